This design comes from an exercise in tuning for a short achievable clock period and few clock cycles on the open sky130 flow, not from production work.
The RTL was checked by simulation tests, not by an equivalence proof against the original design.
Runs are listed by start time; runs that overlapped did not see each other's results, and the first one shown may already differ from the original design.
The series may have gaps, and a smaller design here may also do less where the tests do not look.
Power figures rest on the tool's default switching activity, not on a simulated workload.

<file path="design.v">
package pcmux;
typedef enum bit {
     pc_plus4 = 1'b0
    ,alu_out  = 1'b1
} pcmux_sel_t;
endpackage
package cmpmux;
typedef enum bit {
     rs2_out = 1'b0
    ,i_imm   = 1'b1
} cmpmux_sel_t;
endpackage
package alumux;
typedef enum bit {
     rs1_out = 1'b0
    ,pc_out  = 1'b1
} alumux1_sel_t;
typedef enum bit [2:0] {
     i_imm   = 3'b000
    ,u_imm   = 3'b001
    ,b_imm   = 3'b010
    ,s_imm   = 3'b011
    ,j_imm   = 3'b100
    ,rs2_out = 3'b101
} alumux2_sel_t;
endpackage
package regfilemux;      
typedef enum bit [3:0] {
     alu_out  = 4'b0000
    ,br_en    = 4'b0001
    ,u_imm    = 4'b0010
    ,pc_plus4 = 4'b0011
    ,lw       = 4'b0100
    ,lb       = 4'b0101
    ,lbu      = 4'b0110   
    ,lh       = 4'b0111
    ,lhu      = 4'b1000   
} regfilemux_sel_t;
endpackage
package exmem_rd_mux;
typedef enum bit [1:0] {
     alu_out  = 2'b00
    ,br_en    = 2'b01
    ,u_imm    = 2'b10
    ,pc_plus4 = 2'b11
} exmem_rd_mux_sel_t;
endpackage
package ex_rsmux;
typedef enum bit [1:0] {
     id_ex  = 2'b00
    ,ex_mem = 2'b01
    ,mem_wb = 2'b10
} ex_rsmux_sel_t;
endpackage
package mem_rsmux;
typedef enum bit {
     ex_mem = 1'b0
    ,mem_wb = 1'b1
} mem_rsmux_sel_t;
endpackage
package rv32i_types;
typedef logic [31:0] rv32i_word;
typedef logic [4:0]  rv32i_reg;
typedef logic [3:0]  rv32i_mem_wmask;
typedef enum bit [6:0] {
    op_lui   = 7'b0110111,  
    op_auipc = 7'b0010111,  
    op_jal   = 7'b1101111,  
    op_jalr  = 7'b1100111,  
    op_br    = 7'b1100011,  
    op_load  = 7'b0000011,  
    op_store = 7'b0100011,  
    op_imm   = 7'b0010011,  
    op_reg   = 7'b0110011,  
    op_csr   = 7'b1110011,  
    no_op    = 7'b0000000
} rv32i_opcode;
typedef enum bit [2:0] {
    beq  = 3'b000,
    bne  = 3'b001,
    blt  = 3'b100,
    bge  = 3'b101,
    bltu = 3'b110,
    bgeu = 3'b111
} branch_funct3_t;
typedef enum bit [2:0] {
    lb  = 3'b000,
    lh  = 3'b001,
    lw  = 3'b010,
    lbu = 3'b100,
    lhu = 3'b101
} load_funct3_t;
typedef enum bit [2:0] {
    sb = 3'b000,
    sh = 3'b001,
    sw = 3'b010
} store_funct3_t;
typedef enum bit [2:0] {
    add  = 3'b000,  
    sll  = 3'b001,
    slt  = 3'b010,
    sltu = 3'b011,
    axor = 3'b100,
    sr   = 3'b101,  
    aor  = 3'b110,
    aand = 3'b111
} arith_funct3_t;
typedef enum bit [2:0] {
    alu_add = 3'b000,
    alu_sll = 3'b001,
    alu_sra = 3'b010,
    alu_sub = 3'b011,
    alu_xor = 3'b100,
    alu_srl = 3'b101,
    alu_or  = 3'b110,
    alu_and = 3'b111
} alu_ops;
typedef struct packed {
    logic [6:0]      opcode;          
    logic [2:0]      funct3;
    logic            alumux1_sel;     
    logic [2:0]      alumux2_sel;     
    logic            cmpmux_sel;      
    logic [3:0]      regfilemux_sel;  
    logic [2:0]      aluop;           
    logic [2:0]      cmpop;           
    logic            load_regfile;
    logic            data_read;
    logic            data_write;
    logic            do_jump;        
    logic            is_ujump;       
} control_word_t;
typedef struct packed {
    logic [31:0] inst;
    logic [4:0]  rs1_addr;
    logic [4:0]  rs2_addr;
    logic [31:0] rs1_rdata;
    logic [31:0] rs2_rdata;
    logic        load_regfile;
    logic [4:0]  rd_addr;
    logic [31:0] rd_wdata;
    logic [31:0] pc_rdata;
    logic [31:0] pc_wdata;
    logic [31:0] mem_addr;
    logic [3:0]  mem_rmask;
    logic [3:0]  mem_wmask;
    logic [31:0] mem_rdata;
    logic [31:0] mem_wdata;
} monitor_signals;
endpackage : rv32i_types
import rv32i_types::*;
module alu
(
    input logic [2:0] aluop,
    input [31:0] a, b,
    output logic [31:0] f
);
always_comb
begin
    unique case (aluop)
        alu_add:  f = a + b;
        alu_sll:  f = a << b[4:0];
        alu_sra:  f = $signed(a) >>> b[4:0];
        alu_sub:  f = a - b;
        alu_xor:  f = a ^ b;
        alu_srl:  f = a >> b[4:0];
        alu_or:   f = a | b;
        alu_and:  f = a & b;
    endcase
end
endmodule
import rv32i_types::*;
module cmp
(
    input logic [2:0] cmpop,
    input rv32i_types::rv32i_word rs1,
    input rv32i_types::rv32i_word cmpmux_out,
    output logic br_en
);
always_comb
begin
    unique case (cmpop)
    beq:     br_en = (rs1 == cmpmux_out);
    bne:     br_en = (rs1 != cmpmux_out);
    blt:     br_en = ($signed(rs1) < $signed(cmpmux_out));
    bge:     br_en = ($signed(rs1) >= $signed(cmpmux_out));
    bltu:    br_en = (rs1 < cmpmux_out);
    bgeu:    br_en = (rs1 >= cmpmux_out);
    default: br_en = 1'b0;
    endcase
end
endmodule
import rv32i_types::*;
module control_rom(
    input logic [6:0] opcode,
    input logic [2:0] funct3,
    input logic [6:0] funct7,
    output rv32i_types::control_word_t ctrl
);
always_comb
begin : control_word_logic
    ctrl.opcode         = opcode;
    ctrl.funct3         = funct3;
    ctrl.alumux1_sel    = alumux::rs1_out;
    ctrl.alumux2_sel    = alumux::i_imm;
    ctrl.cmpmux_sel     = cmpmux::rs2_out;
    ctrl.regfilemux_sel = regfilemux::alu_out;
    ctrl.aluop          = funct3;
    ctrl.cmpop          = funct3;
    ctrl.load_regfile   = 1'b0;
    ctrl.data_read      = 1'b0;
    ctrl.data_write     = 1'b0;
    ctrl.do_jump        = 1'b0;
    ctrl.is_ujump       = 1'b0;
    unique case (opcode)
        op_lui: begin
            ctrl.regfilemux_sel = regfilemux::u_imm;
            ctrl.load_regfile = 1'b1;
        end
        op_auipc: begin
            ctrl.aluop = alu_add;
            ctrl.alumux1_sel = alumux::pc_out;
            ctrl.alumux2_sel = alumux::u_imm;
            ctrl.regfilemux_sel = regfilemux::alu_out;
            ctrl.load_regfile = 1'b1;
        end
        op_jal: begin
            ctrl.aluop = alu_add;
            ctrl.alumux1_sel = alumux::pc_out;
            ctrl.alumux2_sel = alumux::j_imm;
            ctrl.regfilemux_sel = regfilemux::pc_plus4;
            ctrl.load_regfile = 1'b1;
            ctrl.do_jump  = 1'b1;
            ctrl.is_ujump = 1'b1;
        end
        op_jalr: begin
            ctrl.aluop = alu_add;
            ctrl.alumux1_sel = alumux::rs1_out;
            ctrl.alumux2_sel = alumux::i_imm;
            ctrl.regfilemux_sel = regfilemux::pc_plus4;
            ctrl.load_regfile = 1'b1;
            ctrl.do_jump  = 1'b1;
            ctrl.is_ujump = 1'b1;
        end
        op_br: begin
            ctrl.aluop = alu_add;
            ctrl.alumux1_sel = alumux::pc_out;
            ctrl.alumux2_sel = alumux::b_imm;
            ctrl.cmpmux_sel = cmpmux::rs2_out;
            ctrl.cmpop = funct3;
            ctrl.do_jump  = 1'b1;
            ctrl.is_ujump = 1'b0;
        end
        op_load: begin
            ctrl.aluop = alu_add;
            ctrl.alumux1_sel = alumux::rs1_out;
            ctrl.alumux2_sel = alumux::i_imm;
            ctrl.data_read = 1'b1;
            ctrl.load_regfile = 1'b1;
            case (funct3)
                lb:  ctrl.regfilemux_sel = regfilemux::lb;
                lh:  ctrl.regfilemux_sel = regfilemux::lh;
                lw:  ctrl.regfilemux_sel = regfilemux::lw;
                lbu: ctrl.regfilemux_sel = regfilemux::lbu;
                lhu: ctrl.regfilemux_sel = regfilemux::lhu;
                default: ctrl.regfilemux_sel = regfilemux::alu_out;
            endcase
        end
        op_store: begin
            ctrl.aluop = alu_add;
            ctrl.alumux1_sel = alumux::rs1_out;
            ctrl.alumux2_sel = alumux::s_imm;
            ctrl.data_write = 1'b1;
        end
        op_imm: begin
            ctrl.alumux1_sel = alumux::rs1_out;
            ctrl.alumux2_sel = alumux::i_imm;
            ctrl.load_regfile = 1'b1;
            case (funct3)
                slt: begin
                    ctrl.regfilemux_sel = regfilemux::br_en;
                    ctrl.cmpmux_sel = cmpmux::i_imm;
                    ctrl.cmpop = rv32i_types::blt;
                end
                sltu: begin
                    ctrl.regfilemux_sel = regfilemux::br_en;
                    ctrl.cmpmux_sel = cmpmux::i_imm;
                    ctrl.cmpop = rv32i_types::bltu;
                end
                sr: begin
                    if (funct7[5]) ctrl.aluop = alu_sra;  
                    else           ctrl.aluop = alu_srl;  
                end
					 default: ;
            endcase
        end
        op_reg: begin
            ctrl.alumux1_sel = alumux::rs1_out;
            ctrl.alumux2_sel = alumux::rs2_out;
            ctrl.load_regfile = 1'b1;
            case (funct3)
                add: begin
                    if (funct7[5]) ctrl.aluop = alu_sub;  
                    else           ctrl.aluop = alu_add;  
                end
                slt: begin
                    ctrl.regfilemux_sel = regfilemux::br_en;
                    ctrl.cmpop = rv32i_types::blt;
                end
                sltu: begin
                    ctrl.regfilemux_sel = regfilemux::br_en;
                    ctrl.cmpop = rv32i_types::bltu;
                end
                sr: begin
                    if (funct7[5]) ctrl.aluop = alu_sra;  
                    else           ctrl.aluop = alu_srl;  
                end
					 default: ;
            endcase
        end
        default: ctrl = 0;  
    endcase
end
endmodule
import rv32i_types::*;
module fw_control
(
    input logic exmem_load_regfile,
    input logic memwb_load_regfile,
    input logic [6:0] idex_opcode,
    input logic [6:0] exmem_opcode,
    input logic [4:0] idex_rs1,
    input logic [4:0] idex_rs2,
    input logic [4:0] exmem_rs2,
    input logic [4:0] exmem_rd,
    input logic [4:0] memwb_rd,
    output logic [1:0] ex_rs1mux_sel,
    output logic [1:0] ex_rs2mux_sel
);
always_comb
begin
    ex_rs1mux_sel  = ex_rsmux::id_ex;
    ex_rs2mux_sel  = ex_rsmux::id_ex;
    if (idex_rs1 == exmem_rd) begin
        if (exmem_load_regfile && (exmem_rd != 0)) ex_rs1mux_sel = ex_rsmux::ex_mem;
        else                                       ex_rs1mux_sel = ex_rsmux::id_ex;
    end else if (idex_rs1 == memwb_rd) begin
        if (memwb_load_regfile && (memwb_rd != 0)) ex_rs1mux_sel = ex_rsmux::mem_wb;
        else                                       ex_rs1mux_sel = ex_rsmux::id_ex;
    end else ;
    if (idex_rs2 == exmem_rd) begin
        if (exmem_load_regfile && (exmem_rd != 0)) ex_rs2mux_sel = ex_rsmux::ex_mem;
        else                                       ex_rs2mux_sel = ex_rsmux::id_ex;
    end else if (idex_rs2 == memwb_rd) begin
        if (memwb_load_regfile && (memwb_rd != 0)) ex_rs2mux_sel = ex_rsmux::mem_wb;
        else                                       ex_rs2mux_sel = ex_rsmux::id_ex;
    end else ;
end
endmodule
import rv32i_types::*;
module hd_control
(
    input logic [6:0] ifid_opcode,
    input logic [6:0] idex_opcode,
    input logic [4:0]  idex_rd,
    input logic [4:0]  ifid_rs1,
    input logic [4:0]  ifid_rs2,
    input logic do_jump,
    input logic is_ujump,
    input logic br_en,
    output logic lu_hazard
);
always_comb
begin
    if (idex_opcode == op_load) begin
        if (ifid_rs1 == idex_rd) begin
            if (ifid_opcode == op_jalr ||
                ifid_opcode == op_br ||
                ifid_opcode == op_load ||
                ifid_opcode == op_store ||
                ifid_opcode == op_imm ||
                ifid_opcode == op_reg) lu_hazard = 1'b1;
            else                       lu_hazard = 1'b0;
        end else if (ifid_rs2 == idex_rd) begin
            if (ifid_opcode == op_br ||
                ifid_opcode == op_store ||
                ifid_opcode == op_imm ||
                ifid_opcode == op_reg) lu_hazard = 1'b1;
            else                       lu_hazard = 1'b0;
        end else lu_hazard = 1'b0;
    end else lu_hazard = 1'b0;
end
endmodule
module regfile
(
    input clk,
    input rst,
    input load,
    input [31:0] in,
    input [4:0] src_a, src_b, dest,
    output logic [31:0] reg_a, reg_b
);
logic [31:0] data [32];
always_ff @(posedge clk)
begin
    if (rst)
    begin
        for (int i=0; i<32; i=i+1) begin
            data[i] <= '0;
        end
    end
    else if (load && dest)
    begin
        data[dest] <= in;
    end
end
always_comb
begin
    if (load & (dest == src_a)) reg_a = src_a ? in : 0; 
    else               reg_a = src_a ? data[src_a] : 0;
    if (load & (dest == src_b)) reg_b = src_b ? in : 0;
    else               reg_b = src_b ? data[src_b] : 0;
end
endmodule
module pc_register #(parameter width = 32)
(
    input clk,
    input rst,
    input load,
    input [width-1:0] in,
    output logic [width-1:0] out
);
logic [width-1:0] data;
always_ff @(posedge clk)
begin
    if (rst)
    begin
        data <= 32'h00000060;
    end
    else if (load)
    begin
        data <= in;
    end
    else
    begin
        data <= data;
    end
end
always_comb
begin
    out = data;
end
endmodule
module shift_reg  #(parameter MSB=8)
(
    input clk,                   
    input rst,                   
    input d,                     
    input en,                    
    output reg [MSB-1:0] out     
);
always @ (posedge clk)
begin
    if (rst)
        out <= 0;
    else begin
        if (en)
            out <= {out[MSB-2:0], d};
        else
            out <= out;
    end
end
endmodule
module array_16set #(parameter width = 1)
(
  input  clk,
  input  rst,
  input  logic load,
  input  logic [3:0] rindex,
  input  logic [3:0] windex,
  input  logic [width-1:0] datain,
  output logic [width-1:0] dataout
);
logic [width-1:0] data [16];
always_comb
begin
    dataout = (load & (rindex == windex)) ? datain : data[rindex];
end
always_ff @(posedge clk)
begin
    if (rst) begin
        for (int i = 0; i < 16; i++)
            data[i] <= '0;
    end
    else begin
        if (load)
            data[windex] <= datain;
    end
end
endmodule
import rv32i_types::*;
module bc_stage_reg
#(parameter idx_width = 4)
(
    input clk,
    input rst,
    input load,
    input [idx_width-1:0] btb_idx_in,
    input [idx_width-1:0] bht_idx_in,
    input        cond_in,
    input [31:0] addr_in,
    output logic [idx_width-1:0] btb_idx_out,
    output logic [idx_width-1:0] bht_idx_out,
    output logic        cond_out,
    output logic [31:0] addr_out
);
logic [idx_width-1:0] btb_idx, bht_idx;
logic        cond;
logic [31:0] addr;
always_ff @(posedge clk)
begin
    if (rst) begin
        btb_idx <= '0;
        bht_idx <= '0;
        cond <= '0;
        addr <= '0;
    end
    else begin
        if (load) begin
            btb_idx <= btb_idx_in;
            bht_idx <= bht_idx_in;
            cond <= cond_in;
            addr <= addr_in;
        end
        else begin
            btb_idx <= btb_idx;
            bht_idx <= bht_idx;
            cond <= cond;
            addr <= addr;
        end
    end
end
always_comb
begin
    btb_idx_out = btb_idx;
    bht_idx_out = bht_idx;
    cond_out = cond;
    addr_out = addr;
end
endmodule
import rv32i_types::*;
module branch_control_global
(
    input clk,
    input rst,
    input [31:0] pc,
    input do_jump,
    input is_ujump,
    input br_en,
    input [31:0] true_addr,
    input [31:0] pc_idex,
    input load_ifid,
    input load_idex,
    input ifid_rst,
    input idex_rst,
    output logic [31:0] pred_addr,
    output logic [31:0] recv_addr,
    output logic br_hazard
);
logic load_gbh, load_tag, load_btb, load_bht;
logic [3:0] gbh;
logic [3:0] btb_rindex, btb_windex, bht_rindex, bht_windex;
logic [3:0] btb_idx_id, btb_idx_ex, bht_idx_id, bht_idx_ex;
logic [25:0] tag_in, tag_out;
logic [31:0] btb_in, btb_out, addr_ifid, addr_idex;
logic        bht_in, bht_out, cond_ifid, cond_idex, pred_cond;
assign btb_rindex = pc[5:2];
assign bht_rindex = pc[5:2] ^ gbh;
assign btb_windex = btb_idx_ex;
assign bht_windex = bht_idx_ex;
assign tag_in = pc_idex[31:6];
assign btb_in = true_addr;
assign pred_cond = bht_out & (pc[31:6] == tag_out);
assign pred_addr = pred_cond ? btb_out : (pc + 4);
always_comb
begin : btb_bht_update_logic
    br_hazard = 1'b0;
    recv_addr = true_addr;
    bht_in    = 1'b0;
    load_gbh  = 1'b0;
    load_tag  = 1'b0;
    load_btb  = 1'b0;
    load_bht  = 1'b0;
    if (do_jump) begin
        load_gbh = (is_ujump) ? 1'b0 : 1'b1;
        if (is_ujump | br_en) begin
            if (cond_idex) begin
                if (addr_idex == true_addr) ;
                else begin
                    br_hazard = 1'b1;
                    load_btb  = 1'b1;
                end
            end
            else begin
                br_hazard = 1'b1;
                bht_in    = 1'b1;
                load_tag  = 1'b1;
                load_btb  = 1'b1;
                load_bht  = 1'b1;
            end
        end
        else begin
            if (cond_idex) begin
                br_hazard = 1'b1;
                recv_addr = pc_idex + 4;
                load_bht  = 1'b1;
            end
            else ;
        end
    end
    else begin
        if (cond_idex) begin
            br_hazard = 1'b1;
            recv_addr = pc_idex + 4;
            load_bht  = 1'b1;
        end
        else ;
    end
end
shift_reg #(4) bhr (.clk(clk), .rst(rst), .d(br_en), .en(load_gbh), .out(gbh));
array_16set #(26) tag (clk, rst, load_tag, btb_rindex, btb_windex, tag_in, tag_out);
array_16set #(32) btb (clk, rst, load_btb, btb_rindex, btb_windex, btb_in, btb_out);
array_16set #(1)  bht (clk, rst, load_bht, bht_rindex, bht_windex, bht_in, bht_out);
bc_stage_reg ifid (clk, ifid_rst, load_ifid, btb_rindex, bht_rindex, pred_cond, btb_out,   btb_idx_id, bht_idx_id, cond_ifid, addr_ifid);
bc_stage_reg idex (clk, idex_rst, load_idex, btb_idx_id, bht_idx_id, cond_ifid, addr_ifid, btb_idx_ex, bht_idx_ex, cond_idex, addr_idex);
endmodule
import rv32i_types::*;
module if_id_reg(
    input clk,
    input rst,
    input load,
    input [31:0] pc_i,
    input [31:0] ir_i,
    output [31:0] pc_o,
    output [31:0] ir_o,
    output logic [6:0] opcode,
    output [2:0] funct3,
    output [6:0] funct7,
    output [4:0] rs1,
    output [4:0] rs2,
    output [4:0] rd
);
logic[31:0] pc_;
logic[31:0] ir_;
assign pc_o = pc_;
assign ir_o = ir_;
assign opcode = ir_[6:0];
assign funct3 = ir_[14:12];
assign funct7 = ir_[31:25];
assign rs1    = ir_[19:15];
assign rs2    = ir_[24:20];
assign rd     = ir_[11:7];
always_ff @(posedge clk)
begin
    if (rst)
    begin
        pc_ <= '0;
        ir_ <= '0;
    end
    else if (load == 1'b1)
    begin
        pc_ <= pc_i;
        ir_ <= ir_i;
    end
    else
    begin
        pc_ <= pc_;
        ir_ <= ir_;
    end
end
endmodule
import rv32i_types::*;
module id_ex_reg(
    input clk,
    input rst,
    input load,
    input [31:0] pc_i,
    input [31:0] ir_i,
    input [31:0] rs1_val_i,
    input [31:0] rs2_val_i,
    input rv32i_types::control_word_t ctrl_wd_i,
    output [31:0] i_imm,
    output [31:0] s_imm,
    output [31:0] b_imm,
    output [31:0] u_imm,
    output [31:0] j_imm,
    output [31:0] pc_o,
    output [31:0] ir_o,
    output [31:0] rs1_val_o,
    output [31:0] rs2_val_o,
    output [4:0]  rs1,
    output [4:0]  rs2,
    output [4:0]  rd,
    output rv32i_types::control_word_t ctrl_wd_o
);
logic[31:0] pc_;
logic[31:0] ir_;
logic[31:0] rs1_val_;
logic[31:0] rs2_val_;
rv32i_types::control_word_t ctrl_wd_;
assign i_imm = {{21{ir_[31]}}, ir_[30:20]};
assign s_imm = {{21{ir_[31]}}, ir_[30:25], ir_[11:7]};
assign b_imm = {{20{ir_[31]}}, ir_[7], ir_[30:25], ir_[11:8], 1'b0};
assign u_imm = {ir_[31:12], 12'h000};
assign j_imm = {{12{ir_[31]}}, ir_[19:12], ir_[20], ir_[30:21], 1'b0};
assign rs1   = ir_[19:15];
assign rs2   = ir_[24:20];
assign rd    = ir_[11:7];
assign pc_o = pc_;
assign ir_o = ir_;
assign rs1_val_o = rs1_val_;
assign rs2_val_o = rs2_val_;
assign ctrl_wd_o = ctrl_wd_;
always_ff @(posedge clk)
begin
    if (rst)
    begin
        pc_      <= '0;
        ir_      <= '0;
        ctrl_wd_ <= '0;
        rs1_val_ <= '0;
        rs2_val_ <= '0;
    end
    else if (load == 1'b1)
    begin
        pc_      <= pc_i;
        ir_      <= ir_i;
        ctrl_wd_ <= ctrl_wd_i;
        rs1_val_ <= rs1_val_i;
        rs2_val_ <= rs2_val_i;
    end
    else
    begin
        pc_      <= pc_;
        ir_      <= ir_;
        ctrl_wd_ <= ctrl_wd_;  
        rs1_val_ <= rs1_val_;
        rs2_val_ <= rs2_val_;
    end
end
endmodule
import rv32i_types::*;
module ex_mem_reg(
    input clk,
    input rst,
    input load,
    input [31:0] pc_i,
    input [31:0] pc_next_i,
    input [31:0] ir_i,
    input [31:0] alu_i,
    input        br_en_i,
    input [31:0] rs2_val_i,
    input rv32i_types::control_word_t ctrl_wd_i,
    output [31:0] pc_o,
    output [31:0] pc_next_o,
    output [31:0] ir_o,
    output [31:0] alu_o,
    output        br_en_o,
    output [31:0] u_imm,
    output [4:0]  rs2,
    output [4:0]  rd,
    output [31:0] rs2_val_o,
    output rv32i_types::control_word_t ctrl_wd_o
);
logic [31:0] pc_;
logic [31:0] pc_next_;
logic [31:0] ir_;
logic [31:0] alu_;
logic        br_en_;
logic [31:0] rs2_val_;
rv32i_types::control_word_t ctrl_wd_;
assign pc_o    = pc_;
assign ir_o    = ir_;
assign alu_o   = alu_;
assign br_en_o = br_en_;
assign u_imm   = {ir_[31:12], 12'h000};
assign rs2       = ir_[24:20];
assign rd        = ir_[11:7];
assign rs2_val_o = rs2_val_;
assign ctrl_wd_o = ctrl_wd_;
assign pc_next_o = pc_next_;
always_ff @(posedge clk)
begin
    if (rst)
    begin
        pc_      <= '0;
        ir_      <= '0;
        ctrl_wd_ <= '0;
        alu_     <= '0;
        br_en_   <= '0;
        rs2_val_ <= '0;
        pc_next_ <= '0;    
    end
    else if (load == 1'b1)
    begin
        pc_      <= pc_i;
        ir_      <= ir_i;
        ctrl_wd_ <= ctrl_wd_i;
        alu_     <= alu_i;
        br_en_   <= br_en_i;
        rs2_val_ <= rs2_val_i;
        pc_next_ <= pc_next_i;
    end
    else
    begin
        pc_      <= pc_;
        ir_      <= ir_;
        ctrl_wd_ <= ctrl_wd_;
        alu_     <= alu_;
        br_en_   <= br_en_;
        rs2_val_ <= rs2_val_;
        pc_next_ <= pc_next_;
    end
end
endmodule
import rv32i_types::*;
module mem_wb_reg(
    input clk,
    input rst,
    input load,
    input [31:0] pc_i,
    input [31:0] pc_next_i,
    input [31:0] ir_i,
    input [31:0] alu_i,
    input        br_en_i,
    input [31:0] data_rdata_i,
    input rv32i_types::control_word_t ctrl_wd_i,
    output [31:0] pc_o,
    output [31:0] pc_next_o,
    output [31:0] ir_o,
    output [31:0] alu_o,
    output        br_en_o,
    output [31:0] data_rdata_o,
    output [31:0] u_imm,
    output [4:0]  rd,
    output rv32i_types::control_word_t ctrl_wd_o
);
logic [31:0] pc_;
logic [31:0] pc_next_;
logic [31:0] ir_;
logic [31:0] alu_;
logic        br_en_;
logic [31:0] data_rdata_;
rv32i_types::control_word_t ctrl_wd_;
assign pc_o         = pc_;
assign ir_o         = ir_;
assign alu_o        = alu_;
assign br_en_o      = br_en_;
assign data_rdata_o = data_rdata_;
assign u_imm        = {ir_[31:12], 12'h000};
assign rd           = ir_[11:7];
assign ctrl_wd_o    = ctrl_wd_;
assign pc_next_o    = pc_next_;
always_ff @(posedge clk)
begin
    if (rst)
    begin
        pc_         <= '0;
        ir_         <= '0;
        ctrl_wd_    <= '0;
        alu_        <= '0;
        br_en_      <= '0; 
        data_rdata_ <= '0;
        pc_next_    <= '0;      
    end
    else if (load == 1'b1)
    begin
        pc_         <= pc_i;
        ir_         <= ir_i;
        ctrl_wd_    <= ctrl_wd_i;
        alu_        <= alu_i;
        br_en_      <= br_en_i;
        data_rdata_ <= data_rdata_i;
        pc_next_    <= pc_next_i;
    end
    else
    begin
        pc_         <= pc_;
        ir_         <= ir_;
        ctrl_wd_    <= ctrl_wd_;
        alu_        <= alu_;
        br_en_      <= br_en_;
        data_rdata_ <= data_rdata_;
        pc_next_    <= pc_next_;
    end
end
endmodule
import rv32i_types::*;
module datapath(
    input clk,
    input rst,
    output logic inst_read,
    output logic [31:0] inst_addr,
    input  logic inst_resp,
    input  logic [31:0] inst_rdata,
    output logic data_read,
    output logic data_write,
    output logic [3:0]  data_mbe,
    output logic [31:0] data_addr,
    output logic [31:0] data_wdata,
    input  logic data_resp,
    input  logic [31:0] data_rdata
);
logic load_pc;
logic [1:0]  pcmux_sel;
logic [31:0] pcmux_out;
logic [31:0] pc_out;
logic load_ifid;
logic [31:0] ifid_pc;
logic [31:0] ifid_ir;
logic [6:0] ifid_opcode;
logic [2:0]  ifid_funct3;
logic [6:0]  ifid_funct7;
logic [4:0]  ifid_rs1;
logic [4:0]  ifid_rs2;
logic [4:0]  ifid_rd;
logic [31:0] rs1_out;
logic [31:0] rs2_out;
logic [31:0] regfilemux_out;
rv32i_types::control_word_t ctrl_wd;
logic load_idex;
logic [31:0] idex_i_imm;
logic [31:0] idex_s_imm;
logic [31:0] idex_b_imm;
logic [31:0] idex_u_imm;
logic [31:0] idex_j_imm;
logic [4:0]  idex_rs1;
logic [4:0]  idex_rs2;
logic [4:0]  idex_rd;
logic [31:0] idex_pc;
logic [31:0] idex_ir;
logic [31:0] idex_rs1_val;
logic [31:0] idex_rs2_val;
rv32i_types::control_word_t idex_ctrl_wd;
logic [31:0] alumux1_out;
logic [31:0] alumux2_out;
logic [31:0] cmpmux_out;
logic [31:0] alu_out;
logic br_en;
logic load_exmem;
logic [31:0] exmem_pc;
logic [31:0] exmem_ir;
logic [31:0] exmem_alu;
logic        exmem_br_en;
logic [31:0] exmem_u_imm;
logic [4:0]  exmem_rs2;
logic [4:0]  exmem_rd;
logic [31:0] exmem_rs2_val;
logic [31:0] exmem_rd_val;
rv32i_types::control_word_t exmem_ctrl_wd;
logic load_memwb;
logic [31:0] memwb_pc;
logic [31:0] memwb_ir;
logic [31:0] memwb_alu;
logic        memwb_br_en;
logic [31:0] memwb_rdata;
logic [31:0] memwb_u_imm;
logic [4:0]  memwb_rd;
rv32i_types::control_word_t memwb_ctrl_wd;
logic [1:0]  ex_rs1mux_sel;
logic [1:0]  ex_rs2mux_sel;
logic [31:0] ex_rs1mux_out;
logic [31:0] ex_rs2mux_out;
logic [31:0] mem_rs2mux_out;
logic lu_hazard;
logic br_hazard;
logic inst_ready;
logic data_ready;
logic ifid_rst;
logic idex_rst;
logic exmem_rst;
logic memwb_rst;
logic [31:0] exmem_pcn, memwb_pcn;
logic [31:0] pred_addr, recv_addr;
assign inst_addr  = pc_out;
assign inst_read  = 1'b1;
assign inst_ready = inst_resp;
assign data_ready = data_resp | (~exmem_ctrl_wd.data_read & ~exmem_ctrl_wd.data_write);
assign load_pc    = inst_ready & data_ready & (~lu_hazard);
assign load_ifid  = inst_ready & data_ready & (~lu_hazard);
assign load_idex  = inst_ready & data_ready;
assign load_exmem = inst_ready & data_ready;
assign load_memwb = inst_ready & data_ready;
assign ifid_rst  = rst |  (br_hazard & inst_ready & data_ready);
assign idex_rst  = rst | ((br_hazard | lu_hazard) & inst_ready & data_ready);
assign exmem_rst = rst;
assign memwb_rst = rst;
always_comb
begin
    if (br_hazard) pcmux_sel = pcmux::alu_out;
    else           pcmux_sel = pcmux::pc_plus4;
end
always_comb
begin
    unique case (pcmux_sel)
        pcmux::pc_plus4:    pcmux_out = pred_addr;
        pcmux::alu_out:     pcmux_out = recv_addr;
        default: pcmux_out = '0;
    endcase
end
pc_register PC(
    .clk    (clk),
    .rst    (rst),
    .load   (load_pc),
    .in     (pcmux_out),
    .out    (pc_out)
);
if_id_reg IF_ID(
    .clk    (clk),
    .rst    (ifid_rst),
    .load   (load_ifid),
    .pc_i   (pc_out),
    .ir_i   (inst_rdata),
    .pc_o   (ifid_pc),
    .ir_o   (ifid_ir),
    .opcode (ifid_opcode),
    .funct3 (ifid_funct3),
    .funct7 (ifid_funct7),
    .rs1    (ifid_rs1),
    .rs2    (ifid_rs2),
    .rd     (ifid_rd)
);
regfile regfile(
    .clk    (clk),
    .rst    (rst),
    .load   (memwb_ctrl_wd.load_regfile),
    .in     (regfilemux_out),
    .src_a  (ifid_rs1),
    .src_b  (ifid_rs2),
    .dest   (memwb_rd),
    .reg_a  (rs1_out),
    .reg_b  (rs2_out)
);
control_rom control_rom(
    .opcode (ifid_opcode),
    .funct3 (ifid_funct3),
    .funct7 (ifid_funct7),
    .ctrl   (ctrl_wd)
);
id_ex_reg ID_EX(
    .clk       (clk),
    .rst       (idex_rst),
    .load      (load_idex),
    .pc_i      (ifid_pc),
    .ir_i      (ifid_ir),
    .rs1_val_i (rs1_out),
    .rs2_val_i (rs2_out),
    .ctrl_wd_i (ctrl_wd),
    .i_imm     (idex_i_imm),
    .s_imm     (idex_s_imm),
    .b_imm     (idex_b_imm),
    .u_imm     (idex_u_imm),
    .j_imm     (idex_j_imm),
    .rs1       (idex_rs1),
    .rs2       (idex_rs2),
    .rd        (idex_rd),
    .pc_o      (idex_pc),
    .ir_o      (idex_ir),
    .rs1_val_o (idex_rs1_val),
    .rs2_val_o (idex_rs2_val),
    .ctrl_wd_o (idex_ctrl_wd)
);
always_comb
begin
    unique case (idex_ctrl_wd.alumux1_sel)
        alumux::rs1_out:    alumux1_out = ex_rs1mux_out;
        alumux::pc_out:     alumux1_out = idex_pc;
        default: alumux1_out = '0;
    endcase
    unique case (idex_ctrl_wd.alumux2_sel)
        alumux::i_imm:      alumux2_out = idex_i_imm;
        alumux::u_imm:      alumux2_out = idex_u_imm;
        alumux::b_imm:      alumux2_out = idex_b_imm;
        alumux::s_imm:      alumux2_out = idex_s_imm;
        alumux::j_imm:      alumux2_out = idex_j_imm;
        alumux::rs2_out:    alumux2_out = ex_rs2mux_out;
        default: alumux2_out = '0;
    endcase
    unique case (idex_ctrl_wd.cmpmux_sel)
        cmpmux::rs2_out:    cmpmux_out = ex_rs2mux_out;
        cmpmux::i_imm:      cmpmux_out = idex_i_imm;
        default: cmpmux_out = '0;
    endcase
end
alu ALU(
    .aluop (idex_ctrl_wd.aluop),
    .a     (alumux1_out),
    .b     (alumux2_out),
    .f     (alu_out)
);
cmp CMP(
    .rs1        (ex_rs1mux_out),
    .cmpop      (idex_ctrl_wd.cmpop),
    .cmpmux_out (cmpmux_out),
    .br_en      (br_en)
);
ex_mem_reg EX_MEM(
    .clk        (clk),
    .rst        (exmem_rst),
    .load       (load_exmem),
    .pc_i       (idex_pc),
    .ir_i       (idex_ir),
    .alu_i      (alu_out),
    .br_en_i    (br_en),
    .rs2_val_i  (ex_rs2mux_out),
    .ctrl_wd_i  (idex_ctrl_wd),
    .pc_o       (exmem_pc),
    .ir_o       (exmem_ir),
    .alu_o      (exmem_alu),
    .br_en_o    (exmem_br_en),
    .u_imm      (exmem_u_imm),
    .rs2        (exmem_rs2),
    .rd         (exmem_rd),
    .rs2_val_o  (exmem_rs2_val),
    .ctrl_wd_o  (exmem_ctrl_wd),
    .pc_next_i  (pcmux_out),
    .pc_next_o  (exmem_pcn)
);
assign data_read  = exmem_ctrl_wd.data_read;
assign data_write = exmem_ctrl_wd.data_write;
assign data_addr  = {exmem_alu[31:2], 2'd0};
assign data_wdata = exmem_rs2_val << (exmem_alu[1:0] * 8);
always_comb
begin : data_mbe_logic
    data_mbe   = '0;
    case (exmem_ctrl_wd.opcode)
        op_load: begin
            unique case (exmem_ctrl_wd.funct3)
                lb:  data_mbe = 4'b0001 << (exmem_alu[1:0]);
                lh:  data_mbe = 4'b0011 << {exmem_alu[1], 1'b0};
                lw:  data_mbe = 4'b1111;
                lbu: data_mbe = 4'b0001 << (exmem_alu[1:0]);
                lhu: data_mbe = 4'b0011 << {exmem_alu[1], 1'b0};
                default: data_mbe = 4'b0000;
            endcase
        end
        op_store: begin
            unique case (exmem_ctrl_wd.funct3)
                sb: data_mbe = 4'b0001 << (exmem_alu[1:0]);
                sh: data_mbe = 4'b0011 << {exmem_alu[1], 1'b0};
                sw: data_mbe = 4'b1111;
                default: data_mbe = 4'b0000;
            endcase
        end
		  default: data_mbe = 4'b0000;
    endcase
end
mem_wb_reg MEM_WB(
    .clk          (clk),
    .rst          (memwb_rst),
    .load         (load_memwb),
    .pc_i         (exmem_pc),
    .ir_i         (exmem_ir),
    .alu_i        (exmem_alu),
    .br_en_i      (exmem_br_en),
    .data_rdata_i (data_rdata),
    .ctrl_wd_i    (exmem_ctrl_wd),
    .pc_o         (memwb_pc),
    .ir_o         (memwb_ir),
    .alu_o        (memwb_alu),
    .br_en_o      (memwb_br_en),
    .data_rdata_o (memwb_rdata),
    .u_imm        (memwb_u_imm),
    .rd           (memwb_rd),
    .ctrl_wd_o    (memwb_ctrl_wd),
    .pc_next_i    (exmem_pcn),
    .pc_next_o    (memwb_pcn)
);
always_comb begin : MUXES
    unique case (memwb_ctrl_wd.regfilemux_sel)
        regfilemux::alu_out:    regfilemux_out = memwb_alu;
        regfilemux::br_en:      regfilemux_out = {31'd0, memwb_br_en};
        regfilemux::u_imm:      regfilemux_out = memwb_u_imm;
        regfilemux::pc_plus4:   regfilemux_out = memwb_pc + 4;
        regfilemux::lw:         regfilemux_out = memwb_rdata;
        regfilemux::lb: begin
            case (memwb_alu[1:0])
                2'b00: regfilemux_out = {{24{memwb_rdata[7]}},  memwb_rdata[7:0]};
                2'b01: regfilemux_out = {{24{memwb_rdata[15]}}, memwb_rdata[15:8]};
                2'b10: regfilemux_out = {{24{memwb_rdata[23]}}, memwb_rdata[23:16]};
                2'b11: regfilemux_out = {{24{memwb_rdata[31]}}, memwb_rdata[31:24]};
            endcase
        end
        regfilemux::lbu: begin
            case (memwb_alu[1:0])
                2'b00: regfilemux_out = {24'd0, memwb_rdata[7:0]};
                2'b01: regfilemux_out = {24'd0, memwb_rdata[15:8]};
                2'b10: regfilemux_out = {24'd0, memwb_rdata[23:16]};
                2'b11: regfilemux_out = {24'd0, memwb_rdata[31:24]};
            endcase
        end
        regfilemux::lh: begin
            case (memwb_alu[1])
                1'b0: regfilemux_out = {{16{memwb_rdata[15]}}, memwb_rdata[15:0]};
                1'b1: regfilemux_out = {{16{memwb_rdata[31]}}, memwb_rdata[31:16]};
            endcase
        end
        regfilemux::lhu: begin
            case (memwb_alu[1])
                1'b0: regfilemux_out = {16'd0, memwb_rdata[15:0]};
                1'b1: regfilemux_out = {16'd0, memwb_rdata[31:16]};
            endcase
        end
        default: regfilemux_out = '0;
    endcase 
end
hd_control hd_control(
    .ifid_opcode (ifid_opcode),
    .idex_opcode (idex_ctrl_wd.opcode),
    .idex_rd     (idex_rd),
    .ifid_rs1    (ifid_rs1),
    .ifid_rs2    (ifid_rs2),
    .do_jump     (idex_ctrl_wd.do_jump),
    .is_ujump    (idex_ctrl_wd.is_ujump),
    .br_en       (br_en),
    .lu_hazard   (lu_hazard)
);
branch_control_global bc (
    .pc        (pc_out),
    .do_jump   (idex_ctrl_wd.do_jump),
    .is_ujump  (idex_ctrl_wd.is_ujump),
    .br_en     (br_en),
    .true_addr (alu_out),
    .pc_idex   (idex_pc),
    .*
);
fw_control fw_control(
    .exmem_load_regfile (exmem_ctrl_wd.load_regfile),
    .memwb_load_regfile (memwb_ctrl_wd.load_regfile),
    .idex_opcode        (idex_ctrl_wd.opcode),
    .exmem_opcode       (exmem_ctrl_wd.opcode),
    .idex_rs1           (idex_rs1),
    .idex_rs2           (idex_rs2),
    .exmem_rs2          (exmem_rs2),
    .exmem_rd           (exmem_rd),
    .memwb_rd           (memwb_rd),
    .ex_rs1mux_sel      (ex_rs1mux_sel),
    .ex_rs2mux_sel      (ex_rs2mux_sel)
);
always_comb
begin
    unique case (exmem_ctrl_wd.regfilemux_sel[1:0])
        exmem_rd_mux::alu_out:  exmem_rd_val = exmem_alu;
        exmem_rd_mux::br_en:    exmem_rd_val = {31'd0, exmem_br_en};
        exmem_rd_mux::u_imm:    exmem_rd_val = exmem_u_imm;
        exmem_rd_mux::pc_plus4: exmem_rd_val = exmem_pc + 4;
    endcase
    unique case (ex_rs1mux_sel)
        ex_rsmux::id_ex:  ex_rs1mux_out = idex_rs1_val;
        ex_rsmux::ex_mem: ex_rs1mux_out = exmem_rd_val;
        ex_rsmux::mem_wb: ex_rs1mux_out = regfilemux_out;
        default: ex_rs1mux_out = '0;      
    endcase
    unique case (ex_rs2mux_sel)
        ex_rsmux::id_ex:  ex_rs2mux_out = idex_rs2_val;
        ex_rsmux::ex_mem: ex_rs2mux_out = exmem_rd_val;
        ex_rsmux::mem_wb: ex_rs2mux_out = regfilemux_out;
        default: ex_rs2mux_out = '0;      
    endcase
end
endmodule
</file>
<file path="run.sh">
#!/bin/bash
# synth_recipe.tcl (not shown) runs the flow's synth.tcl, then flattens the netlist and writes it again
# the make line also repeats each setting of config.mk as NAME=value (left out here)
make -C /OpenROAD-flow-scripts/flow DESIGN_CONFIG=/design/flow/config.mk WORK_HOME=/design/flow/orfs CLKGATE_MAP_FILE= SYNTH_SCRIPT=/design/flow/synth_recipe.tcl finish
</file>
<file path="config.mk">
export PLATFORM = sky130hd
export DESIGN_NAME = datapath
export DESIGN_NICKNAME = datapath
export VERILOG_FILES = /design/flow/design.v
export SDC_FILE = /design/flow/constraint.sdc
export NUM_CORES = 4
export LEC_CHECK = 0
export CAP_MARGIN = 25
export CORE_MARGIN = 2
export CORE_UTILIZATION = 35
export PLACE_DENSITY = 0.55
export SLEW_MARGIN = 35
</file>
<file path="constraint.sdc">
create_clock -name core_clock -period 11.0 [get_ports {clk}]
set_input_delay 2.2000 -clock core_clock [delete_from_list [all_inputs] [get_ports {clk}]]
set_output_delay 2.2000 -clock core_clock [all_outputs]
set_load 0.01 [all_outputs]
</file>
==> run_results.csv, run 1 <==
group,metric,value,unit
global_route,met3_usage,5.53,%
status,status,"complete, no violations",
sta,finalWorstSetupSlack,0.450,ns
cells_and_area,finalNonFillerCells,17200,
yosys,yosys-top-cells-area,"edfxtp_1 (43%), mux4_2 (16%), dfxtp_1 (8.9%)",
yosys,synth_edf_count,1968,
floorplan,die_area,396000,um^2
placed_design,gp_congestion,1.06,
drt,postRouteAntennaNets,0,
worst_setup_path,cpPeakStageDelay,0.79,ns
cts,htree_levels,5,
cts,tritoncts,"yes",
cts,ctsHoldBuffers,0,
cts,path_clk_slew,0.06,ns
global_route,antenna_found_initial,36,
placed_design,portBuffers,167,
sta,slew_headroom,26.2,%
worst_setup_path,end_kind,"register",
global_route,grt.busiest_layer,"met2",
global_route,grt_pass1_wl,804000,um
drt,wl_per_cell,33.8,um
worst_setup_path,worstPathRequired,11.64,ns
cts,clock_sinks,2573,
worst_setup_path,crit_top_cell,"buf_4",
yosys,yosysTopAreaCell,"edfxtp_1",
cells_and_area,mostFrequentLayoutCell,"nor2_1",
sta,setup-tns-final,0,ns
yosys,synth-seq-area-share,52.1,%
global_route,overflow,0,
drt,drc,0,
drt,via_count,105000,
cts,cts_made_buffers,298,
drt,drt_iter0_drc,14000,
yosys,yosys.cell_types.count,107,
sta,period_minus_slack,10.55,ns
worst_setup_path,critPathBufInv,8,
worst_setup_path,critPathKind,"register to register",
yosys,synthArstFlopShare,0,%
job,cap_violations,0,
sta,max_freq,94.8,MHz
cells_and_area,final_util,39.9,%
global_route,grt_max_degree,160,
power_and_ir_drop,p_seq_share,43.8,%
worst_setup_path,cp_max_fo,29,
floorplan,die_y,629,um
cts,cts-root-buf,"clkbuf_16",
worst_setup_path,cp_top_family,"compound AO/OA/AOI/OAI gates",
yosys,synthCells,11900,
floorplan,row_count,229,
yosys,dominantRegCellSynth,"edfxtp_1",
sta,skew,0.0746,ns
placed_design,place_ws,0.797,ns
power_and_ir_drop,switching_share,29.7,%
sta,rsz0062_at_grt,"false",
cells_and_area,final_cell_mix,"nor2_1 (2,069), edfxtp_1 (1,968), nand2_1 (1,205), mux4_2 (943), dfxtp_1 (585)",
cts,clkLatencyLatePin,0.99,ns
placed_design,dpl.hpwl,390000,um
floorplan,ios,171,
worst_setup_path,critPathLaunchType,"register",
hold_path,worstHoldPathType,"register to register",
global_route,grt_use_met2,45.0,%
power_and_ir_drop,leakage,53.3,nW
worst_setup_path,slowest_stage,"o31ai_4",
yosys,synth_top_area_share,43.2,%
floorplan,die_x,629,um
power_and_ir_drop,powerDensity,164,nW/um^2
sta,hold_viol_final,0,
drt,drt_wl_total,580000,um
placed_design,place_inst,16600,
floorplan,initial_core_util,35.1,%
cts,ctsResizeCount,0,
power_and_ir_drop,p_sw,0.00755,W
worst_setup_path,arrival,11.19,ns
sta,drv_slew,0,
floorplan,core,389000,um^2
cts,post-cts-setup-buffer-count,0,
power_and_ir_drop,internal-power,0.0179,W
yosys,yosys_warnings,18,
yosys,postSynthRegisterBits,2573,
sta,final-setup-viol-count,0,
drt,vias_per_cell,6.14,
sta,worst_pin_slew,1.11,ns
cts,cts_buffer_depth,4,
global_route,grt_pass1_vias,101000,
sta,fin_crit_sh,95.9,%
global_route,grt_usage,28.5,%
worst_setup_path,regToRegSetupSlack,0.45,ns
global_route,globalRouteMet1Util,36.7,%
cells_and_area,nets,11900,
power_and_ir_drop,pwr-share-clk,38.6,%
drt,dr.pass1.iters,6,
power_and_ir_drop,peakVddDrop,0.000136,V
sta,hold_ws,0.422,ns
cells_and_area,drive_gt1_share,18.8,%
yosys,synth_area,137000,um^2
yosys,synth_area_per_cell,11.5,um^2
cells_and_area,syn2layout_area_growth,13.6,%
power_and_ir_drop,combPwrFrac,17.6,%
-- flip-flops by register name, indices dropped and copies added (netlist names), 5 cells and up, named ones only --
register	cells
ID_EX.rs1_val_	32
bc.ifid.addr	32
MEM_WB.ctrl_wd_	5
EX_MEM.alu_	32
ID_EX.rs2_val_	32
EX_MEM.pc_	32
bc.tag.data	416
EX_MEM.ctrl_wd_	17
regfile.data	1024
PC.data	32
bc.bht.data	16
bc.btb.data	512
MEM_WB.ir_	25
ID_EX.pc_	29
ID_EX.ctrl_wd_	30
EX_MEM.rs2_val_	32
MEM_WB.pc_	32
MEM_WB.data_rdata_	32
IF_ID.pc_	32
ID_EX.ir_	25
EX_MEM.ir_	25
bc.idex.addr	32
MEM_WB.alu_	32
IF_ID.ir_	32
-- path summary, 6_finish.rpt --
kind / end / depth (start not counted) / start
min: EX_MEM.ctrl_wd_[22]$_SDFFE_PP0P_ / 2 / ID_EX.ctrl_wd_[22]$_SDFFE_PP0P_
min reg2reg: EX_MEM.ctrl_wd_[22]$_SDFFE_PP0P_ / 2 / ID_EX.ctrl_wd_[22]$_SDFFE_PP0P_
max: bc.btb.data[13][21]$_SDFFCE_PN0P_ / 33 / MEM_WB.ctrl_wd_[13]$_SDFFE_PP0P_
max reg2reg: bc.btb.data[13][21]$_SDFFCE_PN0P_ / 33 / MEM_WB.ctrl_wd_[13]$_SDFFE_PP0P_
-- stage by stage --
step | area [um^2] | power [W]
2_1_floorplan | 137000 | 0.0136
3_3_place_gp | 145000 | 0.0156
3_5_place_dp | 146000 | 0.0157
4_1_cts | 155000 | 0.0254
5_1_grt | 155000 | 0.0260
6_report | 155000 | 0.0254
-- cell usage after synthesis, drive strengths merged (22+ instances only) --
| cell type | count |
|---|---|
| a2111oi | 34 |
| a211oi | 137 |
| a21o | 76 |
| a21oi | 641 |
| a221oi | 33 |
| a22oi | 37 |
| a31oi | 47 |
| a32oi | 76 |
| and2 | 79 |
| and3 | 431 |
| and4 | 24 |
| buf | 315 |
| clkbuf | 898 |
| dfxtp | 605 |
| edfxtp | 1968 |
| ha | 138 |
| inv | 150 |
| mux2 | 23 |
| mux2i | 230 |
| mux4 | 943 |
| nand2 | 1269 |
| nand2b | 36 |
| nand3 | 135 |
| nand4 | 82 |
| nor2 | 2088 |
| nor2b | 28 |
| nor3 | 165 |
| nor4 | 47 |
| o211a | 32 |
| o211ai | 62 |
| o21a | 43 |
| o21ai | 278 |
| o221ai | 41 |
| o22ai | 49 |
| o31ai | 42 |
| or2 | 36 |
| or3 | 44 |
| or4 | 22 |
| xnor2 | 131 |
| xor2 | 73 |
-- layer usage --
layer  share of wire [%]  up-vias
li1                    -    43900
met1                  38    54200
met2                  46     5770
met3                 9.1     1317
met4                 6.6       16
met5               0.017        -
-- power by group through the flow --
stage / combinational [W] / clock, W / sequential, W
finish: 0.00449 / 0.00982 / 0.0111
global route: 0.00461 / 0.0103 / 0.0112
CTS: 0.00434 / 0.00992 / 0.0111
detailed placement: 0.00432 / 0 / 0.0113
global placement: 0.00432 / 0 / 0.0113
floorplan: 0.00248 / 0 / 0.0111
-- cell type report --
cell class	count	area (um^2)
flip-flops and latches	2573	71300
fillers	37400	234000
diodes	13	32.5
clock buffers	391	8140
clock inverters	145	1270
multi-input cells	7994	61100
repair buffers	687	6380
inverters	151	569
well taps	5197	6500
-- tightest hold or removal path, cell delays in order (launching register included) --
cell and delay [ns]:
dfxtp_1 0.31, nand2_1 0.05, a21oi_1 0.05
-- kinds of logic after synthesis --
group,Yosys count,share of synthesized area [%]
other,2,0.00549
adder cells (fa/ha/maj),139,1.28
AO/OA/AOI/OAI,1881,9.28
AND/OR/NAND/NOR,4539,14.6
XOR/XNOR,204,1.32
buffers and inverters,1364,4.04
flip-flops,2573,52.1
multiplexers,1196,17.4
Testbench counts, summed over its fixed seeds: cycles 81,443.
==> run 2: changes to the inputs <==
==> design.v (replaced) <==
package pcmux;
typedef enum bit {
     pc_plus4 = 1'b0
    ,alu_out  = 1'b1
} pcmux_sel_t;
endpackage
package cmpmux;
typedef enum bit {
     rs2_out = 1'b0
    ,i_imm   = 1'b1
} cmpmux_sel_t;
endpackage
package alumux;
typedef enum bit {
     rs1_out = 1'b0
    ,pc_out  = 1'b1
} alumux1_sel_t;
typedef enum bit [2:0] {
     i_imm   = 3'b000
    ,u_imm   = 3'b001
    ,b_imm   = 3'b010
    ,s_imm   = 3'b011
    ,j_imm   = 3'b100
    ,rs2_out = 3'b101
} alumux2_sel_t;
endpackage
package regfilemux;      
typedef enum bit [3:0] {
     alu_out  = 4'b0000
    ,br_en    = 4'b0001
    ,u_imm    = 4'b0010
    ,pc_plus4 = 4'b0011
    ,lw       = 4'b0100
    ,lb       = 4'b0101
    ,lbu      = 4'b0110   
    ,lh       = 4'b0111
    ,lhu      = 4'b1000   
} regfilemux_sel_t;
endpackage
package exmem_rd_mux;
typedef enum bit [1:0] {
     alu_out  = 2'b00
    ,br_en    = 2'b01
    ,u_imm    = 2'b10
    ,pc_plus4 = 2'b11
} exmem_rd_mux_sel_t;
endpackage
package ex_rsmux;
typedef enum bit [1:0] {
     id_ex  = 2'b00
    ,ex_mem = 2'b01
    ,mem_wb = 2'b10
} ex_rsmux_sel_t;
endpackage
package mem_rsmux;
typedef enum bit {
     ex_mem = 1'b0
    ,mem_wb = 1'b1
} mem_rsmux_sel_t;
endpackage
package rv32i_types;
typedef logic [31:0] rv32i_word;
typedef logic [4:0]  rv32i_reg;
typedef logic [3:0]  rv32i_mem_wmask;
typedef enum bit [6:0] {
    op_lui   = 7'b0110111,  
    op_auipc = 7'b0010111,  
    op_jal   = 7'b1101111,  
    op_jalr  = 7'b1100111,  
    op_br    = 7'b1100011,  
    op_load  = 7'b0000011,  
    op_store = 7'b0100011,  
    op_imm   = 7'b0010011,  
    op_reg   = 7'b0110011,  
    op_csr   = 7'b1110011,  
    no_op    = 7'b0000000
} rv32i_opcode;
typedef enum bit [2:0] {
    beq  = 3'b000,
    bne  = 3'b001,
    blt  = 3'b100,
    bge  = 3'b101,
    bltu = 3'b110,
    bgeu = 3'b111
} branch_funct3_t;
typedef enum bit [2:0] {
    lb  = 3'b000,
    lh  = 3'b001,
    lw  = 3'b010,
    lbu = 3'b100,
    lhu = 3'b101
} load_funct3_t;
typedef enum bit [2:0] {
    sb = 3'b000,
    sh = 3'b001,
    sw = 3'b010
} store_funct3_t;
typedef enum bit [2:0] {
    add  = 3'b000,  
    sll  = 3'b001,
    slt  = 3'b010,
    sltu = 3'b011,
    axor = 3'b100,
    sr   = 3'b101,  
    aor  = 3'b110,
    aand = 3'b111
} arith_funct3_t;
typedef enum bit [2:0] {
    alu_add = 3'b000,
    alu_sll = 3'b001,
    alu_sra = 3'b010,
    alu_sub = 3'b011,
    alu_xor = 3'b100,
    alu_srl = 3'b101,
    alu_or  = 3'b110,
    alu_and = 3'b111
} alu_ops;
typedef struct packed {
    logic [6:0]      opcode;          
    logic [2:0]      funct3;
    logic            alumux1_sel;     
    logic [2:0]      alumux2_sel;     
    logic            cmpmux_sel;      
    logic [3:0]      regfilemux_sel;  
    logic [2:0]      aluop;           
    logic [2:0]      cmpop;           
    logic            load_regfile;
    logic            data_read;
    logic            data_write;
    logic            do_jump;        
    logic            is_ujump;       
} control_word_t;
typedef struct packed {
    logic [31:0] inst;
    logic [4:0]  rs1_addr;
    logic [4:0]  rs2_addr;
    logic [31:0] rs1_rdata;
    logic [31:0] rs2_rdata;
    logic        load_regfile;
    logic [4:0]  rd_addr;
    logic [31:0] rd_wdata;
    logic [31:0] pc_rdata;
    logic [31:0] pc_wdata;
    logic [31:0] mem_addr;
    logic [3:0]  mem_rmask;
    logic [3:0]  mem_wmask;
    logic [31:0] mem_rdata;
    logic [31:0] mem_wdata;
} monitor_signals;
endpackage : rv32i_types
module datapath (
    input clk,
    input rst,
    output logic        inst_read,
    output logic [31:0] inst_addr,
    input  logic        inst_resp,
    input  logic [31:0] inst_rdata,
    output logic        data_read,
    output logic        data_write,
    output logic [3:0]  data_mbe,
    output logic [31:0] data_addr,
    output logic [31:0] data_wdata,
    input  logic        data_resp,
    input  logic [31:0] data_rdata
);
localparam int BTB_IB = 5;               
localparam int BTB_N  = 1 << BTB_IB;
localparam int BTB_TB = 6;               
localparam int RAS_B  = 3;               
localparam int RAS_N  = 1 << RAS_B;
logic        gstall;         
logic        lu_stall;       
logic        ex_mis;         
logic [31:0] ex_redirect;
logic [31:0] pc;
logic             btb_v    [BTB_N];
logic [BTB_TB-1:0] btb_tag [BTB_N];
logic [29:0]      btb_tgt  [BTB_N];
logic             btb_jmp  [BTB_N];     
logic             btb_ret  [BTB_N];     
logic [1:0]       btb_ctr  [BTB_N];
logic [29:0]      ras [RAS_N];
logic [RAS_B-1:0] ras_sp;
logic        d_v;
logic [31:0] d_pc, d_ir, d_pnext;
logic        e_v, e_we, e_load, e_store, e_br, e_jal, e_jalr, e_mis_s;
logic [4:0]  e_rd;
logic [31:0] e_a, e_b, e_sd, e_pre, e_pc, e_pc4, e_redir, e_jcmp;
logic        e_okt, e_okn;
logic        e_aR, e_aEM, e_aMW, e_bR, e_bEM, e_bMW, e_sR, e_sEM, e_sMW, e_sWB;
logic        e_sub, e_sra;
logic        e_add, e_sll, e_sr, e_slt, e_sltu, e_xor, e_or, e_and, e_pres;
logic        e_beq, e_blt, e_bltu, e_binv;
logic        e_mb, e_mh, e_mw;
logic [2:0]  e_f3;
logic        e_call, e_ret;
logic        e_nw;           
logic [4:0]  e_rs1, e_rs2;
logic        m_we, m_load, m_store, m_sWB, m_jmp;
logic [4:0]  m_rd;
logic [31:0] m_res, m_wdata;
logic [3:0]  m_mbe;
logic [2:0]  m_f3;
logic        w_we;
logic [4:0]  w_rd;
logic [31:0] w_res;
logic [31:0] rf [32];
logic        u_v, u_br, u_taken, u_jmp, u_ret, u_call, u_clear;
logic [31:0] u_pc, u_tgt, u_pc4;
assign inst_addr = pc;
assign inst_read = 1'b1;
wire [BTB_IB-1:0] f_idx = pc[BTB_IB+1:2];
wire [BTB_TB-1:0] f_tag = pc[BTB_IB+BTB_TB+1:BTB_IB+2];
wire        f_hit   = btb_v[f_idx] && (btb_tag[f_idx] == f_tag);
wire        f_taken = f_hit && (btb_jmp[f_idx] || btb_ctr[f_idx][1]);
wire [29:0] f_tgt   = btb_ret[f_idx] ? ras[ras_sp] : btb_tgt[f_idx];
wire [31:0] f_pc4   = pc + 32'd4;
wire [31:0] f_next  = f_taken ? {f_tgt, 2'b00} : f_pc4;
always_ff @(posedge clk) begin
    if (rst) begin
        pc  <= 32'h0000_0060;
        d_v <= 1'b0;
    end else if (!gstall) begin
        if (ex_mis) begin
            pc  <= ex_redirect;
            d_v <= 1'b0;
        end else if (!lu_stall) begin
            pc  <= f_next;
            d_v <= 1'b1;
        end
    end
end
always_ff @(posedge clk) begin
    if (!gstall && !lu_stall) begin
        d_pc    <= pc;
        d_ir    <= inst_rdata;
        d_pnext <= f_next;
    end
end
wire [6:0] op  = d_ir[6:0];
wire [4:0] rd  = d_ir[11:7];
wire [4:0] rs1 = d_ir[19:15];
wire [4:0] rs2 = d_ir[24:20];
wire [2:0] f3  = d_ir[14:12];
wire       f7b = d_ir[30];
wire i_lui   = (op == 7'b0110111);
wire i_auipc = (op == 7'b0010111);
wire i_jal   = (op == 7'b1101111);
wire i_jalr  = (op == 7'b1100111);
wire i_br    = (op == 7'b1100011);
wire i_load  = (op == 7'b0000011);
wire i_store = (op == 7'b0100011);
wire i_opimm = (op == 7'b0010011);
wire i_op    = (op == 7'b0110011);
wire i_alu   = i_opimm | i_op;
wire use1 = i_jalr | i_br | i_load | i_store | i_alu;
wire use2 = i_br | i_op;                  
wire wr   = (i_lui | i_auipc | i_jal | i_jalr | i_load | i_alu) && (rd != 5'd0);
wire [31:0] imm_i = {{21{d_ir[31]}}, d_ir[30:20]};
wire [31:0] imm_s = {{21{d_ir[31]}}, d_ir[30:25], d_ir[11:7]};
wire [31:0] imm_b = {{20{d_ir[31]}}, d_ir[7], d_ir[30:25], d_ir[11:8], 1'b0};
wire [31:0] imm_u = {d_ir[31:12], 12'h000};
wire [31:0] imm_j = {{12{d_ir[31]}}, d_ir[19:12], d_ir[20], d_ir[30:21], 1'b0};
wire [31:0] pcimm   = i_br ? imm_b : (i_jal ? imm_j : imm_u);
wire [31:0] d_tgt   = d_pc + pcimm;
wire [31:0] d_pc4   = d_pc + 32'd4;
wire [31:0] d_bimm  = i_store ? imm_s : imm_i;
wire [31:0] d_pre   = i_lui ? imm_u : (i_auipc ? d_tgt : d_pc4);
wire        d_okt   = (d_pnext == d_tgt);
wire        d_okn   = (d_pnext == d_pc4);
wire [31:0] d_jcmp  = d_pnext - imm_i;
wire [31:0] rv1 = (rs1 == 5'd0) ? 32'd0 : ((w_we && w_rd == rs1) ? w_res : rf[rs1]);
wire [31:0] rv2 = (rs2 == 5'd0) ? 32'd0 : ((w_we && w_rd == rs2) ? w_res : rf[rs2]);
wire ex_w    = e_we;                      
wire h1_ex   = ex_w && (e_rd == rs1);
wire h2_ex   = ex_w && (e_rd == rs2);
wire h1_mem  = m_we && (m_rd == rs1);
wire h2_mem  = m_we && (m_rd == rs2);
assign lu_stall = d_v && e_load && ((use1 && h1_ex) || (use2 && h2_ex));
wire useimm = !i_op && !i_br;
wire qz_ok = !m_jmp && !(m_load && e_store && (e_rs2 == m_rd));
wire q1 = e_nw && (e_rd == rs1) && qz_ok;
wire q2 = e_nw && (e_rd == rs2) && qz_ok;
wire alu_add  = (i_alu && f3 == 3'd0) || i_load || i_store;
wire alu_sub  = i_op && f3 == 3'd0 && f7b;
wire link1 = (rd == 5'd1) || (rd == 5'd5);
wire link2 = (rs1 == 5'd1) || (rs1 == 5'd5);
wire bubble = lu_stall || ex_mis || !d_v;
always_ff @(posedge clk) begin
    if (rst) begin
        e_v <= 1'b0; e_we <= 1'b0; e_load <= 1'b0; e_store <= 1'b0;
        e_br <= 1'b0; e_jal <= 1'b0; e_jalr <= 1'b0; e_mis_s <= 1'b0; e_nw <= 1'b0;
    end else if (!gstall) begin
        e_v     <= !bubble;
        e_we    <= !bubble && wr;
        e_load  <= !bubble && i_load;
        e_store <= !bubble && i_store;
        e_br    <= !bubble && i_br;
        e_jal   <= !bubble && i_jal;
        e_jalr  <= !bubble && i_jalr;
        e_nw    <= !bubble && (i_store || i_br);
        e_mis_s <= !bubble && (i_jal ? !d_okt : (!i_br && !i_jalr && !d_okn));
    end
end
always_ff @(posedge clk) begin
    if (!gstall) begin
        e_rd    <= rd;
        e_rs1   <= rs1;
        e_rs2   <= rs2;
        e_a     <= rv1;
        e_b     <= useimm ? d_bimm : rv2;
        e_sd    <= rv2;
        e_pre   <= d_pre;
        e_pc    <= d_pc;
        e_pc4   <= d_pc4;
        e_redir <= (i_br || i_jal) ? d_tgt : d_pc4;
        e_jcmp  <= d_jcmp;
        e_okt   <= d_okt;
        e_okn   <= d_okn;
        e_aEM <= h1_ex;
        e_aMW <= !h1_ex && h1_mem && !q1;
        e_aR  <= !h1_ex && !(h1_mem && !q1);
        e_bEM <= !useimm && h2_ex;
        e_bMW <= !useimm && !h2_ex && h2_mem && !q2;
        e_bR  <= useimm || (!h2_ex && !(h2_mem && !q2));
        e_sEM <= h2_ex && !e_load;
        e_sWB <= h2_ex && e_load;
        e_sMW <= !h2_ex && h2_mem && !q2;
        e_sR  <= !h2_ex && !(h2_mem && !q2);
        e_sub  <= alu_sub;
        e_sra  <= f7b;
        e_add  <= alu_add;
        e_sll  <= i_alu && f3 == 3'd1;
        e_slt  <= i_alu && f3 == 3'd2;
        e_sltu <= i_alu && f3 == 3'd3;
        e_xor  <= i_alu && f3 == 3'd4;
        e_sr   <= i_alu && f3 == 3'd5;
        e_or   <= i_alu && f3 == 3'd6;
        e_and  <= i_alu && f3 == 3'd7;
        e_pres <= i_lui || i_auipc || i_jal || i_jalr;
        e_beq  <= f3[2:1] == 2'b00;
        e_blt  <= f3[2:1] == 2'b10;
        e_bltu <= f3[2:1] == 2'b11;
        e_binv <= f3[0] && f3[2:1] != 2'b01;
        e_mb <= f3 == 3'd0 || (i_load && f3 == 3'd4);
        e_mh <= f3 == 3'd1 || (i_load && f3 == 3'd5);
        e_mw <= f3 == 3'd2;
        e_f3 <= f3;
        e_call <= link1;
        e_ret  <= i_jalr && link2 && !link1;
    end
end
wire [31:0] A  = ({32{e_aR}} & e_a)  | ({32{e_aEM}} & m_res) | ({32{e_aMW}} & w_res);
wire [31:0] B  = ({32{e_bR}} & e_b)  | ({32{e_bEM}} & m_res) | ({32{e_bMW}} & w_res);
wire [31:0] SD = ({32{e_sR}} & e_sd) | ({32{e_sEM}} & m_res) | ({32{e_sMW}} & w_res);
wire [31:0] sum  = A + (B ^ {32{e_sub}}) + {31'd0, e_sub};
wire        eq   = (A == B);
wire        lt   = ($signed(A) < $signed(B));
wire        ltu  = (A < B);
wire [31:0] shl  = A << B[4:0];
wire [31:0] shr  = $signed({e_sra & A[31], A}) >>> B[4:0];
wire [31:0] ex_res =
      ({32{e_add}}  & sum)
    | ({32{e_sll}}  & shl)
    | ({32{e_sr}}   & shr)
    | ({32{e_slt}}  & {31'd0, lt})
    | ({32{e_sltu}} & {31'd0, ltu})
    | ({32{e_xor}}  & (A ^ B))
    | ({32{e_or}}   & (A | B))
    | ({32{e_and}}  & (A & B))
    | ({32{e_pres}} & e_pre);
wire taken = e_binv ^ ((e_beq & eq) | (e_blt & lt) | (e_bltu & ltu));
wire jalr_bad = (A != e_jcmp);
assign ex_mis = e_mis_s
              | (e_br & (taken ? !e_okt : !e_okn))
              | (e_jalr & jalr_bad);
assign ex_redirect = e_jalr ? sum : ((e_br & !taken) ? e_pc4 : e_redir);
wire [3:0] ex_mbe = e_mb ? (4'b0001 << sum[1:0]) :
                    e_mh ? (4'b0011 << {sum[1], 1'b0}) :
                    e_mw ? 4'b1111 : 4'b0000;
always_ff @(posedge clk) begin
    if (rst) begin
        m_we <= 1'b0; m_load <= 1'b0; m_store <= 1'b0;
    end else if (!gstall) begin
        m_we    <= e_we;
        m_load  <= e_load;
        m_store <= e_store;
    end
end
always_ff @(posedge clk) begin
    if (!gstall) begin
        m_rd    <= e_rd;
        m_res   <= ex_res;
        m_wdata <= SD << {sum[1:0], 3'b000};
        m_mbe   <= (e_load || e_store) ? ex_mbe : 4'b0000;
        m_sWB   <= e_sWB;
        m_f3    <= e_f3;
        m_jmp   <= e_jal | e_jalr;
    end
end
always_ff @(posedge clk) begin
    if (rst) u_v <= 1'b0;
    else     u_v <= !gstall && e_v;
    u_br    <= e_br;
    u_taken <= taken;
    u_jmp   <= e_jal | e_jalr;
    u_ret   <= e_jalr & e_ret;
    u_call  <= (e_jal | e_jalr) & e_call;
    u_clear <= !e_br && !e_jal && !e_jalr && !e_okn;
    u_pc    <= e_pc;
    u_tgt   <= e_jalr ? sum : e_redir;
    u_pc4   <= e_pc4;
end
wire [BTB_IB-1:0] u_idx = u_pc[BTB_IB+1:2];
wire [BTB_TB-1:0] u_tag = u_pc[BTB_IB+BTB_TB+1:BTB_IB+2];
wire u_hit = btb_v[u_idx] && (btb_tag[u_idx] == u_tag);
wire [1:0] u_ctr = btb_ctr[u_idx];
always_ff @(posedge clk) begin
    if (rst) begin
        for (int i = 0; i < BTB_N; i++) btb_v[i] <= 1'b0;
    end else if (u_v) begin
        if (u_clear) begin
            if (u_hit) btb_v[u_idx] <= 1'b0;
        end else if (u_jmp || (u_br && u_taken && !(u_hit && !btb_jmp[u_idx]))) begin
            btb_v[u_idx]   <= 1'b1;
            btb_tag[u_idx] <= u_tag;
            btb_tgt[u_idx] <= u_tgt[31:2];
            btb_jmp[u_idx] <= u_jmp;
            btb_ret[u_idx] <= u_ret;
            btb_ctr[u_idx] <= 2'b10;
        end else if (u_br && u_hit && !btb_jmp[u_idx]) begin
            if (u_taken) begin
                btb_tgt[u_idx] <= u_tgt[31:2];
                if (u_ctr != 2'b11) btb_ctr[u_idx] <= u_ctr + 2'b01;
            end else begin
                if (u_ctr != 2'b00) btb_ctr[u_idx] <= u_ctr - 2'b01;
            end
        end
    end
end
always_ff @(posedge clk) begin
    if (rst) begin
        ras_sp <= '0;
        for (int i = 0; i < RAS_N; i++) ras[i] <= '0;
    end else if (u_v) begin
        if (u_call) begin
            ras_sp <= ras_sp + 1'b1;
            ras[ras_sp + 1'b1] <= u_pc4[31:2];
        end else if (u_ret) begin
            ras_sp <= ras_sp - 1'b1;
        end
    end
end
assign gstall = ~inst_resp | ((m_load | m_store) & ~data_resp);
assign data_read  = m_load;
assign data_write = m_store;
assign data_addr  = {m_res[31:2], 2'b00};
assign data_mbe   = m_mbe;
assign data_wdata = m_sWB ? (w_res << {m_res[1:0], 3'b000}) : m_wdata;
logic [31:0] ld_val;
logic [7:0]  by;
logic [15:0] hw;
always_comb begin
    case (m_res[1:0])
        2'd0: by = data_rdata[7:0];
        2'd1: by = data_rdata[15:8];
        2'd2: by = data_rdata[23:16];
        default: by = data_rdata[31:24];
    endcase
    hw = m_res[1] ? data_rdata[31:16] : data_rdata[15:0];
    case (m_f3)
        3'd0:    ld_val = {{24{by[7]}}, by};
        3'd1:    ld_val = {{16{hw[15]}}, hw};
        3'd4:    ld_val = {24'd0, by};
        3'd5:    ld_val = {16'd0, hw};
        3'd2:    ld_val = data_rdata;
        default: ld_val = m_res;
    endcase
end
always_ff @(posedge clk) begin
    if (rst) w_we <= 1'b0;
    else if (!gstall) w_we <= m_we;
end
always_ff @(posedge clk) begin
    if (!gstall) begin
        w_rd  <= m_rd;
        w_res <= m_load ? ld_val : m_res;
    end
end
always_ff @(posedge clk) begin
    if (rst) begin
        for (int i = 0; i < 32; i++) rf[i] <= 32'd0;
    end else if (w_we) begin
        rf[w_rd] <= w_res;
    end
end
endmodule
==> run_results.csv, run 2 <==
group,metric,value,unit
cells_and_area,syn2layout_area_growth,14.2,%
worst_setup_path,rr_startpoint,"d_ir[5]$_DFFE_PP_",
cts,ctsResizeCount,0,
floorplan,die_x,676,um
worst_setup_path,critPathKind,"register to register",
cts,post-cts-setup-buffer-count,0,
drt,postRouteAntennaNets,0,
cells_and_area,regMostFlops,"rf",
cts,clock_sinks,3211,
sta,max_freq,133,MHz
drt,wl_met3,45100,um
sta,period_minus_slack,7.53,ns
worst_setup_path,cp_max_fo,46,
drt,dr.max_layer_used,"met5",
cells_and_area,largest_reg_flops,1024,
hold_path,worstHoldPathType,"register to register",
sta,skew,0.106,ns
yosys,synth_area_per_cell,14.8,um^2
worst_setup_path,critPathLaunchType,"register",
sta,worst_pin_slew,1.01,ns
cts,tritoncts,"yes",
cells_and_area,finalNonFillerCells,17000,
floorplan,die_y,676,um
worst_setup_path,regToRegSetupSlack,3.47,ns
yosys,post-synth-top-count-cell,"edfxtp_1",
yosys,synthArstFlopShare,0,%
cts,cts_buffer_depth,4,
cts,cts_made_buffers,354,
status,status,"complete, no violations",
floorplan,ios,171,
worst_setup_path,end_kind,"register",
worst_setup_path,cpPeakStageDelay,0.74,ns
floorplan,row_count,246,
sta,rsz0062_at_grt,"false",
cts,clkLatencyLatePin,0.98,ns
yosys,yosysTopAreaCell,"edfxtp_1",
placed_design,place_inst,16300,
cells_and_area,mostFrequentLayoutCell,"edfxtp_1",
job,cap_violations,0,
placed_design,dpl.hpwl,378000,um
cells_and_area,drive_gt1_share,21.1,%
placed_design,gp_congestion,0.929,
worst_setup_path,crit_chain,"buf_4 -> nor2b_1 -> and3_1 -> and2_1 -> nor2_2 -> buf_4 -> nor2_1 -> a21o_1 -> ha_1 -> a21oi_1 -> o2111ai_1 -> nand3_1 -> nor3b_1 -> xor2_1 -> xor2_1 -> nand3_1 -> or4_1 -> or4_1 -> nor4_2 -> o21ai_1",
drt,met1_length,222000,um
yosys,dominantRegCellSynth,"edfxtp_1",
sta,hold_viol_final,0,
cts,htree_levels,5,
drt,wl_per_cell,33.4,um
yosys,yosys.cell_types.count,98,
cells_and_area,final_cell_mix,"edfxtp_1 (3,066), and2_1 (1,258), mux4_2 (1,127), nor2_1 (559), nand2_1 (465)",
global_route,grt_pass1_vias,99100,
power_and_ir_drop,powerDensity,166,nW/um^2
global_route,grt_pass1_wl,787000,um
yosys,synthTopCellsByCount,"edfxtp_1 (3,066), and2_1 (1,261), mux4_2 (1,127)",
sta,setup-tns-final,0,ns
global_route,grt_max_degree,129,
worst_setup_path,cp-startpoint,"d_ir[5]$_DFFE_PP_",
floorplan,core,450000,um^2
yosys,synthCells,10700,
power_and_ir_drop,peakVddDrop,0.000156,V
yosys,synth_area,158000,um^2
cts,cts-root-buf,"clkbuf_16",
sta,hold_ws,0.354,ns
drt,drt_iter0_drc,12800,
yosys,synth-seq-area-share,60.0,%
worst_setup_path,slowest_stage,"nor2_1",
sta,slew_headroom,31.9,%
floorplan,die_area,458000,um^2
placed_design,portBuffers,167,
yosys,synth_edf_count,3066,
global_route,antenna_found_initial,34,
cells_and_area,nets,11000,
drt,via_count,99500,
worst_setup_path,r2r_cells,20,
cts,ctsHoldBuffers,0,
drt,dr.pass1.iters,9,
worst_setup_path,worstPathRequired,11.79,ns
cts,path_clk_slew,0.07,ns
global_route,grt_usage,24.2,%
drt,vias_per_cell,5.86,
yosys,synth_top_area_share,58.2,%
drt,drc,0,
worst_setup_path,crit_path_end,"e_mis_s$_SDFFE_PP0N_",
worst_setup_path,worstReg2RegEnd,"e_mis_s$_SDFFE_PP0N_",
yosys,yosys_warnings,1,
sta,drv_slew,0,
drt,met2WireLength,273000,um
yosys,postSynthRegisterBits,3211,
sta,fin_crit_sh,68.5,%
drt,drt_wl_total,567000,um
global_route,overflow,0,
worst_setup_path,arrival,8.32,ns
yosys,yosys-top-cells-area,"edfxtp_1 (58%), mux4_2 (16%), and2_1 (5.0%)",
cells_and_area,largestRegisters,"rf x1024, btb_tgt x960, ras x240",
floorplan,initial_core_util,35.2,%
sta,final-setup-viol-count,0,
power_and_ir_drop,leakage,60.9,nW
run 2: cell count changes in the layout (fill, tap and decap cells not counted), moves of 77 or more:
cell	previous run	this run
nor2_1	2069	559
and2_1	77	1258
edfxtp_1	1968	3066
nand2_1	1205	465
dfxtp_1	585	111
and3_1	430	32
a21oi_1	578	353
mux4_2	943	1127
buf_4	450	318
o21ai_0	259	340
a22oi_1	37	114
run 2: routing by layer:
layer | vias up | global-route usage [%]
li1 | 41400 | -
met1 | 52200 | 31.7
met2 | 4848 | 40.0
met3 | 975 | 4.01
met4 | 6 | 9.86
met5 | - | 0
run 2: cell families after synthesis:
logic type	count (synthesis)	share of synthesized area (%)
adder cells (fa/ha/maj)	197	1.57
XOR/XNOR	318	1.80
other	2	0.00475
flip-flops	3211	60.0
AND/OR/NAND/NOR	2885	9.56
AO/OA/AOI/OAI	1500	6.20
buffers and inverters	1100	2.74
multiplexers	1449	18.1
run 2: how the worst min path moves through the flow:
stage                             endpoint  depth (start not counted)  slack (ns)                from
final                      u_pc[6]$_DFF_P_                          0        0.35   e_pc[6]$_DFFE_PN_
after global routing       u_pc[4]$_DFF_P_                          0        0.37   e_pc[4]$_DFFE_PN_
after CTS                  u_pc[6]$_DFF_P_                          0        0.35   e_pc[6]$_DFFE_PN_
after detailed placement   u_pc[6]$_DFF_P_                          0        0.34   e_pc[6]$_DFFE_PN_
after global placement     u_pc[6]$_DFF_P_                          0        0.34   e_pc[6]$_DFFE_PN_
after floorplan           u_pc[10]$_DFF_P_                          0        0.32  e_pc[10]$_DFFE_PN_
run 2: final cells by class:
| type | instances | area [um^2] |
|---|---|---|
| antenna | 35 | 87.6 |
| clock buffer | 483 | 9730 |
| clock inverter | 159 | 1580 |
| fill | 40700 | 269000 |
| inverter | 204 | 778 |
| multi-input combinational | 6352 | 60200 |
| sequential | 3211 | 95100 |
| tap | 5952 | 7450 |
| timing repair buffer | 571 | 5930 |
run 2: worst max-delay path: cells and delay by family (launching register included):
kind	cells	cell delay [ns]
and+or+nand+nor	11	4.39
AOI/OAI and AO/OA	4	0.77
xor gates and xnor gates	2	0.72
DFF	1	0.33
adders and majority gates	1	0.38
buffers and inverters	2	0.80
run 2: per-stage QoR:
step / util [%] / power, W / worst slack [ns] / cell area [um^2]
2_1_floorplan: - / 0.0166 / 1.62 / 158000
3_3_place_gp: 37.2 / 0.0184 / 3.20 / 167000
3_5_place_dp: 37.6 / 0.0185 / 3.59 / 169000
4_1_cts: 40.1 / 0.0301 / 3.59 / 181000
5_1_grt: 40.2 / 0.0309 / 3.11 / 181000
6_report: 40.2 / 0.0300 / 3.47 / 181000
run 2: report_power, final:
part           leakage, nW  switching, W  internal [W]
combinational         24.4       0.00259       0.00148
sequential            30.9      0.000419        0.0138
clock                 5.49       0.00502       0.00671
total                 60.9       0.00802        0.0220
Testbench counts for the RTL of run 2, summed over its fixed seeds: cycles 77,522.
==> run 3: changes to the inputs <==
--- a/design.v
+++ b/design.v
@@ -182,18 +182,19 @@
 logic [29:0]      ras [RAS_N];
 logic [RAS_B-1:0] ras_sp;
 logic        d_v;
-logic [31:0] d_pc, d_ir, d_pnext;
+logic [31:0] d_pc, d_ir, d_pnext, d_pc4;
 logic        e_v, e_we, e_load, e_store, e_br, e_jal, e_jalr, e_mis_s;
 logic [4:0]  e_rd;
 logic [31:0] e_a, e_b, e_sd, e_pre, e_pc, e_pc4, e_redir, e_jcmp;
-logic        e_okt, e_okn;
+logic        e_okn;
+logic [31:0] e_tgt, e_pnext;
 logic        e_aR, e_aEM, e_aMW, e_bR, e_bEM, e_bMW, e_sR, e_sEM, e_sMW, e_sWB;
 logic        e_sub, e_sra;
 logic        e_add, e_sll, e_sr, e_slt, e_sltu, e_xor, e_or, e_and, e_pres;
 logic        e_beq, e_blt, e_bltu, e_binv;
 logic        e_mb, e_mh, e_mw;
 logic [2:0]  e_f3;
-logic        e_call, e_ret;
+logic        e_ret;
 logic        e_nw;           
 logic [4:0]  e_rs1, e_rs2;
 logic        m_we, m_load, m_store, m_sWB, m_jmp;
@@ -205,8 +206,8 @@
 logic [4:0]  w_rd;
 logic [31:0] w_res;
 logic [31:0] rf [32];
-logic        u_v, u_br, u_taken, u_jmp, u_ret, u_call, u_clear;
-logic [31:0] u_pc, u_tgt, u_pc4;
+logic        u_v, u_br, u_taken, u_jmp, u_ret, u_clear;
+logic [31:0] u_pc, u_tgt;
 assign inst_addr = pc;
 assign inst_read = 1'b1;
 wire [BTB_IB-1:0] f_idx = pc[BTB_IB+1:2];
@@ -235,6 +236,7 @@
         d_pc    <= pc;
         d_ir    <= inst_rdata;
         d_pnext <= f_next;
+        d_pc4   <= f_pc4;
     end
 end
 wire [6:0] op  = d_ir[6:0];
@@ -263,10 +265,8 @@
 wire [31:0] imm_j = {{12{d_ir[31]}}, d_ir[19:12], d_ir[20], d_ir[30:21], 1'b0};
 wire [31:0] pcimm   = i_br ? imm_b : (i_jal ? imm_j : imm_u);
 wire [31:0] d_tgt   = d_pc + pcimm;
-wire [31:0] d_pc4   = d_pc + 32'd4;
 wire [31:0] d_bimm  = i_store ? imm_s : imm_i;
 wire [31:0] d_pre   = i_lui ? imm_u : (i_auipc ? d_tgt : d_pc4);
-wire        d_okt   = (d_pnext == d_tgt);
 wire        d_okn   = (d_pnext == d_pc4);
 wire [31:0] d_jcmp  = d_pnext - imm_i;
 wire [31:0] rv1 = (rs1 == 5'd0) ? 32'd0 : ((w_we && w_rd == rs1) ? w_res : rf[rs1]);
@@ -299,7 +299,7 @@
         e_jal   <= !bubble && i_jal;
         e_jalr  <= !bubble && i_jalr;
         e_nw    <= !bubble && (i_store || i_br);
-        e_mis_s <= !bubble && (i_jal ? !d_okt : (!i_br && !i_jalr && !d_okn));
+        e_mis_s <= !bubble && !i_jal && !i_br && !i_jalr && !d_okn;
     end
 end
 always_ff @(posedge clk) begin
@@ -315,7 +315,8 @@
         e_pc4   <= d_pc4;
         e_redir <= (i_br || i_jal) ? d_tgt : d_pc4;
         e_jcmp  <= d_jcmp;
-        e_okt   <= d_okt;
+        e_tgt   <= d_tgt;
+        e_pnext <= d_pnext;
         e_okn   <= d_okn;
         e_aEM <= h1_ex;
         e_aMW <= !h1_ex && h1_mem && !q1;
@@ -346,7 +347,6 @@
         e_mh <= f3 == 3'd1 || (i_load && f3 == 3'd5);
         e_mw <= f3 == 3'd2;
         e_f3 <= f3;
-        e_call <= link1;
         e_ret  <= i_jalr && link2 && !link1;
     end
 end
@@ -370,8 +370,10 @@
     | ({32{e_and}}  & (A & B))
     | ({32{e_pres}} & e_pre);
 wire taken = e_binv ^ ((e_beq & eq) | (e_blt & lt) | (e_bltu & ltu));
+wire e_okt = (e_pnext == e_tgt);
 wire jalr_bad = (A != e_jcmp);
 assign ex_mis = e_mis_s
+              | (e_jal & !e_okt)
               | (e_br & (taken ? !e_okt : !e_okn))
               | (e_jalr & jalr_bad);
 assign ex_redirect = e_jalr ? sum : ((e_br & !taken) ? e_pc4 : e_redir);
@@ -405,11 +407,9 @@
     u_taken <= taken;
     u_jmp   <= e_jal | e_jalr;
     u_ret   <= e_jalr & e_ret;
-    u_call  <= (e_jal | e_jalr) & e_call;
     u_clear <= !e_br && !e_jal && !e_jalr && !e_okn;
     u_pc    <= e_pc;
     u_tgt   <= e_jalr ? sum : e_redir;
-    u_pc4   <= e_pc4;
 end
 wire [BTB_IB-1:0] u_idx = u_pc[BTB_IB+1:2];
 wire [BTB_TB-1:0] u_tag = u_pc[BTB_IB+BTB_TB+1:BTB_IB+2];
@@ -442,11 +442,11 @@
     if (rst) begin
         ras_sp <= '0;
         for (int i = 0; i < RAS_N; i++) ras[i] <= '0;
-    end else if (u_v) begin
-        if (u_call) begin
+    end else if (!gstall && !bubble && (i_jal || i_jalr)) begin
+        if (link1) begin
             ras_sp <= ras_sp + 1'b1;
-            ras[ras_sp + 1'b1] <= u_pc4[31:2];
-        end else if (u_ret) begin
+            ras[ras_sp + 1'b1] <= d_pc4[31:2];
+        end else if (i_jalr && link2) begin
             ras_sp <= ras_sp - 1'b1;
         end
     end
--- a/config.mk
+++ b/config.mk
@@ -9,4 +9,5 @@
 export CORE_MARGIN = 2
 export CORE_UTILIZATION = 35
 export PLACE_DENSITY = 0.55
+export SETUP_SLACK_MARGIN = 5
 export SLEW_MARGIN = 35
==> run_results.csv, run 3 <==
group,metric,value,unit
cts,cts-root-buf,"clkbuf_16",
worst_setup_path,arrival,3.87,ns
cells_and_area,finalNonFillerCells,16800,
floorplan,row_count,247,
global_route,grt_pass1_vias,99300,
yosys,synth_area,159000,um^2
sta,setup-tns-final,0,ns
status,status,"complete, no violations",
drt,wl_per_cell,35.2,um
yosys,yosys-top-cells-area,"edfxtp_1 (60%), mux4_2 (16%), and2_1 (4.9%)",
cells_and_area,regMostFlops,"rf",
power_and_ir_drop,powerDensity,170,nW/um^2
sta,drv_slew,0,
cts,htree_levels,5,
cells_and_area,final_util,40.1,%
worst_setup_path,worstPathRequired,8.80,ns
placed_design,gp_congestion,0.988,
drt,via_count,101000,
drt,vias_per_cell,5.98,
sta,slew_headroom,26.7,%
sta,fin_crit_sh,55.2,%
global_route,antenna_found_initial,72,
drt,drc,0,
yosys,synth_top_area_share,59.7,%
global_route,overflow,0,
floorplan,die_area,459000,um^2
hold_path,worstHoldPathType,"register to register",
sta,skew,0.115,ns
cts,cts_made_buffers,362,
cts,tritoncts,"yes",
yosys,synth-seq-area-share,61.1,%
sta,max_freq,165,MHz
placed_design,place_inst,16100,
cts,path_clk_slew,0.06,ns
yosys,yosys.cell_types.count,87,
cells_and_area,largestRegisters,"rf x1024, btb_tgt x960, ras x240",
yosys,synthArstFlopShare,0,%
cells_and_area,syn2layout_area_growth,14.1,%
worst_setup_path,rr_startpoint,"e_bEM$_DFFE_PN_",
yosys,synth_edf_count,3157,
yosys,yosysTopAreaCell,"edfxtp_1",
worst_setup_path,cpPeakStageDelay,0.76,ns
floorplan,core,452000,um^2
worst_setup_path,critPathKind,"register to primary output",
power_and_ir_drop,power,0.0309,W
cts,clock_sinks,3271,
placed_design,place_ws,3.60,ns
placed_design,portBuffers,167,
power_and_ir_drop,peakVddDrop,0.000135,V
yosys,synthCells,10500,
worst_setup_path,cp_max_fo,46,
yosys,synthTopCellsByCount,"edfxtp_1 (3,157), and2_1 (1,256), mux4_2 (1,147)",
hold_path,holdCritStartpoint,"e_pc[3]$_DFFE_PN_",
sta,worst_pin_slew,1.10,ns
floorplan,initial_core_util,35.1,%
cells_and_area,nFillCells,41200,
cells_and_area,largest_reg_flops,1024,
sta,finalWorstSetupSlack,4.93,ns
global_route,grt_usage,25.2,%
cts,ctsHoldBuffers,0,
cells_and_area,final_cell_mix,"edfxtp_1 (3,157), and2_1 (1,254), mux4_2 (1,147), nor2_1 (504), nand2_1 (504)",
worst_setup_path,critPathBufInv,2,
yosys,post-synth-top-count-cell,"edfxtp_1",
yosys,postSynthRegisterBits,3271,
sta,period_minus_slack,6.07,ns
yosys,dominantRegCellSynth,"edfxtp_1",
cts,clkLatencyLatePin,1.00,ns
drt,dr.pass1.iters,8,
sta,final-setup-viol-count,0,
power_and_ir_drop,leakage,61.6,nW
cells_and_area,mostFrequentLayoutCell,"edfxtp_1",
yosys,synth_area_per_cell,15.2,um^2
global_route,grt_pass1_wl,814000,um
worst_setup_path,cp-startpoint,"m_res[0]$_DFFE_PN_",
sta,hold_viol_final,0,
cts,cts_buffer_depth,4,
drt,drt_iter0_drc,14600,
worst_setup_path,crit_chain,"buf_4 -> nor2b_1 -> a211oi_1 -> a21oi_1 -> mux2_2 -> clkdlybuf4s50_1",
floorplan,ios,171,
yosys,yosys_warnings,1,
drt,drt_wl_total,592000,um
placed_design,dpl.hpwl,385000,um
floorplan,die_y,678,um
worst_setup_path,slowest_stage,"a211oi_1",
global_route,grt_max_degree,152,
job,cap_violations,0,
cells_and_area,drive_gt1_share,22.6,%
worst_setup_path,critPathLaunchType,"register",
worst_setup_path,cp_top_family,"buffers and inverters",
worst_setup_path,end_kind,"primary output",
drt,postRouteAntennaNets,0,
cells_and_area,nets,10800,
floorplan,die_x,678,um
sta,rsz0062_at_grt,"true",
-- run 3: layout make-up --
class | count | area [um^2] | area share [%]
Sequential cell | 3271 | 97200 | 53.6
Antenna cell | 27 | 67.6 | 0.0373
Multi-Input combinational cell | 6131 | 58800 | 32.4
Clock inverter | 195 | 1870 | 1.03
Timing Repair Buffer | 573 | 5410 | 2.98
Inverter | 171 | 673 | 0.371
Tap cell | 5976 | 7480 | 4.12
Clock buffer | 472 | 9820 | 5.41
-- run 3: report_power, final --
group          switching, W  internal [W]
Clock               0.00516       0.00694
Combinational       0.00278       0.00151
Sequential         0.000406        0.0141
-- run 3: through the flow --
step,instance area (um^2),hold WS (ns)
after detailed placement,169000,0.329
final,181000,0.340
after global placement,168000,0.336
after floorplan,159000,0.323
after CTS,181000,0.343
after global routing,181000,0.342
-- run 3: kinds of logic (layout without fill, tap and decap cells) --
logic type / count (synthesis) / count (layout) / synth area share, %
buffers and inverters: 1067 / 1411 / 2.66
DFF: 3271 / 3271 / 61.1
muxes: 1410 / 1410 / 18.0
AOI/OAI and AO/OA: 1374 / 1374 / 5.69
other: 2 / 30 / 0.00473
and+or+nand+nor: 2845 / 2858 / 9.44
xor gates and xnor gates: 290 / 290 / 1.60
adders and majority gates: 196 / 196 / 1.56
-- run 3: timing repair --
action                                 4_1_cts  5_1_grt
gates resized for setup                     28       19
pin swaps                                   16        2
setup buffers                               35        7
endpoints found under the hold margin        0        0
setup endpoints to repair                  529     1220
gates cloned                                 8        5
-- run 3: final timing paths --
kind / endpoint / slack [ns] / cells after the start
hold reg to reg: u_pc[3]$_DFF_P_ / 0.34 / 0
setup / recovery: data_wdata[28] / 4.93 / 6
hold / removal: u_pc[3]$_DFF_P_ / 0.34 / 0
setup reg to reg: ras[2][15]$_SDFFCE_PN0P_ / 5.10 / 19
-- run 3: layer usage --
| layer | GRT usage, % | routed length [um] |
|---|---|---|
| met1 | 34.6 | 237000 |
| met2 | 38.5 | 266000 |
| met3 | 5.19 | 58100 |
| met4 | 11.3 | 31300 |
| met5 | 0 | 85 |
Testbench counts for the RTL of run 3, summed over its fixed seeds: cycles 76,862.
==> run 4: changes to the inputs <==
--- a/design.v
+++ b/design.v
@@ -194,7 +194,7 @@
 logic        e_beq, e_blt, e_bltu, e_binv;
 logic        e_mb, e_mh, e_mw;
 logic [2:0]  e_f3;
-logic        e_ret;
+logic        e_ret, e_call;
 logic        e_nw;           
 logic [4:0]  e_rs1, e_rs2;
 logic        m_we, m_load, m_store, m_sWB, m_jmp;
@@ -290,6 +290,7 @@
     if (rst) begin
         e_v <= 1'b0; e_we <= 1'b0; e_load <= 1'b0; e_store <= 1'b0;
         e_br <= 1'b0; e_jal <= 1'b0; e_jalr <= 1'b0; e_mis_s <= 1'b0; e_nw <= 1'b0;
+        e_call <= 1'b0; e_ret <= 1'b0;
     end else if (!gstall) begin
         e_v     <= !bubble;
         e_we    <= !bubble && wr;
@@ -299,6 +300,8 @@
         e_jal   <= !bubble && i_jal;
         e_jalr  <= !bubble && i_jalr;
         e_nw    <= !bubble && (i_store || i_br);
+        e_call  <= !bubble && (i_jal || i_jalr) && link1;
+        e_ret   <= !bubble && i_jalr && link2 && !link1;
         e_mis_s <= !bubble && !i_jal && !i_br && !i_jalr && !d_okn;
     end
 end
@@ -347,7 +350,6 @@
         e_mh <= f3 == 3'd1 || (i_load && f3 == 3'd5);
         e_mw <= f3 == 3'd2;
         e_f3 <= f3;
-        e_ret  <= i_jalr && link2 && !link1;
     end
 end
 wire [31:0] A  = ({32{e_aR}} & e_a)  | ({32{e_aEM}} & m_res) | ({32{e_aMW}} & w_res);
@@ -406,47 +408,69 @@
     u_br    <= e_br;
     u_taken <= taken;
     u_jmp   <= e_jal | e_jalr;
-    u_ret   <= e_jalr & e_ret;
+    u_ret   <= e_ret;
     u_clear <= !e_br && !e_jal && !e_jalr && !e_okn;
     u_pc    <= e_pc;
     u_tgt   <= e_jalr ? sum : e_redir;
 end
 wire [BTB_IB-1:0] u_idx = u_pc[BTB_IB+1:2];
 wire [BTB_TB-1:0] u_tag = u_pc[BTB_IB+BTB_TB+1:BTB_IB+2];
-wire u_hit = btb_v[u_idx] && (btb_tag[u_idx] == u_tag);
+wire       u_hit = btb_v[u_idx] && (btb_tag[u_idx] == u_tag);
+wire       u_hbr = u_hit && !btb_jmp[u_idx];       
 wire [1:0] u_ctr = btb_ctr[u_idx];
+logic             bw_en;
+logic [BTB_IB-1:0] bw_idx;
+logic             bw_v, bw_jmp, bw_ret;
+logic [BTB_TB-1:0] bw_tag;
+logic [29:0]      bw_tgt;
+logic [1:0]       bw_ctr;
+always_ff @(posedge clk) begin
+    if (rst) bw_en <= 1'b0;
+    else     bw_en <= u_v && ((u_clear && u_hit) || u_jmp || (u_br && (u_taken || u_hbr)));
+    bw_idx <= u_idx;
+    bw_tag <= u_tag;
+    if (u_clear) begin
+        bw_v   <= 1'b0;
+        bw_jmp <= btb_jmp[u_idx];
+        bw_ret <= btb_ret[u_idx];
+        bw_tgt <= btb_tgt[u_idx];
+        bw_ctr <= u_ctr;
+    end else if (u_jmp || !u_hbr) begin
+        bw_v   <= 1'b1;
+        bw_jmp <= u_jmp;
+        bw_ret <= u_ret;
+        bw_tgt <= u_tgt[31:2];
+        bw_ctr <= 2'b10;
+    end else begin
+        bw_v   <= 1'b1;
+        bw_jmp <= 1'b0;
+        bw_ret <= 1'b0;
+        bw_tgt <= u_taken ? u_tgt[31:2] : btb_tgt[u_idx];
+        bw_ctr <= u_taken ? ((u_ctr == 2'b11) ? 2'b11 : u_ctr + 2'b01)
+                          : ((u_ctr == 2'b00) ? 2'b00 : u_ctr - 2'b01);
+    end
+end
 always_ff @(posedge clk) begin
     if (rst) begin
         for (int i = 0; i < BTB_N; i++) btb_v[i] <= 1'b0;
-    end else if (u_v) begin
-        if (u_clear) begin
-            if (u_hit) btb_v[u_idx] <= 1'b0;
-        end else if (u_jmp || (u_br && u_taken && !(u_hit && !btb_jmp[u_idx]))) begin
-            btb_v[u_idx]   <= 1'b1;
-            btb_tag[u_idx] <= u_tag;
-            btb_tgt[u_idx] <= u_tgt[31:2];
-            btb_jmp[u_idx] <= u_jmp;
-            btb_ret[u_idx] <= u_ret;
-            btb_ctr[u_idx] <= 2'b10;
-        end else if (u_br && u_hit && !btb_jmp[u_idx]) begin
-            if (u_taken) begin
-                btb_tgt[u_idx] <= u_tgt[31:2];
-                if (u_ctr != 2'b11) btb_ctr[u_idx] <= u_ctr + 2'b01;
-            end else begin
-                if (u_ctr != 2'b00) btb_ctr[u_idx] <= u_ctr - 2'b01;
-            end
-        end
+    end else if (bw_en) begin
+        btb_v[bw_idx]   <= bw_v;
+        btb_tag[bw_idx] <= bw_tag;
+        btb_tgt[bw_idx] <= bw_tgt;
+        btb_jmp[bw_idx] <= bw_jmp;
+        btb_ret[bw_idx] <= bw_ret;
+        btb_ctr[bw_idx] <= bw_ctr;
     end
 end
 always_ff @(posedge clk) begin
     if (rst) begin
         ras_sp <= '0;
         for (int i = 0; i < RAS_N; i++) ras[i] <= '0;
-    end else if (!gstall && !bubble && (i_jal || i_jalr)) begin
-        if (link1) begin
+    end else if (!gstall) begin
+        if (e_call) begin
             ras_sp <= ras_sp + 1'b1;
-            ras[ras_sp + 1'b1] <= d_pc4[31:2];
-        end else if (i_jalr && link2) begin
+            ras[ras_sp + 1'b1] <= e_pc4[31:2];
+        end else if (e_ret) begin
             ras_sp <= ras_sp - 1'b1;
         end
     end
==> run_results.csv, run 4 <==
group,metric,value,unit
sta,drv_slew,0,
worst_setup_path,arrival,3.64,ns
cts,cts_made_buffers,370,
yosys,synth_edf_count,3156,
worst_setup_path,worstReg2RegEnd,"pc[1]$_SDFFE_PP0P_",
yosys,synthCells,10800,
yosys,synthArstFlopShare,0,%
sta,final-setup-viol-count,0,
yosys,yosys.cell_types.count,84,
drt,drt_wl_total,629000,um
cells_and_area,final_cell_area,190000,um^2
floorplan,die_x,695,um
drt,drc,0,
hold_path,min_path_cells,0,
hold_path,worstHoldPathType,"register to register",
placed_design,postPlaceCellArea,178000,um^2
power_and_ir_drop,power,0.0317,W
placed_design,place_ws,4.38,ns
drt,postRouteAntennaNets,0,
floorplan,initial_core_util,35.2,%
yosys,synth_top_area_share,56.7,%
sta,setup-tns-final,0,ns
power_and_ir_drop,leakage,64.2,nW
cells_and_area,largest_reg_flops,1024,
cts,htree_levels,5,
floorplan,ios,171,
global_route,antenna_found_initial,80,
job,cap_violations,0,
yosys,dominantRegCellSynth,"edfxtp_1",
floorplan,die_y,695,um
cells_and_area,nets,11100,
worst_setup_path,worstPathRequired,8.80,ns
yosys,synth-seq-area-share,58.6,%
cells_and_area,drive_gt1_share,24.6,%
hold_path,holdPathEnd,"u_pc[5]$_DFF_P_",
worst_setup_path,end_kind,"primary output",
global_route,grt_pass1_vias,106000,
floorplan,core,475000,um^2
drt,drt_iter0_drc,15300,
drt,dr.pass1.iters,10,
yosys,synth_area,167000,um^2
sta,worst_pin_slew,1.09,ns
hold_path,holdCritStartpoint,"e_pc[5]$_DFFE_PN_",
cts,clock_sinks,3319,
sta,fin_crit_sh,53.1,%
sta,period_minus_slack,5.84,ns
cts,cts-root-buf,"clkbuf_16",
yosys,synth_area_per_cell,15.5,um^2
placed_design,portBuffers,167,
yosys,yosys_warnings,1,
drt,wl_per_cell,35.9,um
global_route,grt_pass1_wl,861000,um
global_route,grt_max_degree,239,
cts,ctsHoldBuffers,0,
cells_and_area,mostFrequentLayoutCell,"edfxtp_1",
status,status,"complete, no violations",
global_route,overflow,0,
yosys,post-synth-top-count-cell,"edfxtp_1",
sta,hold_viol_final,0,
worst_setup_path,critPathLaunchType,"register",
floorplan,die_area,483000,um^2
placed_design,gp_congestion,0.958,
global_route,grt_usage,25.5,%
cts,cts_buffer_depth,4,
yosys,synthTopCellsByCount,"edfxtp_1 (3,156), mux4_2 (1,472), and2_1 (1,292)",
sta,skew,0.145,ns
sta,max_freq,171,MHz
sta,slew_headroom,26.8,%
cts,clkLatencyLatePin,1.01,ns
cts,tritoncts,"yes",
placed_design,dpl.hpwl,402000,um
worst_setup_path,r2r_cells,19,
floorplan,row_count,253,
cells_and_area,regMostFlops,"rf",
cells_and_area,final_cell_mix,"edfxtp_1 (3,156), mux4_2 (1,472), and2_1 (1,290), nand2_1 (514), nor2_1 (452)",
power_and_ir_drop,powerDensity,167,nW/um^2
worst_setup_path,critPathKind,"register to primary output",
yosys,yosysTopAreaCell,"edfxtp_1",
cells_and_area,largestRegisters,"rf x1024, btb_tgt x960, ras x240",
yosys,postSynthRegisterBits,3319,
drt,via_count,106000,
power_and_ir_drop,peakVddDrop,0.000151,V
worst_setup_path,rr_startpoint,"e_aR$_DFFE_PN_",
worst_setup_path,cp_max_fo,47,
sta,finalWorstSetupSlack,5.16,ns
cts,path_clk_slew,0.06,ns
yosys,yosys-top-cells-area,"edfxtp_1 (57%), mux4_2 (20%), and2_1 (4.8%)",
worst_setup_path,regToRegSetupSlack,5.17,ns
sta,rsz0062_at_grt,"false",
cells_and_area,syn2layout_area_growth,13.6,%
drt,vias_per_cell,6.06,
## run 4: cell count changes in the layout (fill, tap and decap cells not counted), sizes merged, moves of 28 or more
| cell | change |
|---|---|
| a22oi | -45 |
| mux4 | +325 |
| dfxtp | +49 |
| o21ai | +81 |
| xnor2 | +31 |
| nor2 | -75 |
| mux2i | +48 |
| nand2b | -28 |
| or2 | -50 |
| and2 | +36 |
## run 4: stage by stage
step                cells  hold WS, ns  utilization (%)
floorplan           10800        0.323                -
global placement    16800        0.331             37.2
detailed placement  16800        0.328             37.4
CTS                 17500        0.348             39.9
global route        17500        0.349             40.0
finish              17500        0.345             40.0
## run 4: worst max path at each step
stage | from | end | slack [ns] | depth (start not counted)
floorplan | rst | rf[0][0]$_SDFFCE_PN0P_ | 5.04 | 7
global placement | e_bEM$_DFFE_PN_ | register | 4.06 | 16
detailed placement | e_bEM$_DFFE_PN_ | register | 4.38 | 16
CTS | w_res[14]$_DFFE_PN_ | register | 5.06 | 18
global route | d_ir[5]$_DFFE_PP_ | e_pre[29]$_DFFE_PN_ | 5.02 | 19
finish | m_res[0]$_DFFE_PN_ | data_wdata[29] | 5.16 | 6
## run 4: cell families (layout without fill, tap and decap cells)
logic type               count (synthesis)  in the layout  share of synthesized area, %
XOR/XNOR                               295            295                          1.55
multiplexers                          1803           1803                          21.9
adder cells (fa/ha/maj)                195            195                          1.47
flip-flops                            3319           3319                          58.6
other                                    2             22                       0.00449
buffers and inverters                 1101           1392                          2.62
AO/OA/AOI/OAI                         1398           1398                          5.38
AND/OR/NAND/NOR                       2697           2697                          8.46
## run 4: power by group
group          leakage, nW  internal (W)  switching (W)
combinational         26.6       0.00169        0.00292
clock                 5.70       0.00695        0.00528
sequential            31.9        0.0144       0.000490
## run 4: repair_timing
item | in CTS | in global routing
resized for setup | 8 | 3
pin swaps | 5 | 2
buffers inserted | 7 | 6
setup endpoints to repair | 68 | 33
## run 4: final cells by class
class | instances | area, um^2
Clock inverter | 176 | 1630
Antenna cell | 19 | 47.5
Inverter | 161 | 638
Tap cell | 6375 | 7980
Sequential cell | 3319 | 98200
Multi-Input combinational cell | 6391 | 66000
Fill cell | 43100 | 285000
Clock buffer | 496 | 10100
Timing Repair Buffer | 559 | 5300
## run 4: worst max-delay path, cell delays in order, from the launching register on
cell             delay (ns)
edfxtp_1               0.32
buf_4                  0.59
nor2b_1                0.18
a211oi_1               0.68
a21oi_1                0.08
mux2_2                 0.29
clkdlybuf4s50_1        0.48
## run 4: per-layer routing
| layer | routed length [um] | GRT usage, % | vias to the layer above |
|---|---|---|---|
| met2 | 285000 | 39.4 | 6113 |
| met3 | 64800 | 5.92 | 1172 |
| met4 | 31500 | 10.9 | 30 |
| li1 | - | - | 42500 |
| met5 | 237 | 0 | - |
| met1 | 247000 | 34.5 | 56100 |
Testbench counts for the RTL of run 4, summed over its fixed seeds: cycles 76,862.
==> run 5: changes to the inputs <==
==> flow/run.sh (new file) <==
#!/bin/bash
# Standard layout, with timing repair aiming further below the clock period.
set -euo pipefail
bash standard.sh SETUP_SLACK_MARGIN=7 finish > standard_flow.log 2>&1
==> standard.sh (new file) <==
#!/bin/bash
# synth_recipe.tcl (not shown) runs the flow's synth.tcl, then flattens the netlist and writes it again
# the make line also repeats each setting of config.mk as NAME=value (left out here)
make -C /OpenROAD-flow-scripts/flow DESIGN_CONFIG=/design/flow/config.mk WORK_HOME=/design/flow/orfs CLKGATE_MAP_FILE= SYNTH_SCRIPT=/design/flow/synth_recipe.tcl "${@:-finish}"
removed: run.sh
==> run_results.csv, run 5 <==
group,metric,value,unit
global_route,overflow,0,
sta,period_minus_slack,5.01,ns
drt,via_count,110000,
cts,tritoncts,"yes",
placed_design,place_ws,4.43,ns
global_route,antenna_found_initial,70,
global_route,grt_max_degree,141,
worst_setup_path,cp_max_fo,9,
power_and_ir_drop,powerDensity,165,nW/um^2
sta,final-setup-viol-count,0,
global_route,grt_pass1_vias,109000,
sta,worst_pin_slew,1.05,ns
placed_design,postPlaceCellArea,177000,um^2
cells_and_area,mostFrequentLayoutCell,"edfxtp_1",
placed_design,portBuffers,167,
floorplan,row_count,253,
drt,drt_iter0_drc,17000,
drt,vias_per_cell,6.14,
status,status,"complete, no violations",
yosys,synthArstFlopShare,0,%
cells_and_area,nFillCells,42100,
yosys,yosysTopAreaCell,"edfxtp_1",
worst_setup_path,regToRegSetupSlack,6.17,ns
floorplan,die_x,695,um
drt,drc,0,
hold_path,worstHoldPathType,"register to register",
sta,skew,0.121,ns
floorplan,die_y,695,um
worst_setup_path,slowest_stage,"edfxtp_1",
cts,clkLatencyLatePin,1.02,ns
cells_and_area,regMostFlops,"rf",
cells_and_area,largest_reg_flops,1024,
placed_design,gp_congestion,0.976,
cts,path_clk_slew,0.06,ns
cells_and_area,largestRegisters,"rf x1024, btb_tgt x960, ras x240",
yosys,yosys.cell_types.count,84,
yosys,synth_mux_area_share,21.9,%
global_route,grt_pass1_wl,898000,um
sta,hold_viol_final,0,
drt,postRouteAntennaNets,0,
yosys,yosys.area_share.adder,1.47,%
drt,wl_per_cell,36.8,um
cts,cts-root-buf,"clkbuf_16",
drt,dr.pass1.iters,12,
cells_and_area,nets,11500,
yosys,synthCells,10800,
yosys,synth_top_family_by_area,"multiplexers",
worst_setup_path,cp_top_family,"buffers and inverters",
yosys,synth_area_per_cell,15.5,um^2
yosys,synth_simple_gate_area_share,8.46,%
yosys,synthTopCellsByCount,"edfxtp_1 (3,156), mux4_2 (1,472), and2_1 (1,292)",
global_route,grt_usage,26.6,%
power_and_ir_drop,leakage,68.5,nW
cts,clock_sinks,3319,
yosys,yosys_warnings,1,
cells_and_area,final_util,42.1,%
floorplan,ios,171,
cells_and_area,multiInputGateArea,69800,um^2
sta,setup-tns-final,0,ns
floorplan,core,475000,um^2
yosys,synth_top_area_share,56.7,%
cts,cts_made_buffers,375,
cts,cts_buffer_depth,4,
sta,max_freq,200,MHz
sta,rsz0062_at_grt,"true",
worst_setup_path,critPathLaunchType,"register",
drt,drt_wl_total,661000,um
cts,htree_levels,5,
cts,ctsHoldBuffers,0,
worst_setup_path,critPathBufInv,2,
yosys,synthXorXnorAreaFrac,1.55,%
yosys,synth_edf_count,3156,
worst_setup_path,worstPathRequired,8.80,ns
cells_and_area,final_cell_area,200000,um^2
cells_and_area,seq_area,98300,um^2
cells_and_area,final_cell_mix,"edfxtp_1 (3,156), mux4_2 (1,472), and2_1 (1,283), buf_4 (469), nand2_1 (466)",
sta,fin_crit_sh,45.5,%
floorplan,initial_core_util,35.2,%
worst_setup_path,arrival,2.81,ns
worst_setup_path,end_kind,"primary output",
worst_setup_path,cpPeakStageDelay,0.46,ns
yosys,dominantRegCellSynth,"edfxtp_1",
worst_setup_path,critPathKind,"register to primary output",
yosys,postSynthRegisterBits,3319,
yosys,post-synth-top-count-cell,"edfxtp_1",
yosys,synth_area,167000,um^2
sta,drv_slew,0,
yosys,yosys-top-cells-area,"edfxtp_1 (57%), mux4_2 (20%), and2_1 (4.8%)",
job,cap_violations,0,
sta,slew_headroom,30.2,%
placed_design,dpl.hpwl,396000,um
sta,finalWorstSetupSlack,5.99,ns
yosys,synth_compound_area_share,5.38,%
power_and_ir_drop,peakVddDrop,0.000127,V
power_and_ir_drop,power,0.0330,W
cells_and_area,syn2layout_area_growth,19.7,%
yosys,synth-seq-area-share,58.6,%
worst_setup_path,crit_chain,"buf_4 -> nor2b_1 -> a211oi_4 -> a21oi_1 -> mux2_2 -> dlygate4sd2_1",
floorplan,die_area,483000,um^2
cells_and_area,drive_gt1_share,33.3,%
[run 5: cell counts after synthesis]
Identical to the previous run, type by type.
[run 5: path summary, 6_finish.rpt]
check,endpoint,cells after the start,startpoint
setup reg to reg,pc[12]$_SDFFE_PP0P_,21,e_aR$_DFFE_PN_
hold reg to reg,u_pc[2]$_DFF_P_,0,e_pc[2]$_DFFE_PN_
hold / removal,u_pc[2]$_DFF_P_,0,e_pc[2]$_DFFE_PN_
setup / recovery,data_wdata[30],6,m_res[0]$_DFFE_PN_
[run 5: cell families (layout without fill, tap and decap cells)]
logic type / Yosys count / count (layout)
AOI/OAI and AO/OA: 1398 / 1398
other: 2 / 31
buffers and inverters: 1101 / 1821
DFF: 3319 / 3319
xor gates and xnor gates: 295 / 295
and+or+nand+nor: 2697 / 2703
adders and majority gates: 195 / 195
muxes: 1803 / 1803
[run 5: what timing repair did]
item                                     CTS  global route
setup buffers                            337            83
cloned                                    52             9
gates resized for setup                 1255           338
hold endpoints to repair                   0             0
endpoints found under the setup margin  2569          1027
pin swaps                                236           155
[run 5: layout make-up]
type	count	area share (%)
sequential	3319	49.1
multi-input combinational	6397	34.9
timing repair buffer	978	5.48
clock buffer	487	5.12
tap	6375	3.99
clock inverter	194	1.05
inverter	161	0.346
antenna	28	0.0350
timing repair inverter	1	0.00813
[run 5: routing by layer]
| metal | track usage [%] | part of all wire [%] | up-vias |
|---|---|---|---|
| li1 | - | - | 43500 |
| met1 | 35.5 | 38 | 57900 |
| met2 | 41.3 | 45 | 7126 |
| met3 | 6.02 | 11 | 1531 |
| met4 | 12.7 | 5.9 | 34 |
| met5 | 0 | 0.037 | - |
[run 5: metrics by stage]
step | hold slack, ns | instances
finish | 0.345 | 17900
global route | 0.363 | 17900
CTS | 0.347 | 17800
detailed placement | 0.327 | 16700
global placement | 0.334 | 16700
floorplan | 0.323 | 10800
[run 5: power by group]
group / internal, W / switching [W] / total (W)
combinational: 0.00218 / 0.00322 / 0.00540
clock: 0.00741 / 0.00538 / 0.0128
sequential: 0.0143 / 0.000506 / 0.0149
==> run 6: changes to the inputs <==
--- a/design.v
+++ b/design.v
@@ -166,26 +166,34 @@
 localparam int BTB_IB = 5;               
 localparam int BTB_N  = 1 << BTB_IB;
 localparam int BTB_TB = 6;               
-localparam int RAS_B  = 3;               
+localparam int RAS_B  = 3;
+localparam int GH_B   = 4;               
+localparam int PHT_B  = 4 + GH_B;        
+localparam int PHT_N  = 1 << PHT_B;               
 localparam int RAS_N  = 1 << RAS_B;
 logic        gstall;         
 logic        lu_stall;       
 logic        ex_mis;         
-logic [31:0] ex_redirect;
+logic        jr_pend;        
+logic [31:0] jr_tgt;
+logic        rst_q;
+always_ff @(posedge clk) rst_q <= rst;
 logic [31:0] pc;
 logic             btb_v    [BTB_N];
 logic [BTB_TB-1:0] btb_tag [BTB_N];
 logic [29:0]      btb_tgt  [BTB_N];
 logic             btb_jmp  [BTB_N];     
 logic             btb_ret  [BTB_N];     
-logic [1:0]       btb_ctr  [BTB_N];
 logic [29:0]      ras [RAS_N];
 logic [RAS_B-1:0] ras_sp;
+logic [1:0]       pht [PHT_N];
+logic [GH_B-1:0]  ghist;
 logic        d_v;
 logic [31:0] d_pc, d_ir, d_pnext, d_pc4;
+logic [PHT_B-1:0] d_pidx, e_pidx, u_pidx;
 logic        e_v, e_we, e_load, e_store, e_br, e_jal, e_jalr, e_mis_s;
 logic [4:0]  e_rd;
-logic [31:0] e_a, e_b, e_sd, e_pre, e_pc, e_pc4, e_redir, e_jcmp;
+logic [31:0] e_a, e_b, e_sd, e_pre, e_pc, e_pc4, e_jcmp;
 logic        e_okn;
 logic [31:0] e_tgt, e_pnext;
 logic        e_aR, e_aEM, e_aMW, e_bR, e_bEM, e_bMW, e_sR, e_sEM, e_sMW, e_sWB;
@@ -213,22 +221,27 @@
 wire [BTB_IB-1:0] f_idx = pc[BTB_IB+1:2];
 wire [BTB_TB-1:0] f_tag = pc[BTB_IB+BTB_TB+1:BTB_IB+2];
 wire        f_hit   = btb_v[f_idx] && (btb_tag[f_idx] == f_tag);
-wire        f_taken = f_hit && (btb_jmp[f_idx] || btb_ctr[f_idx][1]);
+wire [PHT_B-1:0] f_pidx = {pc[5:2], ghist};
+wire        f_taken = f_hit && (btb_jmp[f_idx] || pht[f_pidx][1]);
 wire [29:0] f_tgt   = btb_ret[f_idx] ? ras[ras_sp] : btb_tgt[f_idx];
 wire [31:0] f_pc4   = pc + 32'd4;
 wire [31:0] f_next  = f_taken ? {f_tgt, 2'b00} : f_pc4;
+logic [31:0] pc_seq, pc_t, pc_n, pc_o, pc_nx;
+logic        mis_t, mis_n, mis_o;
+always_comb begin
+    pc_seq = lu_stall ? pc : f_next;
+    pc_t   = mis_t ? e_tgt   : pc_seq;
+    pc_n   = mis_n ? e_pc4   : pc_seq;
+    pc_o   = mis_o ? (e_jal ? e_tgt : e_pc4) : pc_seq;
+    pc_nx  = jr_pend ? jr_tgt : (e_br ? (taken ? pc_t : pc_n) : pc_o);
+end
 always_ff @(posedge clk) begin
     if (rst) begin
         pc  <= 32'h0000_0060;
         d_v <= 1'b0;
     end else if (!gstall) begin
-        if (ex_mis) begin
-            pc  <= ex_redirect;
-            d_v <= 1'b0;
-        end else if (!lu_stall) begin
-            pc  <= f_next;
-            d_v <= 1'b1;
-        end
+        pc  <= pc_nx;
+        d_v <= !jr_pend && !ex_mis && (d_v || !lu_stall);
     end
 end
 always_ff @(posedge clk) begin
@@ -237,6 +250,7 @@
         d_ir    <= inst_rdata;
         d_pnext <= f_next;
         d_pc4   <= f_pc4;
+        d_pidx  <= f_pidx;
     end
 end
 wire [6:0] op  = d_ir[6:0];
@@ -316,9 +330,9 @@
         e_pre   <= d_pre;
         e_pc    <= d_pc;
         e_pc4   <= d_pc4;
-        e_redir <= (i_br || i_jal) ? d_tgt : d_pc4;
         e_jcmp  <= d_jcmp;
         e_tgt   <= d_tgt;
+        e_pidx  <= d_pidx;
         e_pnext <= d_pnext;
         e_okn   <= d_okn;
         e_aEM <= h1_ex;
@@ -374,11 +388,15 @@
 wire taken = e_binv ^ ((e_beq & eq) | (e_blt & lt) | (e_bltu & ltu));
 wire e_okt = (e_pnext == e_tgt);
 wire jalr_bad = (A != e_jcmp);
-assign ex_mis = e_mis_s
-              | (e_jal & !e_okt)
-              | (e_br & (taken ? !e_okt : !e_okn))
-              | (e_jalr & jalr_bad);
-assign ex_redirect = e_jalr ? sum : ((e_br & !taken) ? e_pc4 : e_redir);
+assign mis_t  = !e_okt;
+assign mis_n  = !e_okn;
+assign mis_o  = e_mis_s | (e_jal & !e_okt);
+assign ex_mis = e_br ? (taken ? mis_t : mis_n) : (mis_o | (e_jalr & jalr_bad));
+always_ff @(posedge clk) begin
+    if (rst) jr_pend <= 1'b0;
+    else if (!gstall) jr_pend <= e_jalr & jalr_bad;
+    if (!jr_pend) jr_tgt <= sum;
+end
 wire [3:0] ex_mbe = e_mb ? (4'b0001 << sum[1:0]) :
                     e_mh ? (4'b0011 << {sum[1], 1'b0}) :
                     e_mw ? 4'b1111 : 4'b0000;
@@ -411,68 +429,77 @@
     u_ret   <= e_ret;
     u_clear <= !e_br && !e_jal && !e_jalr && !e_okn;
     u_pc    <= e_pc;
-    u_tgt   <= e_jalr ? sum : e_redir;
+    u_pidx  <= e_pidx;
+    u_tgt   <= e_jalr ? sum : e_tgt;
 end
 wire [BTB_IB-1:0] u_idx = u_pc[BTB_IB+1:2];
 wire [BTB_TB-1:0] u_tag = u_pc[BTB_IB+BTB_TB+1:BTB_IB+2];
 wire       u_hit = btb_v[u_idx] && (btb_tag[u_idx] == u_tag);
-wire       u_hbr = u_hit && !btb_jmp[u_idx];       
-wire [1:0] u_ctr = btb_ctr[u_idx];
+logic             pw_en;
+logic [PHT_B-1:0] pw_idx;
+logic [1:0]       pw_ctr;
+wire  [1:0]       u_pc2 = pht[u_pidx];
+always_ff @(posedge clk) begin
+    if (rst) pw_en <= 1'b0;
+    else     pw_en <= u_v && u_br;
+    pw_idx <= u_pidx;
+    pw_ctr <= u_taken ? ((u_pc2 == 2'b11) ? 2'b11 : u_pc2 + 2'b01)
+                      : ((u_pc2 == 2'b00) ? 2'b00 : u_pc2 - 2'b01);
+end
+always_ff @(posedge clk) begin
+    if (rst_q) begin
+        for (int i = 0; i < PHT_N; i++) pht[i] <= 2'b10;
+    end else if (pw_en) begin
+        pht[pw_idx] <= pw_ctr;
+    end
+end
+always_ff @(posedge clk) begin
+    if (rst) ghist <= '0;
+    else if (!gstall && e_br) ghist <= {ghist[GH_B-2:0], taken};
+end
 logic             bw_en;
 logic [BTB_IB-1:0] bw_idx;
 logic             bw_v, bw_jmp, bw_ret;
 logic [BTB_TB-1:0] bw_tag;
 logic [29:0]      bw_tgt;
-logic [1:0]       bw_ctr;
 always_ff @(posedge clk) begin
     if (rst) bw_en <= 1'b0;
-    else     bw_en <= u_v && ((u_clear && u_hit) || u_jmp || (u_br && (u_taken || u_hbr)));
+    else     bw_en <= u_v && ((u_clear && u_hit) || u_jmp || (u_br && u_taken));
     bw_idx <= u_idx;
     bw_tag <= u_tag;
-    if (u_clear) begin
-        bw_v   <= 1'b0;
-        bw_jmp <= btb_jmp[u_idx];
-        bw_ret <= btb_ret[u_idx];
-        bw_tgt <= btb_tgt[u_idx];
-        bw_ctr <= u_ctr;
-    end else if (u_jmp || !u_hbr) begin
-        bw_v   <= 1'b1;
-        bw_jmp <= u_jmp;
-        bw_ret <= u_ret;
-        bw_tgt <= u_tgt[31:2];
-        bw_ctr <= 2'b10;
-    end else begin
-        bw_v   <= 1'b1;
-        bw_jmp <= 1'b0;
-        bw_ret <= 1'b0;
-        bw_tgt <= u_taken ? u_tgt[31:2] : btb_tgt[u_idx];
-        bw_ctr <= u_taken ? ((u_ctr == 2'b11) ? 2'b11 : u_ctr + 2'b01)
-                          : ((u_ctr == 2'b00) ? 2'b00 : u_ctr - 2'b01);
-    end
+    bw_v   <= !u_clear;
+    bw_jmp <= u_jmp;
+    bw_ret <= u_ret;
+    bw_tgt <= u_tgt[31:2];
 end
 always_ff @(posedge clk) begin
     if (rst) begin
         for (int i = 0; i < BTB_N; i++) btb_v[i] <= 1'b0;
     end else if (bw_en) begin
         btb_v[bw_idx]   <= bw_v;
+    end
+end
+always_ff @(posedge clk) begin
+    if (bw_en) begin
         btb_tag[bw_idx] <= bw_tag;
         btb_tgt[bw_idx] <= bw_tgt;
         btb_jmp[bw_idx] <= bw_jmp;
         btb_ret[bw_idx] <= bw_ret;
-        btb_ctr[bw_idx] <= bw_ctr;
     end
 end
 always_ff @(posedge clk) begin
     if (rst) begin
         ras_sp <= '0;
-        for (int i = 0; i < RAS_N; i++) ras[i] <= '0;
     end else if (!gstall) begin
-        if (e_call) begin
-            ras_sp <= ras_sp + 1'b1;
-            ras[ras_sp + 1'b1] <= e_pc4[31:2];
-        end else if (e_ret) begin
-            ras_sp <= ras_sp - 1'b1;
-        end
+        if (e_call)     ras_sp <= ras_sp + 1'b1;
+        else if (e_ret) ras_sp <= ras_sp - 1'b1;
+    end
+end
+always_ff @(posedge clk) begin
+    if (rst_q) begin
+        for (int i = 0; i < RAS_N; i++) ras[i] <= '0;
+    end else if (e_call) begin
+        ras[ras_sp + 1'b1] <= e_pc4[31:2];
     end
 end
 assign gstall = ~inst_resp | ((m_load | m_store) & ~data_resp);
@@ -512,7 +539,7 @@
     end
 end
 always_ff @(posedge clk) begin
-    if (rst) begin
+    if (rst_q) begin
         for (int i = 0; i < 32; i++) rf[i] <= 32'd0;
     end else if (w_we) begin
         rf[w_rd] <= w_res;
==> flow/run.sh (replaced) <==
#!/bin/bash
set -euo pipefail
MARGIN=${MARGIN:-7}
bash standard.sh SETUP_SLACK_MARGIN=$MARGIN finish > standard_flow.log 2>&1
==> run_results.csv, run 6 <==
group,metric,value,unit
status,status,"complete, no violations",
yosys,synthTopCellsByCount,"edfxtp_1 (3,613), mux4_2 (1,386), and2_1 (1,284)",
cells_and_area,syn2layout_area_growth,17.3,%
yosys,synth_area,184000,um^2
yosys,yosys-top-cells-area,"edfxtp_1 (59%), mux4_2 (17%), and2_1 (4.4%)",
global_route,grt_max_degree,159,
drt,via_count,117000,
yosys,synth_mux_area_share,18.6,%
cts,path_clk_slew,0.08,ns
drt,drc,0,
yosys,synth_edf_count,3613,
sta,drv_slew,0,
floorplan,row_count,266,
yosys,synth_compound_area_share,5.90,%
cts,cts_buffer_depth,4,
placed_design,gp_congestion,0.959,
yosys,synth_top_family_by_area,"multiplexers",
job,cap_violations,0,
drt,dr.pass1.iters,12,
power_and_ir_drop,leakage,72.6,nW
sta,period_minus_slack,4.89,ns
sta,hold_viol_final,0,
global_route,grt_usage,24.8,%
drt,drt_wl_total,680000,um
worst_setup_path,critPathLaunchType,"register",
yosys,yosys.area_share.adder,1.34,%
yosys,synthCells,12100,
floorplan,initial_core_util,35.1,%
yosys,synthXorXnorAreaFrac,1.40,%
worst_setup_path,critPathKind,"register to primary output",
cells_and_area,mostFrequentLayoutCell,"edfxtp_1",
floorplan,die_y,730,um
yosys,post-synth-top-count-cell,"edfxtp_1",
worst_setup_path,cp_max_fo,6,
floorplan,core,525000,um^2
power_and_ir_drop,powerDensity,168,nW/um^2
cells_and_area,largest_reg_flops,1024,
yosys,yosys.cell_types.count,103,
worst_setup_path,end_kind,"primary output",
placed_design,postPlaceCellArea,195000,um^2
drt,postRouteAntennaNets,0,
hold_path,worstHoldPathType,"register to register",
sta,skew,0.142,ns
global_route,grt_pass1_vias,114000,
yosys,dominantRegCellSynth,"edfxtp_1",
global_route,overflow,0,
cells_and_area,final_cell_area,216000,um^2
global_route,antenna_found_initial,51,
placed_design,dpl.hpwl,404000,um
cells_and_area,drive_gt1_share,29.2,%
sta,rsz0062_at_grt,"true",
worst_setup_path,worstPathRequired,8.80,ns
drt,met2WireLength,307000,um
drt,drt_iter0_drc,16700,
cells_and_area,nets,12700,
yosys,postSynthRegisterBits,3791,
sta,setup-tns-final,0,ns
global_route,grt_pass1_wl,929000,um
drt,wl_per_cell,34.4,um
cts,cts-root-buf,"clkbuf_16",
cts,tritoncts,"yes",
sta,final-setup-viol-count,0,
cts,clock_sinks,3791,
yosys,synth_simple_gate_area_share,9.22,%
yosys,synth_top_area_share,58.8,%
floorplan,ios,171,
cells_and_area,largestRegisters,"rf x1024, btb_tgt x960, pht x512",
power_and_ir_drop,peakVddDrop,0.000128,V
sta,max_freq,204,MHz
cts,cts_made_buffers,412,
floorplan,die_area,533000,um^2
yosys,synth-seq-area-share,60.7,%
sta,worst_pin_slew,1.03,ns
drt,met1_length,271000,um
yosys,yosysTopAreaCell,"edfxtp_1",
drt,dr.max_layer_used,"met5",
cells_and_area,final_cell_mix,"edfxtp_1 (3,613), mux4_2 (1,386), and2_1 (1,278), nand2_1 (644), nor2_1 (614)",
drt,vias_per_cell,5.91,
floorplan,die_x,730,um
drt,wl_met3,63900,um
worst_setup_path,arrival,2.69,ns
sta,slew_headroom,31.1,%
yosys,synthArstFlopShare,0,%
yosys,synth_area_per_cell,15.3,um^2
cts,clkLatencyLatePin,1.06,ns
cts,htree_levels,5,
sta,fin_crit_sh,44.5,%
yosys,yosys_warnings,1,
placed_design,portBuffers,167,
cells_and_area,final_util,41.2,%
cells_and_area,regMostFlops,"rf",
-- run 6: cell types whose count changed after synthesis, sizes merged, moves of 54 or more --
cell	delta
buf	+54
or2	+85
nand2	+154
a21o	+156
o21bai	+69
o21ai	-80
nor2	+199
clkbuf	+73
mux4	-86
edfxtp	+457
-- run 6: final timing paths --
kind | slack (ns) | cells after the start | to | startpoint
max reg2reg | 6.23 | 20 | pc[24]$_SDFFE_PP0N_ | e_aR$_DFFE_PN_
max | 6.11 | 7 | data_wdata[24] | m_res[0]$_DFFE_PN_
min | 0.33 | 0 | bw_tgt[17]$_DFF_P_ | u_tgt[19]$_DFF_P_
min reg2reg | 0.33 | 0 | bw_tgt[17]$_DFF_P_ | u_tgt[19]$_DFF_P_
-- run 6: cells by family (layout without fill, tap and decap cells) --
group,count (synthesis),in the layout
AO/OA/AOI/OAI,1581,1581
XOR/XNOR,294,294
adder cells (fa/ha/maj),196,196
buffers and inverters,1255,1907
flip-flops,3791,3791
multiplexers,1688,1688
other,2,36
AND/OR/NAND/NOR,3284,3286
-- run 6: area by class of cell --
cell class	count	area [um^2]
Fill cell	47000	309000
Sequential cell	3791	112000
Multi-Input combinational cell	7048	71200
Clock buffer	529	11200
Timing Repair Buffer	957	9810
Tap cell	6968	8720
Clock inverter	232	2370
Inverter	188	767
Antenna cell	33	82.6
Timing Repair inverter	1	11.3
-- run 6: stage by stage --
stage	hold WS (ns)	instances	setup slack, ns	total power (W)
after global routing	0.336	19700	6.05	0.0371
after floorplan	0.310	12100	6.62	0.0196
final	0.328	19700	6.11	0.0363
after global placement	0.312	18500	5.11	0.0215
after CTS	0.326	19600	6.07	0.0361
after detailed placement	0.312	18500	5.35	0.0215
-- run 6: layer usage --
metal,up-vias,global-route usage (%)
met4,16,11.2
met3,1286,4.95
met5,-,0
met1,61400,33.8
met2,6318,38.4
li1,47600,-
-- run 6: timing repair --
action,4_1_cts,5_1_grt
pin swaps,187,150
gates cloned,26,10
buffers inserted,278,99
setup endpoints to repair,558,287
gates resized for setup,1162,275
hold buffers,0,0
-- run 6: power breakdown --
group	total, W	leakage, nW	switching (W)	internal, W
combinational	0.00518	29.8	0.00311	0.00206
clock	0.0142	6.61	0.00603	0.00812
sequential	0.0169	36.2	0.000529	0.0164
total	0.0363	72.6	0.00968	0.0266
-- run 6: worst max-delay path, stage by stage (launching register included) --
cell	delay (ns)
edfxtp_1	0.40
buf_6	0.19
buf_12	0.12
buf_16	0.14
mux2i_4	0.29
a21oi_2	0.07
mux2_4	0.34
buf_6	0.14
Testbench counts for the RTL of run 6, summed over its fixed seeds: cycles 75,614.
==> run 7: changes to the inputs <==
==> flow/run.sh (replaced) <==
#!/bin/bash
# The standard layout (standard.sh) with these changes to how it is made:
#  - repair may change a cell's footprint (not only its drive strength within
#    the footprint), and the port buffers are plain buffers instead of the
#    platform's default delay-buffer cells.
# The clock period and all constraints are the design's (constraint.sdc).
# ORFS's own logs are under orfs/logs/; make's output goes to standard_flow.log.
set -euo pipefail
MARGIN=${MARGIN:-7}
bash standard.sh SETUP_SLACK_MARGIN=$MARGIN MATCH_CELL_FOOTPRINT=0 \
    "BUFFER_PORTS_ARGS=-buffer_cell sky130_fd_sc_hd__buf_4" finish > standard_flow.log 2>&1
==> run_results.csv, run 7 <==
group,metric,value,unit
floorplan,die_area,533000,um^2
power_and_ir_drop,leakage,72.2,nW
floorplan,ios,171,
yosys,yosysTopAreaCell,"edfxtp_1",
yosys,synth_area_per_cell,15.3,um^2
placed_design,dpl.hpwl,421000,um
yosys,synthTopCellsByCount,"edfxtp_1 (3,613), mux4_2 (1,386), and2_1 (1,284)",
worst_setup_path,end_kind,"register",
worst_setup_path,crit_chain,"buf_12 -> a222oi_1 -> bufbuf_16 -> ha_4 -> nor2b_1 -> o211ai_1 -> a21oi_2 -> a2111oi_4 -> o22ai_4 -> a211oi_4 -> buf_4 -> o21ai_4 -> and3_4 -> or3_4 -> buf_12 -> buf_12 -> a211o_1 -> a211oi_2",
worst_setup_path,cp_max_fo,8,
worst_setup_path,critPathKind,"register to register",
yosys,yosys-top-cells-area,"edfxtp_1 (59%), mux4_2 (17%), and2_1 (4.4%)",
yosys,synth_simple_gate_area_share,9.22,%
yosys,yosys.area_share.adder,1.34,%
global_route,grt_max_degree,107,
global_route,grt_usage,25.3,%
floorplan,die_y,730,um
cells_and_area,largest_reg_flops,1024,
yosys,yosys_warnings,1,
worst_setup_path,slowest_stage,"edfxtp_1",
drt,vias_per_cell,5.95,
global_route,grt_pass1_wl,945000,um
yosys,synth_compound_area_share,5.90,%
power_and_ir_drop,peakVddDrop,0.000146,V
global_route,antenna_found_initial,50,
sta,final-setup-viol-count,0,
power_and_ir_drop,powerDensity,168,nW/um^2
sta,skew,0.158,ns
sta,rsz0062_at_grt,"true",
yosys,synth_top_area_share,58.8,%
placed_design,postPlaceCellArea,195000,um^2
placed_design,portBuffers,167,
floorplan,core,525000,um^2
drt,dr.pass1.iters,8,
cts,path_clk_slew,0.06,ns
sta,fin_crit_sh,45.1,%
global_route,overflow,0,
worst_setup_path,arrival,5.81,ns
yosys,synth_area,184000,um^2
placed_design,gp_congestion,0.976,
cells_and_area,final_cell_mix,"edfxtp_1 (3,613), mux4_2 (1,386), and2_1 (1,278), nand2_1 (652), buf_4 (617)",
sta,period_minus_slack,4.97,ns
cts,cts_buffer_depth,4,
cts,cts_made_buffers,412,
cells_and_area,drive_gt1_share,29.0,%
status,status,"complete, no violations",
sta,worst_pin_slew,1.12,ns
yosys,synth_mux_area_share,18.6,%
cts,tritoncts,"yes",
global_route,grt_pass1_vias,114000,
cts,clock_sinks,3791,
sta,slew_headroom,25.1,%
drt,postRouteAntennaNets,0,
worst_setup_path,critPathBufInv,5,
yosys,postSynthRegisterBits,3791,
drt,drt_iter0_drc,17000,
cts,cts-root-buf,"clkbuf_16",
cells_and_area,final_cell_area,215000,um^2
yosys,synthArstFlopShare,0,%
yosys,synth_top_family_by_area,"multiplexers",
yosys,yosys.cell_types.count,103,
yosys,synthCells,12100,
yosys,synth_edf_count,3613,
cells_and_area,nets,12600,
worst_setup_path,critPathLaunchType,"register",
cts,clkLatencyLatePin,1.06,ns
sta,hold_viol_final,0,
floorplan,row_count,266,
yosys,synthXorXnorAreaFrac,1.40,%
drt,drt_wl_total,693000,um
sta,setup-tns-final,0,ns
yosys,synth-seq-area-share,60.7,%
yosys,dominantRegCellSynth,"edfxtp_1",
cells_and_area,syn2layout_area_growth,16.7,%
cells_and_area,mostFrequentLayoutCell,"edfxtp_1",
worst_setup_path,worstPathRequired,11.84,ns
floorplan,die_x,730,um
sta,drv_slew,0,
cts,htree_levels,5,
drt,wl_per_cell,35.1,um
cells_and_area,largestRegisters,"rf x1024, btb_tgt x960, pht x512",
floorplan,initial_core_util,35.1,%
worst_setup_path,cpPeakStageDelay,0.46,ns
hold_path,worstHoldPathType,"register to register",
cells_and_area,regMostFlops,"rf",
sta,max_freq,201,MHz
job,cap_violations,0,
worst_setup_path,cp_top_family,"compound AO/OA/AOI/OAI gates",
drt,drc,0,
worst_setup_path,crit_top_cell,"buf_12",
yosys,post-synth-top-count-cell,"edfxtp_1",
drt,via_count,117000,
## run 7: changes by cell type in the layout (fill, tap and decap cells not counted), moves of 15 or more
cell,previous run,this run
buf_12,52,72
buf_6,183,146
clkinv_1,81,103
o21ai_1,24,42
buf_16,31,16
buf_4,542,617
clkdlybuf4s50_1,66,0
buf_2,41,4
## run 7: cell type report
cell class | instances | area, um^2
sequential | 3791 | 112000
multi-input combinational | 7049 | 71000
fill | 47000 | 310000
timing repair buffer | 904 | 9120
clock inverter | 243 | 2260
clock buffer | 530 | 11100
inverter | 188 | 781
antenna | 41 | 103
tap | 6968 | 8720
## run 7: logic make-up (layout without fill, tap and decap cells)
group	Yosys count	in the layout
simple gates	3284	3284
other cells	2	44
mux	1688	1688
fa+ha+maj	196	196
buf+inv	1255	1865
flops	3791	3791
compound gates	1581	1584
xor+xnor	294	294
## run 7: stage by stage
stage | instances | setup WS, ns | total power (W) | util (%) | hold slack, ns
floorplan | 12100 | 6.61 | 0.0196 | - | 0.310
global placement | 18500 | 4.78 | 0.0216 | 36.9 | 0.312
detailed placement | 18600 | 4.79 | 0.0216 | 37.1 | 0.312
CTS | 19600 | 6.14 | 0.0359 | 40.6 | 0.316
global route | 19700 | 5.96 | 0.0370 | 41.0 | 0.329
finish | 19700 | 6.03 | 0.0361 | 41.0 | 0.325
## run 7: worst register-to-register path: stages, from the launching register on
cell and delay [ns]:
edfxtp_1 0.46, buf_12 0.18, a222oi_1 0.47, bufbuf_16 0.36
ha_4 0.21, nor2b_1 0.12, o211ai_1 0.42, a21oi_2 0.16
a2111oi_4 0.32, o22ai_4 0.17, a211oi_4 0.46, buf_4 0.21
o21ai_4 0.05, and3_4 0.16, or3_4 0.37, buf_12 0.17
buf_12 0.15, a211o_1 0.24, a211oi_2 0.21
## run 7: final timing paths
kind / from / endpoint / slack [ns] / depth (start not counted)
setup / recovery: e_bEM$_DFFE_PN_ / pc[21]$_SDFFE_PP0N_ / 6.03 / 18
hold / removal: u_tgt[10]$_DFF_P_ / bw_tgt[8]$_DFF_P_ / 0.33 / 0
setup reg to reg: e_bEM$_DFFE_PN_ / pc[21]$_SDFFE_PP0N_ / 6.03 / 18
hold reg to reg: u_tgt[10]$_DFF_P_ / bw_tgt[8]$_DFF_P_ / 0.33 / 0
## run 7: timing repair
item,CTS,global route
hold endpoints to repair,0,0
endpoints found under the setup margin,542,284
setup buffers,235,71
pin swaps,150,131
gates cloned,25,7
gates resized for setup,619,288
hold buffers,0,0
## run 7: layer usage
layer	global-route usage, %	up-vias	part of all wire, %	wire [um]
li1	-	47600	-	-
met1	34.0	61900	39	270000
met2	39.6	6650	46	317000
met3	4.96	1260	9.4	64800
met4	12.1	20	5.8	40200
met5	0	-	0.018	124
## run 7: report_power, final
group / switching [W] / leakage [nW] / total [W] / internal, W
registers: 0.000530 / 36.2 / 0.0169 / 0.0164
logic: 0.00318 / 29.5 / 0.00524 / 0.00206
clock network: 0.00602 / 6.51 / 0.0140 / 0.00794
==> run 8: changes to the inputs <==
--- a/design.v
+++ b/design.v
@@ -172,7 +172,7 @@
 localparam int PHT_N  = 1 << PHT_B;               
 localparam int RAS_N  = 1 << RAS_B;
 logic        gstall;         
-logic        lu_stall;       
+logic        ag_stall;       
 logic        ex_mis;         
 logic        jr_pend;        
 logic [31:0] jr_tgt;
@@ -193,29 +193,26 @@
 logic [PHT_B-1:0] d_pidx, e_pidx, u_pidx;
 logic        e_v, e_we, e_load, e_store, e_br, e_jal, e_jalr, e_mis_s;
 logic [4:0]  e_rd;
-logic [31:0] e_a, e_b, e_sd, e_pre, e_pc, e_pc4, e_jcmp;
+logic [31:0] e_a, e_b, e_sd, e_pre, e_pc, e_pc4, e_jcmp, e_addr;
 logic        e_okn;
 logic [31:0] e_tgt, e_pnext;
-logic        e_aR, e_aEM, e_aMW, e_bR, e_bEM, e_bMW, e_sR, e_sEM, e_sMW, e_sWB;
+logic        e_aW, e_bW, e_sW;
 logic        e_sub, e_sra;
 logic        e_add, e_sll, e_sr, e_slt, e_sltu, e_xor, e_or, e_and, e_pres;
 logic        e_beq, e_blt, e_bltu, e_binv;
-logic        e_mb, e_mh, e_mw;
+logic [3:0]  e_mbe;
 logic [2:0]  e_f3;
 logic        e_ret, e_call;
 logic        e_nw;           
 logic [4:0]  e_rs1, e_rs2;
-logic        m_we, m_load, m_store, m_sWB, m_jmp;
-logic [4:0]  m_rd;
-logic [31:0] m_res, m_wdata;
-logic [3:0]  m_mbe;
-logic [2:0]  m_f3;
-logic        w_we;
+logic        w_we, w_load, w_jmp;
 logic [4:0]  w_rd;
 logic [31:0] w_res;
+logic [31:0] w_old;          
 logic [31:0] rf [32];
 logic        u_v, u_br, u_taken, u_jmp, u_ret, u_clear;
 logic [31:0] u_pc, u_tgt;
+logic        taken;
 assign inst_addr = pc;
 assign inst_read = 1'b1;
 wire [BTB_IB-1:0] f_idx = pc[BTB_IB+1:2];
@@ -229,7 +226,7 @@
 logic [31:0] pc_seq, pc_t, pc_n, pc_o, pc_nx;
 logic        mis_t, mis_n, mis_o;
 always_comb begin
-    pc_seq = lu_stall ? pc : f_next;
+    pc_seq = ag_stall ? pc : f_next;
     pc_t   = mis_t ? e_tgt   : pc_seq;
     pc_n   = mis_n ? e_pc4   : pc_seq;
     pc_o   = mis_o ? (e_jal ? e_tgt : e_pc4) : pc_seq;
@@ -241,11 +238,11 @@
         d_v <= 1'b0;
     end else if (!gstall) begin
         pc  <= pc_nx;
-        d_v <= !jr_pend && !ex_mis && (d_v || !lu_stall);
+        d_v <= !jr_pend && !ex_mis && (d_v || !ag_stall);
     end
 end
 always_ff @(posedge clk) begin
-    if (!gstall && !lu_stall) begin
+    if (!gstall && !ag_stall) begin
         d_pc    <= pc;
         d_ir    <= inst_rdata;
         d_pnext <= f_next;
@@ -269,8 +266,6 @@
 wire i_opimm = (op == 7'b0010011);
 wire i_op    = (op == 7'b0110011);
 wire i_alu   = i_opimm | i_op;
-wire use1 = i_jalr | i_br | i_load | i_store | i_alu;
-wire use2 = i_br | i_op;                  
 wire wr   = (i_lui | i_auipc | i_jal | i_jalr | i_load | i_alu) && (rd != 5'd0);
 wire [31:0] imm_i = {{21{d_ir[31]}}, d_ir[30:20]};
 wire [31:0] imm_s = {{21{d_ir[31]}}, d_ir[30:25], d_ir[11:7]};
@@ -283,23 +278,27 @@
 wire [31:0] d_pre   = i_lui ? imm_u : (i_auipc ? d_tgt : d_pc4);
 wire        d_okn   = (d_pnext == d_pc4);
 wire [31:0] d_jcmp  = d_pnext - imm_i;
-wire [31:0] rv1 = (rs1 == 5'd0) ? 32'd0 : ((w_we && w_rd == rs1) ? w_res : rf[rs1]);
-wire [31:0] rv2 = (rs2 == 5'd0) ? 32'd0 : ((w_we && w_rd == rs2) ? w_res : rf[rs2]);
-wire ex_w    = e_we;                      
-wire h1_ex   = ex_w && (e_rd == rs1);
-wire h2_ex   = ex_w && (e_rd == rs2);
-wire h1_mem  = m_we && (m_rd == rs1);
-wire h2_mem  = m_we && (m_rd == rs2);
-assign lu_stall = d_v && e_load && ((use1 && h1_ex) || (use2 && h2_ex));
+wire qz_ok = e_nw && w_we && !w_jmp && !(w_load && ((e_rs1 == w_rd) || (e_rs2 == w_rd)));
+wire q1 = qz_ok && (e_rd == rs1);
+wire q2 = qz_ok && (e_rd == rs2);
+wire [31:0] rv1 = (rs1 == 5'd0) ? 32'd0 : ((w_we && w_rd == rs1) ? (q1 ? w_old : w_res) : rf[rs1]);
+wire [31:0] rv2 = (rs2 == 5'd0) ? 32'd0 : ((w_we && w_rd == rs2) ? (q2 ? w_old : w_res) : rf[rs2]);
+wire [31:0] d_addr = rv1 + d_bimm;
+wire h1_ex = e_we && (e_rd == rs1);       
+wire h2_ex = e_we && (e_rd == rs2);
+assign ag_stall = d_v && (i_load || i_store) && h1_ex;
 wire useimm = !i_op && !i_br;
-wire qz_ok = !m_jmp && !(m_load && e_store && (e_rs2 == m_rd));
-wire q1 = e_nw && (e_rd == rs1) && qz_ok;
-wire q2 = e_nw && (e_rd == rs2) && qz_ok;
 wire alu_add  = (i_alu && f3 == 3'd0) || i_load || i_store;
 wire alu_sub  = i_op && f3 == 3'd0 && f7b;
 wire link1 = (rd == 5'd1) || (rd == 5'd5);
 wire link2 = (rs1 == 5'd1) || (rs1 == 5'd5);
-wire bubble = lu_stall || ex_mis || !d_v;
+wire m_b = f3 == 3'd0 || (i_load && f3 == 3'd4);
+wire m_h = f3 == 3'd1 || (i_load && f3 == 3'd5);
+wire m_w = f3 == 3'd2;
+wire [3:0] d_mbe = m_b ? (4'b0001 << d_addr[1:0]) :
+                   m_h ? (4'b0011 << {d_addr[1], 1'b0}) :
+                   m_w ? 4'b1111 : 4'b0000;
+wire bubble = ag_stall || ex_mis || !d_v;
 always_ff @(posedge clk) begin
     if (rst) begin
         e_v <= 1'b0; e_we <= 1'b0; e_load <= 1'b0; e_store <= 1'b0;
@@ -327,6 +326,8 @@
         e_a     <= rv1;
         e_b     <= useimm ? d_bimm : rv2;
         e_sd    <= rv2;
+        e_addr  <= d_addr;
+        e_mbe   <= (i_load || i_store) ? d_mbe : 4'b0000;
         e_pre   <= d_pre;
         e_pc    <= d_pc;
         e_pc4   <= d_pc4;
@@ -335,16 +336,9 @@
         e_pidx  <= d_pidx;
         e_pnext <= d_pnext;
         e_okn   <= d_okn;
-        e_aEM <= h1_ex;
-        e_aMW <= !h1_ex && h1_mem && !q1;
-        e_aR  <= !h1_ex && !(h1_mem && !q1);
-        e_bEM <= !useimm && h2_ex;
-        e_bMW <= !useimm && !h2_ex && h2_mem && !q2;
-        e_bR  <= useimm || (!h2_ex && !(h2_mem && !q2));
-        e_sEM <= h2_ex && !e_load;
-        e_sWB <= h2_ex && e_load;
-        e_sMW <= !h2_ex && h2_mem && !q2;
-        e_sR  <= !h2_ex && !(h2_mem && !q2);
+        e_aW <= h1_ex;
+        e_bW <= !useimm && h2_ex;
+        e_sW <= h2_ex;
         e_sub  <= alu_sub;
         e_sra  <= f7b;
         e_add  <= alu_add;
@@ -360,15 +354,12 @@
         e_blt  <= f3[2:1] == 2'b10;
         e_bltu <= f3[2:1] == 2'b11;
         e_binv <= f3[0] && f3[2:1] != 2'b01;
-        e_mb <= f3 == 3'd0 || (i_load && f3 == 3'd4);
-        e_mh <= f3 == 3'd1 || (i_load && f3 == 3'd5);
-        e_mw <= f3 == 3'd2;
         e_f3 <= f3;
     end
 end
-wire [31:0] A  = ({32{e_aR}} & e_a)  | ({32{e_aEM}} & m_res) | ({32{e_aMW}} & w_res);
-wire [31:0] B  = ({32{e_bR}} & e_b)  | ({32{e_bEM}} & m_res) | ({32{e_bMW}} & w_res);
-wire [31:0] SD = ({32{e_sR}} & e_sd) | ({32{e_sEM}} & m_res) | ({32{e_sMW}} & w_res);
+wire [31:0] A  = e_aW ? w_res : e_a;
+wire [31:0] B  = e_bW ? w_res : e_b;
+wire [31:0] SD = e_sW ? w_res : e_sd;
 wire [31:0] sum  = A + (B ^ {32{e_sub}}) + {31'd0, e_sub};
 wire        eq   = (A == B);
 wire        lt   = ($signed(A) < $signed(B));
@@ -385,7 +376,7 @@
     | ({32{e_or}}   & (A | B))
     | ({32{e_and}}  & (A & B))
     | ({32{e_pres}} & e_pre);
-wire taken = e_binv ^ ((e_beq & eq) | (e_blt & lt) | (e_bltu & ltu));
+assign taken = e_binv ^ ((e_beq & eq) | (e_blt & lt) | (e_bltu & ltu));
 wire e_okt = (e_pnext == e_tgt);
 wire jalr_bad = (A != e_jcmp);
 assign mis_t  = !e_okt;
@@ -397,27 +388,50 @@
     else if (!gstall) jr_pend <= e_jalr & jalr_bad;
     if (!jr_pend) jr_tgt <= sum;
 end
-wire [3:0] ex_mbe = e_mb ? (4'b0001 << sum[1:0]) :
-                    e_mh ? (4'b0011 << {sum[1], 1'b0}) :
-                    e_mw ? 4'b1111 : 4'b0000;
+assign gstall = ~inst_resp | ((e_load | e_store) & ~data_resp);
+assign data_read  = e_load;
+assign data_write = e_store;
+assign data_addr  = {e_addr[31:2], 2'b00};
+assign data_mbe   = e_mbe;
+assign data_wdata = SD << {e_addr[1:0], 3'b000};
+logic [31:0] ld_val;
+logic [7:0]  by;
+logic [15:0] hw;
+always_comb begin
+    case (e_addr[1:0])
+        2'd0: by = data_rdata[7:0];
+        2'd1: by = data_rdata[15:8];
+        2'd2: by = data_rdata[23:16];
+        default: by = data_rdata[31:24];
+    endcase
+    hw = e_addr[1] ? data_rdata[31:16] : data_rdata[15:0];
+    case (e_f3)
+        3'd0:    ld_val = {{24{by[7]}}, by};
+        3'd1:    ld_val = {{16{hw[15]}}, hw};
+        3'd4:    ld_val = {24'd0, by};
+        3'd5:    ld_val = {16'd0, hw};
+        3'd2:    ld_val = data_rdata;
+        default: ld_val = e_addr;
+    endcase
+end
 always_ff @(posedge clk) begin
-    if (rst) begin
-        m_we <= 1'b0; m_load <= 1'b0; m_store <= 1'b0;
-    end else if (!gstall) begin
-        m_we    <= e_we;
-        m_load  <= e_load;
-        m_store <= e_store;
-    end
+    if (rst) w_we <= 1'b0;
+    else if (!gstall) w_we <= e_we;
 end
 always_ff @(posedge clk) begin
     if (!gstall) begin
-        m_rd    <= e_rd;
-        m_res   <= ex_res;
-        m_wdata <= SD << {sum[1:0], 3'b000};
-        m_mbe   <= (e_load || e_store) ? ex_mbe : 4'b0000;
-        m_sWB   <= e_sWB;
-        m_f3    <= e_f3;
-        m_jmp   <= e_jal | e_jalr;
+        w_rd   <= e_rd;
+        w_old  <= (w_we && w_rd == e_rd) ? w_res : rf[e_rd];
+        w_res  <= e_load ? ld_val : ex_res;
+        w_load <= e_load;
+        w_jmp  <= e_jal | e_jalr;
+    end
+end
+always_ff @(posedge clk) begin
+    if (rst_q) begin
+        for (int i = 0; i < 32; i++) rf[i] <= 32'd0;
+    end else if (w_we) begin
+        rf[w_rd] <= w_res;
     end
 end
 always_ff @(posedge clk) begin
@@ -502,47 +516,4 @@
         ras[ras_sp + 1'b1] <= e_pc4[31:2];
     end
 end
-assign gstall = ~inst_resp | ((m_load | m_store) & ~data_resp);
-assign data_read  = m_load;
-assign data_write = m_store;
-assign data_addr  = {m_res[31:2], 2'b00};
-assign data_mbe   = m_mbe;
-assign data_wdata = m_sWB ? (w_res << {m_res[1:0], 3'b000}) : m_wdata;
-logic [31:0] ld_val;
-logic [7:0]  by;
-logic [15:0] hw;
-always_comb begin
-    case (m_res[1:0])
-        2'd0: by = data_rdata[7:0];
-        2'd1: by = data_rdata[15:8];
-        2'd2: by = data_rdata[23:16];
-        default: by = data_rdata[31:24];
-    endcase
-    hw = m_res[1] ? data_rdata[31:16] : data_rdata[15:0];
-    case (m_f3)
-        3'd0:    ld_val = {{24{by[7]}}, by};
-        3'd1:    ld_val = {{16{hw[15]}}, hw};
-        3'd4:    ld_val = {24'd0, by};
-        3'd5:    ld_val = {16'd0, hw};
-        3'd2:    ld_val = data_rdata;
-        default: ld_val = m_res;
-    endcase
-end
-always_ff @(posedge clk) begin
-    if (rst) w_we <= 1'b0;
-    else if (!gstall) w_we <= m_we;
-end
-always_ff @(posedge clk) begin
-    if (!gstall) begin
-        w_rd  <= m_rd;
-        w_res <= m_load ? ld_val : m_res;
-    end
-end
-always_ff @(posedge clk) begin
-    if (rst_q) begin
-        for (int i = 0; i < 32; i++) rf[i] <= 32'd0;
-    end else if (w_we) begin
-        rf[w_rd] <= w_res;
-    end
-end
 endmodule
==> flow/run.sh (replaced) <==
#!/bin/bash
set -euo pipefail
MARGIN=${MARGIN:-7}
bash standard.sh SETUP_SLACK_MARGIN=$MARGIN finish > standard_flow.log 2>&1
==> run_results.csv, run 8 <==
group,metric,value,unit
status,status,"complete, no violations",
cells_and_area,largest_reg_flops,1024,
sta,drv_slew,0,
yosys,synthArstFlopShare,0,%
sta,worst_pin_slew,1.05,ns
cts,htree_levels,5,
yosys,synthCells,12700,
worst_setup_path,worstReg2RegEnd,"e_addr[16]$_DFFE_PN_",
cells_and_area,largestRegisters,"rf x1024, btb_tgt x960, pht x512",
floorplan,die_area,556000,um^2
yosys,post-synth-top-count-cell,"edfxtp_1",
cells_and_area,finalNonFillerCells,20700,
worst_setup_path,worstPathRequired,11.71,ns
global_route,antenna_found_initial,61,
cells_and_area,regMostFlops,"rf",
power_and_ir_drop,power,0.0377,W
cts,clkLatencyLatePin,1.04,ns
sta,rsz0062_at_grt,"true",
global_route,grt_use_met2,39.5,%
cts,tritoncts,"yes",
yosys,yosysTopAreaCell,"edfxtp_1",
global_route,grt_usage,25.2,%
drt,drt_iter0_drc,17400,
global_route,grt.busiest_layer,"met2",
yosys,synth-seq-area-share,58.0,%
sta,max_freq,185,MHz
global_route,grt_max_degree,146,
global_route,overflow,0,
worst_setup_path,regToRegSetupSlack,5.59,ns
floorplan,die_y,746,um
power_and_ir_drop,leakage,75.0,nW
cells_and_area,syn2layout_area_growth,18.9,%
cts,clock_sinks,3780,
hold_path,worstHoldPathType,"register to register",
yosys,synthTopCellsByCount,"edfxtp_1 (3,600), mux4_2 (1,699), and2_1 (1,045)",
worst_setup_path,end_kind,"register",
yosys,yosys_warnings,1,
drt,vias_per_cell,6.06,
hold_path,holdCritStartpoint,"e_pidx[5]$_DFFE_PN_",
sta,period_minus_slack,5.41,ns
yosys,synth_edf_count,3600,
placed_design,place_inst,19400,
floorplan,core,548000,um^2
cells_and_area,final_util,41.7,%
cells_and_area,nets,13400,
global_route,grt_pass1_vias,122000,
sta,fin_crit_sh,49.2,%
yosys,yosys.cell_types.count,83,
drt,via_count,126000,
drt,postRouteAntennaNets,0,
cts,path_clk_slew,0.06,ns
placed_design,place_ws,4.13,ns
yosys,yosys-top-cells-area,"edfxtp_1 (56%), mux4_2 (20%), and2_1 (3.4%)",
yosys,postSynthRegisterBits,3780,
worst_setup_path,arrival,6.13,ns
cells_and_area,mostFrequentLayoutCell,"edfxtp_1",
placed_design,portBuffers,167,
floorplan,die_x,746,um
yosys,dominantRegCellSynth,"edfxtp_1",
global_route,globalRouteMet1Util,33.5,%
cells_and_area,final_cell_mix,"edfxtp_1 (3,600), mux4_2 (1,699), and2_1 (1,039), nand2_1 (612), buf_4 (571)",
placed_design,gp_congestion,0.953,
placed_design,dpl.hpwl,438000,um
worst_setup_path,r2r_cells,26,
cells_and_area,drive_gt1_share,32.7,%
cts,cts-root-buf,"clkbuf_16",
hold_path,holdPathEnd,"u_pc[3]$_DFF_P_",
floorplan,row_count,272,
sta,final-setup-viol-count,0,
hold_path,min_path_cells,0,
worst_setup_path,critPathLaunchType,"register",
yosys,synth_area_per_cell,15.1,um^2
yosys,synth_area,192000,um^2
cts,cts_made_buffers,403,
worst_setup_path,critPathKind,"register to register",
power_and_ir_drop,powerDensity,165,nW/um^2
drt,drc,0,
sta,finalWorstSetupSlack,5.59,ns
global_route,met3_usage,5.72,%
floorplan,initial_core_util,35.1,%
drt,drt_wl_total,725000,um
global_route,grt_pass1_wl,993000,um
floorplan,ios,171,
drt,dr.pass1.iters,6,
job,cap_violations,0,
worst_setup_path,cp_max_fo,7,
sta,setup-tns-final,0,ns
power_and_ir_drop,peakVddDrop,0.000129,V
sta,slew_headroom,30.0,%
sta,hold_viol_final,0,
sta,skew,0.102,ns
drt,wl_per_cell,35.0,um
yosys,synth_top_area_share,56.2,%
cts,cts_buffer_depth,4,
==> run 8: cell types whose count changed after synthesis, sizes merged, moves of 59 or more <==
cell	change
o21ai	+350
mux4	+313
and2	-238
a21o	-148
clkbuf	+133
mux2i	+126
nor4	+111
nor3	+109
nor2	-95
o21bai	-75
a211oi	+73
a222oi	-73
or2	-59
==> run 8: metrics by stage <==
stage | hold WS (ns) | instance area, um^2
CTS | 0.294 | 225000
floorplan | 0.310 | 193000
finish | 0.292 | 229000
detailed placement | 0.312 | 204000
global route | 0.302 | 229000
global placement | 0.311 | 203000
==> run 8: where the power goes <==
part | total (W) | leakage, nW | internal, W | switching (W)
clock network | 0.0140 | 6.53 | 0.00799 | 0.00605
registers | 0.0169 | 36.1 | 0.0164 | 0.000545
logic | 0.00674 | 32.4 | 0.00278 | 0.00397
==> run 8: layout make-up <==
type,instances,area [um^2]
fillers,49000,319000
flip-flops and latches,3780,112000
multi-input cells,7554,81500
repair buffers,1098,12000
clock buffers,536,11100
well taps,7261,9080
clock inverters,213,2270
inverters,226,910
diodes,43,108
repair inverters,1,8.76
==> run 8: repair_timing <==
| action | CTS | global route |
|---|---|---|
| hold buffers | 0 | 0 |
| pin swaps | 243 | 218 |
| endpoints found under the setup margin | 530 | 240 |
| buffers inserted | 343 | 141 |
| gates cloned | 41 | 5 |
| resized for setup | 1280 | 493 |
==> run 8: critical path, cell delays in order (launching register included) <==
cell and delay (ns):
dfxtp_4 0.39, buf_12 0.17, buf_16 0.16, buf_12 0.12, mux4_2 0.49, mux4_2 0.63
nor2b_4 0.19, a211oi_4 0.31, a211oi_2 0.11, ha_2 0.23, inv_2 0.06, fa_2 0.21
nor2b_1 0.05, o21ai_1 0.18, a21boi_2 0.09, o41a_1 0.49, o21ai_4 0.23, buf_4 0.15
buf_6 0.08, buf_6 0.08, buf_6 0.08, buf_6 0.08, buf_6 0.10, nor2b_4 0.05
a21o_1 0.16, a21oi_2 0.14, xnor2_1 0.08
==> run 8: metal layers <==
metal	part of all wire, %	vias to the layer above
met3	9.9	1426
li1	-	50900
met2	46	6936
met1	39	66200
met5	0.020	-
met4	5.4	22
==> run 8: logic make-up after synthesis <==
group,Yosys count,synth area share (%)
buf+inv,1414,2.91
compound gates,1711,5.51
other cells,2,0.00390
xor+xnor,314,1.43
mux,2108,22.1
simple gates,3187,8.54
fa+ha+maj,228,1.50
flops,3780,58.0
==> run 8: how the worst max path moves through the flow <==
stage | from | end | slack (ns) | cells past startpoint
final | register | e_addr[16]$_DFFE_PN_ | 5.59 | 26
after global routing | register | e_addr[30]$_DFFE_PN_ | 5.46 | 21
after CTS | register | e_addr[30]$_DFFE_PN_ | 5.65 | 22
after detailed placement | register | e_addr[31]$_DFFE_PN_ | 4.13 | 18
after global placement | register | e_addr[31]$_DFFE_PN_ | 3.88 | 17
after floorplan | register | e_addr[31]$_DFFE_PN_ | 5.93 | 21
Testbench counts for the RTL of run 8, summed over its fixed seeds: cycles 70,801.

==> afterwards: timing with drivers on the ports <==
No port has a modelled driver above. Below, the same layouts with a new extraction and two added sets of constraints. Step 1 sets driving cells, clkbuf_16 on the clock port and buf_2 on the other inputs (assumed; they add their load-dependent delay and slew). Step 2 times the ports against the registers' clock, not the clock port: input delays grow and output delays shrink by t, the midpoint of the rising clock arrivals with the driver on. Slacks: ideal / step 1 / step 2; pairs: ideal / step 1.
run	t (ns)	slack for setup (ns)	latest minus earliest clock arrival (ns)	pins driven straight from the clock port
run 1	1.056	0.450 / 0.450 / 0.450	0.076 / 0.076	1
run 2	1.046	3.468 / 3.468 / 3.468	0.113 / 0.113	1
run 3	1.048	4.933 / 4.826 / 5.001	0.124 / 0.125	1
run 4	1.053	5.163 / 5.050 / 4.888	0.149 / 0.149	1
run 5	1.067	5.991 / 5.877 / 5.925	0.142 / 0.143	1
run 6	1.103	6.109 / 5.993 / 5.929	0.143 / 0.143	1
run 7	1.099	6.034 / 5.974 / 5.993	0.158 / 0.159	1
run 8	1.117	5.588 / 5.588 / 5.588	0.102 / 0.102	1
After both steps setup and hold are still met in every run listed. For run 4, which loses most, drivers alone change the setup slack by -0.113 ns; drivers and shift together by -0.275 ns.
